Context: an optimization exercise on an open-source flow, tuned for small area. The choices shown serve that exercise and are no tape-out recipe. The RTL was checked by simulation tests, not by an equivalence proof against the original design. Runs are listed by start time; runs that overlapped did not see each other's results, and the first one shown may already differ from the original design. Some runs may be left out. An edit can pass the tests and still lose a function that they never use.

### flow/run.sh
#!/bin/bash
# synth_recipe.tcl (not shown) runs the flow's synth.tcl, then flattens the netlist and writes it again
# the make line also repeats each setting of config.mk as NAME=value (left out here)
make -C /OpenROAD-flow-scripts/flow DESIGN_CONFIG=/design/flow/config.mk WORK_HOME=/design/flow/orfs CLKGATE_MAP_FILE= SYNTH_SCRIPT=/design/flow/synth_recipe.tcl finish
### flow/config.mk
export PLATFORM = sky130hd
export DESIGN_NAME = mtm_Alu
export DESIGN_NICKNAME = mtm_Alu
export VERILOG_FILES = /design/flow/design.v
export SDC_FILE = /design/flow/constraint.sdc
export NUM_CORES = 4
export LEC_CHECK = 0
export CAP_MARGIN = 20
export CORE_MARGIN = 2
export CORE_UTILIZATION = 40
export SLEW_MARGIN = 20
### flow/constraint.sdc
create_clock -name core_clock -period 10.0 [get_ports {clk}]
set_input_delay 2.0000 -clock core_clock [delete_from_list [all_inputs] [get_ports {clk}]]
set_output_delay 2.0000 -clock core_clock [all_outputs]
set_load 0.01 [all_outputs]
### flow/design.v
`timescale 1ns / 1ps
module mtm_Alu_deserializer (
    input wire clk,
    input wire rst,
    input wire serial_in,
    input wire ack_in,
    output reg [31:0] data_out_A,
    output reg [31:0] data_out_B,
    output reg ack,
    output reg frame_error,
    output reg crc_error, 
    output reg [2 :0] opcode
    );
  localparam 
       DES_IDLE               = 4'b0000,        
       START_BIT_SAMPLING     = 4'b0001,      
       PACKET_TYPE_SAMPLING   = 4'b0010,     
       DATA_BITS_SAMPLING     = 4'b0011,
       CMD_FIRST_BIT_SAMPLING = 4'b0100,
       CMD_OPCODE_SAMPLING    = 4'b0101,
       CMD_CRC_SAMPLING       = 4'b0110,
       STOP_BIT_SAMPLING      = 4'b0111,        
       LATCH_DATA             = 4'b1000, 
       FRAME_ERROR            = 4'b1001,
       CRC_CALC               = 4'b1010,
       CRC_ERROR              = 4'b1011,
       FRAME_SIZE = 7, 
       A_DATA_LAST = 4,
       B_DATA_LAST = 8,
       CMD_FRAME = 8,
       FRAME_NUMBER = 9,
       OVERSAMPLING_NUMBER = 15,
       DATA_OUT_SIZE = 31,  
       OPCODE_OUT_SIZE = 2,
       CRC_OUT_SIZE = 3;   
    reg[31:0] data_out_A_nxt;
    reg[31:0] data_out_B_nxt;
    reg ack_nxt;
    reg frame_error_nxt;    
    reg [2:0] opcode_nxt;
    reg crc_error_nxt;
    reg [DATA_OUT_SIZE:0] parallel_data_A;
    reg [DATA_OUT_SIZE:0] parallel_data_A_nxt; 
    reg [DATA_OUT_SIZE:0] parallel_data_B;
    reg [DATA_OUT_SIZE:0] parallel_data_B_nxt; 
    reg [CRC_OUT_SIZE:0] parallel_crc;
    reg [CRC_OUT_SIZE:0] parallel_crc_nxt;
    reg [OPCODE_OUT_SIZE:0] parallel_opcode; 
    reg [OPCODE_OUT_SIZE:0] parallel_opcode_nxt;
    reg [3:0] oversample_counter;  
    reg [3:0] oversample_counter_nxt;    
    reg [5:0] bit_counter; 
    reg [5:0] bit_counter_nxt;    
    reg [3:0] frame_counter;
    reg [3:0] frame_counter_nxt;
    reg [3:0]des_state;
    reg [3:0]des_state_nxt; 
    reg [3:0]crc_calc;
    reg [3:0]crc_calc_nxt; 
    always @( posedge clk)                                            
    begin 
        if(rst == 0)                                                                  
        begin
            data_out_A <= 32'b0;
            data_out_B <= 32'b0;
            ack <= 1'b0;       
            opcode <= 3'b0;
            frame_error <= 1'b0;  
            parallel_crc <= 4'b0;
            parallel_opcode <= 3'b0;
            oversample_counter <= 4'b0;           
            des_state <= DES_IDLE;            
            bit_counter <= 6'b0;
            parallel_data_A <= 32'b0;            
            parallel_data_B <= 32'b0;
            frame_counter <= 4'b0;          
            crc_calc <= 4'b0;
            crc_error <= 1'b0;
        end
        else                                                                                 
        begin 
            data_out_A <= data_out_A_nxt;
            data_out_B <= data_out_B_nxt;
            frame_error <=  frame_error_nxt;
            ack <= ack_nxt;
            opcode <= opcode_nxt;
            crc_error <= crc_error_nxt;
            parallel_data_A <= parallel_data_A_nxt;
            parallel_data_B <= parallel_data_B_nxt;
            parallel_crc <= parallel_crc_nxt;
            parallel_opcode <= parallel_opcode_nxt;
            oversample_counter <= oversample_counter_nxt; 
            frame_counter <= frame_counter_nxt;   
            bit_counter <= bit_counter_nxt; 
            crc_calc <= crc_calc_nxt;
            des_state <= des_state_nxt;
        end          
    end    
    always @*                                                                                 
    begin
    case( des_state )                                                                        
        DES_IDLE:                                                                            
        begin 
            data_out_A_nxt = data_out_A;
            data_out_B_nxt = data_out_B;                             
            opcode_nxt = opcode;
            ack_nxt = 1'b0; 
            frame_error_nxt = 1'b0;
            crc_error_nxt = 1'b0;
            parallel_data_A_nxt = parallel_data_A;
            parallel_data_B_nxt = parallel_data_B;
            parallel_crc_nxt = parallel_crc;
            parallel_opcode_nxt = parallel_opcode;
            frame_counter_nxt = frame_counter;
            oversample_counter_nxt = 4'b0;
            bit_counter_nxt = 6'b0; 
            crc_calc_nxt = crc_calc;
            if(( serial_in == 0 ) ) des_state_nxt = START_BIT_SAMPLING;
            else  des_state_nxt = DES_IDLE;
        end
        START_BIT_SAMPLING:                                                               
        begin 
            data_out_A_nxt = data_out_A;
            data_out_B_nxt = data_out_B;                             
            opcode_nxt = opcode;
            ack_nxt = 1'b0; 
            frame_error_nxt = 1'b0;
            crc_error_nxt = 1'b0; 
            parallel_crc_nxt = parallel_crc;
            parallel_opcode_nxt = parallel_opcode;
             crc_calc_nxt = crc_calc;
            if( oversample_counter == OVERSAMPLING_NUMBER/2 )
            begin                  
                if( frame_counter < A_DATA_LAST ) begin
                    parallel_data_A_nxt = parallel_data_A<<1;
                    parallel_data_B_nxt = parallel_data_B;
                end
                else if (frame_counter < B_DATA_LAST)
                begin
                    parallel_data_A_nxt = parallel_data_A;   
                    parallel_data_B_nxt = parallel_data_B<<1;
                end
                else 
                begin
                    parallel_data_A_nxt = parallel_data_A;   
                    parallel_data_B_nxt = parallel_data_B;
                end
                frame_counter_nxt       = frame_counter;
                oversample_counter_nxt  = 4'b0;
                bit_counter_nxt         = 6'b0; 
                des_state_nxt = PACKET_TYPE_SAMPLING;            
            end
            else 
            begin
                parallel_data_A_nxt = parallel_data_A;
                parallel_data_B_nxt = parallel_data_B;
                frame_counter_nxt       = frame_counter;
                oversample_counter_nxt  = oversample_counter+1'b1;
                bit_counter_nxt         = 6'b0; 
                 des_state_nxt = START_BIT_SAMPLING; 
            end       
        end
        PACKET_TYPE_SAMPLING:                                                         
        begin    
            data_out_A_nxt = data_out_A;
            data_out_B_nxt = data_out_B;                             
            opcode_nxt = opcode;
            ack_nxt = 1'b0; 
            frame_error_nxt = 1'b0;
            crc_error_nxt = 1'b0;
            parallel_data_A_nxt = parallel_data_A;
            parallel_data_B_nxt = parallel_data_B;
            parallel_crc_nxt = parallel_crc;
            parallel_opcode_nxt = parallel_opcode;
            crc_calc_nxt = crc_calc;
            if( oversample_counter == OVERSAMPLING_NUMBER )
            begin
                frame_counter_nxt       = frame_counter;
                oversample_counter_nxt  = 4'b0;
                bit_counter_nxt         = 6'b0; 
                if( ( serial_in == 1 ) && ( frame_counter == 8 ) ) 
                    des_state_nxt = CMD_FIRST_BIT_SAMPLING;
                else if( ( serial_in == 0 ) && ( frame_counter < 8 ) )
                    des_state_nxt = DATA_BITS_SAMPLING;     
                else 
                    des_state_nxt = FRAME_ERROR;            
            end
            else 
            begin       
                frame_counter_nxt       = frame_counter;
                oversample_counter_nxt  = oversample_counter+1'b1;
                bit_counter_nxt         = 6'b0; 
                des_state_nxt = PACKET_TYPE_SAMPLING;
            end            
        end
        DATA_BITS_SAMPLING:                                                                             
        begin       
            data_out_A_nxt = data_out_A;
            data_out_B_nxt = data_out_B;                            
            opcode_nxt = opcode;
            ack_nxt = 1'b0; 
            frame_error_nxt = 1'b0; 
            crc_error_nxt = 1'b0;
            parallel_crc_nxt = parallel_crc;
            parallel_opcode_nxt = parallel_opcode;  
             crc_calc_nxt = crc_calc;                                            
            if(( bit_counter == FRAME_SIZE ) && ( oversample_counter == OVERSAMPLING_NUMBER ))
            begin
                parallel_data_A_nxt = parallel_data_A;
                parallel_data_B_nxt = parallel_data_B;
                frame_counter_nxt       = frame_counter;
                oversample_counter_nxt  = 4'b0;
                bit_counter_nxt         = 6'b0; 
                des_state_nxt = STOP_BIT_SAMPLING;
            end            
            else if(oversample_counter == OVERSAMPLING_NUMBER)
            begin       
                if( frame_counter < A_DATA_LAST ) begin
                    parallel_data_A_nxt = parallel_data_A<<1;
                    parallel_data_B_nxt = parallel_data_B;
                end
                else 
                begin
                    parallel_data_A_nxt = parallel_data_A;   
                    parallel_data_B_nxt = parallel_data_B<<1;
                end
                frame_counter_nxt       = frame_counter;
                oversample_counter_nxt  = 4'b0;
                bit_counter_nxt         = bit_counter+1'b1;
                des_state_nxt = DATA_BITS_SAMPLING;              
            end
            else 
            begin  
                if( frame_counter < A_DATA_LAST )
                begin
                    parallel_data_A_nxt = { parallel_data_A[31:1] , serial_in };
                    parallel_data_B_nxt = parallel_data_B;
                end
                else 
                begin
                    parallel_data_A_nxt = parallel_data_A;  
                    parallel_data_B_nxt = { parallel_data_B[31:1] , serial_in };                                             
                end
                frame_counter_nxt       = frame_counter;
                oversample_counter_nxt  = oversample_counter+1'b1;
                bit_counter_nxt         = bit_counter;
                des_state_nxt = DATA_BITS_SAMPLING;                 
            end           
        end
        CMD_FIRST_BIT_SAMPLING:
        begin 
            data_out_A_nxt = data_out_A;
            data_out_B_nxt = data_out_B;                             
            opcode_nxt = opcode;
            ack_nxt = 1'b0; 
            frame_error_nxt = 1'b0;
            crc_error_nxt = 1'b0;
            parallel_data_A_nxt = parallel_data_A;
            parallel_data_B_nxt = parallel_data_B;
            parallel_crc_nxt = parallel_crc;
            parallel_opcode_nxt = parallel_opcode;
             crc_calc_nxt = crc_calc;
            if( oversample_counter == OVERSAMPLING_NUMBER )
            begin           
                frame_counter_nxt       = frame_counter;
                oversample_counter_nxt  = 4'b0;
                bit_counter_nxt         = 6'b0; 
                if( serial_in == 1 ) 
                    des_state_nxt = CMD_OPCODE_SAMPLING;
                else 
                    des_state_nxt = FRAME_ERROR;                
            end
            else 
            begin       
                frame_counter_nxt       = frame_counter;
                oversample_counter_nxt  = oversample_counter+1'b1;
                bit_counter_nxt         = 6'b0; 
                des_state_nxt = CMD_FIRST_BIT_SAMPLING;
            end            
        end
        CMD_OPCODE_SAMPLING:
        begin
            data_out_A_nxt = data_out_A;
            data_out_B_nxt = data_out_B;                             
            opcode_nxt = opcode;
            ack_nxt = 1'b0; 
            frame_error_nxt = 1'b0;
            crc_error_nxt = 1'b0;
            parallel_data_A_nxt = parallel_data_A;
            parallel_data_B_nxt = parallel_data_B;
            parallel_crc_nxt = parallel_crc;
             crc_calc_nxt = crc_calc;
            if(( bit_counter == OPCODE_OUT_SIZE ) && ( oversample_counter == OVERSAMPLING_NUMBER ))
            begin
                parallel_opcode_nxt = parallel_opcode;
                frame_counter_nxt       = frame_counter;
                oversample_counter_nxt  = 4'b0;
                bit_counter_nxt         = 6'b0; 
                des_state_nxt = CMD_CRC_SAMPLING;
            end            
            else if(oversample_counter == OVERSAMPLING_NUMBER)
            begin       
                parallel_opcode_nxt = parallel_opcode << 1;
                frame_counter_nxt       = frame_counter;
                oversample_counter_nxt  = 4'b0;
                bit_counter_nxt         = bit_counter+1'b1;
                des_state_nxt = CMD_OPCODE_SAMPLING;              
            end
            else 
            begin  
                parallel_opcode_nxt = {parallel_opcode[2:1], serial_in};
                frame_counter_nxt       = frame_counter;
                oversample_counter_nxt  = oversample_counter+1'b1;
                bit_counter_nxt         = bit_counter;
                des_state_nxt = CMD_OPCODE_SAMPLING;                 
            end           
        end
        CMD_CRC_SAMPLING:
        begin
            data_out_A_nxt = data_out_A;
            data_out_B_nxt = data_out_B;                             
            opcode_nxt = opcode;
            ack_nxt = 1'b0; 
            frame_error_nxt = 1'b0;
            crc_error_nxt = 1'b0;
            parallel_data_A_nxt = parallel_data_A;
            parallel_data_B_nxt = parallel_data_B;
            parallel_opcode_nxt = parallel_opcode;
             crc_calc_nxt = crc_calc;
            if(( bit_counter == CRC_OUT_SIZE ) && ( oversample_counter == OVERSAMPLING_NUMBER ))
            begin
                parallel_crc_nxt = parallel_crc;
                frame_counter_nxt       = frame_counter;
                oversample_counter_nxt  = 4'b0;
                bit_counter_nxt         = 6'b0; 
                des_state_nxt = STOP_BIT_SAMPLING;
            end            
            else if(oversample_counter == OVERSAMPLING_NUMBER)
            begin       
                parallel_crc_nxt = parallel_crc << 1;
                frame_counter_nxt       = frame_counter;
                oversample_counter_nxt  = 4'b0;
                bit_counter_nxt         = bit_counter+1'b1;
                des_state_nxt = CMD_CRC_SAMPLING;              
            end
            else 
            begin  
                parallel_crc_nxt = {parallel_crc[3:1], serial_in};
                frame_counter_nxt       = frame_counter;
                oversample_counter_nxt  = oversample_counter+1'b1;
                bit_counter_nxt         = bit_counter;
                des_state_nxt = CMD_CRC_SAMPLING;                 
            end           
        end
        STOP_BIT_SAMPLING:
        begin 
            data_out_A_nxt = data_out_A;
            data_out_B_nxt = data_out_B;                             
            opcode_nxt = opcode;
            ack_nxt = 1'b0; 
            frame_error_nxt = 1'b0;
            crc_error_nxt = 1'b0;
            parallel_data_A_nxt = parallel_data_A;
            parallel_data_B_nxt = parallel_data_B;
            parallel_crc_nxt = parallel_crc;
            parallel_opcode_nxt = parallel_opcode;
             crc_calc_nxt = crc_calc;
            if(oversample_counter == OVERSAMPLING_NUMBER)
            begin
                frame_counter_nxt       = frame_counter+1'b1;
                oversample_counter_nxt  = 4'b0;
                bit_counter_nxt         = 6'b0; 
                if( serial_in != 1 )
                    des_state_nxt = FRAME_ERROR;
                if(frame_counter == CMD_FRAME)
                    des_state_nxt = CRC_CALC;
                else
                    des_state_nxt = DES_IDLE;    
            end
            else 
            begin
                frame_counter_nxt       = frame_counter;
                oversample_counter_nxt  = oversample_counter+1'b1;
                bit_counter_nxt         = 6'b0; 
                des_state_nxt = STOP_BIT_SAMPLING;
            end                
        end
        CRC_CALC: 
        begin     
           data_out_A_nxt = data_out_A;
           data_out_B_nxt = data_out_B;                             
           opcode_nxt = opcode;
           ack_nxt = 1'b0; 
           frame_error_nxt = 1'b0;
           crc_error_nxt = 1'b0;
            parallel_data_A_nxt = parallel_data_A;
            parallel_data_B_nxt = parallel_data_B;
            parallel_crc_nxt = parallel_crc;
            parallel_opcode_nxt = parallel_opcode;
             crc_calc_nxt = nextCRC4_D68({parallel_data_A, parallel_data_B, 1'b1, parallel_opcode}, 4'b0000);
            frame_counter_nxt       = 4'b0;
            oversample_counter_nxt  = 4'b0;
            bit_counter_nxt         = 6'b0; 
            des_state_nxt = LATCH_DATA;
        end      
        LATCH_DATA: 
        begin     
            data_out_A_nxt = parallel_data_A;
            data_out_B_nxt = parallel_data_B;                             
            opcode_nxt = parallel_opcode;
            ack_nxt = 1'b1; 
            frame_error_nxt = 1'b0;
            crc_error_nxt = 1'b0;
            parallel_data_A_nxt = parallel_data_A;
            parallel_data_B_nxt = parallel_data_B;
            parallel_crc_nxt = parallel_crc;
            parallel_opcode_nxt = parallel_opcode;
             crc_calc_nxt = crc_calc;
            frame_counter_nxt       = 4'b0;
            oversample_counter_nxt  = 4'b0;
            bit_counter_nxt         = 6'b0; 
            if(crc_calc != parallel_crc) des_state_nxt =CRC_ERROR;
            else if( ack_in == 1'b1 )des_state_nxt = DES_IDLE;
            else des_state_nxt = LATCH_DATA;
        end        
        FRAME_ERROR: 
        begin     
            data_out_A_nxt = data_out_A;
            data_out_B_nxt = data_out_B;                            
            opcode_nxt = parallel_opcode;
            ack_nxt = 1'b0; 
            frame_error_nxt = 1'b1;
            crc_error_nxt = 1'b0;
            parallel_data_A_nxt = parallel_data_A;
            parallel_data_B_nxt = parallel_data_B;
            parallel_crc_nxt = parallel_crc;
            parallel_opcode_nxt = parallel_opcode;
            crc_calc_nxt = crc_calc;
            frame_counter_nxt       = 4'b0;
            oversample_counter_nxt  = 4'b0;
            bit_counter_nxt         = 6'b0; 
            des_state_nxt = FRAME_ERROR;
        end   
        CRC_ERROR: 
        begin     
            data_out_A_nxt = data_out_A;
            data_out_B_nxt = data_out_B;                            
            opcode_nxt = parallel_opcode;
            ack_nxt = 1'b0; 
            frame_error_nxt = 1'b0;
            crc_error_nxt = 1'b1;
            parallel_data_A_nxt = parallel_data_A;
            parallel_data_B_nxt = parallel_data_B;
            parallel_crc_nxt = parallel_crc;
            parallel_opcode_nxt = parallel_opcode;
            frame_counter_nxt       = 4'b0;
            oversample_counter_nxt  = 4'b0;
            bit_counter_nxt         = 6'b0; 
            des_state_nxt = CRC_ERROR;
            crc_calc_nxt = crc_calc;
        end   
        default: 
        begin     
            data_out_A_nxt = 0;
            data_out_B_nxt = 0;                            
            opcode_nxt = 3'b0;
            ack_nxt = 1'b0; 
            frame_error_nxt = 1'b0;
            crc_error_nxt = 1'b0;
            parallel_data_A_nxt = 0;
            parallel_data_B_nxt = 0;
            parallel_crc_nxt = 4'b0;
            parallel_opcode_nxt = 3'b0;
            frame_counter_nxt       = 4'b0;
            oversample_counter_nxt  = 4'b0;
            bit_counter_nxt         = 6'b0; 
            des_state_nxt = DES_IDLE;
            crc_calc_nxt = 4'b0;
        end   
    endcase
    end
    function [3:0] nextCRC4_D68;
      input [67:0] Data;
      input [3:0] crc;
      reg [67:0] d;
      reg [3:0] c;
      reg [3:0] newcrc;
    begin
      d = Data;
      c = crc;
      newcrc[0] = d[66] ^ d[64] ^ d[63] ^ d[60] ^ d[56] ^ d[55] ^ d[54] ^ d[53] ^ d[51] ^ d[49] ^ d[48] ^ d[45] ^ d[41] ^ d[40] ^ d[39] ^ d[38] ^ d[36] ^ d[34] ^ d[33] ^ d[30] ^ d[26] ^ d[25] ^ d[24] ^ d[23] ^ d[21] ^ d[19] ^ d[18] ^ d[15] ^ d[11] ^ d[10] ^ d[9] ^ d[8] ^ d[6] ^ d[4] ^ d[3] ^ d[0] ^ c[0] ^ c[2];
      newcrc[1] = d[67] ^ d[66] ^ d[65] ^ d[63] ^ d[61] ^ d[60] ^ d[57] ^ d[53] ^ d[52] ^ d[51] ^ d[50] ^ d[48] ^ d[46] ^ d[45] ^ d[42] ^ d[38] ^ d[37] ^ d[36] ^ d[35] ^ d[33] ^ d[31] ^ d[30] ^ d[27] ^ d[23] ^ d[22] ^ d[21] ^ d[20] ^ d[18] ^ d[16] ^ d[15] ^ d[12] ^ d[8] ^ d[7] ^ d[6] ^ d[5] ^ d[3] ^ d[1] ^ d[0] ^ c[1] ^ c[2] ^ c[3];
      newcrc[2] = d[67] ^ d[66] ^ d[64] ^ d[62] ^ d[61] ^ d[58] ^ d[54] ^ d[53] ^ d[52] ^ d[51] ^ d[49] ^ d[47] ^ d[46] ^ d[43] ^ d[39] ^ d[38] ^ d[37] ^ d[36] ^ d[34] ^ d[32] ^ d[31] ^ d[28] ^ d[24] ^ d[23] ^ d[22] ^ d[21] ^ d[19] ^ d[17] ^ d[16] ^ d[13] ^ d[9] ^ d[8] ^ d[7] ^ d[6] ^ d[4] ^ d[2] ^ d[1] ^ c[0] ^ c[2] ^ c[3];
      newcrc[3] = d[67] ^ d[65] ^ d[63] ^ d[62] ^ d[59] ^ d[55] ^ d[54] ^ d[53] ^ d[52] ^ d[50] ^ d[48] ^ d[47] ^ d[44] ^ d[40] ^ d[39] ^ d[38] ^ d[37] ^ d[35] ^ d[33] ^ d[32] ^ d[29] ^ d[25] ^ d[24] ^ d[23] ^ d[22] ^ d[20] ^ d[18] ^ d[17] ^ d[14] ^ d[10] ^ d[9] ^ d[8] ^ d[7] ^ d[5] ^ d[3] ^ d[2] ^ c[1] ^ c[3];
      nextCRC4_D68 = newcrc;
    end
    endfunction
endmodule
`timescale 1ns / 1ps
module  mtm_Alu_core(
        input wire clk,
        input wire rst,
        input wire req,
        input wire ack_in,
        output reg ack, 
        input  wire [31:0] a,
        input  wire [31:0] b,
        input  wire [2:0]  ALUControl,
        output reg  [31:0] Result,
        output reg         OP_Err,
        output reg [3:0]  ALUFlags,
        output reg [2:0]crc_out,
        output reg des_ack
        );
        localparam 
            IDLE = 3'b000,
            PROCESSING = 3'b001,
            CRC = 3'b010,
            FINISH = 3'b011,
            OP_ERR = 3'b101;
      reg [2:0]alu_state;
      reg [2:0]alu_state_nxt;
      reg  [31:0] Result_nxt;
      reg         OP_Err_nxt;
      reg [3:0]  ALUFlags_nxt;
      wire [32:0]   sum_nxt;
      reg [2:0]crc_out_nxt;
      reg ack_nxt;
       reg des_ack_nxt;
        wire  neg, zero, carry, overflow;
        wire [31:0] condinvb;
        wire [32:0]   sum;
        assign condinvb = ALUControl[0] ? ~b : b;
        assign sum      = {1'b0,a} + ({1'b0,condinvb} + {30'b0,ALUControl[0]});
        always @(posedge clk) begin
            if(rst==0) begin    
                alu_state <= IDLE;
                Result <= 0;
                ALUFlags <= 4'b0;
                OP_Err <= 1'b0;  
                ack <= 1'b0;           
                crc_out <= 3'b0;      
                des_ack <= 1'b0;
            end
            else begin
                alu_state <= alu_state_nxt;
                Result <= Result_nxt;
                ALUFlags <= ALUFlags_nxt;
                OP_Err <= OP_Err_nxt; 
                ack <= ack_nxt;    
                crc_out <= crc_out_nxt;    
                des_ack <= des_ack_nxt; 
            end
        end
        always @*
            case(alu_state) 
            IDLE:
            begin
                crc_out_nxt = crc_out; 
                Result_nxt = Result;
                OP_Err_nxt = OP_Err;
                ALUFlags_nxt = ALUFlags;
                des_ack_nxt <= 1'b0;
                ack_nxt = 1'b0;
                if(req == 1) alu_state_nxt = PROCESSING;               
                else alu_state_nxt = IDLE;
            end
            PROCESSING:
            begin
                des_ack_nxt <= 1'b1;
                ALUFlags_nxt ={neg, zero, carry, overflow};
                ack_nxt = 1'b0;    
                crc_out_nxt = crc_out; 
                casex (ALUControl[2:0])
                    3'b000: begin
                                Result_nxt = a & b;   
                                OP_Err_nxt = 1'b0;        
                                alu_state_nxt = CRC; 
                            end
                    3'b001: begin
                                Result_nxt = a | b;
                                OP_Err_nxt = 1'b0;
                                alu_state_nxt = CRC;
                            end
                    3'b10?: begin
                                Result_nxt = sum[31:0];
                                OP_Err_nxt = 1'b0;
                                alu_state_nxt = CRC;
                            end
                    default: begin 
                            Result_nxt = 0;
                            OP_Err_nxt = 1'b1;
                            alu_state_nxt = OP_ERR;
                        end
                endcase
              end
              CRC: 
              begin
                des_ack_nxt <= 1'b1;
                ALUFlags_nxt = ALUFlags;
                crc_out_nxt = nextCRC3_D37({Result, 1'b1, ALUFlags}, 3'b000); 
                Result_nxt = Result;
                OP_Err_nxt = OP_Err;
                ack_nxt = 1'b0;
                alu_state_nxt = FINISH;               
              end
              FINISH: 
              begin
                des_ack_nxt <= 1'b1;
                ALUFlags_nxt = ALUFlags;
                crc_out_nxt = crc_out; 
                Result_nxt = Result;
                OP_Err_nxt = OP_Err;
                ack_nxt = 1'b1;
                if(ack_in==1)alu_state_nxt = IDLE;   
                else alu_state_nxt = FINISH;             
              end
              OP_ERR: 
              begin
                des_ack_nxt <= 1'b0;
                ALUFlags_nxt = ALUFlags;
                crc_out_nxt = crc_out; 
                Result_nxt = Result;
                OP_Err_nxt = OP_Err;
                ack_nxt = 1'b0;
                alu_state_nxt = IDLE;              
              end
              default: 
              begin
               des_ack_nxt <= 1'b0;
                  crc_out_nxt = crc_out; 
                  Result_nxt = Result;
                  OP_Err_nxt = OP_Err;
                  ALUFlags_nxt = ALUFlags;
                  ack_nxt = 1'b0;
                  alu_state_nxt = IDLE;
              end
        endcase
    assign neg      = Result_nxt[31];
    assign zero     = (Result_nxt == {32{1'b0}});
    assign carry    = ( sum[32]&&((ALUControl == 3'b100))||(((ALUControl == 3'b101) && (b>a))) );
    assign overflow = sum[31]&&((ALUControl == 3'b100)&(!a[31]&!b[31]) )||!sum[31]&&(((ALUControl == 3'b101) & (a[31]&!b[31])));
      function [2:0] nextCRC3_D37;
        input [36:0] Data;
        input [2:0] crc;
        reg [36:0] d;
        reg [2:0] c;
        reg [2:0] newcrc;
      begin
        d = Data;
        c = crc;
        newcrc[0] = d[35] ^ d[32] ^ d[31] ^ d[30] ^ d[28] ^ d[25] ^ d[24] ^ d[23] ^ d[21] ^ d[18] ^ d[17] ^ d[16] ^ d[14] ^ d[11] ^ d[10] ^ d[9] ^ d[7] ^ d[4] ^ d[3] ^ d[2] ^ d[0] ^ c[1];
        newcrc[1] = d[36] ^ d[35] ^ d[33] ^ d[30] ^ d[29] ^ d[28] ^ d[26] ^ d[23] ^ d[22] ^ d[21] ^ d[19] ^ d[16] ^ d[15] ^ d[14] ^ d[12] ^ d[9] ^ d[8] ^ d[7] ^ d[5] ^ d[2] ^ d[1] ^ d[0] ^ c[1] ^ c[2];
        newcrc[2] = d[36] ^ d[34] ^ d[31] ^ d[30] ^ d[29] ^ d[27] ^ d[24] ^ d[23] ^ d[22] ^ d[20] ^ d[17] ^ d[16] ^ d[15] ^ d[13] ^ d[10] ^ d[9] ^ d[8] ^ d[6] ^ d[3] ^ d[2] ^ d[1] ^ c[0] ^ c[2];
        nextCRC3_D37 = newcrc;
      end
      endfunction
    endmodule
`timescale 1ns / 1ps
module mtm_Alu_serializer(
    input wire clk,
    input wire rst,
    input wire req,
    input wire [31:0]data_in,
    input wire [2:0]crc_in,
    input wire [3:0]alu_flags_in,
    input wire data_err_in,
    input wire crc_err_in,
    input wire op_err_in,
    output reg serial_out,
    output reg ack
    );
    reg serial_out_nxt;
    reg ack_nxt;
    reg [3:0] state;
    reg [3:0] state_nxt;
    reg [4:0] bit_counter;
    reg [4:0] bit_counter_nxt;
    reg [4:0] frame_counter;
    reg [4:0] frame_counter_nxt;
    reg [31:0]internal_data;
    reg [2:0]internal_crc;
    reg [3:0]internal_alu_flags;
    reg [31:0]internal_data_nxt;
    reg [2:0]internal_crc_nxt;
    reg [3:0]internal_alu_flags_nxt;
    reg [5:0] internal_errors;
    reg [5:0] internal_errors_nxt;
    reg [3:0] pclk_ctr;
    reg prst;
    localparam 
        IDLE = 4'b0000,
        LATCH_DATA = 4'b0001,
        START_SENDING = 4'b0010,
        CTL_BIT_SENDING = 4'b0011,
        DATA_BIT_SENDING = 4'b0100,
        DATA_BITS_SENDING = 4'b0101,
        CTL_FIRST_BIT_SENDING = 4'b0110,
        FLAGS_SENDING = 4'b0111,
        CRC_SENDING = 4'b1000,
        ERR_FLAGS_SENDING = 4'b1001,
        PARITY_SENDING = 4'b1010,
        STOP_SENDING = 4'b1011,
        ERROR_STOP = 4'b1100;   
always @(posedge clk ) begin
    if( rst == 0) begin 
        serial_out             <= 1'b1;
        ack                    <= 1'b1;
        state                  <= IDLE;
        bit_counter            <= 5'b0;
        frame_counter          <= 5'b0;
        internal_data          <= 32'b0;
        internal_crc           <= 3'b0;
        internal_alu_flags     <= 4'b0;
        internal_errors        <= 6'b0;
        pclk_ctr <= 4'b0;
    end 
    else begin
        serial_out             <= serial_out_nxt;
        ack                    <= ack_nxt;
        state                  <= state_nxt;
        bit_counter            <= bit_counter_nxt;
        frame_counter          <= frame_counter_nxt;
        internal_data          <= internal_data_nxt;
        internal_crc           <= internal_crc_nxt;
        internal_alu_flags     <= internal_alu_flags_nxt;
        internal_errors        <= internal_errors_nxt;
        pclk_ctr <= pclk_ctr +1'b1;
    end
end
always @* begin
if( pclk_ctr == 0 ) begin
    case( state ) 
        IDLE:  
        begin
            serial_out_nxt = 1'b1;
            ack_nxt = 1'b1;
            bit_counter_nxt = 5'b0;
            frame_counter_nxt = 5'b0;
            internal_data_nxt = internal_data;
            internal_crc_nxt = internal_crc;
            internal_alu_flags_nxt = internal_alu_flags;
            internal_errors_nxt = 6'b0;
            if((req == 1)||(crc_err_in|op_err_in|data_err_in)) state_nxt = LATCH_DATA;
            else state_nxt = IDLE;            
         end
         LATCH_DATA:
         begin
             serial_out_nxt = 1'b1;
             ack_nxt = 1'b1;
             bit_counter_nxt = 5'b0;
             frame_counter_nxt = 5'b0;
             internal_data_nxt = data_in;
             internal_crc_nxt = crc_in;
             internal_alu_flags_nxt = alu_flags_in;
             internal_errors_nxt = {crc_err_in,op_err_in,data_err_in, crc_err_in,op_err_in,data_err_in};
             state_nxt = START_SENDING;            
          end
          START_SENDING:
          begin
              serial_out_nxt = 1'b0;
              ack_nxt = 1'b0;
              bit_counter_nxt =   5'b0;
              frame_counter_nxt = frame_counter;
              internal_data_nxt = internal_data;
              internal_crc_nxt = internal_crc;
              internal_alu_flags_nxt = internal_alu_flags;
              internal_errors_nxt = internal_errors;
              if((frame_counter < 4 )&&(internal_errors == 0) )state_nxt = DATA_BIT_SENDING;
              else state_nxt = CTL_BIT_SENDING;
           end
           DATA_BIT_SENDING:
           begin
               serial_out_nxt = 1'b0;
               ack_nxt = 1'b0;
               bit_counter_nxt = 5'b0;
               frame_counter_nxt = frame_counter;
               internal_data_nxt = internal_data;
               internal_crc_nxt = internal_crc;
               internal_alu_flags_nxt = internal_alu_flags;
               internal_errors_nxt = internal_errors;
               state_nxt = DATA_BITS_SENDING;            
            end
           DATA_BITS_SENDING:
           begin
               serial_out_nxt = internal_data[31];
               ack_nxt = 1'b0;
               bit_counter_nxt = bit_counter + 1'b1;
               frame_counter_nxt = frame_counter;
               internal_data_nxt = internal_data<<1;
               internal_crc_nxt = internal_crc;
               internal_alu_flags_nxt = internal_alu_flags;
                internal_errors_nxt = internal_errors;
               if(bit_counter == 7) state_nxt = STOP_SENDING;
               else state_nxt = DATA_BITS_SENDING;            
            end
            STOP_SENDING:
            begin
                serial_out_nxt = 1'b1;
                ack_nxt = 1'b0;
                bit_counter_nxt = 5'b0;
                frame_counter_nxt = frame_counter+1'b1;
                internal_data_nxt = internal_data;
                internal_crc_nxt = internal_crc;
                internal_alu_flags_nxt = internal_alu_flags;
                 internal_errors_nxt = internal_errors;
                if(frame_counter < 4) state_nxt = START_SENDING;  
                else state_nxt = IDLE;
             end    
             CTL_BIT_SENDING:
             begin
                 serial_out_nxt = 1'b1;
                 ack_nxt = 1'b0;
                 bit_counter_nxt = 5'b0;
                 frame_counter_nxt = frame_counter;
                 internal_data_nxt = internal_data;
                 internal_crc_nxt = internal_crc;
                 internal_alu_flags_nxt = internal_alu_flags;
                 internal_errors_nxt = internal_errors;
                 state_nxt = CTL_FIRST_BIT_SENDING;            
              end 
              CTL_FIRST_BIT_SENDING:
              begin
                  serial_out_nxt = 1'b1;
                  ack_nxt = 1'b0;
                  bit_counter_nxt = 5'b0;
                  frame_counter_nxt = frame_counter;
                  internal_data_nxt = internal_data;
                  internal_crc_nxt = internal_crc;
                  internal_alu_flags_nxt = internal_alu_flags;
                  internal_errors_nxt = internal_errors;
                  if(internal_errors!=0) state_nxt = ERR_FLAGS_SENDING;
                  else state_nxt = FLAGS_SENDING;            
               end 
              FLAGS_SENDING:
              begin
                serial_out_nxt = internal_alu_flags[3];
                ack_nxt = 1'b0;
                bit_counter_nxt = bit_counter + 1'b1;
                frame_counter_nxt = frame_counter;
                internal_data_nxt = internal_data;
                internal_crc_nxt = internal_crc;
                internal_alu_flags_nxt = internal_alu_flags<<1;
                internal_errors_nxt = internal_errors;
                if(bit_counter == 3) state_nxt = CRC_SENDING;
                else state_nxt = FLAGS_SENDING;            
              end 
              CRC_SENDING:
              begin
                serial_out_nxt = internal_crc[2];
                ack_nxt = 1'b0;
                bit_counter_nxt = bit_counter + 1'b1;
                frame_counter_nxt = frame_counter;
                internal_data_nxt = internal_data;
                internal_crc_nxt = internal_crc<<1;
                internal_alu_flags_nxt = internal_alu_flags;
                internal_errors_nxt = internal_errors;
                if(bit_counter == 6) state_nxt = STOP_SENDING;
                else state_nxt = CRC_SENDING;            
              end 
              ERR_FLAGS_SENDING:
              begin
                serial_out_nxt = internal_errors[5];
                ack_nxt = 1'b0;
                bit_counter_nxt = bit_counter + 1'b1;
                frame_counter_nxt = frame_counter;
                internal_data_nxt = internal_data;
                internal_crc_nxt = internal_crc;
                internal_alu_flags_nxt = internal_alu_flags;
                internal_errors_nxt = internal_errors<<1;
                if(bit_counter == 5) state_nxt = PARITY_SENDING;
                else state_nxt = ERR_FLAGS_SENDING;            
              end 
              PARITY_SENDING:
              begin
                  serial_out_nxt = (^internal_errors)^1'b1;
                  ack_nxt = 1'b0;
                  bit_counter_nxt = 5'b0;
                  frame_counter_nxt = frame_counter;
                  internal_data_nxt = internal_data;
                  internal_crc_nxt = internal_crc;
                  internal_alu_flags_nxt = internal_alu_flags;
                  internal_errors_nxt = internal_errors;
               state_nxt = ERROR_STOP;            
               end
               ERROR_STOP:
               begin
                   serial_out_nxt = 1'b1;
                   ack_nxt = 1'b0;
                   bit_counter_nxt = 5'b0;
                   frame_counter_nxt = frame_counter;
                   internal_data_nxt = internal_data;
                   internal_crc_nxt = internal_crc;
                   internal_alu_flags_nxt = internal_alu_flags;
                   internal_errors_nxt = internal_errors;
                   state_nxt = ERROR_STOP;            
                end
                default:  
                begin
                    serial_out_nxt = 1'b1;
                    ack_nxt = 1'b1;
                    bit_counter_nxt = 5'b0;
                    frame_counter_nxt = 5'b0;
                    internal_data_nxt = internal_data;
                    internal_crc_nxt = internal_crc;
                    internal_alu_flags_nxt = internal_alu_flags;
                    internal_errors_nxt = 6'b0;
                    state_nxt = IDLE;            
                 end
    endcase
end    
 else begin
     serial_out_nxt = serial_out;
     ack_nxt = ack;
     bit_counter_nxt = bit_counter;
     frame_counter_nxt = frame_counter;
     internal_data_nxt = internal_data;
     internal_crc_nxt = internal_crc;
     internal_alu_flags_nxt = internal_alu_flags;
     internal_errors_nxt = internal_errors;
     state_nxt = state;            
 end 
end
endmodule
`timescale 1ns / 1ps
module mtm_Alu(
    input clk,
    input rst_n,
    input sin,
    output sout
    );
    wire [31:0]data_A;
    wire [31:0]data_B;
    wire [2:0]opcode;
    wire ack_des;
    wire ack_ser;
    wire data_error;
    wire crc_error;
    wire ack_alu;
    wire [31:0]result;
    wire op_err;
    wire [2:0]crc_out;
    wire [3:0]flags_out;
    wire des_ack;
    mtm_Alu_deserializer u_mtm_Alu_deserializer(
        .clk(clk),
        .rst(rst_n),
        .serial_in(sin),
        .data_out_A(data_A),
        .data_out_B(data_B),
        .ack(ack_des),
        .frame_error(data_error),
        .crc_error(crc_error), 
        .opcode(opcode),
        .ack_in(des_ack)
    );
    mtm_Alu_core u_mtm_Alu_core(
            .clk(clk),
            .rst(rst_n),
            .req(ack_des),
            .ack_in(!ack_ser),
            .ack(ack_alu), 
            .a(data_A),
            .b(data_B),
            .ALUControl(opcode),
            .Result(result),
            .OP_Err(op_err),
            .ALUFlags(flags_out),
            .crc_out(crc_out),
            .des_ack(des_ack)
            );
   mtm_Alu_serializer u_mtm_Alu_serializer(
        .clk(clk),
        .rst(rst_n),
        .req(ack_alu),
        .data_in(result),
        .crc_in(crc_out),
        .alu_flags_in(flags_out),
        .data_err_in(data_error),
        .crc_err_in(crc_error),
        .op_err_in(op_err),
        .serial_out(sout),
        .ack(ack_ser)
    );
endmodule
==> summary.txt, run 1 <==
Global routing
  – Initial antenna violation count: 0
  – First-pass GRT wire length: 69800 um
  – GRT Util Overall: 19.5%
  – Vias in the first global route: between 10k and 15k
  – GR Overflow Total: 0
  – Largest net degree at the start of global routing: 87

Die
  – Die Wd: 207 um
  – FP Rows: 74
  – Initial Util: 40.5%
  – I/O pins: 4
  – Die span in y: between 200 and 250 um
  – Die footprint: between 0.04 and 0.05 sq mm
  – Core area: 0.0407 sq mm

Detailed routing
  – Vias per inst: 5.45
  – Wirelength per Cell: 16.7 um
  – Initial DRC Count: 986
  – Post-route DRC: 0
  – Detailed Route WL: 42800 um
  – Routed Antenna Nets: 0
  – Via count: 14.0k
  – TritonRoute pass-1 iters: 5

STA
  – Minimum clock period: just under 5000 ps
  – Clk_skew: 12.8 ps
  – Period utilisation layout: 48.7%
  – Highest Clock Rate: about 0.2 GHz
  – Slew at the pin closest to its max-slew limit: 1020 ps
  – # setup viols final: 0
  – Slew Viols, Final: 0
  – Hold Vio Cnt, Final: 0
  – Setup TNS: 0 ps
  – Slew Limit Headroom: 32.2%
  – RSZ-0062 raised after global routing: no

Synth
  – Post-synth EDFFs: 0
  – Synth top cells by count: dfxtp_1, nor2_1, nand2_1, a21oi_1, ha_1
  – Post-synth top area share: between 30 and 40%
  – Synth warn: 3
  – Cell Area, Synth: 0.0165 sq mm
  – Net Count, Synth: 2224
  – Most common cell in the netlist: dfxtp_1
  – Average cell area after synthesis: 7.93 sq um
  – Synth area leader: dfxtp_1
  – Synth top area cells: dfxtp_1, ha_1, a21oi_1, xnor2_1, nor2_1
  – Register bit total from synthesis: about 270
  – Gate Count Post-Synth: 2078
  – Ys async rst share: 0%
  – Synth cell types: 84
  – Seq/Total Area, Yosys: 33.1%
  – Primary FF master, synth: dfxtp_1

Setup path
  – Startpoint types: flip-flop
  – Critical path class: flip-flop to flip-flop
  – Worst path max stage delay: 760 ps
  – Crit path DAT: 5330 ps
  – Critical-path cell list: buf_4 > mux2_4 > inv_1 > fa_1 > nor2b_1 > o2111ai_1 > a41oi_1 > a21oi_2 > o21ai_1 > a21boi_0 > xnor2_1 > a222oi_1 > nand4_1 > o31ai_1
  – Critical path peak fanout: 80
  – Slowest cell on the critical path: a41oi_1
  – Crit path required time: 10460 ps
  – Crit. End Element: flip-flop

Placement
  – GP Congestion: 0.887
  – Final HPWL from detailed placement: 31200 um
  – Number of buffers added on ports: 3

Clocking
  – Clock latency at the later pin of the worst-skew pair: 550 ps
  – CTS clk-pin slew, worst paths: 60 ps
  – Total CTS buffers: 30
  – CTS tree: yes
  – Hold_buf cts: 0
  – Post-CTS setup buffer count: 0
  – Max Buffers Root-to-Sink: 3
  – Clock root cell: clkbuf_16
  – CTS resizes: 0
  – Htree depth: 1
  – Clk sinks: 273

Layout
  – Layout cell share with drive strength beyond 1: 5.17%
  – Area growth, synth to finish: 8.82%
  – Final net count: around 2.2k
  – Antenna diodes: 0

Worst hold path
  – Min-Delay Path Class: flip-flop to flip-flop

Run
  – Max cap viols: 0

Status
  – Outcome: complete, no violations
## metrics by stage
step | util (%) | worst slack, ps | std cells | hold WS [ps] | cell area [sq um]
after floorplan | - | 5570 | 2078 | 418 | 16500
after global placement | 41.5 | 4640 | 2510 | 434 | 16900
after detailed placement | 41.5 | 4720 | 2510 | 443 | 16900
after CTS | 44.0 | 5140 | 2563 | 459 | 17900
after global routing | 44.0 | 4890 | 2563 | 488 | 17900
final | 44.0 | 5130 | 2563 | 451 | 17900
## worst max-delay path, delay by kind of cell (launching register included)
kind                     cells  cell delay (ps)
adder cells (fa/ha/maj)      1              410
XOR/XNOR                     1              150
AND/OR/NAND/NOR              2              380
AO/OA/AOI/OAI                7             2270
flip-flops                   1              380
buffers and inverters        2              810
multiplexers                 1              350
## cells by family after synthesis
group / after synthesis / share of synthesized area [%]
buffers and inverters: 238 / 5.55
DFF: 273 / 33.1
AOI/OAI and AO/OA: 502 / 19.7
and+or+nand+nor: 707 / 18.9
xor gates and xnor gates: 189 / 10.2
adders and majority gates: 143 / 10.9
muxes: 26 / 1.62
## final cells by class
class	count	area [sq um]
tap	532	666
sequential	273	5470
clock inverter	14	204
inverter	116	438
timing repair buffer	22	173
fill	4053	22800
multi-input combinational	1567	10200
clock buffer	39	836
## registers in the layout, indices dropped and copies added, names as in the netlist, 5 cells and up
signal                                  count
u_mtm_Alu_core.Result                      32
u_mtm_Alu_deserializer.data_out_A          32
u_mtm_Alu_deserializer.data_out_B          32
u_mtm_Alu_deserializer.parallel_data_A     32
u_mtm_Alu_deserializer.parallel_data_B     32
u_mtm_Alu_serializer.internal_data         32
u_mtm_Alu_deserializer.bit_counter          6
u_mtm_Alu_serializer.internal_errors        6
u_mtm_Alu_serializer.bit_counter            5
u_mtm_Alu_serializer.frame_counter          5
## cells in the final DEF (no fill, tap or decap), drive strengths merged, types with 25 or more instances in the layout
master	netlist	routed
a21oi	214	214
a22oi	58	58
dfxtp	273	273
nor3	25	25
nand2	233	233
inv	116	116
xnor2	114	114
xor2	74	74
o21ai	54	54
a211oi	50	50
nand3	57	57
ha	142	142
nand2b	25	25
clkbuf	104	39
nor2	265	265
## per-layer routing
layer  GRT usage [%]  vias up  share of wire [%]
met5               0        -                  0
met4            4.09        0                1.8
met3            1.83       51                3.8
met2            31.1      306                 45
met1            28.5     6565                 49
li1                -     7046                  -
## path summary, 6_finish.rpt
check	startpoint	endpoint	slack, ps	cells past startpoint
worst max-delay path	u_mtm_Alu_deserializer.opcode[0]$_SDFFE_PN0N_	u_mtm_Alu_core.ALUFlags[2]$_SDFFE_PN0N_	5130	14
worst min-delay path	u_mtm_Alu_deserializer.oversample_counter[0]$_SDFF_PN0_	u_mtm_Alu_deserializer.oversample_counter[0]$_SDFF_PN0_	450	1
worst max register to register	u_mtm_Alu_deserializer.opcode[0]$_SDFFE_PN0N_	u_mtm_Alu_core.ALUFlags[2]$_SDFFE_PN0N_	5130	14
worst min register to register	u_mtm_Alu_deserializer.oversample_counter[0]$_SDFF_PN0_	u_mtm_Alu_deserializer.oversample_counter[0]$_SDFF_PN0_	450	1
Power of run 1 is not shown: the default activity estimate is doubtful for this run.
==> run 2, diff against run 1 <==
==> flow/design.v (replaced) <==
module mtm_Alu (
    input  clk,
    input  rst_n,
    input  sin,
    output sout
);
  reg [5:0] ph;
  always @(posedge clk) ph <= ph + 6'd1;
  reg  [63:0] ring;
  reg         tx_act;
  reg  [2:0]  tfc;
  wire        txgo;
  reg       rx_act;    
  reg [3:0] os;        
  reg [3:0] bc;        
  reg [3:0] fc;        
  reg       cmd;       
  reg [3:0] c4;        
  reg [2:0] op;
  reg [2:0] err;       
  wire      dead = |err;
  wire smp  = rx_act & (os == 4'd7);
  wire pay  = ~bc[3];
  wire fb4  = c4[3] ^ sin;
  wire [3:0] c4n = {c4[2:0], 1'b0} ^ {2'b00, fb4, fb4};
  reg pend, run, cy;
  reg fN, fZ, fC, fV;
  reg resp;            
  wire a   = ring[15];
  wire b   = ring[47];
  wire i0  = (ph == 6'd48);
  wire i31 = (ph == 6'd15);
  wire cin = i0 ? op[0] : cy;
  wire bb  = b ^ op[0];
  wire s   = a ^ bb ^ cin;
  wire co  = (a & bb) | (a & cin) | (bb & cin);
  wire r   = op[2] ? s : (op[0] ? (a | b) : (a & b));
  wire [5:0]  u   = {fc[2:0], bc[2:0]} + ph + 6'd1;
  wire        dwr = rx_act & ~dead & ~cmd & pay & (u[3:0] == 4'd0);
  wire [3:0]  we;
  assign we[0] = dwr & (u[5:4] == 2'd0);
  assign we[1] = dwr & (u[5:4] == 2'd1);
  assign we[2] = dwr & (u[5:4] == 2'd2);
  assign we[3] = (dwr & (u[5:4] == 2'd3)) | run;
  wire din = run ? r : sin;
  genvar g;
  generate
    for (g = 0; g < 64; g = g + 1) begin : rg
      if (g % 16 == 0) begin : ins
        always @(posedge clk) ring[g] <= we[g / 16] ? din : ring[(g + 63) % 64];
      end else begin : sh
        always @(posedge clk) ring[g] <= ring[g - 1];
      end
    end
  endgenerate
  always @(posedge clk) begin
    if (!rst_n) begin
      rx_act <= 1'b0;
      fc     <= 4'd0;
      c4     <= 4'd0;
      err    <= 3'd0;
      pend   <= 1'b0;
      run    <= 1'b0;
      resp   <= 1'b0;
    end else begin
      if (!rx_act) begin
        if (!sin && !dead) begin
          rx_act <= 1'b1;
          os     <= 4'd1;
          bc     <= 4'd14;
        end
      end else begin
        os <= os + 4'd1;
        if (os == 4'd15) begin
          bc <= bc + 4'd1;
          if (bc == 4'd7) begin
            rx_act <= 1'b0;
            if (!cmd) fc <= fc + 4'd1;
          end
        end
      end
      if (smp && !dead) begin
        if (bc == 4'd15) begin
          cmd <= sin;
          if (sin ? (fc != 4'd8) : (fc == 4'd8)) err <= 3'b001;
        end
        if (pay) c4 <= c4n;
        if (cmd && bc == 4'd0 && !sin) err <= 3'b001;
        if (cmd && (bc == 4'd1 || bc == 4'd2 || bc == 4'd3)) op <= {op[1:0], sin};
        if (cmd && bc == 4'd3) pend <= 1'b1;
        if (cmd && bc == 4'd7) begin
          fc <= 4'd0;
          if (c4n != 4'd0) err <= {1'b1, op[1], 1'b0};
          else if (op[1]) err <= 3'b010;
          else resp <= 1'b1;
        end
      end
      if (pend && ph == 6'd47) begin
        pend <= 1'b0;
        run  <= 1'b1;
      end
      if (run && i31) run <= 1'b0;
      if (txgo && !dead) resp <= 1'b0;
    end
  end
  always @(posedge clk) begin
    if (run) begin
      cy <= co;
      fZ <= (i0 | fZ) & ~r;
      if (i31) begin
        fN <= r;
        fC <= op[2] & (co ^ op[0]);
        fV <= op[2] & ~b & (a ^ s) & ~(a ^ op[0]);
      end
    end
  end
  reg [3:0] tbc;       
  reg       so;
  reg       stg;       
  reg [2:0] c3;        
  wire bnd  = (ph[3:0] == 4'd15);
  assign txgo = bnd & ~tx_act & ((resp & ~pend & ~run) | (dead & (tfc != 3'd4)));
  wire [4:0] k    = {tfc[1:0], 3'b000} + {1'b0, tbc[3:0]} - 5'd1;
  wire [5:0] w    = {1'b0, k} + ph + 6'd1;
  wire       fwin = tx_act & ~tfc[2] & (tbc >= 4'd1) & (tbc <= 4'd8);
  wire       fet  = fwin & (w[3:0] == 4'd0);
  wire       tap  = (w[5:4] == 2'd0) ? ring[31] :
                    (w[5:4] == 2'd1) ? ring[47] :
                    (w[5:4] == 2'd2) ? ring[63] : ring[15];
  always @(posedge clk) if (fet) stg <= tap;
  wire [3:0] nb = tbc + 4'd1;
  wire [2:0] pp = nb[2:0] - 3'd2;      
  reg        pv;                       
  always @(*) begin
    if (!tfc[2]) pv = fet ? tap : stg;
    else if (dead)
      case (pp)
        3'd0, 3'd7: pv = 1'b1;
        3'd1, 3'd4: pv = err[2];
        3'd2, 3'd5: pv = err[1];
        default:    pv = err[0];
      endcase
    else
      case (pp)
        3'd0:    pv = 1'b1;
        3'd1:    pv = fN;
        3'd2:    pv = fZ;
        3'd3:    pv = fC;
        3'd4:    pv = fV;
        default: pv = c3[2];
      endcase
  end
  wire npay = (nb >= 4'd2) & (nb <= 4'd9);
  wire fb3  = c3[2] ^ pv;
  always @(posedge clk) begin
    if (!rst_n) begin
      tx_act <= 1'b0;
      tfc    <= 3'd0;
      so     <= 1'b1;
      c3     <= 3'd0;
    end else if (bnd) begin
      if (!tx_act) begin
        if (txgo) begin
          tx_act <= 1'b1;
          tbc    <= 4'd0;
          tfc    <= dead ? 3'd4 : 3'd0;
          so     <= 1'b0;
        end
      end else if (tbc == 4'd10) begin
        if (tfc == 3'd4) begin
          tx_act <= 1'b0;
          if (!dead) tfc <= 3'd0;
        end else begin
          tfc <= tfc + 3'd1;
          tbc <= 4'd0;
          so  <= 1'b0;
        end
      end else begin
        tbc <= nb;
        if (nb == 4'd1) so <= tfc[2];
        else if (nb == 4'd10) so <= 1'b1;
        else begin
          so <= pv;
          c3 <= {c3[1:0], 1'b0} ^ {1'b0, fb3, fb3};
        end
      end
    end
  end
  assign sout = so;
endmodule
==> run 2 against run 1 <==
  * Still clean on timing, DRC and antenna
  * Utilization increased by 3.3 points
  * Via count decreased by 79%
  * Hold slack got worse by 130 ps
  * Critical path type unchanged
  * Critical endpoint is now c3[1]$_SDFFE_PN0P_
  * Largest cell class is now sequential cells
==> summary.txt, run 2 <==
Detailed routing
  – Wirelength per Cell: 13.4 um (-20%)
  – TritonRoute pass-1 iters: 5 (unchanged)
  – Via count: 2910 (-79%)
  – Post-route DRC: 0 (unchanged)
  – Vias per inst: 4.92 (-9.8%)
  – Initial DRC Count: 164 (-83%)
  – Detailed Route WL: 7940 um (-81%)
  – Routed Antenna Nets: 0 (unchanged)

Die
  – FP Rows: 39 (-47%)
  – Core area: 0.0113 sq mm (-72%)
  – I/O pins: 4 (unchanged)
  – Initial Util: 40.6% (+0.12 points)
  – Die Wd: 111 um (-46%)
  – Die footprint: 0.0123 sq mm (-71%)
  – Die span in y: 111 um (-46%)

Layout
  – Design Area, Final: 0.00533 sq mm (-70%)
  – Commonest non-fill, non-tap cell in the layout: dfxtp_1
  – Area growth, synth to finish: 16.5%
  – Post-Layout Cell Count: 592 (-77%)
  – Final net count: 474 (-78%)
  – Most frequent cells in the layout: dfxtp_1, nor2_1, ha_1
  – Layout cell share with drive strength beyond 1: 9.80% (+4.6 points)
  – Biggest regs: ring x64, ph x6
  – Antenna diodes: 0 (unchanged)
  – Max reg flops: 64
  – Largest Register: ring
  – Fillers: 1024 (-75%)

Synth
  – Ys async rst share: 0% (unchanged)
  – Primary FF master, synth: dfxtp_1
  – Synth warn: 1 (-2)
  – Gate Count Post-Synth: 422 (-80%)
  – Cell Area, Synth: 0.00458 sq mm (-72%)
  – Net Count, Synth: 460 (-79%)
  – Synth top area cells: dfxtp_1, edfxtp_1, ha_1, nor2_1, xnor2_1
  – Register bit total from synthesis: 115 (-58%)
  – Post-synth top area share: 41.1% (+8.0 points)
  – Most common cell in the netlist: dfxtp_1
  – Post-synth EDFFs: 21 (+21)
  – Synth cell types: 52 (-38%)
  – Synth area leader: dfxtp_1
  – Average cell area after synthesis: 10.8 sq um (+37%)
  – Seq/Total Area, Yosys: 54.9% (+22 points)
  – Synth top cells by count: dfxtp_1, nor2_1, ha_1, nand2_1

Setup path
  – Critical path class: flip-flop to flip-flop
  – Slowest cell on the critical path: edfxtp_1
  – Crit path required time: 10340 ps (-120 ps)
  – Startpoint types: flip-flop
  – Critical-path cell list: inv_1 > ha_1 > inv_1 > fa_1 > xnor2_1 > ha_1 > or2_0 > a2111oi_0 > o21ai_0 > a31oi_1 > a32o_1 > mux2_4 > xnor3_1 > a21oi_1
  – Worst r2r src: tbc[1]$_SDFFCE_PP0P_
  – R2R Setup Slk: 6340 ps (+1210 ps)
  – Critical path peak fanout: 8 (-90%)
  – Crit. Startpoint: tbc[1]$_SDFFCE_PP0P_
  – Crit. End Element: flip-flop
  – Crit path DAT: 4000 ps (-1330 ps)
  – Worst path max stage delay: 510 ps (-250 ps)

STA
  – Hold Vio Cnt, Final: 0 (unchanged)
  – # setup viols final: 0 (unchanged)
  – Clk_skew: 7.60 ps (-5.16 ps)
  – Setup TNS: 0 ps (unchanged)
  – RSZ-0062 raised after global routing: no
  – Highest Clock Rate: 0.273 GHz (+33%)
  – Period utilisation layout: 36.6% (-12 points)
  – Slew Limit Headroom: 36.7% (+4.6 points)
  – Minimum clock period: 3660 ps (-1210 ps)
  – Slew Viols, Final: 0 (unchanged)
  – Slew at the pin closest to its max-slew limit: 940 ps (-77.5 ps)

Clocking
  – Clock latency at the later pin of the worst-skew pair: 410 ps (-140 ps)
  – Htree depth: 4 (+3)
  – Post-CTS setup buffer count: 0 (unchanged)
  – Total CTS buffers: 17 (-43%)
  – CTS tree: yes
  – CTS resizes: 0 (unchanged)
  – Clock root cell: clkbuf_16
  – Clk sinks: 115 (-58%)
  – Max Buffers Root-to-Sink: 2 (-1)
  – CTS clk-pin slew, worst paths: 50 ps (about the same)
  – Hold_buf cts: 0 (unchanged)

Global routing
  – GR Overflow Total: 0 (unchanged)
  – First-pass GRT wire length: 13900 um (-80%)
  – Initial antenna violation count: 0 (unchanged)
  – Vias in the first global route: 2848 (-78%)
  – Largest net degree at the start of global routing: 17 (-80%)
  – GRT Util Overall: 14.4% (-5.0 points)

Placement
  – GP Congestion: 0.823 (-7.3%)
  – Dpl cells: 560 (-78%)
  – Post-DP Area: 0.00475 sq mm (-72%)
  – Final HPWL from detailed placement: 5770 um (-81%)
  – Number of buffers added on ports: 3 (unchanged)

Worst hold path
  – Hold_sp: ring[35]$_DFF_P_
  – Min-Delay Path Class: flip-flop to flip-flop

Run
  – Max cap viols: 0 (unchanged)

Status
  – Outcome: complete, no violations
[run 2: cell types whose count changed after synthesis, moves of 21 or more]
cell,before,now
ha_1,142,33
o21ai_0,49,9
nand2_1,232,29
a21oi_1,213,24
dfxtp_1,273,94
xor2_1,73,12
a211oi_1,49,3
nor2_1,265,52
xnor2_1,114,14
nand3_1,57,7
edfxtp_1,0,21
a22oi_1,58,1
clkbuf_1,103,6
inv_1,115,24
[run 2: cell families (layout without fill, tap and decap cells)]
group	after synthesis	count (layout)	share of synthesized area (%)
AND/OR/NAND/NOR	137	137	14.3
adder cells (fa/ha/maj)	35	35	9.90
AO/OA/AOI/OAI	58	58	8.15
flip-flops	115	115	54.9
multiplexers	17	17	4.07
buffers and inverters	32	59	2.68
XOR/XNOR	28	28	5.99
[run 2: worst paths after layout]
check        cells past startpoint                 end
max                             14  c3[1]$_SDFFE_PN0P_
min                              0    ring[36]$_DFF_P_
max reg2reg                     14  c3[1]$_SDFFE_PN0P_
min reg2reg                      0    ring[36]$_DFF_P_
[run 2: layout make-up]
| type | count | area, sq um | area share (%) |
|---|---|---|---|
| well taps | 143 | 179 | 3.36 |
| clock buffers | 18 | 429 | 8.05 |
| inverters | 24 | 90.1 | 1.69 |
| clock inverters | 14 | 151 | 2.84 |
| multi-input cells | 275 | 1940 | 36.4 |
| repair buffers | 3 | 30.0 | 0.563 |
| flip-flops and latches | 115 | 2510 | 47.1 |
[run 2: worst max-delay path: cells and delay by family (launching register included)]
family	cells	cell delay, ps
flops	1	510
fa+ha+maj	3	980
mux	1	170
simple gates	1	220
buf+inv	2	310
compound gates	5	1020
xor+xnor	2	380
[run 2: stage by stage]
stage                     utilization [%]  worst slack [ps]  hold WS [ps]
after detailed placement             42.2              6310           312
after floorplan                         -              6630           310
after global routing                 47.3              6020           322
after global placement               42.2              6390           310
after CTS                            47.3              6320           322
final                                47.3              6340           322
[run 2: metal layers]
| metal | vias to the layer above | global-route usage, % | wire length (um) |
|---|---|---|---|
| met2 | 35 | 21.8 | 3630 |
| li1 | 1489 | - | - |
| met5 | - | 0 | 0 |
| met1 | 1373 | 19.1 | 3950 |
| met4 | 0 | 6.75 | 139 |
| met3 | 13 | 4.26 | 218 |
Power of run 2 is not shown: the default activity estimate is doubtful for this run.
==> run 3, diff against run 2 <==
--- a/flow/config.mk
+++ b/flow/config.mk
@@ -9,3 +9,6 @@
 export CORE_MARGIN = 2
 export CORE_UTILIZATION = 40
+export CTS_BUF_LIST = sky130_fd_sc_hd__clkbuf_4
+export CTS_CLUSTER_DIAMETER = 200
+export CTS_CLUSTER_SIZE = 60
 export SLEW_MARGIN = 20
==> run 3 against run 2 <==
  * Still clean
  * Sequential share of layout area up 2.7 points
  * Cell count stayed put
  * Synthesized area unchanged
  * Synthesized cell count did not move
  * Via count down 0.10%
  * Design area down 5.5%
  * Non-clock buffer count unchanged
  * Register-to-register slack about the same
  * First-iteration DRC count is 5.5% lower
  * Critical path type unchanged
==> summary.txt, run 3 <==
Layout
  – Most frequent cells in the layout: dfxtp_1, nor2_1, ha_1
  – Commonest non-fill, non-tap cell in the layout: dfxtp_1
  – Layout cell share with drive strength beyond 1: 10.0% (+0.22 points)
  – Largest Register: ring
  – Max reg flops: 64 (unchanged)
  – Final net count: 474 (unchanged)
  – Area growth, synth to finish: 10.1%
  – Biggest regs: ring x64, ph x6
  – Antenna diodes: 0 (unchanged)
  – Post-Layout Cell Count: 592 (unchanged)

STA
  – Minimum clock period: 3660 ps (-3.29 ps)
  – Slew Viols, Final: 0 (unchanged)
  – Setup TNS: 0 ps (unchanged)
  – Clk_skew: 21.5 ps (+13.9 ps)
  – Hold Vio Cnt, Final: 0 (unchanged)
  – Highest Clock Rate: 0.273 GHz (about the same)
  – Slew Limit Headroom: 37.2% (+0.43 points)
  – RSZ-0062 raised after global routing: no
  – Slew at the pin closest to its max-slew limit: 934 ps (-6.38 ps)
  – WHS: 320 ps (-1.35 ps)
  – # setup viols final: 0 (unchanged)
  – Period utilisation layout: 36.6% (about the same)

Synth
  – Seq/Total Area, Yosys: 54.9% (unchanged)
  – Post-synth top area share: 41.1% (unchanged)
  – Register bit total from synthesis: 115 (unchanged)
  – Most common cell in the netlist: dfxtp_1
  – Average cell area after synthesis: 10.8 sq um (unchanged)
  – Synth warn: 1 (unchanged)
  – Post-synth EDFFs: 21 (unchanged)
  – Synth cell types: 52 (unchanged)
  – Net Count, Synth: 460 (unchanged)
  – Synth top cells by count: dfxtp_1, nor2_1, ha_1, nand2_1
  – Primary FF master, synth: dfxtp_1
  – Synth top area cells: dfxtp_1, edfxtp_1, ha_1, nor2_1, xnor2_1
  – Gate Count Post-Synth: 422 (unchanged)
  – Synth area leader: dfxtp_1
  – Ys async rst share: 0% (unchanged)
  – Cell Area, Synth: 0.00458 sq mm (unchanged)

Global routing
  – GRT Util Overall: 14.3% (-0.13 points)
  – First-pass GRT wire length: 13800 um (-0.60%)
  – Vias in the first global route: 2822 (-0.91%)
  – Grt met3 use: 4.92% (+0.66 points)
  – Largest net degree at the start of global routing: 17 (unchanged)
  – Initial antenna violation count: 0 (unchanged)
  – Grt peak-use layer: met2
  – Global Route met1 Usage: 19.1% (-0.063 points)
  – Met2 Use GR: 21.5% (-0.25 points)
  – GR Overflow Total: 0 (unchanged)

Clocking
  – Clock root cell: clkbuf_4
  – CTS resizes: 0 (unchanged)
  – Hold_buf cts: 0 (unchanged)
  – Post-CTS setup buffer count: 0 (unchanged)
  – CTS clk-pin slew, worst paths: 110 ps (+60 ps)
  – CTS tree: yes
  – Total CTS buffers: 17 (unchanged)
  – Max Buffers Root-to-Sink: 2 (unchanged)
  – Htree depth: 4 (unchanged)
  – Clock latency at the later pin of the worst-skew pair: 520 ps (+110 ps)
  – Clk sinks: 115 (unchanged)

Placement
  – GP Congestion: 0.823 (unchanged)
  – Number of buffers added on ports: 3 (unchanged)
  – Final HPWL from detailed placement: 5770 um (unchanged)
  – Dpl cells: 560 (unchanged)

Run
  – Max cap viols: 0 (unchanged)

Detailed routing
  – Vias per inst: 4.91 (-0.10%)
  – Detailed Route WL: 7830 um (-1.4%)
  – Routed Antenna Nets: 0 (unchanged)
  – Post-route DRC: 0 (unchanged)
  – TritonRoute pass-1 iters: 4 (-1)
  – Initial DRC Count: 155 (-5.5%)
  – Via count: 2907 (-0.10%)
  – Wirelength per Cell: 13.2 um (-1.4%)

Setup path
  – Critical path peak fanout: 8 (unchanged)
  – Crit path required time: 10450 ps (+110 ps)
  – Crit. End Element: flip-flop
  – Critical path class: flip-flop to flip-flop
  – Crit path DAT: 4100 ps (+100 ps)
  – Startpoint types: flip-flop

Die
  – Initial Util: 40.6% (unchanged)
  – Die footprint: 0.0123 sq mm (unchanged)
  – Die span in y: 111 um (unchanged)
  – Core area: 0.0113 sq mm (unchanged)
  – Die Wd: 111 um (unchanged)
  – I/O pins: 4 (unchanged)
  – FP Rows: 39 (unchanged)

Worst hold path
  – Min-Delay Path Class: flip-flop to flip-flop

Status
  – Outcome: complete, no violations
[run 3: cell counts after synthesis]
Identical to the previous run, type by type.
[run 3: kinds of logic (layout without fill, tap and decap cells)]
group           Yosys count  in the layout  synth area share, %
simple gates            137            137                 14.3
flops                   115            115                 54.9
compound gates           58             58                 8.15
fa+ha+maj                35             35                 9.90
buf+inv                  32             59                 2.68
xor+xnor                 28             28                 5.99
mux                      17             17                 4.07
[run 3: final timing paths]
| kind | endpoint | startpoint | cells past startpoint | slack, ps |
|---|---|---|---|---|
| setup / recovery | c3[1]$_SDFFE_PN0P_ | tbc[1]$_SDFFCE_PP0P_ | 14 | 6340 |
| hold / removal | ring[30]$_DFF_P_ | ring[29]$_DFF_P_ | 0 | 320 |
| hold reg to reg | ring[30]$_DFF_P_ | ring[29]$_DFF_P_ | 0 | 320 |
| setup reg to reg | c3[1]$_SDFFE_PN0P_ | tbc[1]$_SDFFCE_PP0P_ | 14 | 6340 |
[run 3: final cells by class]
class                           count  area (sq um)
Fill cell                        1056          6230
Sequential cell                   115          2510
Multi-Input combinational cell    275          1940
Tap cell                          143           179
Clock inverter                     14           151
Clock buffer                       18           135
Inverter                           24          90.1
Timing Repair Buffer                3          30.0
[run 3: layer usage]
metal  share of wire (%)  wire (um)
met2                  46       3600
met3                 3.7        288
met1                  49       3830
met5                   0          0
met4                 1.5        116
[run 3: metrics by stage]
| stage | util (%) | instance area (sq um) | worst slack (ps) |
|---|---|---|---|
| global route | 44.7 | 5040 | 6000 |
| floorplan | - | 4580 | 6630 |
| CTS | 44.7 | 5040 | 6310 |
| detailed placement | 42.2 | 4750 | 6310 |
| finish | 44.7 | 5040 | 6340 |
| global placement | 42.2 | 4750 | 6390 |
[run 3: critical path: stages (launching register included)]
cell	delay (ps)
edfxtp_1	520
inv_1	190
ha_1	300
inv_1	120
fa_1	380
xnor2_1	180
ha_1	280
or2_0	220
a2111oi_0	330
o21ai_0	180
a31oi_1	170
a32o_1	200
mux2_4	170
xnor3_1	200
a21oi_1	140
Power of run 3 is not shown: the default activity estimate is doubtful for this run.
==> run 4, diff against run 3 <==
==> flow/design.v (replaced) <==
module mtm_Alu (
    input  clk,
    input  rst_n,
    input  sin,
    output sout
);
  reg [5:0] ph;
  always @(posedge clk) ph <= ph + 6'd1;
  wire tick = (ph[3:0] == 4'd15);
  reg  [63:0] ring;
  reg [3:0] bc;        
  reg [3:0] fc;        
  reg       cmd;       
  reg       h, hv;     
  reg [3:0] c4;        
  reg [2:0] op;
  reg [1:0] e;         
  wire      dead = |e;
  wire s_type = tick & (bc == 4'd14);
  wire s_pay  = tick & ((bc == 4'd15) | (bc <= 4'd6));    
  wire s_stop = tick & (bc == 4'd7);
  wire fb4    = c4[3] ^ sin;
  wire [3:0] c4n = {c4[2:0], 1'b0} ^ {2'b00, fb4, fb4};
  reg pend, run, resp, cy;
  reg fN, fZ, fC, fV;
  wire a   = ring[15];
  wire b   = ring[47];
  wire i0  = (ph == 6'd48);
  wire i31 = (ph == 6'd15);
  wire cin = i0 ? op[0] : cy;
  wire bb  = b ^ op[0];
  wire s   = a ^ bb ^ cin;
  wire co  = (a & bb) | (a & cin) | (bb & cin);
  wire r   = op[2] ? s : (op[0] ? (a | b) : (a & b));
  wire       dwr = hv & (ph[3:0] == ~{fc[0], bc[2:0]});
  wire [1:0] dsel = fc[2:1] + ph[5:4] + 2'd1;
  wire [3:0] we;
  assign we[0] = dwr & (dsel == 2'd0);
  assign we[1] = dwr & (dsel == 2'd1);
  assign we[2] = dwr & (dsel == 2'd2);
  assign we[3] = (dwr & (dsel == 2'd3)) | run;
  wire din = run ? r : h;
  genvar g;
  generate
    for (g = 0; g < 64; g = g + 1) begin : rg
      if (g % 16 == 0) begin : ins
        always @(posedge clk) ring[g] <= we[g / 16] ? din : ring[(g + 63) % 64];
      end else begin : sh
        always @(posedge clk) ring[g] <= ring[g - 1];
      end
    end
  endgenerate
  reg [3:0] tbc;       
  reg [2:0] tfc;       
  reg       so;
  reg       stg;       
  reg [2:0] c3;        
  wire txgo = (tbc == 4'd14) & ((resp & ~pend & ~run) | dead);
  wire       fet  = ~tfc[2] & ~tbc[3] & (ph[3:0] == ~{tfc[0], tbc[2:0]});
  wire [1:0] tsel = ph[5:4] + {1'b0, tfc[1]} + 2'd2;
  wire       tap  = (tsel == 2'd0) ? ring[15] :
                    (tsel == 2'd1) ? ring[31] :
                    (tsel == 2'd2) ? ring[47] : ring[63];
  always @(posedge clk) if (fet) stg <= tap;
  reg pv;              
  always @(*) begin
    if (!tfc[2]) pv = fet ? tap : stg;
    else if (dead)
      case (tbc[2:0])
        3'd0, 3'd7: pv = 1'b1;
        3'd1, 3'd4: pv = e[1] & e[0];
        3'd2, 3'd5: pv = e[1] & op[1];
        default:    pv = ~e[1];
      endcase
    else
      case (tbc[2:0])
        3'd0:    pv = 1'b1;
        3'd1:    pv = fN;
        3'd2:    pv = fZ;
        3'd3:    pv = fC;
        3'd4:    pv = fV;
        default: pv = c3[2];
      endcase
  end
  wire fb3 = c3[2] ^ pv;
  always @(posedge clk) begin
    if (!rst_n) begin
      bc   <= 4'd8;
      fc   <= 4'd0;
      c4   <= 4'd0;
      e    <= 2'd0;
      pend <= 1'b0;
      run  <= 1'b0;
      resp <= 1'b0;
    end else begin
      if (bc == 4'd8) begin
        if (!sin && !dead) bc <= tick ? 4'd14 : 4'd13;
      end else if (tick) bc <= bc + 4'd1;
      if (!dead) begin
        if (s_type) begin
          cmd <= sin;
          if (sin ^ fc[3]) e <= 2'b01;
        end
        if (s_stop && !cmd) fc <= fc + 4'd1;
        if (s_pay) begin
          c4 <= c4n;
          if (cmd) begin
            if (bc == 4'd15 && !sin) e <= 2'b01;
            if (bc <= 4'd2) op <= {op[1:0], sin};
            if (bc == 4'd2) pend <= 1'b1;
            if (bc == 4'd6) begin
              fc <= 4'd0;
              if (c4n != 4'd0) e <= 2'b11;
              else if (op[1]) e <= 2'b10;
              else resp <= 1'b1;
            end
          end
        end
      end
      if (pend && ph == 6'd47) begin
        pend <= 1'b0;
        run  <= 1'b1;
      end
      if (run && i31) run <= 1'b0;
      if (tick && txgo) resp <= 1'b0;
    end
  end
  always @(posedge clk) begin
    if (dwr) hv <= 1'b0;
    if (s_pay && !cmd) begin
      h  <= sin;
      hv <= 1'b1;
    end
  end
  always @(posedge clk) begin
    if (run) begin
      cy <= co;
      fZ <= (i0 | fZ) & ~r;
      if (i31) begin
        fN <= r;
        fC <= op[2] & (co ^ op[0]);
        fV <= op[2] & ~b & (a ^ s) & ~(a ^ op[0]);
      end
    end
  end
  always @(posedge clk) begin
    if (!rst_n) begin
      tbc <= 4'd14;
      so  <= 1'b1;
      c3  <= 3'd0;
    end else if (tick) begin
      case (tbc)
        4'd14: if (txgo) begin
          tbc <= 4'd15;
          tfc <= dead ? 3'd4 : 3'd0;
          so  <= 1'b0;
        end
        4'd13: ;
        4'd15: begin
          tbc <= 4'd0;
          so  <= tfc[2];
        end
        4'd8: begin
          tbc <= 4'd9;
          so  <= 1'b1;
        end
        4'd9: begin
          if (tfc[2]) tbc <= dead ? 4'd13 : 4'd14;
          else begin
            tbc <= 4'd15;
            tfc <= tfc + 3'd1;
            so  <= 1'b0;
          end
        end
        default: begin
          tbc <= tbc + 4'd1;
          so  <= pv;
          c3  <= {c3[1:0], 1'b0} ^ {1'b0, fb3, fb3};
        end
      endcase
    end
  end
  assign sout = so;
endmodule
--- a/flow/config.mk
+++ b/flow/config.mk
@@ -9,6 +9,4 @@
 export CORE_MARGIN = 2
 export CORE_UTILIZATION = 40
-export CTS_BUF_LIST = sky130_fd_sc_hd__clkbuf_4
-export CTS_CLUSTER_DIAMETER = 200
-export CTS_CLUSTER_SIZE = 60
+export CTS_BUF_LIST = sky130_fd_sc_hd__clkbuf_4 sky130_fd_sc_hd__clkbuf_8
 export SLEW_MARGIN = 20
==> run 4 against run 3 <==
  * Clock skew is 15 ps lower
  * Synthesized cell count fell by 11%
  * Count of clock-buffer cells in the layout fell by 9
  * Via count is 12% lower
  * Routed wire length shrank 9.2%
  * Sequential share of layout area increased by 2.6 points
  * Hold slack gained 12 ps
  * Global-route usage shrank 0.47 points
  * Critical endpoint is now tfc[1]$_SDFFCE_PN0P_
==> summary.txt, run 4 <==
Status
  – Outcome: complete, no violations

Die
  – FP Rows: 37 (-5.1%)
  – Core area: 0.0102 sq mm (-9.2%)
  – Die span in y: 106 um (-4.3%)
  – I/O pins: 4 (unchanged)
  – Die footprint: 0.0113 sq mm (-8.3%)
  – Initial Util: 40.9% (+0.27 points)
  – Die Wd: 106 um (-4.3%)

Setup path
  – Crit path DAT: 3870 ps (-230 ps)
  – Crit. Startpoint: rst_n
  – Startpoint types: primary input
  – Reg2Reg Depth: 9 (-5)
  – Critical path peak fanout: 15 (+7)
  – Crit. End Element: flip-flop
  – Critical path class: primary input to flip-flop
  – FF-to-FF End: ring[16]$_DFF_P_
  – Worst r2r src: ph[0]$_DFF_P_
  – R2R Setup Slk: 7430 ps (+1090 ps)
  – Crit path required time: 10040 ps (-410 ps)

Worst hold path
  – Hold_sp: ring[54]$_DFF_P_
  – Worst hold stages: 0 (unchanged)
  – Min-Delay Path Class: flip-flop to flip-flop
  – Worst hold endpoint: ring[55]$_DFF_P_

Layout
  – Commonest non-fill, non-tap cell in the layout: dfxtp_1
  – Antenna diodes: 0 (unchanged)
  – Fillers: 953 (-9.8%)
  – Area growth, synth to finish: 6.41%
  – Most frequent cells in the layout: dfxtp_1, nor2_1, nand2_1
  – Biggest regs: ring x64, ph x6
  – Area of the multi-input gates: 0.00166 sq mm (-14%)
  – Layout cell share with drive strength beyond 1: 8.14% (-1.9 points)
  – Util after Layout: 43.5% (-1.2 points)
  – Max reg flops: 64 (unchanged)
  – Sequential Area: 0.00233 sq mm (-7.2%)
  – Final net count: 399 (-16%)
  – Post-Layout Cell Count: 517 (-13%)
  – Largest Register: ring

Clocking
  – Post-CTS setup buffer count: 0 (unchanged)
  – Clk sinks: 110 (-4.3%)
  – Htree depth: 3 (-1)
  – CTS tree: yes
  – Max Buffers Root-to-Sink: 2 (unchanged)
  – Hold_buf cts: 0 (unchanged)
  – Clock latency at the later pin of the worst-skew pair: 360 ps (-160 ps)
  – CTS resizes: 0 (unchanged)
  – Clock root cell: clkbuf_8
  – CTS clk-pin slew, worst paths: 100 ps (about the same)
  – Total CTS buffers: 9 (-8)

Global routing
  – Initial antenna violation count: 0 (unchanged)
  – GRT Util Overall: 13.8% (-0.47 points)
  – Global Route met1 Usage: 19.0% (-0.078 points)
  – Vias in the first global route: 2449 (-13%)
  – Grt met3 use: 3.43% (-1.5 points)
  – Met2 Use GR: 21.1% (-0.45 points)
  – Largest net degree at the start of global routing: 20 (+3)
  – First-pass GRT wire length: 12200 um (-12%)
  – GR Overflow Total: 0 (unchanged)
  – Grt peak-use layer: met2

Synth
  – Synth top area cells: dfxtp_1, edfxtp_1, ha_1, nor2_1, xor2_1
  – Synth area leader: dfxtp_1
  – Synth warn: 1 (unchanged)
  – Primary FF master, synth: dfxtp_1
  – Net Count, Synth: 399 (-13%)
  – Synth cell types: 59 (+13%)
  – Seq/Total Area, Yosys: 55.8% (+0.88 points)
  – Gate Count Post-Synth: 377 (-11%)
  – Ys async rst share: 0% (unchanged)
  – Most common cell in the netlist: dfxtp_1
  – Synth top cells by count: dfxtp_1, nor2_1, nand2_1, inv_1, ha_1
  – Cell Area, Synth: 0.00418 sq mm (-8.6%)
  – Average cell area after synthesis: 11.1 sq um (+2.3%)
  – Register bit total from synthesis: 110 (-4.3%)
  – Post-synth top area share: 46.5% (+5.3 points)
  – Post-synth EDFFs: 13 (-38%)

Detailed routing
  – Wirelength per Cell: 13.8 um (+4.0%)
  – Vias per inst: 4.97 (+1.2%)
  – Via count: 2569 (-12%)
  – Routed Antenna Nets: 0 (unchanged)
  – TritonRoute pass-1 iters: 5 (+1)
  – Initial DRC Count: 128 (-17%)
  – Post-route DRC: 0 (unchanged)
  – Detailed Route WL: 7110 um (-9.2%)

STA
  – Slew Viols, Final: 0 (unchanged)
  – Minimum clock period: 3830 ps (+174 ps)
  – RSZ-0062 raised after global routing: no
  – Highest Clock Rate: 0.261 GHz (-4.6%)
  – Clk_skew: 6.91 ps (-14.6 ps)
  – Slew at the pin closest to its max-slew limit: 715 ps (-219 ps)
  – Setup TNS: 0 ps (unchanged)
  – Period utilisation layout: 38.3% (+1.7 points)
  – # setup viols final: 0 (unchanged)
  – Slew Limit Headroom: 52.3% (+15 points)
  – Hold Vio Cnt, Final: 0 (unchanged)

Placement
  – Number of buffers added on ports: 3 (unchanged)
  – GP Congestion: 0.846 (+2.8%)
  – Final HPWL from detailed placement: 5080 um (-12%)
  – Dpl cells: 502 (-10%)

Run
  – Max cap viols: 0 (unchanged)
==> run 4: cell count changes after synthesis, moves of 4 or more <==
cell,before,now
xnor2_1,14,10
clkbuf_8,0,4
inv_1,24,20
a21oi_1,24,12
ha_1,33,18
buf_2,1,5
nand3_1,7,11
nor2_1,52,37
edfxtp_1,21,13
==> run 4: logic make-up (layout without fill, tap and decap cells) <==
| group | after synthesis | after routing | synth area share (%) |
|---|---|---|---|
| and+or+nand+nor | 116 | 116 | 14.0 |
| adders and majority gates | 20 | 20 | 6.11 |
| DFF | 110 | 110 | 55.8 |
| AOI/OAI and AO/OA | 57 | 57 | 10.3 |
| muxes | 16 | 16 | 4.40 |
| xor gates and xnor gates | 24 | 24 | 5.03 |
| buffers and inverters | 34 | 38 | 4.43 |
==> run 4: layout make-up <==
class | count | area share, %
clock inverters | 6 | 1.21
clock buffers | 9 | 2.78
well taps | 136 | 3.83
flip-flops and latches | 110 | 52.4
inverters | 20 | 1.69
repair buffers | 3 | 0.675
multi-input cells | 233 | 37.4
==> run 4: routing by layer <==
metal,part of all wire [%],routed length [um]
met2,45,3180
met4,1.3,91
met1,50,3530
met5,0,0
met3,4.2,302
==> run 4: how the worst max path moves through the flow <==
stage	end	slack, ps	cells past startpoint
global placement	tfc[0]$_SDFFCE_PN0P_	5920	4
global route	tfc[0]$_SDFFCE_PN0P_	6030	4
floorplan	e[0]$_SDFFE_PN0N_	6940	8
detailed placement	tfc[1]$_SDFFCE_PN0P_	5750	4
CTS	tfc[0]$_SDFFCE_PN0P_	6160	4
finish	tfc[1]$_SDFFCE_PN0P_	6170	4
==> run 4: worst max-delay path, stage by stage <==
cell	delay, ps
clkdlybuf4s50_1	780
inv_1	380
a211oi_1	360
a21boi_0	350
==> run 4: stage by stage <==
step	setup slack, ps	cell area (sq um)	hold slack (ps)
after global placement	5920	4270	310
final	6170	4450	332
after detailed placement	5750	4270	312
after CTS	6160	4450	334
after global routing	6030	4450	331
after floorplan	6940	4180	310
Power of run 4 is not shown: the default activity estimate is doubtful for this run.
==> run 5, diff against run 4 <==
--- a/flow/config.mk
+++ b/flow/config.mk
@@ -9,4 +9,4 @@
 export CORE_MARGIN = 2
 export CORE_UTILIZATION = 40
-export CTS_BUF_LIST = sky130_fd_sc_hd__clkbuf_4 sky130_fd_sc_hd__clkbuf_8
+export CTS_BUF_LIST = sky130_fd_sc_hd__clkbuf_8
 export SLEW_MARGIN = 20
==> run 5 against run 4 <==
  * Design area did not move
  * Clock skew did not move
  * Setup slack did not move
  * Global-route usage did not move
  * Register-to-register slack barely moved
  * Synthesized area did not move
  * Maximum frequency did not move
  * Critical endpoint unchanged
==> summary.txt, run 5 <==
Clocking
  – Hold_buf cts: 0 (unchanged)
  – Htree depth: 3 (unchanged)
  – CTS clk-pin slew, worst paths: 100 ps (about the same)
  – CTS resizes: 0 (unchanged)
  – Post-CTS setup buffer count: 0 (unchanged)
  – Clock latency at the later pin of the worst-skew pair: 360 ps (about the same)
  – Clock root cell: clkbuf_8
  – Clk sinks: 110 (unchanged)
  – Max Buffers Root-to-Sink: 2 (unchanged)
  – CTS tree: yes
  – Total CTS buffers: 9 (unchanged)

Layout
  – Max reg flops: 64 (unchanged)
  – Final net count: 399 (unchanged)
  – Area growth, synth to finish: 6.41% (unchanged)
  – Design Area, Final: 0.00445 sq mm (unchanged)
  – Antenna diodes: 0 (unchanged)
  – Layout cell share with drive strength beyond 1: 8.14% (unchanged)
  – Largest Register: ring
  – Commonest non-fill, non-tap cell in the layout: dfxtp_1
  – Most frequent cells in the layout: dfxtp_1, nor2_1, nand2_1
  – Biggest regs: ring x64, ph x6

Setup path
  – Critical-path cell list: clkdlybuf4s50_1 > inv_1 > a211oi_1 > a21boi_0
  – Crit. End Element: flip-flop
  – Worst path bufs/invs: 2 (unchanged)
  – Slowest cell on the critical path: clkdlybuf4s50_1
  – Crit path DAT: 3870 ps (about the same)
  – Critical path peak fanout: 15 (unchanged)
  – Critical path class: primary input to flip-flop
  – Worst path max stage delay: 780 ps (about the same)
  – Startpoint types: primary input
  – Crit path required time: 10040 ps (about the same)
  – Top delay family on crit path: buffers and inverters

STA
  – Setup TNS: 0 ps (unchanged)
  – WHS: 332 ps (unchanged)
  – Final worst slack: 6170 ps (unchanged)
  – Period utilisation layout: 38.3% (unchanged)
  – RSZ-0062 raised after global routing: no
  – # setup viols final: 0 (unchanged)
  – Minimum clock period: 3830 ps (unchanged)
  – Slew at the pin closest to its max-slew limit: 715 ps (unchanged)
  – Slew Limit Headroom: 52.3% (unchanged)
  – Slew Viols, Final: 0 (unchanged)
  – Clk_skew: 6.91 ps (unchanged)
  – Highest Clock Rate: 0.261 GHz (unchanged)
  – Hold Vio Cnt, Final: 0 (unchanged)

Detailed routing
  – Routed Antenna Nets: 0 (unchanged)
  – Post-route DRC: 0 (unchanged)
  – Via count: 2569 (unchanged)
  – Wirelength per Cell: 13.8 um (unchanged)
  – Detailed Route WL: 7110 um (unchanged)
  – Initial DRC Count: 128 (unchanged)
  – Vias per inst: 4.97 (unchanged)
  – TritonRoute pass-1 iters: 5 (unchanged)

Synth
  – Gate Count Post-Synth: 377 (unchanged)
  – Synth area leader: dfxtp_1
  – Synth top area cells: dfxtp_1, edfxtp_1, ha_1, nor2_1, xor2_1
  – Synth top cells by count: dfxtp_1, nor2_1, nand2_1, inv_1, ha_1
  – Cell Area, Synth: 0.00418 sq mm (unchanged)
  – Register bit total from synthesis: 110 (unchanged)
  – Most common cell in the netlist: dfxtp_1
  – Post-synth top area share: 46.5% (unchanged)
  – Ys async rst share: 0% (unchanged)
  – Average cell area after synthesis: 11.1 sq um (unchanged)
  – Seq/Total Area, Yosys: 55.8% (unchanged)
  – Synth cell types: 59 (unchanged)
  – Net Count, Synth: 399 (unchanged)
  – Synth warn: 1 (unchanged)
  – Primary FF master, synth: dfxtp_1
  – Post-synth EDFFs: 13 (unchanged)

Die
  – I/O pins: 4 (unchanged)
  – Die Wd: 106 um (unchanged)
  – Initial Util: 40.9% (unchanged)
  – Die footprint: 0.0113 sq mm (unchanged)
  – Core area: 0.0102 sq mm (unchanged)
  – FP Rows: 37 (unchanged)
  – Die span in y: 106 um (unchanged)

Placement
  – Post-DP Area: 0.00427 sq mm (unchanged)
  – GP Congestion: 0.846 (unchanged)
  – Dpl ws: 5750 ps (unchanged)
  – Final HPWL from detailed placement: 5080 um (unchanged)
  – Number of buffers added on ports: 3 (unchanged)

Global routing
  – GRT Util Overall: 13.8% (unchanged)
  – Largest net degree at the start of global routing: 20 (unchanged)
  – Initial antenna violation count: 0 (unchanged)
  – First-pass GRT wire length: 12200 um (unchanged)
  – Vias in the first global route: 2449 (unchanged)
  – GR Overflow Total: 0 (unchanged)

Worst hold path
  – Min-Delay Path Class: flip-flop to flip-flop

Status
  – Outcome: complete, no violations

Run
  – Max cap viols: 0 (unchanged)
run 5: cell counts in the layout (fill, tap and decap cells not counted):
No cell type changed its count.
run 5: cell type report:
class                   count  area (sq um)
inverters                  20          75.1
repair buffers              3          30.0
clock buffers               9           124
multi-input cells         233          1660
flip-flops and latches    110          2330
fillers                   953          5780
well taps                 136           170
clock inverters             6          53.8
run 5: final timing paths:
check,cells after the start,from,slack [ps],endpoint
max,4,rst_n,6170,tfc[1]$_SDFFCE_PN0P_
min,0,ring[54]$_DFF_P_,330,ring[55]$_DFF_P_
max reg2reg,9,ph[0]$_DFF_P_,7430,ring[16]$_DFF_P_
min reg2reg,0,ring[54]$_DFF_P_,330,ring[55]$_DFF_P_
run 5: layer usage:
metal  track usage (%)  vias to the layer above  share of wire [%]
li1                  -                     1307                  -
met1              19.0                     1211                 50
met2              21.1                       44                 45
met3              3.43                        7                4.2
met4              5.26                        0                1.3
met5                 0                        -                  0
run 5: cell families (layout without fill, tap and decap cells):
group                    after synthesis  count (layout)  synth area share, %
flip-flops                           110             110                 55.8
multiplexers                          16              16                 4.40
buffers and inverters                 34              38                 4.43
AO/OA/AOI/OAI                         57              57                 10.3
AND/OR/NAND/NOR                      116             116                 14.0
adder cells (fa/ha/maj)               20              20                 6.11
XOR/XNOR                              24              24                 5.03
run 5: per-stage QoR:
step / cells / utilization [%]
after global placement: 502 / 41.7
final: 517 / 43.5
after floorplan: 377 / -
after global routing: 517 / 43.5
after CTS: 517 / 43.5
after detailed placement: 502 / 41.7
Power of run 5 is not shown: the default activity estimate is doubtful for this run.
==> run 6, diff against run 5 <==
--- a/flow/config.mk
+++ b/flow/config.mk
@@ -6,4 +6,5 @@
 export NUM_CORES = 4
 export LEC_CHECK = 0
+export ABC_AREA = 1
 export CAP_MARGIN = 20
 export CORE_MARGIN = 2
==> run 6 against run 5 <==
  * Register-to-register slack better by 40 ps
  * Cell count up 17%
  * Flip-flop and latch count unchanged
  * Synthesized cell count up 20%
  * Utilization up 1.3 points
  * Hold slack worse by 5.5 ps
  * Via count up 12%
  * Clock skew up 1.7 ps
  * Highest routed layer unchanged
==> summary.txt, run 6 <==
Status
  – Outcome: complete, no violations

Layout
  – Commonest non-fill, non-tap cell in the layout: dfxtp_1
  – Final net count: 484 (+21%)
  – Most frequent cells in the layout: dfxtp_1, inv_1, nand2_1
  – Antenna diodes: 0 (unchanged)
  – Max reg flops: 64 (unchanged)
  – Largest Register: ring
  – Biggest regs: ring x64, ph x6
  – Fillers: 975 (+2.3%)
  – Area growth, synth to finish: 8.77%
  – Layout cell share with drive strength beyond 1: 12.4% (+4.3 points)
  – Util after Layout: 44.8% (+1.3 points)
  – Post-Layout Cell Count: 603 (+17%)

Global routing
  – Largest net degree at the start of global routing: 22 (+10%)
  – First-pass GRT wire length: 13300 um (+8.7%)
  – GRT Util Overall: 15.1% (+1.3 points)
  – Initial antenna violation count: 0 (unchanged)
  – GR Overflow Total: 0 (unchanged)
  – Vias in the first global route: 2732 (+12%)

Detailed routing
  – Met3 Wirelength: 423 um (+40%)
  – Initial DRC Count: 189 (+48%)
  – Detailed Route WL: 7690 um (+8.2%)
  – Routed Antenna Nets: 0 (unchanged)
  – Via count: 2883 (+12%)
  – Top layer in use: met4
  – DR WL met2: 3450 um (+8.2%)
  – Wirelength per Cell: 12.8 um (-7.2%)
  – DRT met1 WL: 3670 um (+4.0%)
  – TritonRoute pass-1 iters: 5 (unchanged)
  – Vias per inst: 4.78 (-3.8%)
  – Post-route DRC: 0 (unchanged)

Die
  – Die span in y: 107 um (+0.81%)
  – Core area: 0.0103 sq mm (+0.91%)
  – Initial Util: 41.2% (+0.32 points)
  – Die Wd: 107 um (+0.81%)
  – Die footprint: 0.0115 sq mm (+1.6%)
  – I/O pins: 4 (unchanged)
  – FP Rows: 37 (unchanged)

STA
  – # setup viols final: 0 (unchanged)
  – Slew Limit Headroom: 58.5% (+6.3 points)
  – Hold Vio Cnt, Final: 0 (unchanged)
  – Clk_skew: 8.60 ps (+1.69 ps)
  – RSZ-0062 raised after global routing: no
  – Period utilisation layout: 37.1% (-1.2 points)
  – Slew Viols, Final: 0 (unchanged)
  – Setup TNS: 0 ps (unchanged)
  – Minimum clock period: 3710 ps (-118 ps)
  – Slew at the pin closest to its max-slew limit: 620 ps (-94.8 ps)
  – Highest Clock Rate: 0.269 GHz (+3.2%)
  – Final worst slack: 6290 ps (+118 ps)

Clocking
  – Clock latency at the later pin of the worst-skew pair: 380 ps (+20 ps)
  – Hold_buf cts: 0 (unchanged)
  – Total CTS buffers: 9 (unchanged)
  – Clk sinks: 110 (unchanged)
  – Htree depth: 3 (unchanged)
  – CTS clk-pin slew, worst paths: 110 ps (about the same)
  – CTS tree: yes
  – CTS resizes: 0 (unchanged)
  – Clock root cell: clkbuf_8
  – Max Buffers Root-to-Sink: 2 (unchanged)
  – Post-CTS setup buffer count: 0 (unchanged)

Synth
  – Post-synth top area share: 45.7% (-0.78 points)
  – Cell Area, Synth: 0.00425 sq mm (+1.7%)
  – Synth top area cells: dfxtp_1, edfxtp_1, inv_1, ha_1, nand2_1
  – Post-synth EDFFs: 13 (unchanged)
  – Synth cell types: 42 (-29%)
  – Synth top cells by count: dfxtp_1, inv_1, nand2_1, nor2_1, nand3_1
  – Ys async rst share: 0% (unchanged)
  – Seq/Total Area, Yosys: 54.9% (-0.94 points)
  – Primary FF master, synth: dfxtp_1
  – Average cell area after synthesis: 9.39 sq um (-15%)
  – Register bit total from synthesis: 110 (unchanged)
  – Synth warn: 1 (unchanged)
  – Most common cell in the netlist: dfxtp_1
  – Net Count, Synth: 475 (+19%)
  – Gate Count Post-Synth: 453 (+20%)
  – Synth area leader: dfxtp_1

Setup path
  – Critical path peak fanout: 18 (+3)
  – Crit path required time: 10060 ps (+20 ps)
  – Critical path class: primary input to flip-flop
  – Crit. End Element: flip-flop
  – Crit. Startpoint: rst_n
  – Worst setup path endpoint: tfc[0]$_SDFFCE_PN0P_
  – Worst r2r src: ph[0]$_DFF_P_
  – FF-to-FF End: ring[16]$_DFF_P_
  – R2R Setup Slk: 7470 ps (+40 ps)
  – Crit path DAT: 3780 ps (-90 ps)
  – Startpoint types: primary input
  – Reg2Reg Depth: 9 (unchanged)

Placement
  – Final HPWL from detailed placement: 5820 um (+14%)
  – Dpl ws: 5860 ps (+107 ps)
  – Number of buffers added on ports: 3 (unchanged)
  – Dpl cells: 587 (+17%)
  – GP Congestion: 0.929 (+9.9%)

Run
  – Max cap viols: 0 (unchanged)

Worst hold path
  – Min-Delay Path Class: flip-flop to flip-flop
-- run 6: kinds of logic (layout without fill, tap and decap cells) --
logic type	count (synthesis)	after routing	share of synthesized area, %
buf+inv	73	87	6.68
flops	110	110	54.9
fa+ha+maj	19	19	5.77
mux	2	2	0.471
compound gates	69	69	9.30
simple gates	168	168	20.5
xor+xnor	12	12	2.47
-- run 6: final cells by class --
| class | count | area (sq um) | area share, % |
|---|---|---|---|
| multi-input cells | 270 | 1640 | 35.4 |
| flip-flops and latches | 110 | 2330 | 50.4 |
| clock buffers | 9 | 124 | 2.68 |
| repair buffers | 3 | 30.0 | 0.649 |
| inverters | 68 | 255 | 5.52 |
| well taps | 136 | 170 | 3.68 |
| clock inverters | 7 | 77.6 | 1.68 |
-- run 6: worst min-delay path by stage --
stage	to	startpoint	cells after the start	slack (ps)
2_1_floorplan	ring[10]$_DFF_P_	ring[9]$_DFF_P_	0	310
3_3_place_gp	ring[23]$_DFF_P_	ring[22]$_DFF_P_	0	310
3_5_place_dp	ring[23]$_DFF_P_	ring[22]$_DFF_P_	0	310
4_1_cts	ring[26]$_DFF_P_	ring[25]$_DFF_P_	0	330
5_1_grt	ring[6]$_DFF_P_	ring[5]$_DFF_P_	0	340
6_report	ring[26]$_DFF_P_	ring[25]$_DFF_P_	0	330
-- run 6: per-stage QoR --
step	hold slack, ps	cell area (sq um)
floorplan	310	4250
global placement	310	4420
detailed placement	312	4420
CTS	329	4620
global route	335	4620
finish	326	4620
-- run 6: worst max-delay path, cell delays in order --
cell and delay (ps):
clkdlybuf4s50_1 870, inv_1 290, nor2_1 230, nand2_1 90, nor3_1 300
-- run 6: per-layer routing --
metal	track usage, %	vias up
li1	-	1493
met2	22.1	62
met4	6.12	0
met3	5.47	15
met5	0	-
met1	20.2	1313
Power of run 6 is not shown: the default activity estimate is doubtful for this run.
==> run 7, diff against run 6 <==
--- a/flow/design.v
+++ b/flow/design.v
@@ -11,10 +11,10 @@
   reg [3:0] bc;        
   reg [3:0] fc;        
-  reg       cmd;       
-  reg       h, hv;     
+  reg       h;         
   reg [3:0] c4;        
   reg [2:0] op;
   reg [1:0] e;         
   wire      dead = |e;
+  wire      cmd  = fc[3];
   wire s_type = tick & (bc == 4'd14);
   wire s_pay  = tick & ((bc == 4'd15) | (bc <= 4'd6));    
@@ -22,6 +22,8 @@
   wire fb4    = c4[3] ^ sin;
   wire [3:0] c4n = {c4[2:0], 1'b0} ^ {2'b00, fb4, fb4};
-  reg pend, run, resp, cy;
+  reg cy;
   reg fN, fZ, fC, fV;
+  wire run = cmd & (ph[5:4] == 2'd3 ? (bc >= 4'd3 && bc <= 4'd6) :
+                    ph[5:4] == 2'd0 ? (bc >= 4'd4 && bc <= 4'd7) : 1'b0);
   wire a   = ring[15];
   wire b   = ring[47];
@@ -33,5 +35,5 @@
   wire co  = (a & bb) | (a & cin) | (bb & cin);
   wire r   = op[2] ? s : (op[0] ? (a | b) : (a & b));
-  wire       dwr = hv & (ph[3:0] == ~{fc[0], bc[2:0]});
+  wire       dwr = ~cmd & ~bc[3] & (ph[3:0] == ~{fc[0], bc[2:0]});
   wire [1:0] dsel = fc[2:1] + ph[5:4] + 2'd1;
   wire [3:0] we;
@@ -56,5 +58,5 @@
   reg       stg;       
   reg [2:0] c3;        
-  wire txgo = (tbc == 4'd14) & ((resp & ~pend & ~run) | dead);
+  wire txgo = ((tbc == 4'd12) & ~run) | ((tbc == 4'd14) & dead);
   wire       fet  = ~tfc[2] & ~tbc[3] & (ph[3:0] == ~{tfc[0], tbc[2:0]});
   wire [1:0] tsel = ph[5:4] + {1'b0, tfc[1]} + 2'd2;
@@ -90,7 +92,4 @@
       c4   <= 4'd0;
       e    <= 2'd0;
-      pend <= 1'b0;
-      run  <= 1'b0;
-      resp <= 1'b0;
     end else begin
       if (bc == 4'd8) begin
@@ -98,9 +97,6 @@
       end else if (tick) bc <= bc + 4'd1;
       if (!dead) begin
-        if (s_type) begin
-          cmd <= sin;
-          if (sin ^ fc[3]) e <= 2'b01;
-        end
-        if (s_stop && !cmd) fc <= fc + 4'd1;
+        if (s_type && (sin ^ cmd)) e <= 2'b01;
+        if (s_stop) fc <= cmd ? 4'd0 : fc + 4'd1;
         if (s_pay) begin
           c4 <= c4n;
@@ -108,32 +104,17 @@
             if (bc == 4'd15 && !sin) e <= 2'b01;
             if (bc <= 4'd2) op <= {op[1:0], sin};
-            if (bc == 4'd2) pend <= 1'b1;
             if (bc == 4'd6) begin
-              fc <= 4'd0;
               if (c4n != 4'd0) e <= 2'b11;
               else if (op[1]) e <= 2'b10;
-              else resp <= 1'b1;
             end
           end
         end
       end
-      if (pend && ph == 6'd47) begin
-        pend <= 1'b0;
-        run  <= 1'b1;
-      end
-      if (run && i31) run <= 1'b0;
-      if (tick && txgo) resp <= 1'b0;
     end
   end
+  always @(posedge clk) if (s_pay && !cmd) h <= sin;
   always @(posedge clk) begin
-    if (dwr) hv <= 1'b0;
-    if (s_pay && !cmd) begin
-      h  <= sin;
-      hv <= 1'b1;
-    end
-  end
-  always @(posedge clk) begin
+    cy <= co;
     if (run) begin
-      cy <= co;
       fZ <= (i0 | fZ) & ~r;
       if (i31) begin
@@ -149,7 +130,9 @@
       so  <= 1'b1;
       c3  <= 3'd0;
+    end else if (!dead && s_pay && cmd && bc == 4'd6 && c4n == 4'd0 && !op[1]) begin
+      tbc <= 4'd12;
     end else if (tick) begin
       case (tbc)
-        4'd14: if (txgo) begin
+        4'd12, 4'd14: if (txgo) begin
           tbc <= 4'd15;
           tfc <= dead ? 3'd4 : 3'd0;
--- a/flow/config.mk
+++ b/flow/config.mk
@@ -6,5 +6,4 @@
 export NUM_CORES = 4
 export LEC_CHECK = 0
-export ABC_AREA = 1
 export CAP_MARGIN = 20
 export CORE_MARGIN = 2
==> run 7 against run 6 <==
  * Design area down 6.1%
  * First-iteration DRC count down 46%
  * Critical endpoint is now c3[0]$_SDFFE_PN0P_
  * Hold slack better by 9.4 ps
  * Clock skew down 0.88 ps
  * Non-clock buffer count unchanged
  * Still clean
  * Critical path depth up 4
  * Utilization down 0.36 points
  * Cell count down 15%
  * Register-to-register slack worse by 410 ps
==> summary.txt, run 7 <==
STA
  – WHS: 336 ps (+9.41 ps)
  – Period utilisation layout: 42.5% (+5.3 points)
  – RSZ-0062 raised after global routing: no
  – Setup TNS: 0 ps (unchanged)
  – Slew at the pin closest to its max-slew limit: 819 ps (+199 ps)
  – Highest Clock Rate: 0.236 GHz (-13%)
  – # setup viols final: 0 (unchanged)
  – Clk_skew: 7.72 ps (-0.884 ps)
  – Final worst slack: 5750 ps (-532 ps)
  – Slew Viols, Final: 0 (unchanged)
  – Minimum clock period: 4250 ps (+532 ps)
  – Hold Vio Cnt, Final: 0 (unchanged)
  – Slew Limit Headroom: 44.9% (-14 points)

Detailed routing
  – Wirelength per Cell: 14.1 um (+11%)
  – TritonRoute pass-1 iters: 4 (-1)
  – Routed Antenna Nets: 0 (unchanged)
  – Detailed Route WL: 7210 um (-6.3%)
  – Initial DRC Count: 103 (-46%)
  – Post-route DRC: 0 (unchanged)
  – Vias per inst: 5.07 (+6.0%)
  – Via count: 2585 (-10%)

Setup path
  – Critical-path cell list: clkdlybuf4s50_1 > xnor2_1 > ha_1 > nor4b_1 > nand4_1 > nor4_2 > nor3_1 > o21ai_0 > a31oi_1
  – Reg2Reg Depth: 8 (-1)
  – Critical path depth: 9 (+4)
  – Startpoint types: primary input
  – Slowest cell on the critical path: clkdlybuf4s50_1
  – Worst path max stage delay: 600 ps (-270 ps)
  – Critical path class: primary input to flip-flop
  – Crit. End Element: flip-flop
  – Crit path DAT: 4470 ps (+690 ps)
  – Worst path bufs/invs: 1 (-1)
  – Top delay family on crit path: simple AND/OR/NAND/NOR gates
  – Critical path peak fanout: 7 (-11)
  – Crit path required time: 10230 ps (+170 ps)

Layout
  – Util after Layout: 44.4% (-0.36 points)
  – Commonest non-fill, non-tap cell in the layout: dfxtp_1
  – Largest Register: ring
  – Final net count: 392 (-19%)
  – Antenna diodes: 0 (unchanged)
  – Area growth, synth to finish: 7.49%
  – Most frequent cells in the layout: dfxtp_1, nor2_1, a21oi_1, ha_1
  – Biggest regs: ring x64, ph x6
  – Max reg flops: 64 (unchanged)
  – Layout cell share with drive strength beyond 1: 9.02% (-3.4 points)

Status
  – Outcome: complete, no violations

Placement
  – Number of buffers added on ports: 3 (unchanged)
  – Final HPWL from detailed placement: 4970 um (-15%)
  – GP Congestion: 0.852 (-8.4%)
  – Dpl ws: 5420 ps (-437 ps)

Clocking
  – Clock latency at the later pin of the worst-skew pair: 370 ps (about the same)
  – Clk sinks: 105 (-4.5%)
  – CTS clk-pin slew, worst paths: 110 ps (about the same)
  – Max Buffers Root-to-Sink: 2 (unchanged)
  – Htree depth: 3 (unchanged)
  – CTS tree: yes
  – CTS resizes: 0 (unchanged)
  – Total CTS buffers: 9 (unchanged)
  – Post-CTS setup buffer count: 0 (unchanged)
  – Clock root cell: clkbuf_8
  – Hold_buf cts: 0 (unchanged)

Worst hold path
  – Worst hold stages: 0 (unchanged)
  – Min-Delay Path Class: flip-flop to flip-flop

Synth
  – Net Count, Synth: 395 (-17%)
  – XOR/XNOR Fraction of Synth Area: 4.74% (+2.3 points)
  – Synth area leader: dfxtp_1
  – Synth warn: 1 (unchanged)
  – Main combinational cell family by area after synthesis: simple AND/OR/NAND/NOR gates
  – Post-synth top area share: 46.6% (+0.90 points)
  – Most common cell in the netlist: dfxtp_1
  – Primary FF master, synth: dfxtp_1
  – Simple-gate share of the synthesized area: 16.8% (-3.7 points)
  – Seq/Total Area, Yosys: 54.8% (-0.10 points)
  – Register bit total from synthesis: 105 (-4.5%)
  – Synth cell types: 53 (+26%)
  – Synth top area cells: dfxtp_1, edfxtp_1, ha_1, xor2_1, mux2_2
  – Synth top cells by count: dfxtp_1, nor2_1, a21oi_1, ha_1
  – Gate Count Post-Synth: 375 (-17%)
  – Post-Synth Adder-Cell Area: 5.45% (-0.32 points)
  – Cell Area, Synth: 0.00404 sq mm (-5.0%)
  – Ys async rst share: 0% (unchanged)
  – Average cell area after synthesis: 10.8 sq um (+15%)
  – Post-synth EDFFs: 11 (-2)
  – Compound-gate portion of the synthesized area: 9.45% (+0.15 points)
  – Mux contribution to synthesized area: 5.05% (+4.6 points)

Die
  – FP Rows: 36 (-2.7%)
  – Die span in y: 105 um (-2.4%)
  – Die footprint: 0.0109 sq mm (-4.8%)
  – Die Wd: 105 um (-2.4%)
  – I/O pins: 4 (unchanged)
  – Initial Util: 41.3% (+0.15 points)
  – Core area: 0.00977 sq mm (-5.3%)

Global routing
  – Largest net degree at the start of global routing: 27 (+23%)
  – GRT Util Overall: 14.1% (-0.97 points)
  – Initial antenna violation count: 0 (unchanged)
  – First-pass GRT wire length: 12200 um (-8.2%)
  – GR Overflow Total: 0 (unchanged)
  – Vias in the first global route: 2485 (-9.0%)

Run
  – Max cap viols: 0 (unchanged)
==> run 7: cell types whose count changed in the layout (fill, tap and decap cells not counted), sizes merged, moves of 7 or more <==
cell,change
a21oi,-7
inv,-52
mux2,+9
nand2,-50
nand3,-26
nand4,+7
nor2,-24
nor2b,+14
o21ai,-17
==> run 7: worst paths after layout <==
check                         from                  to  slack (ps)
setup reg to reg     ph[5]$_DFF_P_    ring[16]$_DFF_P_        7060
setup / recovery               sin  c3[0]$_SDFFE_PN0P_        5750
hold / removal    ring[40]$_DFF_P_    ring[41]$_DFF_P_         340
hold reg to reg   ring[40]$_DFF_P_    ring[41]$_DFF_P_         340
==> run 7: cell type report <==
class,instances,area (sq um)
fillers,955,5430
multi-input cells,238,1670
inverters,15,56.3
flip-flops and latches,105,2210
clock inverters,7,80.1
well taps,133,166
repair buffers,3,30.0
clock buffers,9,124
==> run 7: kinds of logic (layout without fill, tap and decap cells) <==
logic type,after synthesis,after routing
AOI/OAI and AO/OA,60,60
xor gates and xnor gates,21,21
adders and majority gates,17,17
buffers and inverters,32,34
DFF,105,105
muxes,18,18
and+or+nand+nor,122,122
==> run 7: per-layer routing <==
metal,vias up,wire [um],global-route usage [%]
met5,-,0,0
li1,1309,-,-
met2,30,3230,21.0
met4,0,103,5.50
met3,9,226,3.26
met1,1237,3640,19.9
==> run 7: per-stage QoR <==
stage               std cells  cell area [sq um]
floorplan                 375               4040
global placement          494               4140
detailed placement        494               4140
CTS                       510               4340
global route              510               4340
finish                    510               4340
Power of run 7 is not shown: the default activity estimate is doubtful for this run.
==> run 8, diff against run 7 <==
==> flow/flow/run.sh (new file) <==
#!/bin/bash
# Standard layout, with clock tree synthesis told not to add dummy loads.
set -euo pipefail
export CTS_ARGS="-sink_clustering_enable -repair_clock_nets -buf_list sky130_fd_sc_hd__clkbuf_8 -dont_use_dummy_load"
bash standard.sh > standard.log 2>&1
==> flow/standard.sh (new file) <==
#!/bin/bash
# synth_recipe.tcl (not shown) runs the flow's synth.tcl, then flattens the netlist and writes it again
# the make line also repeats each setting of config.mk as NAME=value (left out here)
make -C /OpenROAD-flow-scripts/flow DESIGN_CONFIG=/design/flow/config.mk WORK_HOME=/design/flow/orfs CLKGATE_MAP_FILE= SYNTH_SCRIPT=/design/flow/synth_recipe.tcl "${@:-finish}"
removed: flow/run.sh
==> run 8 against run 7 <==
  * Clock skew grew 24 ps
  * Cell count is 1.4% lower
  * Design area is 1.8% lower
  * Setup slack worse by 36 ps
  * Die area did not move
  * Flip-flop and latch count unchanged
  * Routed wire length decreased by 0.68%
  * First-iteration DRC count increased by 18%
  * Utilization decreased by 0.82 points
  * Global-route usage is 0.080 points lower
  * Via count fell by 1.2%
  * Critical endpoint unchanged
  * Highest routed layer unchanged
==> summary.txt, run 8 <==
Layout
  – Most frequent cells in the layout: dfxtp_1, nor2_1, a21oi_1, ha_1
  – Max reg flops: 64 (unchanged)
  – Final net count: 392 (unchanged)
  – Commonest non-fill, non-tap cell in the layout: dfxtp_1
  – Biggest regs: ring x64, ph x6
  – Antenna diodes: 0 (unchanged)
  – Util after Layout: 43.6% (-0.82 points)
  – Largest Register: ring
  – Area growth, synth to finish: 5.51%
  – Layout cell share with drive strength beyond 1: 7.30% (-1.7 points)

Synth
  – Most common cell in the netlist: dfxtp_1
  – Average cell area after synthesis: 10.8 sq um (unchanged)
  – Register bit total from synthesis: 105 (unchanged)
  – Net Count, Synth: 395 (unchanged)
  – Gate Count Post-Synth: 375 (unchanged)
  – Synth area leader: dfxtp_1
  – Post-synth top area share: 46.6% (unchanged)
  – Primary FF master, synth: dfxtp_1
  – Synth cell types: 53 (unchanged)
  – Ys async rst share: 0% (unchanged)
  – Synth warn: 1 (unchanged)
  – Post-synth EDFFs: 11 (unchanged)
  – Synth top cells by count: dfxtp_1, nor2_1, a21oi_1, ha_1
  – Cell Area, Synth: 0.00404 sq mm (unchanged)
  – Synth top area cells: dfxtp_1, edfxtp_1, ha_1, xor2_1, mux2_2
  – Seq/Total Area, Yosys: 54.8% (unchanged)

STA
  – Period utilisation layout: 42.8% (+0.36 points)
  – Clk_skew: 32.2 ps (+24.5 ps)
  – Minimum clock period: 4280 ps (+36.5 ps)
  – # setup viols final: 0 (unchanged)
  – Setup TNS: 0 ps (unchanged)
  – Highest Clock Rate: 0.234 GHz (-0.85%)
  – Slew Limit Headroom: 45.0% (+0.14 points)
  – Hold Vio Cnt, Final: 0 (unchanged)
  – Slew Viols, Final: 0 (unchanged)
  – Slew at the pin closest to its max-slew limit: 817 ps (-2.03 ps)
  – RSZ-0062 raised after global routing: no

Setup path
  – Critical path peak fanout: 7 (unchanged)
  – FF-to-FF End: ring[16]$_DFF_P_
  – Slowest cell on the critical path: clkdlybuf4s50_1
  – Crit path DAT: 4490 ps (+20 ps)
  – Startpoint types: primary input
  – Critical path class: primary input to flip-flop
  – Worst path max stage delay: 600 ps (about the same)
  – Crit path required time: 10200 ps (-30 ps)
  – Crit. End Element: flip-flop
  – R2R Setup Slk: 7060 ps (about the same)
  – Critical-path cell list: clkdlybuf4s50_1 > xnor2_1 > ha_1 > nor4b_1 > nand4_1 > nor4_2 > nor3_1 > o21ai_0 > a31oi_1
  – Reg2Reg Depth: 8 (unchanged)
  – Worst r2r src: ph[5]$_DFF_P_

Worst hold path
  – Min-Delay Path Class: flip-flop to flip-flop
  – Hold_sp: ring[0]$_DFF_P_
  – Worst hold stages: 0 (unchanged)
  – Worst hold endpoint: ring[1]$_DFF_P_

Clocking
  – Total CTS buffers: 9 (unchanged)
  – CTS tree: yes
  – CTS resizes: 0 (unchanged)
  – CTS clk-pin slew, worst paths: 110 ps (about the same)
  – Clk sinks: 105 (unchanged)
  – Post-CTS setup buffer count: 0 (unchanged)
  – Htree depth: 3 (unchanged)
  – Max Buffers Root-to-Sink: 2 (unchanged)
  – Hold_buf cts: 0 (unchanged)
  – Clock latency at the later pin of the worst-skew pair: 360 ps (about the same)
  – Clock root cell: clkbuf_8

Detailed routing
  – Via count: 2555 (-1.2%)
  – Routed Antenna Nets: 0 (unchanged)
  – Post-route DRC: 0 (unchanged)
  – Vias per inst: 5.08 (+0.21%)
  – Initial DRC Count: 122 (+18%)
  – TritonRoute pass-1 iters: 4 (unchanged)
  – Detailed Route WL: 7160 um (-0.68%)
  – Wirelength per Cell: 14.2 um (+0.70%)

Die
  – Initial Util: 41.3% (unchanged)
  – Die Wd: 105 um (unchanged)
  – FP Rows: 36 (unchanged)
  – I/O pins: 4 (unchanged)
  – Die span in y: 105 um (unchanged)
  – Core area: 0.00977 sq mm (unchanged)
  – Die footprint: 0.0109 sq mm (unchanged)

Placement
  – Number of buffers added on ports: 3 (unchanged)
  – Final HPWL from detailed placement: 4970 um (unchanged)
  – GP Congestion: 0.852 (unchanged)

Global routing
  – Largest net degree at the start of global routing: 27 (unchanged)
  – GRT Util Overall: 14.1% (-0.080 points)
  – Initial antenna violation count: 0 (unchanged)
  – Vias in the first global route: 2484 (-0.040%)
  – First-pass GRT wire length: 12200 um (-0.29%)
  – GR Overflow Total: 0 (unchanged)

Run
  – Max cap viols: 0 (unchanged)

Status
  – Outcome: complete, no violations
run 8: layout make-up:
class                      instances  area, sq um
timing repair buffer               3         30.0
tap                              133          166
multi-input combinational        238         1670
inverter                          15         56.3
clock buffer                       9          124
fill                             956         5510
sequential                       105         2210
run 8: cells by family after synthesis:
logic type,after synthesis,share of synthesized area (%)
flops,105,54.8
xor+xnor,21,4.74
buf+inv,32,3.81
fa+ha+maj,17,5.45
mux,18,5.05
compound gates,60,9.45
simple gates,122,16.8
run 8: worst max-delay path, delay by kind of cell:
kind | cells | cell delay, ps
simple gates | 4 | 1230
buf+inv | 1 | 600
xor+xnor | 1 | 170
fa+ha+maj | 1 | 200
compound gates | 2 | 290
run 8: through the flow:
step,instance area [sq um],hold WS [ps],cells,worst slack (ps)
6_report,4260,312,503,5720
5_1_grt,4260,322,503,5500
4_1_cts,4260,314,503,5770
3_5_place_dp,4140,312,494,5420
3_3_place_gp,4140,311,494,5530
2_1_floorplan,4040,310,375,6380
run 8: worst max path at each step:
stage | slack (ps) | end | depth (start not counted) | from
global route | 5500 | c3[0]$_SDFFE_PN0P_ | 9 | sin
finish | 5720 | c3[0]$_SDFFE_PN0P_ | 9 | sin
global placement | 5530 | c3[0]$_SDFFE_PN0P_ | 9 | sin
CTS | 5770 | c3[0]$_SDFFE_PN0P_ | 9 | sin
detailed placement | 5420 | c3[0]$_SDFFE_PN0P_ | 9 | sin
floorplan | 6380 | c3[0]$_SDFFE_PN0P_ | 8 | sin
run 8: per-layer routing:
layer	routed length (um)	global-route usage, %	part of all wire [%]
met4	113	6.27	1.6
met2	3210	21.0	45
met1	3680	19.8	51
met5	0	0	0
met3	148	2.51	2.1
Power of run 8 is not shown: the default activity estimate is doubtful for this run.
==> run 9, diff against run 8 <==
==> flow/flow/run.sh (replaced) <==
#!/bin/bash
# Standard layout, with a flatter clock tree: large clusters, no dummy loads.
set -euo pipefail
export CTS_ARGS="-sink_clustering_enable -repair_clock_nets -buf_list sky130_fd_sc_hd__clkbuf_16 -root_buf sky130_fd_sc_hd__clkbuf_16 -sink_clustering_size 100 -sink_clustering_max_diameter 500 -dont_use_dummy_load"
bash standard.sh > standard.log 2>&1
==> run 9 against run 8 <==
  * Via count rose by 0.12%
  * Maximum frequency fell by 0.60%
  * Synthesized area did not move
  * Synthesized cell count did not move
  * Largest cell class unchanged
==> summary.txt, run 9 <==
Setup path
  – Startpoint types: primary input
  – FF-to-FF End: ring[48]$_DFF_P_
  – Top delay family on crit path: simple AND/OR/NAND/NOR gates
  – Crit. End Element: flip-flop
  – Critical-path cell list: clkdlybuf4s50_1 > xnor2_1 > ha_1 > nor4b_1 > nand4_1 > nor4_2 > nor3_1 > o21ai_0 > a31oi_1
  – Critical path peak fanout: 7 (unchanged)
  – Worst r2r src: ph[5]$_DFF_P_
  – R2R Setup Slk: 7030 ps (-30 ps)
  – Crit path required time: 10180 ps (-20 ps)
  – Worst path bufs/invs: 1 (unchanged)
  – Critical path class: primary input to flip-flop
  – Worst path max stage delay: 600 ps (about the same)
  – Reg2Reg Depth: 8 (unchanged)
  – Slowest cell on the critical path: clkdlybuf4s50_1
  – Crit path DAT: 4490 ps (about the same)

Synth
  – Most common cell in the netlist: dfxtp_1
  – Cell Area, Synth: 0.00404 sq mm (unchanged)
  – Synth top cells by count: dfxtp_1, nor2_1, a21oi_1, ha_1
  – Gate Count Post-Synth: 375 (unchanged)
  – Seq/Total Area, Yosys: 54.8% (unchanged)
  – Net Count, Synth: 395 (unchanged)
  – Synth warn: 1 (unchanged)
  – Ys async rst share: 0% (unchanged)
  – Synth top area cells: dfxtp_1, edfxtp_1, ha_1, xor2_1, mux2_2
  – Register bit total from synthesis: 105 (unchanged)
  – Synth area leader: dfxtp_1
  – Primary FF master, synth: dfxtp_1
  – Post-synth EDFFs: 11 (unchanged)
  – Synth cell types: 53 (unchanged)
  – Average cell area after synthesis: 10.8 sq um (unchanged)
  – Post-synth top area share: 46.6% (unchanged)

Die
  – Die footprint: 0.0109 sq mm (unchanged)
  – Initial Util: 41.3% (unchanged)
  – I/O pins: 4 (unchanged)
  – Die Wd: 105 um (unchanged)
  – FP Rows: 36 (unchanged)
  – Die span in y: 105 um (unchanged)
  – Core area: 0.00977 sq mm (unchanged)

Clocking
  – CTS tree: yes
  – Hold_buf cts: 0 (unchanged)
  – Clock root cell: clkbuf_16
  – Clk sinks: 105 (unchanged)
  – Htree depth: 3 (unchanged)
  – CTS resizes: 0 (unchanged)
  – Max Buffers Root-to-Sink: 2 (unchanged)
  – Post-CTS setup buffer count: 0 (unchanged)
  – CTS clk-pin slew, worst paths: 70 ps (-40 ps)
  – Total CTS buffers: 9 (unchanged)
  – Clock latency at the later pin of the worst-skew pair: 340 ps (-20 ps)

Layout
  – Area growth, synth to finish: 8.02%
  – Max reg flops: 64 (unchanged)
  – Antenna diodes: 0 (unchanged)
  – Layout cell share with drive strength beyond 1: 7.30% (unchanged)
  – Fillers: 942 (-1.5%)
  – Most frequent cells in the layout: dfxtp_1, nor2_1, a21oi_1, ha_1
  – Post-Layout Cell Count: 503 (unchanged)
  – Commonest non-fill, non-tap cell in the layout: dfxtp_1
  – Largest Register: ring
  – Design Area, Final: 0.00436 sq mm (+2.4%)
  – Final net count: 392 (unchanged)
  – Biggest regs: ring x64, ph x6

Placement
  – GP Congestion: 0.852 (unchanged)
  – Final HPWL from detailed placement: 4970 um (unchanged)
  – Dpl cells: 494 (unchanged)
  – Number of buffers added on ports: 3 (unchanged)
  – Post-DP Area: 0.00414 sq mm (unchanged)

STA
  – Minimum clock period: 4310 ps (+25.7 ps)
  – Period utilisation layout: 43.1% (+0.26 points)
  – Hold Vio Cnt, Final: 0 (unchanged)
  – RSZ-0062 raised after global routing: no
  – Setup TNS: 0 ps (unchanged)
  – Slew Limit Headroom: 42.8% (-2.2 points)
  – # setup viols final: 0 (unchanged)
  – Highest Clock Rate: 0.232 GHz (-0.60%)
  – Clk_skew: 20.1 ps (-12.0 ps)
  – Slew at the pin closest to its max-slew limit: 850 ps (+32.5 ps)
  – Slew Viols, Final: 0 (unchanged)

Detailed routing
  – Post-route DRC: 0 (unchanged)
  – Via count: 2558 (+0.12%)
  – Wirelength per Cell: 14.4 um (+1.2%)
  – Vias per inst: 5.09 (+0.12%)
  – Initial DRC Count: 111 (-9.0%)
  – Detailed Route WL: 7240 um (+1.2%)
  – TritonRoute pass-1 iters: 4 (unchanged)
  – Routed Antenna Nets: 0 (unchanged)

Global routing
  – GR Overflow Total: 0 (unchanged)
  – Largest net degree at the start of global routing: 27 (unchanged)
  – First-pass GRT wire length: 12200 um (+0.74%)
  – Vias in the first global route: 2486 (+0.081%)
  – GRT Util Overall: 14.2% (+0.11 points)
  – Initial antenna violation count: 0 (unchanged)

Worst hold path
  – Hold_sp: ring[0]$_DFF_P_
  – Worst hold stages: 0 (unchanged)
  – Min-Delay Path Class: flip-flop to flip-flop
  – Worst hold endpoint: ring[1]$_DFF_P_

Run
  – Max cap viols: 0 (unchanged)

Status
  – Outcome: complete, no violations
-- run 9: cell types whose count changed in the layout (fill, tap and decap cells not counted) --
cell,delta
clkbuf_8,-9
clkbuf_16,+9
-- run 9: cell families (layout without fill, tap and decap cells) --
family | after synthesis | in the layout | synth area share, %
compound gates | 60 | 60 | 9.45
xor+xnor | 21 | 21 | 4.74
fa+ha+maj | 17 | 17 | 5.45
buf+inv | 32 | 27 | 3.81
flops | 105 | 105 | 54.8
mux | 18 | 18 | 5.05
simple gates | 122 | 122 | 16.8
-- run 9: per-layer routing --
layer / global-route usage [%] / vias to the layer above / wire [um] / share of wire [%]
li1: - / 1304 / - / -
met1: 19.9 / 1228 / 3700 / 51
met2: 21.2 / 20 / 3260 / 45
met3: 3.45 / 6 / 179 / 2.5
met4: 4.92 / 0 / 103 / 1.4
met5: 0 / - / 0 / 0
-- run 9: area by class of cell --
cell class | instances | area [sq um] | share of cell area (%)
flip-flops and latches | 105 | 2210 | 50.7
inverters | 15 | 56.3 | 1.29
repair buffers | 3 | 30.0 | 0.688
well taps | 133 | 166 | 3.81
clock buffers | 9 | 225 | 5.16
multi-input cells | 238 | 1670 | 38.4
-- run 9: worst max-delay path by stage --
stage	depth (start not counted)	startpoint	slack (ps)	to
final	9	sin	5690	c3[0]$_SDFFE_PN0P_
after floorplan	8	sin	6380	c3[0]$_SDFFE_PN0P_
after global placement	9	sin	5530	c3[0]$_SDFFE_PN0P_
after CTS	9	sin	5730	c3[0]$_SDFFE_PN0P_
after detailed placement	9	sin	5420	c3[0]$_SDFFE_PN0P_
after global routing	9	sin	5470	c3[0]$_SDFFE_PN0P_
-- run 9: per-stage QoR --
stage	util, %	hold slack [ps]	worst slack [ps]
finish	44.6	315	5690
global route	44.6	332	5470
CTS	44.6	319	5730
detailed placement	42.3	312	5420
global placement	42.3	311	5530
floorplan	-	310	6380
Power of run 9 is not shown: the default activity estimate is doubtful for this run.
==> run 10, diff against run 9 <==
==> flow/flow/run.sh (replaced) <==
#!/bin/bash
# The standard layout (standard.sh), with three changes:
#  - synthesis maps logic with an area-oriented ABC script (ORFS's ABC_AREA
#    path, its script replaced by two rounds of "strash; dch; map -a"),
#  - no adder extraction (ADDER_MAP_FILE empty), so counters are left to ABC,
#  - clock tree synthesis adds no dummy loads.
# Registers come out of synthesis exactly as in the standard flow: ABC and the
# adder step only touch combinational logic.
set -euo pipefail
here=$PWD
rm -rf "$here/scripts_area"
cp -r "$FLOW_HOME/scripts" "$here/scripts_area"
printf 'strash\ndch\nmap -a\nstrash\ndch\nmap -a\n' > "$here/scripts_area/abc_area.script"
export SCRIPTS_DIR="$here/scripts_area"
export ADDER_MAP_FILE=
export ABC_AREA=1
export CTS_ARGS="-sink_clustering_enable -repair_clock_nets -buf_list sky130_fd_sc_hd__clkbuf_8 -dont_use_dummy_load"
bash standard.sh > standard.log 2>&1
==> run 10 against run 9 <==
  * Still clean
  * Design area fell by 12%
  * Sequential share of layout area up 7.0 points
  * First-iteration DRC count is 2.7% higher
  * Clock skew is 15 ps higher
  * Synthesized area down 12%
  * Critical path type unchanged
  * Highest routed layer unchanged
==> summary.txt, run 10 <==
Status
  – Outcome: complete, no violations

STA
  – # setup viols final: 0 (unchanged)
  – Slew Limit Headroom: 60.1% (+17 points)
  – Minimum clock period: 3910 ps (-394 ps)
  – Slew at the pin closest to its max-slew limit: 593 ps (-256 ps)
  – Period utilisation layout: 39.1% (-3.9 points)
  – Setup TNS: 0 ps (unchanged)
  – WHS: 315 ps (+0.452 ps)
  – Clk_skew: 35.5 ps (+15.4 ps)
  – RSZ-0062 raised after global routing: no
  – Slew Viols, Final: 0 (unchanged)
  – Highest Clock Rate: 0.255 GHz (+10%)
  – Hold Vio Cnt, Final: 0 (unchanged)

Worst hold path
  – Worst hold stages: 0 (unchanged)
  – Min-Delay Path Class: flip-flop to flip-flop

Layout
  – Largest Register: ring
  – Util after Layout: 44.2% (-0.46 points)
  – Commonest non-fill, non-tap cell in the layout: dfxtp_1
  – Area growth, synth to finish: 8.15%
  – Antenna diodes: 0 (unchanged)
  – Most frequent cells in the layout: dfxtp_1, nor2_1, clkinv_1
  – Final net count: 400 (+2.0%)
  – Fillers: 831 (-12%)
  – Max reg flops: 64 (unchanged)
  – Biggest regs: ring x64, ph x6
  – Layout cell share with drive strength beyond 1: 2.53% (-4.8 points)

Run
  – Max cap viols: 0 (unchanged)

Setup path
  – Crit path DAT: 4160 ps (-330 ps)
  – Crit. End Element: flip-flop
  – Reg2Reg Depth: 12 (+4)
  – Crit path required time: 10240 ps (+60 ps)
  – Slowest cell on the critical path: clkdlybuf4s50_1
  – Critical-path cell list: clkdlybuf4s50_1 > xnor2_1 > clkinv_1 > nor2_1 > clkinv_1 > nor3_1 > clkinv_1 > nor2_1 > nand3_1 > clkinv_1 > nor3_1 > clkinv_1 > nand2_1 > nand2_1 > nor2_1 > a211oi_1
  – Critical path class: primary input to flip-flop
  – Cell mode on critical path: clkinv_1
  – Critical path peak fanout: 5 (-2)
  – Startpoint types: primary input
  – Worst path max stage delay: 590 ps (about the same)

Synth
  – Mux contribution to synthesized area: 0% (-5.0 points)
  – Cell Area, Synth: 0.00355 sq mm (-12%)
  – Synth area leader: dfxtp_1
  – Post-synth EDFFs: 11 (unchanged)
  – Ys async rst share: 0% (unchanged)
  – Synth warn: 1 (unchanged)
  – Compound-gate portion of the synthesized area: 14.9% (+5.5 points)
  – Net Count, Synth: 386 (-2.3%)
  – Synth cell types: 30 (-43%)
  – Most common cell in the netlist: dfxtp_1
  – Gate Count Post-Synth: 383 (+2.1%)
  – Primary FF master, synth: dfxtp_1
  – Main combinational cell family by area after synthesis: compound AO/OA/AOI/OAI gates
  – Post-synth top area share: 53.1% (+6.5 points)
  – Synth top area cells: dfxtp_1, edfxtp_1, nor2_1, clkinv_1, a21oi_1
  – Average cell area after synthesis: 9.26 sq um (-14%)
  – Simple-gate share of the synthesized area: 14.4% (-2.3 points)
  – Post-Synth Adder-Cell Area: 0% (-5.5 points)
  – Synth top cells by count: dfxtp_1, nor2_1, clkinv_1, a21oi_1, o21ai_0
  – XOR/XNOR Fraction of Synth Area: 2.22% (-2.5 points)
  – Seq/Total Area, Yosys: 62.4% (+7.6 points)
  – Register bit total from synthesis: 105 (unchanged)

Detailed routing
  – TritonRoute pass-1 iters: 4 (unchanged)
  – Routed Antenna Nets: 0 (unchanged)
  – Wirelength per Cell: 13.1 um (-9.1%)
  – Detailed Route WL: 6580 um (-9.1%)
  – Via count: 2540 (-0.70%)
  – Post-route DRC: 0 (unchanged)
  – Vias per inst: 5.05 (-0.70%)
  – Initial DRC Count: 114 (+2.7%)

Die
  – FP Rows: 34 (-5.6%)
  – Core area: 0.00868 sq mm (-11%)
  – I/O pins: 4 (unchanged)
  – Die Wd: 98.2 um (-6.1%)
  – Initial Util: 40.9% (-0.47 points)
  – Die span in y: 98.2 um (-6.1%)
  – Die footprint: 0.00963 sq mm (-12%)

Clocking
  – Clock root cell: clkbuf_8
  – Total CTS buffers: 9 (unchanged)
  – Max Buffers Root-to-Sink: 2 (unchanged)
  – Clock latency at the later pin of the worst-skew pair: 370 ps (+30 ps)
  – Clk sinks: 105 (unchanged)
  – Post-CTS setup buffer count: 0 (unchanged)
  – CTS tree: yes
  – Htree depth: 3 (unchanged)
  – Hold_buf cts: 0 (unchanged)
  – CTS resizes: 0 (unchanged)
  – CTS clk-pin slew, worst paths: 100 ps (+30 ps)

Placement
  – Final HPWL from detailed placement: 4720 um (-4.9%)
  – Number of buffers added on ports: 3 (unchanged)
  – GP Congestion: 0.852 (about the same)

Global routing
  – GRT Util Overall: 14.5% (+0.33 points)
  – Vias in the first global route: 2345 (-5.7%)
  – Initial antenna violation count: 0 (unchanged)
  – GR Overflow Total: 0 (unchanged)
  – Largest net degree at the start of global routing: 22 (-19%)
  – First-pass GRT wire length: 11100 um (-9.0%)
-- run 10: cell count changes after synthesis, moves of 8 or more --
cell	change
xor2_1	-9
o21ai_0	+15
inv_1	-15
clkinv_1	+57
a21oi_1	+13
mux2i_1	-8
mux2_2	-9
nor2_1	+52
ha_1	-16
nand4_1	-8
nor2b_1	-13
-- run 10: per-layer routing --
layer / GRT usage, % / share of wire, % / vias up
met4: 4.95 / 1.5 / 0
met1: 20.5 / 51 / 1168
met2: 20.8 / 43 / 50
met5: 0 / 0 / -
li1: - / - / 1313
met3: 4.94 / 4.3 / 9
-- run 10: path summary, 6_finish.rpt --
path | start | end | slack [ps]
max | sin | c3[1]$_SDFFE_PN0P_ | 6090
min | ring[5]$_DFF_P_ | ring[6]$_DFF_P_ | 320
max reg2reg | bc[0]$_SDFFE_PN0P_ | op[2]$_DFFE_PP_ | 6990
min reg2reg | ring[5]$_DFF_P_ | ring[6]$_DFF_P_ | 320
-- run 10: critical path: cells and delay by family --
kind	cells	cell delay [ps]
compound gates	1	170
buf+inv	6	1100
xor+xnor	1	180
simple gates	8	720
-- run 10: final cells by class --
type | count | area [sq um] | share of cell area, %
Tap cell | 108 | 135 | 3.52
Inverter | 57 | 214 | 5.58
Timing Repair Buffer | 3 | 30.0 | 0.783
Clock buffer | 9 | 124 | 3.23
Sequential cell | 105 | 2210 | 57.7
Multi-Input combinational cell | 221 | 1120 | 29.2
-- run 10: cells by family (layout without fill, tap and decap cells) --
family                    after synthesis  count (layout)
xor gates and xnor gates                9               9
AOI/OAI and AO/OA                      88              88
and+or+nand+nor                       124             124
DFF                                   105             105
buffers and inverters                  57              69
-- run 10: per-stage QoR --
step	instance area (sq um)	setup WS (ps)	cells
3_3_place_gp	3710	5850	494
3_5_place_dp	3710	5690	494
4_1_cts	3830	6080	503
5_1_grt	3830	5800	503
6_report	3830	6090	503
2_1_floorplan	3550	6540	383
Power of run 10 is not shown: the default activity estimate is doubtful for this run.
==> run 11, diff against run 10 <==
--- a/flow/flow/run.sh
+++ b/flow/flow/run.sh
@@ -15,4 +15,4 @@
 export ADDER_MAP_FILE=
 export ABC_AREA=1
-export CTS_ARGS="-sink_clustering_enable -repair_clock_nets -buf_list sky130_fd_sc_hd__clkbuf_8 -dont_use_dummy_load"
+export CTS_ARGS="-repair_clock_nets -buf_list sky130_fd_sc_hd__clkbuf_8 -dont_use_dummy_load"
 bash standard.sh > standard.log 2>&1
==> run 11 against run 10 <==
  * Register-to-register slack is essentially flat
  * Non-clock buffer count stayed put
  * First-iteration DRC count did not move
  * Routed wire length is the same
  * Via count is the same
  * Critical endpoint unchanged
  * Die area unchanged
  * Global-route usage did not move
  * Clock skew is the same
  * Still clean
  * Maximum frequency stayed put
  * Synthesized area stayed put
==> summary.txt, run 11 <==
Setup path
  – Crit path required time: 10240 ps (about the same)
  – Startpoint types: primary input
  – Reg2Reg Depth: 12 (unchanged)
  – Cell mode on critical path: clkinv_1
  – Crit. End Element: flip-flop
  – Critical-path cell list: clkdlybuf4s50_1 > xnor2_1 > clkinv_1 > nor2_1 > clkinv_1 > nor3_1 > clkinv_1 > nor2_1 > nand3_1 > clkinv_1 > nor3_1 > clkinv_1 > nand2_1 > nand2_1 > nor2_1 > a211oi_1
  – Critical path peak fanout: 5 (unchanged)
  – Crit path DAT: 4160 ps (about the same)
  – Worst path max stage delay: 590 ps (about the same)
  – Slowest cell on the critical path: clkdlybuf4s50_1
  – Critical path class: primary input to flip-flop

Die
  – Die Wd: 98.2 um (unchanged)
  – Core area: 0.00868 sq mm (unchanged)
  – I/O pins: 4 (unchanged)
  – Die span in y: 98.2 um (unchanged)
  – Initial Util: 40.9% (unchanged)
  – FP Rows: 34 (unchanged)
  – Die footprint: 0.00963 sq mm (unchanged)

Clocking
  – Clock latency at the later pin of the worst-skew pair: 370 ps (about the same)
  – CTS resizes: 0 (unchanged)
  – Total CTS buffers: 9 (unchanged)
  – Max Buffers Root-to-Sink: 2 (unchanged)
  – CTS clk-pin slew, worst paths: 100 ps (about the same)
  – CTS tree: yes
  – Clock root cell: clkbuf_8
  – Hold_buf cts: 0 (unchanged)
  – Post-CTS setup buffer count: 0 (unchanged)
  – Htree depth: 3 (unchanged)
  – Clk sinks: 105 (unchanged)

Detailed routing
  – Vias per inst: 5.05 (unchanged)
  – Detailed Route WL: 6580 um (unchanged)
  – Via count: 2540 (unchanged)
  – Post-route DRC: 0 (unchanged)
  – Initial DRC Count: 114 (unchanged)
  – Wirelength per Cell: 13.1 um (unchanged)
  – Routed Antenna Nets: 0 (unchanged)
  – TritonRoute pass-1 iters: 4 (unchanged)

Synth
  – Synth area leader: dfxtp_1
  – Most common cell in the netlist: dfxtp_1
  – Register bit total from synthesis: 105 (unchanged)
  – Synth warn: 1 (unchanged)
  – Seq/Total Area, Yosys: 62.4% (unchanged)
  – Gate Count Post-Synth: 383 (unchanged)
  – Net Count, Synth: 386 (unchanged)
  – Synth top cells by count: dfxtp_1, nor2_1, clkinv_1, a21oi_1, o21ai_0
  – Cell Area, Synth: 0.00355 sq mm (unchanged)
  – Post-synth top area share: 53.1% (unchanged)
  – Primary FF master, synth: dfxtp_1
  – Average cell area after synthesis: 9.26 sq um (unchanged)
  – Post-synth EDFFs: 11 (unchanged)
  – Ys async rst share: 0% (unchanged)
  – Synth cell types: 30 (unchanged)
  – Synth top area cells: dfxtp_1, edfxtp_1, nor2_1, clkinv_1, a21oi_1

STA
  – Hold Vio Cnt, Final: 0 (unchanged)
  – Slew at the pin closest to its max-slew limit: 593 ps (unchanged)
  – Highest Clock Rate: 0.255 GHz (unchanged)
  – # setup viols final: 0 (unchanged)
  – Minimum clock period: 3910 ps (unchanged)
  – Period utilisation layout: 39.1% (unchanged)
  – Slew Limit Headroom: 60.1% (unchanged)
  – RSZ-0062 raised after global routing: no
  – Slew Viols, Final: 0 (unchanged)
  – Clk_skew: 35.5 ps (unchanged)
  – Setup TNS: 0 ps (unchanged)

Global routing
  – Largest net degree at the start of global routing: 22 (unchanged)
  – GRT Util Overall: 14.5% (unchanged)
  – GR Overflow Total: 0 (unchanged)
  – Initial antenna violation count: 0 (unchanged)
  – First-pass GRT wire length: 11100 um (unchanged)
  – Vias in the first global route: 2345 (unchanged)

Layout
  – Max reg flops: 64 (unchanged)
  – Layout cell share with drive strength beyond 1: 2.53% (unchanged)
  – Largest Register: ring
  – Final net count: 400 (unchanged)
  – Antenna diodes: 0 (unchanged)
  – Area growth, synth to finish: 8.15% (unchanged)
  – Commonest non-fill, non-tap cell in the layout: dfxtp_1
  – Biggest regs: ring x64, ph x6
  – Most frequent cells in the layout: dfxtp_1, nor2_1, clkinv_1
  – Fillers: 831 (unchanged)

Placement
  – Final HPWL from detailed placement: 4720 um (unchanged)
  – Number of buffers added on ports: 3 (unchanged)
  – GP Congestion: 0.852 (unchanged)

Run
  – Max cap viols: 0 (unchanged)

Status
  – Outcome: complete, no violations

Worst hold path
  – Worst hold stages: 0 (unchanged)
  – Min-Delay Path Class: flip-flop to flip-flop
## run 11: cell counts after synthesis
Identical to the previous run, type by type.
## run 11: per-stage QoR
stage                     setup WS (ps)  std cells  util (%)  hold slack [ps]  cell area (sq um)
after global routing               5800        503      44.2              320               3830
final                              6090        503      44.2              315               3830
after floorplan                    6540        383         -              310               3550
after global placement             5850        494      42.8              311               3710
after detailed placement           5690        494      42.8              312               3710
after CTS                          6080        503      44.2              323               3830
## run 11: area by class of cell
type / instances / area [sq um] / share of cell area, %
sequential: 105 / 2210 / 57.7
inverter: 57 / 214 / 5.58
timing repair buffer: 3 / 30.0 / 0.783
clock buffer: 9 / 124 / 3.23
multi-input combinational: 221 / 1120 / 29.2
tap: 108 / 135 / 3.52
## run 11: final timing paths
path | start | slack [ps] | endpoint
setup / recovery | sin | 6090 | c3[1]$_SDFFE_PN0P_
hold / removal | ring[5]$_DFF_P_ | 320 | ring[6]$_DFF_P_
setup reg to reg | bc[0]$_SDFFE_PN0P_ | 6990 | op[2]$_DFFE_PP_
hold reg to reg | ring[5]$_DFF_P_ | 320 | ring[6]$_DFF_P_
## run 11: logic make-up (layout without fill, tap and decap cells)
logic type                after synthesis  in the layout  share of synthesized area [%]
DFF                                   105            105                           62.4
AOI/OAI and AO/OA                      88             88                           14.9
xor gates and xnor gates                9              9                           2.22
buffers and inverters                  57             69                           6.03
and+or+nand+nor                       124            124                           14.4
## run 11: routing by layer
metal / vias up / wire length (um) / track usage (%)
li1: 1313 / - / -
met1: 1168 / 3380 / 20.5
met2: 50 / 2810 / 20.8
met3: 9 / 283 / 4.94
met4: 0 / 101 / 4.95
met5: - / 0 / 0
## run 11: worst max-delay path: cells and delay by family
kind	cells	cell delay, ps
compound gates	1	170
xor+xnor	1	180
buf+inv	6	1100
simple gates	8	720
Power of run 11 is not shown: the default activity estimate is doubtful for this run.
==> run 12, diff against run 11 <==
--- a/flow/flow/run.sh
+++ b/flow/flow/run.sh
@@ -15,4 +15,4 @@
 export ADDER_MAP_FILE=
 export ABC_AREA=1
-export CTS_ARGS="-repair_clock_nets -buf_list sky130_fd_sc_hd__clkbuf_8 -dont_use_dummy_load"
+export CTS_ARGS="-sink_clustering_enable -repair_clock_nets -buf_list sky130_fd_sc_hd__clkbuf_8 -dont_use_dummy_load -sink_clustering_size 50 -sink_clustering_max_diameter 300"
 bash standard.sh > standard.log 2>&1
==> run 12 against run 11 <==
  * Still clean
  * Sequential share of layout area did not move
  * Maximum frequency did not move
  * Flip-flop and latch count did not move
  * Setup slack did not move
  * Synthesized area did not move
  * Count of clock-buffer cells in the layout did not move
  * Global-route usage did not move
==> summary.txt, run 12 <==
Status
  – Outcome: complete, no violations

Synth
  – Synth area leader: dfxtp_1
  – Primary FF master, synth: dfxtp_1
  – Gate Count Post-Synth: 383 (unchanged)
  – Synth top cells by count: dfxtp_1, nor2_1, clkinv_1, a21oi_1, o21ai_0
  – Synth cell types: 30 (unchanged)
  – Most common cell in the netlist: dfxtp_1
  – Register bit total from synthesis: 105 (unchanged)
  – Synth top area cells: dfxtp_1, edfxtp_1, nor2_1, clkinv_1, a21oi_1
  – Seq/Total Area, Yosys: 62.4% (unchanged)
  – Net Count, Synth: 386 (unchanged)
  – Post-synth top area share: 53.1% (unchanged)
  – Average cell area after synthesis: 9.26 sq um (unchanged)
  – Cell Area, Synth: 0.00355 sq mm (unchanged)
  – Synth warn: 1 (unchanged)
  – Post-synth EDFFs: 11 (unchanged)
  – Ys async rst share: 0% (unchanged)

Die
  – Die footprint: 0.00963 sq mm (unchanged)
  – Initial Util: 40.9% (unchanged)
  – FP Rows: 34 (unchanged)
  – Die span in y: 98.2 um (unchanged)
  – Core area: 0.00868 sq mm (unchanged)
  – Die Wd: 98.2 um (unchanged)
  – I/O pins: 4 (unchanged)

Setup path
  – Critical path peak fanout: 5 (unchanged)
  – Worst path max stage delay: 590 ps (about the same)
  – Crit path required time: 10240 ps (about the same)
  – Startpoint types: primary input
  – Critical-path cell list: clkdlybuf4s50_1 > xnor2_1 > clkinv_1 > nor2_1 > clkinv_1 > nor3_1 > clkinv_1 > nor2_1 > nand3_1 > clkinv_1 > nor3_1 > clkinv_1 > nand2_1 > nand2_1 > nor2_1 > a211oi_1
  – Worst path bufs/invs: 6 (unchanged)
  – Crit. Startpoint: sin
  – Crit. End Element: flip-flop
  – Critical path class: primary input to flip-flop
  – Slowest cell on the critical path: clkdlybuf4s50_1
  – Cell mode on critical path: clkinv_1
  – R2R Setup Slk: 6990 ps (about the same)
  – Worst r2r src: bc[0]$_SDFFE_PN0P_
  – Worst setup path endpoint: c3[1]$_SDFFE_PN0P_
  – Crit path DAT: 4160 ps (about the same)
  – FF-to-FF End: op[2]$_DFFE_PP_
  – Critical path depth: 16 (unchanged)
  – Reg2Reg Depth: 12 (unchanged)
  – Top delay family on crit path: buffers and inverters

Detailed routing
  – Vias per inst: 5.05 (unchanged)
  – Initial DRC Count: 114 (unchanged)
  – Wirelength per Cell: 13.1 um (unchanged)
  – Routed Antenna Nets: 0 (unchanged)
  – Post-route DRC: 0 (unchanged)
  – Detailed Route WL: 6580 um (unchanged)
  – Via count: 2540 (unchanged)
  – TritonRoute pass-1 iters: 4 (unchanged)

Clocking
  – CTS resizes: 0 (unchanged)
  – Htree depth: 3 (unchanged)
  – Total CTS buffers: 9 (unchanged)
  – CTS tree: yes
  – Hold_buf cts: 0 (unchanged)
  – Clock latency at the later pin of the worst-skew pair: 370 ps (about the same)
  – Post-CTS setup buffer count: 0 (unchanged)
  – Clock root cell: clkbuf_8
  – Clk sinks: 105 (unchanged)
  – Max Buffers Root-to-Sink: 2 (unchanged)
  – CTS clk-pin slew, worst paths: 100 ps (about the same)

Layout
  – Largest Register: ring
  – Most frequent cells in the layout: dfxtp_1, nor2_1, clkinv_1
  – Post-Layout Cell Count: 503 (unchanged)
  – Antenna diodes: 0 (unchanged)
  – Max reg flops: 64 (unchanged)
  – Design Area, Final: 0.00383 sq mm (unchanged)
  – Layout cell share with drive strength beyond 1: 2.53% (unchanged)
  – Final net count: 400 (unchanged)
  – Biggest regs: ring x64, ph x6
  – Area growth, synth to finish: 8.15% (unchanged)
  – Commonest non-fill, non-tap cell in the layout: dfxtp_1

Placement
  – Dpl cells: 494 (unchanged)
  – GP Congestion: 0.852 (unchanged)
  – Post-DP Area: 0.00371 sq mm (unchanged)
  – Number of buffers added on ports: 3 (unchanged)
  – Final HPWL from detailed placement: 4720 um (unchanged)

STA
  – Setup TNS: 0 ps (unchanged)
  – Minimum clock period: 3910 ps (unchanged)
  – # setup viols final: 0 (unchanged)
  – Slew Viols, Final: 0 (unchanged)
  – Clk_skew: 35.5 ps (unchanged)
  – RSZ-0062 raised after global routing: no
  – Hold Vio Cnt, Final: 0 (unchanged)
  – Slew Limit Headroom: 60.1% (unchanged)
  – Slew at the pin closest to its max-slew limit: 593 ps (unchanged)
  – Period utilisation layout: 39.1% (unchanged)
  – Highest Clock Rate: 0.255 GHz (unchanged)

Global routing
  – GRT Util Overall: 14.5% (unchanged)
  – GR Overflow Total: 0 (unchanged)
  – Global Route met1 Usage: 20.5% (unchanged)
  – Largest net degree at the start of global routing: 22 (unchanged)
  – First-pass GRT wire length: 11100 um (unchanged)
  – Vias in the first global route: 2345 (unchanged)
  – Grt met3 use: 4.94% (unchanged)
  – Met2 Use GR: 20.8% (unchanged)
  – Initial antenna violation count: 0 (unchanged)
  – Grt peak-use layer: met2

Worst hold path
  – Min-Delay Path Class: flip-flop to flip-flop

Run
  – Max cap viols: 0 (unchanged)
[run 12: cell counts after synthesis]
No cell type changed its count.
[run 12: metal layers]
layer  vias to the layer above  wire (um)
met3                         9        283
li1                       1313          -
met5                         -          0
met1                      1168       3380
met2                        50       2810
met4                         0        101
[run 12: how the worst min path moves through the flow]
stage	cells after the start	from	slack, ps	to
global placement	0	ring[2]$_DFF_P_	310	ring[3]$_DFF_P_
CTS	0	ring[5]$_DFF_P_	320	ring[6]$_DFF_P_
floorplan	0	ring[9]$_DFF_P_	310	ring[10]$_DFF_P_
global route	0	ring[5]$_DFF_P_	320	ring[6]$_DFF_P_
finish	0	ring[5]$_DFF_P_	320	ring[6]$_DFF_P_
detailed placement	0	ring[23]$_DFF_P_	310	ring[24]$_DFF_P_
[run 12: final cells by class]
class	instances	area [sq um]
inverter	57	214
clock buffer	9	124
multi-input combinational	221	1120
sequential	105	2210
timing repair buffer	3	30.0
tap	108	135
fill	831	4840
[run 12: through the flow]
step | utilization (%) | hold slack [ps] | setup WS [ps]
5_1_grt | 44.2 | 320 | 5800
3_3_place_gp | 42.8 | 311 | 5850
4_1_cts | 44.2 | 323 | 6080
2_1_floorplan | - | 310 | 6540
6_report | 44.2 | 315 | 6090
3_5_place_dp | 42.8 | 312 | 5690
[run 12: cell families after synthesis]
logic type             after synthesis  share of synthesized area (%)
XOR/XNOR                             9                           2.22
AO/OA/AOI/OAI                       88                           14.9
buffers and inverters               57                           6.03
flip-flops                         105                           62.4
AND/OR/NAND/NOR                    124                           14.4
Power of run 12 is not shown: the default activity estimate is doubtful for this run.
==> run 13, diff against run 12 <==
--- a/flow/flow/run.sh
+++ b/flow/flow/run.sh
@@ -15,4 +15,4 @@
 export ADDER_MAP_FILE=
 export ABC_AREA=1
-export CTS_ARGS="-sink_clustering_enable -repair_clock_nets -buf_list sky130_fd_sc_hd__clkbuf_8 -dont_use_dummy_load -sink_clustering_size 50 -sink_clustering_max_diameter 300"
+export CTS_ARGS="-sink_clustering_enable -repair_clock_nets -buf_list sky130_fd_sc_hd__clkbuf_8 -dont_use_dummy_load"
 bash standard.sh > standard.log 2>&1
--- a/flow/config.mk
+++ b/flow/config.mk
@@ -8,5 +8,6 @@
 export CAP_MARGIN = 20
 export CORE_MARGIN = 2
-export CORE_UTILIZATION = 40
+export CORE_UTILIZATION = 80
 export CTS_BUF_LIST = sky130_fd_sc_hd__clkbuf_8
+export PLACE_DENSITY = 0.9
 export SLEW_MARGIN = 20
==> run 13 against run 12 <==
  * Utilization increased by 43 points
  * First-iteration DRC count increased to 4.0 times the previous value
  * Clock skew shrank 22 ps
  * Sequential share of layout area grew 1.1 points
  * Hold slack got worse by 0.65 ps
  * Via count grew 17%
  * Maximum frequency decreased by 6.8%
  * Critical path type unchanged
  * Largest cell class unchanged
==> summary.txt, run 13 <==
Setup path
  – Worst setup path endpoint: c3[1]$_SDFFE_PN0P_
  – Startpoint types: primary input
  – Crit path DAT: 4470 ps (+310 ps)
  – Top delay family on crit path: buffers and inverters
  – Worst path max stage delay: 550 ps (-40 ps)
  – Slowest cell on the critical path: clkdlybuf4s50_1
  – FF-to-FF End: op[0]$_DFFE_PP_
  – Crit. End Element: flip-flop
  – Reg2Reg Depth: 8 (-4)
  – Critical path depth: 16 (unchanged)
  – Worst path bufs/invs: 6 (unchanged)
  – R2R Setup Slk: 6630 ps (-360 ps)
  – Cell mode on critical path: clkinv_1
  – Crit path required time: 10270 ps (+30 ps)
  – Critical path peak fanout: 5 (unchanged)
  – Crit. Startpoint: sin
  – Worst r2r src: ph[2]$_DFF_P_
  – Critical path class: primary input to flip-flop
  – Critical-path cell list: clkdlybuf4s50_1 > xnor2_1 > clkinv_1 > nor2_1 > clkinv_1 > nor3_1 > clkinv_1 > nor2_1 > nand3_1 > clkinv_1 > nor3_1 > clkinv_1 > nand2_1 > nand2_1 > nor2_1 > a211oi_1

STA
  – Slew Viols, Final: 0 (unchanged)
  – Setup TNS: 0 ps (unchanged)
  – Final worst slack: 5800 ps (-285 ps)
  – Minimum clock period: 4200 ps (+285 ps)
  – # setup viols final: 0 (unchanged)
  – Clk_skew: 13.3 ps (-22.2 ps)
  – Period utilisation layout: 42.0% (+2.8 points)
  – Slew Limit Headroom: 46.3% (-14 points)
  – Highest Clock Rate: 0.238 GHz (-6.8%)
  – Slew at the pin closest to its max-slew limit: 798 ps (+204 ps)
  – Hold Vio Cnt, Final: 0 (unchanged)
  – RSZ-0062 raised after global routing: no

Synth
  – Average cell area after synthesis: 9.26 sq um (unchanged)
  – Synth top area cells: dfxtp_1, edfxtp_1, nor2_1, clkinv_1, a21oi_1
  – Cell Area, Synth: 0.00355 sq mm (unchanged)
  – Seq/Total Area, Yosys: 62.4% (unchanged)
  – Post-synth EDFFs: 11 (unchanged)
  – Gate Count Post-Synth: 383 (unchanged)
  – Ys async rst share: 0% (unchanged)
  – Synth area leader: dfxtp_1
  – Register bit total from synthesis: 105 (unchanged)
  – Synth cell types: 30 (unchanged)
  – Net Count, Synth: 386 (unchanged)
  – Synth top cells by count: dfxtp_1, nor2_1, clkinv_1, a21oi_1, o21ai_0
  – Synth warn: 1 (unchanged)
  – Primary FF master, synth: dfxtp_1
  – Most common cell in the netlist: dfxtp_1
  – Post-synth top area share: 53.1% (unchanged)

Detailed routing
  – Initial DRC Count: 453 (+300%)
  – Via count: 2979 (+17%)
  – Routed Antenna Nets: 0 (unchanged)
  – Detailed Route WL: 8860 um (+35%)
  – Vias per inst: 6.66 (+32%)
  – Post-route DRC: 0 (unchanged)
  – Wirelength per Cell: 19.8 um (+51%)
  – TritonRoute pass-1 iters: 5 (+1)

Placement
  – GP Congestion: 0.931 (+9.2%)
  – Dpl cells: 438 (-11%)
  – Dpl ws: 5590 ps (-101 ps)
  – Final HPWL from detailed placement: 6220 um (+32%)
  – Number of buffers added on ports: 3 (unchanged)

Layout
  – Post-Layout Cell Count: 447 (-11%)
  – Commonest non-fill, non-tap cell in the layout: dfxtp_1
  – Most frequent cells in the layout: dfxtp_1, nor2_1, clkinv_1
  – Area growth, synth to finish: 6.17%
  – Antenna diodes: 0 (unchanged)
  – Largest Register: ring
  – Layout cell share with drive strength beyond 1: 2.53% (unchanged)
  – Fillers: 206 (-75%)
  – Max reg flops: 64 (unchanged)
  – Biggest regs: ring x64, ph x6
  – Final net count: 400 (unchanged)

Clocking
  – Post-CTS setup buffer count: 0 (unchanged)
  – Total CTS buffers: 9 (unchanged)
  – Htree depth: 3 (unchanged)
  – Max Buffers Root-to-Sink: 2 (unchanged)
  – Hold_buf cts: 0 (unchanged)
  – Clock root cell: clkbuf_8
  – CTS tree: yes
  – Clk sinks: 105 (unchanged)
  – CTS resizes: 0 (unchanged)
  – CTS clk-pin slew, worst paths: 90 ps (about the same)
  – Clock latency at the later pin of the worst-skew pair: 360 ps (about the same)

Global routing
  – Initial antenna violation count: 0 (unchanged)
  – Largest net degree at the start of global routing: 17 (-23%)
  – First-pass GRT wire length: 13800 um (+24%)
  – GR Overflow Total: 0 (unchanged)
  – Vias in the first global route: 2924 (+25%)
  – GRT Util Overall: 37.1% (+23 points)

Run
  – Max cap viols: 0 (unchanged)

Status
  – Outcome: complete, no violations

Die
  – Die footprint: 0.00498 sq mm (-48%)
  – FP Rows: 24 (-29%)
  – Die Wd: 70.6 um (-28%)
  – Core area: 0.00432 sq mm (-50%)
  – I/O pins: 4 (unchanged)
  – Die span in y: 70.6 um (-28%)
  – Initial Util: 82.0% (+41 points)

Worst hold path
  – Hold_sp: ring[7]$_DFF_P_
  – Min-Delay Path Class: flip-flop to flip-flop
## run 13: logic make-up (layout without fill, tap and decap cells)
kind of cell           count (synthesis)  in the layout  synth area share [%]
buffers and inverters                 57             69                  6.03
flip-flops                           105            105                  62.4
AND/OR/NAND/NOR                      124            124                  14.4
XOR/XNOR                               9              9                  2.22
AO/OA/AOI/OAI                         88             88                  14.9
## run 13: layout make-up
| class | count | area, sq um | area share (%) |
|---|---|---|---|
| flip-flops and latches | 105 | 2210 | 58.8 |
| multi-input cells | 221 | 1120 | 29.7 |
| well taps | 52 | 65.1 | 1.73 |
| repair buffers | 3 | 30.0 | 0.798 |
| inverters | 57 | 214 | 5.68 |
| clock buffers | 9 | 124 | 3.29 |
## run 13: how the worst min path moves through the flow
stage               depth (start not counted)               end  slack [ps]
floorplan                                   0  ring[10]$_DFF_P_         310
global placement                            0   ring[1]$_DFF_P_         310
detailed placement                          0  ring[53]$_DFF_P_         310
CTS                                         0   ring[8]$_DFF_P_         320
global route                                0   ring[8]$_DFF_P_         330
finish                                      0   ring[8]$_DFF_P_         310
## run 13: routing by layer
layer / routed length (um) / vias to the layer above / track usage, %
li1: - / 1308 / -
met1: 3170 / 1382 / 41.1
met2: 4380 / 220 / 63.8
met3: 836 / 69 / 11.4
met4: 474 / 0 / 20.5
met5: 0 / - / 0
## run 13: metrics by stage
step / util (%) / instance area, sq um / hold WS, ps
after global placement: 84.2 / 3640 / 310
after CTS: 87.1 / 3760 / 318
after global routing: 87.1 / 3760 / 331
final: 87.1 / 3760 / 315
after detailed placement: 84.2 / 3640 / 312
after floorplan: - / 3550 / 310
## run 13: worst register-to-register path, cell delays in order, from the launching register on
cell	delay, ps
dfxtp_1	450
clkinv_1	150
nor3_1	450
nand2_1	410
nor2_1	300
clkinv_1	150
nor2_1	370
clkinv_1	250
nor3_1	470
Power of run 13 is not shown: the default activity estimate is doubtful for this run.
==> run 14, diff against run 13 <==
--- a/flow/config.mk
+++ b/flow/config.mk
@@ -8,6 +8,5 @@
 export CAP_MARGIN = 20
 export CORE_MARGIN = 2
-export CORE_UTILIZATION = 80
+export CORE_UTILIZATION = 65
 export CTS_BUF_LIST = sky130_fd_sc_hd__clkbuf_8
-export PLACE_DENSITY = 0.9
 export SLEW_MARGIN = 20
==> run 14 against run 13 <==
  * Setup slack improved by 200 ps
  * Design area grew 0.60%
  * Synthesized cell count unchanged
  * Synthesized area is the same
  * Critical path depth fell by 3
  * Cell count grew 4.0%
  * Via count is 13% lower
  * Non-clock buffer count unchanged
  * Routed wire length decreased by 21%
  * Critical path type unchanged
==> summary.txt, run 14 <==
Global routing
  – Initial antenna violation count: 0 (unchanged)
  – First-pass GRT wire length: 11800 um (-15%)
  – GR Overflow Total: 0 (unchanged)
  – Largest net degree at the start of global routing: 19 (+2)
  – GRT Util Overall: 25.7% (-11 points)
  – Vias in the first global route: 2468 (-16%)

Layout
  – Area growth, synth to finish: 6.81%
  – Util after Layout: 73.2% (-14 points)
  – Fillers: 358 (+74%)
  – Final net count: 400 (unchanged)
  – Most frequent cells in the layout: dfxtp_1, nor2_1, clkinv_1
  – Layout cell share with drive strength beyond 1: 2.53% (unchanged)
  – Largest Register: ring
  – Biggest regs: ring x64, ph x6
  – Antenna diodes: 0 (unchanged)
  – Max reg flops: 64 (unchanged)
  – Commonest non-fill, non-tap cell in the layout: dfxtp_1

Clocking
  – Hold_buf cts: 0 (unchanged)
  – Post-CTS setup buffer count: 0 (unchanged)
  – Clock latency at the later pin of the worst-skew pair: 360 ps (about the same)
  – CTS resizes: 0 (unchanged)
  – Htree depth: 3 (unchanged)
  – CTS tree: yes
  – Total CTS buffers: 9 (unchanged)
  – Clk sinks: 105 (unchanged)
  – Clock root cell: clkbuf_8
  – Max Buffers Root-to-Sink: 2 (unchanged)
  – CTS clk-pin slew, worst paths: 90 ps (about the same)

Detailed routing
  – Post-route DRC: 0 (unchanged)
  – Initial DRC Count: 226 (-50%)
  – Detailed Route WL: 7020 um (-21%)
  – Vias per inst: 5.60 (-16%)
  – TritonRoute pass-1 iters: 4 (-1)
  – Wirelength per Cell: 15.1 um (-24%)
  – Routed Antenna Nets: 0 (unchanged)
  – Via count: 2605 (-13%)

STA
  – RSZ-0062 raised after global routing: no
  – Highest Clock Rate: 0.250 GHz (+5.0%)
  – # setup viols final: 0 (unchanged)
  – Minimum clock period: 4000 ps (-199 ps)
  – Clk_skew: 24.8 ps (+11.5 ps)
  – Period utilisation layout: 40.0% (-2.0 points)
  – Slew Limit Headroom: 55.3% (+9.0 points)
  – Slew at the pin closest to its max-slew limit: 664 ps (-134 ps)
  – Slew Viols, Final: 0 (unchanged)
  – Hold Vio Cnt, Final: 0 (unchanged)
  – Setup TNS: 0 ps (unchanged)

Setup path
  – Critical-path cell list: clkdlybuf4s50_1 > xnor2_1 > clkinv_1 > nor2_1 > clkinv_1 > nor3_1 > clkinv_1 > nor2_1 > nand3_1 > clkinv_1 > nor2_1 > clkinv_1 > nor4_1
  – Crit path DAT: 3970 ps (-500 ps)
  – Cell mode on critical path: clkinv_1
  – Crit. End Element: flip-flop
  – Critical path class: primary input to flip-flop
  – Slowest cell on the critical path: clkdlybuf4s50_1
  – Crit path required time: 9970 ps (-300 ps)
  – Critical path peak fanout: 5 (unchanged)
  – Worst path max stage delay: 610 ps (+60 ps)
  – Startpoint types: primary input

Synth
  – Primary FF master, synth: dfxtp_1
  – Synth area leader: dfxtp_1
  – Cell Area, Synth: 0.00355 sq mm (unchanged)
  – Synth warn: 1 (unchanged)
  – Ys async rst share: 0% (unchanged)
  – Post-synth top area share: 53.1% (unchanged)
  – Synth top area cells: dfxtp_1, edfxtp_1, nor2_1, clkinv_1, a21oi_1
  – Seq/Total Area, Yosys: 62.4% (unchanged)
  – Gate Count Post-Synth: 383 (unchanged)
  – Most common cell in the netlist: dfxtp_1
  – Synth cell types: 30 (unchanged)
  – Net Count, Synth: 386 (unchanged)
  – Post-synth EDFFs: 11 (unchanged)
  – Register bit total from synthesis: 105 (unchanged)
  – Average cell area after synthesis: 9.26 sq um (unchanged)
  – Synth top cells by count: dfxtp_1, nor2_1, clkinv_1, a21oi_1, o21ai_0

Worst hold path
  – Min-Delay Path Class: flip-flop to flip-flop

Run
  – Max cap viols: 0 (unchanged)

Die
  – Die span in y: 77.9 um (+10%)
  – FP Rows: 26 (+8.3%)
  – Die footprint: 0.00606 sq mm (+22%)
  – Initial Util: 68.6% (-13 points)
  – Core area: 0.00517 sq mm (+20%)
  – I/O pins: 4 (unchanged)
  – Die Wd: 77.9 um (+10%)

Placement
  – Final HPWL from detailed placement: 4990 um (-20%)
  – Number of buffers added on ports: 3 (unchanged)
  – GP Congestion: 0.894 (-4.0%)

Status
  – Outcome: complete, no violations
run 14: cell counts in the layout (fill, tap and decap cells not counted):
No cell type changed its count.
run 14: worst max-delay path: cells and delay by family:
kind / cells / cell delay (ps)
buffers and inverters: 6 / 1040
AND/OR/NAND/NOR: 6 / 810
XOR/XNOR: 1 / 120
run 14: area by class of cell:
type	instances	area, sq um	area share (%)
Multi-Input combinational cell	221	1120	29.6
Sequential cell	105	2210	58.4
Timing Repair Buffer	3	30.0	0.793
Tap cell	70	87.6	2.31
Inverter	57	214	5.65
Clock buffer	9	124	3.27
run 14: cells by family after synthesis:
logic type,after synthesis,share of synthesized area (%)
AND/OR/NAND/NOR,124,14.4
flip-flops,105,62.4
AO/OA/AOI/OAI,88,14.9
buffers and inverters,57,6.03
XOR/XNOR,9,2.22
run 14: path summary, 6_finish.rpt:
| check | from | endpoint | slack, ps | cells after the start |
|---|---|---|---|---|
| max | sin | tfc[0]$_SDFFCE_PN0P_ | 6000 | 13 |
| min | ring[9]$_DFF_P_ | ring[10]$_DFF_P_ | 310 | 0 |
| min reg2reg | ring[9]$_DFF_P_ | ring[10]$_DFF_P_ | 310 | 0 |
| max reg2reg | bc[1]$_SDFFE_PN0P_ | tfc[0]$_SDFFCE_PN0P_ | 7030 | 16 |
run 14: stage by stage:
stage	hold WS (ps)	worst slack (ps)	area [sq um]	cells
2_1_floorplan	310	6540	3550	383
3_3_place_gp	310	5840	3660	456
4_1_cts	315	6070	3790	465
3_5_place_dp	312	5720	3660	456
6_report	307	6000	3790	465
5_1_grt	320	5690	3790	465
run 14: routing by layer:
| metal | vias up | share of wire [%] | track usage, % |
|---|---|---|---|
| li1 | 1313 | - | - |
| met3 | 8 | 6.2 | 8.26 |
| met2 | 75 | 47 | 40.8 |
| met1 | 1209 | 45 | 33.7 |
| met5 | - | 0 | 0 |
| met4 | 0 | 1.1 | 7.86 |
Power of run 14 is not shown: the default activity estimate is doubtful for this run.
==> run 15, diff against run 14 <==
==> flow/flow/run.sh (replaced) <==
#!/bin/bash
# The standard layout (standard.sh), with these changes:
#  - synthesis maps logic with an area-oriented ABC script (ORFS's ABC_AREA
#    path, with its script replaced by the one below),
#  - no adder extraction (ADDER_MAP_FILE empty), so counters are left to ABC,
#  - the port buffers are the smallest buffer, sky130_fd_sc_hd__buf_1,
#  - clock tree synthesis adds no dummy loads.
# Registers come out of synthesis exactly as in the standard flow: ABC and the
# adder step only touch combinational logic.
set -euo pipefail
here=$PWD
rm -rf "$here/scripts_area"
cp -r "$FLOW_HOME/scripts" "$here/scripts_area"
printf 'strash\ndch\nmap -a\nstrash\n&get -n\n&dch\n&nf -a -R 100\n&put\n' > "$here/scripts_area/abc_area.script"
export SCRIPTS_DIR="$here/scripts_area"
export ADDER_MAP_FILE=
export ABC_AREA=1
export BUFFER_PORTS_ARGS="-buffer_cell sky130_fd_sc_hd__buf_1"
export CTS_ARGS="-sink_clustering_enable -repair_clock_nets -buf_list sky130_fd_sc_hd__clkbuf_8 -dont_use_dummy_load"
bash standard.sh > standard.log 2>&1
--- a/flow/config.mk
+++ b/flow/config.mk
@@ -8,5 +8,5 @@
 export CAP_MARGIN = 20
 export CORE_MARGIN = 2
-export CORE_UTILIZATION = 65
+export CORE_UTILIZATION = 40
 export CTS_BUF_LIST = sky130_fd_sc_hd__clkbuf_8
 export SLEW_MARGIN = 20
==> run 15 against run 14 <==
  * Still clean
  * Cell count shrank 3.9%
  * Register-to-register slack gained 140 ps
  * Count of clock-buffer cells in the layout unchanged
  * Maximum frequency rose by 8.9%
  * Critical path depth decreased by 5
  * Hold slack better by 0.93 ps
  * Via count down 9.0%
  * Design area grew 0.63%
  * Non-clock buffer count rose by 1
  * Setup slack better by 330 ps
  * First-iteration DRC count shrank 45%
==> summary.txt, run 15 <==
Layout
  – Antenna diodes: 0 (unchanged)
  – Final net count: 344 (-14%)
  – Biggest regs: ring x64, ph x6
  – Commonest non-fill, non-tap cell in the layout: dfxtp_1
  – Max reg flops: 64 (unchanged)
  – Fillers: 823 (+130%)
  – Layout cell share with drive strength beyond 1: 3.24% (+0.71 points)
  – Area growth, synth to finish: 7.86%
  – Largest Register: ring
  – Most frequent cells in the layout: dfxtp_1, nor2_1, nand2_1

Setup path
  – Worst r2r src: tbc[1]$_SDFFE_PN1P_
  – Crit path DAT: 3920 ps (-50 ps)
  – Critical path peak fanout: 6 (+1)
  – Crit path required time: 10250 ps (+280 ps)
  – Critical path class: primary input to flip-flop
  – Crit. End Element: flip-flop
  – Crit. Startpoint: sin
  – Startpoint types: primary input

STA
  – # setup viols final: 0 (unchanged)
  – Clk_skew: 26.0 ps (+1.18 ps)
  – Slew Limit Headroom: 38.0% (-17 points)
  – Highest Clock Rate: 0.272 GHz (+8.9%)
  – Hold Vio Cnt, Final: 0 (unchanged)
  – Slew at the pin closest to its max-slew limit: 906 ps (+242 ps)
  – Slew Viols, Final: 0 (unchanged)
  – Period utilisation layout: 36.7% (-3.3 points)
  – Setup TNS: 0 ps (unchanged)
  – RSZ-0062 raised after global routing: no
  – Minimum clock period: 3670 ps (-326 ps)

Synth
  – Post-synth EDFFs: 11 (unchanged)
  – Seq/Total Area, Yosys: 62.6% (+0.22 points)
  – Gate Count Post-Synth: 326 (-15%)
  – Primary FF master, synth: dfxtp_1
  – Ys async rst share: 0% (unchanged)
  – Synth cell types: 48 (+60%)
  – Net Count, Synth: 329 (-15%)
  – Synth warn: 1 (unchanged)
  – Synth top area cells: dfxtp_1, edfxtp_1, nor2_1, nand2_1, xor2_1
  – Synth area leader: dfxtp_1
  – Average cell area after synthesis: 10.8 sq um (+17%)
  – Synth top cells by count: dfxtp_1, nor2_1, nand2_1, a21oi_1, o21ai_0
  – Cell Area, Synth: 0.00353 sq mm (-0.35%)
  – Most common cell in the netlist: dfxtp_1
  – Register bit total from synthesis: 105 (unchanged)
  – Post-synth top area share: 53.3% (+0.19 points)

Clocking
  – Max Buffers Root-to-Sink: 2 (unchanged)
  – Post-CTS setup buffer count: 0 (unchanged)
  – Total CTS buffers: 9 (unchanged)
  – Clock latency at the later pin of the worst-skew pair: 360 ps (about the same)
  – CTS clk-pin slew, worst paths: 100 ps (about the same)
  – CTS resizes: 0 (unchanged)
  – CTS tree: yes
  – Clock root cell: clkbuf_8
  – Hold_buf cts: 0 (unchanged)
  – Htree depth: 3 (unchanged)
  – Clk sinks: 105 (unchanged)

Detailed routing
  – Vias per inst: 5.30 (-5.3%)
  – Wirelength per Cell: 13.7 um (-9.4%)
  – Post-route DRC: 0 (unchanged)
  – Initial DRC Count: 125 (-45%)
  – Via count: 2371 (-9.0%)
  – Detailed Route WL: 6110 um (-13%)
  – Routed Antenna Nets: 0 (unchanged)
  – TritonRoute pass-1 iters: 4 (unchanged)

Global routing
  – First-pass GRT wire length: 10400 um (-12%)
  – Met2 Use GR: 20.7% (-20 points)
  – Grt peak-use layer: met2
  – Initial antenna violation count: 0 (unchanged)
  – Largest net degree at the start of global routing: 22 (+3)
  – GRT Util Overall: 13.6% (-12 points)
  – Vias in the first global route: 2187 (-11%)
  – GR Overflow Total: 0 (unchanged)
  – Global Route met1 Usage: 18.1% (-16 points)
  – Grt met3 use: 3.29% (-5.0 points)

Placement
  – Number of buffers added on ports: 3 (unchanged)
  – GP Congestion: 0.835 (-6.5%)
  – Final HPWL from detailed placement: 4170 um (-16%)

Die
  – Die span in y: 98.0 um (+26%)
  – I/O pins: 4 (unchanged)
  – Core area: 0.00864 sq mm (+67%)
  – FP Rows: 34 (+31%)
  – Die footprint: 0.00960 sq mm (+58%)
  – Initial Util: 40.9% (-28 points)
  – Die Wd: 98.0 um (+26%)

Status
  – Outcome: complete, no violations

Worst hold path
  – Min-Delay Path Class: flip-flop to flip-flop
  – Hold_sp: ring[29]$_DFF_P_

Run
  – Max cap viols: 0 (unchanged)
==> run 15: cell types whose count changed after synthesis, sizes merged, moves of 6 or more <==
cell | previous run | this run
xor2 | 4 | 11
nor3 | 15 | 2
o21ai | 27 | 16
a211oi | 9 | 2
clkinv | 57 | 7
a21oi | 29 | 18
mux2 | 0 | 6
nand2 | 20 | 29
nor2 | 75 | 39
==> run 15: final cells by class <==
class	instances	area (sq um)	area share, %
clock buffers	9	124	3.25
inverters	7	26.3	0.689
multi-input cells	214	1290	34.0
flip-flops and latches	105	2210	58.0
well taps	108	135	3.55
repair buffers	4	18.8	0.492
==> run 15: path summary, 6_finish.rpt <==
kind | slack [ps] | to | cells after the start
worst max-delay path | 6330 | c3[1]$_SDFFE_PN0P_ | 8
worst min-delay path | 310 | ring[30]$_DFF_P_ | 0
worst max register to register | 7170 | c3[1]$_SDFFE_PN0P_ | 8
worst min register to register | 310 | ring[30]$_DFF_P_ | 0
==> run 15: critical path: stages <==
cell and delay, ps:
buf_1 230, xor2_1 160, or4_1 450, nor2_1 140
nand3_1 170, nand3_1 220, mux2_1 340, o211a_1 200
==> run 15: cell families after synthesis <==
group	synth area share (%)
compound gates	14.0
buf+inv	0.744
mux	2.83
flops	62.6
simple gates	14.8
fa+ha+maj	0.283
xor+xnor	4.71
==> run 15: routing by layer <==
metal | share of wire (%) | vias to the layer above | wire [um]
li1 | - | 1190 | -
met1 | 50 | 1129 | 3060
met2 | 44 | 44 | 2700
met3 | 3.8 | 8 | 232
met4 | 1.9 | 0 | 119
met5 | 0 | - | 0
==> run 15: metrics by stage <==
stage | util, % | hold slack [ps] | worst slack [ps] | instance area [sq um] | cells
after detailed placement | 42.7 | 312 | 5970 | 3690 | 438
after CTS | 44.1 | 306 | 6350 | 3810 | 447
after global routing | 44.1 | 303 | 6180 | 3810 | 447
after floorplan | - | 310 | 6380 | 3530 | 326
final | 44.1 | 308 | 6330 | 3810 | 447
after global placement | 42.7 | 310 | 6020 | 3690 | 438
Power of run 15 is not shown: the default activity estimate is doubtful for this run.
==> run 16, diff against run 15 <==
--- a/flow/flow/run.sh
+++ b/flow/flow/run.sh
@@ -17,4 +17,4 @@
 export ABC_AREA=1
 export BUFFER_PORTS_ARGS="-buffer_cell sky130_fd_sc_hd__buf_1"
-export CTS_ARGS="-sink_clustering_enable -repair_clock_nets -buf_list sky130_fd_sc_hd__clkbuf_8 -dont_use_dummy_load"
+export CTS_ARGS="-sink_clustering_enable -repair_clock_nets -buf_list sky130_fd_sc_hd__clkbuf_4 -root_buf sky130_fd_sc_hd__clkbuf_8 -dont_use_dummy_load"
 bash standard.sh > standard.log 2>&1
==> run 16 against run 15 <==
  * Global-route usage did not move
  * Via count did not move
  * Highest routed layer unchanged
  * Still clean on timing, DRC and antenna
  * Synthesized area did not move
  * Cell count did not move
  * Flip-flop and latch count did not move
  * Sequential share of layout area did not move
==> summary.txt, run 16 <==
Synth
  – Synth cell types: 48 (unchanged)
  – Register bit total from synthesis: 105 (unchanged)
  – Synth warn: 1 (unchanged)
  – Seq/Total Area, Yosys: 62.6% (unchanged)
  – Primary FF master, synth: dfxtp_1
  – Net Count, Synth: 329 (unchanged)
  – Gate Count Post-Synth: 326 (unchanged)
  – Ys async rst share: 0% (unchanged)
  – Most common cell in the netlist: dfxtp_1
  – Synth top cells by count: dfxtp_1, nor2_1, nand2_1, a21oi_1, o21ai_0
  – Post-synth EDFFs: 11 (unchanged)
  – Synth area leader: dfxtp_1
  – Synth top area cells: dfxtp_1, edfxtp_1, nor2_1, nand2_1, xor2_1
  – Average cell area after synthesis: 10.8 sq um (unchanged)
  – Cell Area, Synth: 0.00353 sq mm (unchanged)
  – Post-synth top area share: 53.3% (unchanged)

Die
  – Die span in y: 98.0 um (unchanged)
  – Die footprint: 0.00960 sq mm (unchanged)
  – FP Rows: 34 (unchanged)
  – Die Wd: 98.0 um (unchanged)
  – I/O pins: 4 (unchanged)
  – Core area: 0.00864 sq mm (unchanged)
  – Initial Util: 40.9% (unchanged)

Placement
  – GP Congestion: 0.835 (unchanged)
  – Number of buffers added on ports: 3 (unchanged)
  – Final HPWL from detailed placement: 4170 um (unchanged)

Clocking
  – CTS resizes: 0 (unchanged)
  – Clock latency at the later pin of the worst-skew pair: 360 ps (about the same)
  – Clk sinks: 105 (unchanged)
  – Hold_buf cts: 0 (unchanged)
  – Total CTS buffers: 9 (unchanged)
  – CTS clk-pin slew, worst paths: 100 ps (about the same)
  – CTS tree: yes
  – Clock root cell: clkbuf_8
  – Htree depth: 3 (unchanged)
  – Max Buffers Root-to-Sink: 2 (unchanged)
  – Post-CTS setup buffer count: 0 (unchanged)

Setup path
  – Slowest cell on the critical path: or4_1
  – Crit path required time: 10250 ps (about the same)
  – Cell mode on critical path: nand3_1
  – Worst path bufs/invs: 1 (unchanged)
  – Critical path class: primary input to flip-flop
  – Startpoint types: primary input
  – Crit path DAT: 3920 ps (about the same)
  – Worst path max stage delay: 450 ps (about the same)
  – Top delay family on crit path: simple AND/OR/NAND/NOR gates
  – Crit. End Element: flip-flop
  – Critical-path cell list: buf_1 > xor2_1 > or4_1 > nor2_1 > nand3_1 > nand3_1 > mux2_1 > o211a_1
  – Critical path peak fanout: 6 (unchanged)

STA
  – Period utilisation layout: 36.7% (unchanged)
  – Hold Vio Cnt, Final: 0 (unchanged)
  – Minimum clock period: 3670 ps (unchanged)
  – Slew Viols, Final: 0 (unchanged)
  – RSZ-0062 raised after global routing: no
  – Highest Clock Rate: 0.272 GHz (unchanged)
  – Slew at the pin closest to its max-slew limit: 906 ps (unchanged)
  – # setup viols final: 0 (unchanged)
  – Slew Limit Headroom: 38.0% (unchanged)
  – Clk_skew: 26.0 ps (unchanged)
  – Setup TNS: 0 ps (unchanged)

Detailed routing
  – TritonRoute pass-1 iters: 4 (unchanged)
  – Vias per inst: 5.30 (unchanged)
  – DR WL met2: 2700 um (unchanged)
  – DRT met1 WL: 3060 um (unchanged)
  – Initial DRC Count: 125 (unchanged)
  – Routed Antenna Nets: 0 (unchanged)
  – Detailed Route WL: 6110 um (unchanged)
  – Wirelength per Cell: 13.7 um (unchanged)
  – Via count: 2371 (unchanged)
  – Met3 Wirelength: 232 um (unchanged)
  – Top layer in use: met4
  – Post-route DRC: 0 (unchanged)

Layout
  – Fillers: 823 (unchanged)
  – Antenna diodes: 0 (unchanged)
  – Commonest non-fill, non-tap cell in the layout: dfxtp_1
  – Most frequent cells in the layout: dfxtp_1, nor2_1, nand2_1
  – Area growth, synth to finish: 7.86% (unchanged)
  – Util after Layout: 44.1% (unchanged)
  – Final net count: 344 (unchanged)
  – Max reg flops: 64 (unchanged)
  – Largest Register: ring
  – Layout cell share with drive strength beyond 1: 3.24% (unchanged)
  – Biggest regs: ring x64, ph x6

Global routing
  – GRT Util Overall: 13.6% (unchanged)
  – Largest net degree at the start of global routing: 22 (unchanged)
  – GR Overflow Total: 0 (unchanged)
  – Vias in the first global route: 2187 (unchanged)
  – First-pass GRT wire length: 10400 um (unchanged)
  – Initial antenna violation count: 0 (unchanged)

Run
  – Max cap viols: 0 (unchanged)

Worst hold path
  – Min-Delay Path Class: flip-flop to flip-flop

Status
  – Outcome: complete, no violations
## run 16: cell counts in the layout (fill, tap and decap cells not counted)
No cell type changed its count.
## run 16: final cells by class
class / instances / area [sq um] / share of cell area [%]
clock buffers: 9 / 124 / 3.25
flip-flops and latches: 105 / 2210 / 58.0
well taps: 108 / 135 / 3.55
multi-input cells: 214 / 1290 / 34.0
inverters: 7 / 26.3 / 0.689
repair buffers: 4 / 18.8 / 0.492
## run 16: cells by family after synthesis
group,synth area share [%]
compound gates,14.0
xor+xnor,4.71
fa+ha+maj,0.283
buf+inv,0.744
flops,62.6
mux,2.83
simple gates,14.8
## run 16: worst reg2reg max path, cell delays in order, from the launching register on
cell       delay [ps]
dfxtp_1           690
nor2b_1           200
nand2_1           130
nor2_1            120
a2111oi_0         680
nand3_1           300
a211oi_1          420
nand2_1           100
o211a_1           110
## run 16: metal layers
layer  vias to the layer above  track usage (%)
li1                       1190                -
met1                      1129             18.1
met2                        44             20.7
met3                         8             3.29
met4                         0             7.05
met5                         -                0
## run 16: final timing paths
kind / startpoint / endpoint / slack, ps / cells after the start
setup / recovery: sin / c3[1]$_SDFFE_PN0P_ / 6330 / 8
hold / removal: ring[29]$_DFF_P_ / ring[30]$_DFF_P_ / 310 / 0
setup reg to reg: tbc[1]$_SDFFE_PN1P_ / c3[1]$_SDFFE_PN0P_ / 7170 / 8
hold reg to reg: ring[29]$_DFF_P_ / ring[30]$_DFF_P_ / 310 / 0
## run 16: metrics by stage
| stage | worst slack [ps] | hold slack [ps] | area (sq um) | cells |
|---|---|---|---|---|
| floorplan | 6380 | 310 | 3530 | 326 |
| finish | 6330 | 308 | 3810 | 447 |
| detailed placement | 5970 | 312 | 3690 | 438 |
| CTS | 6350 | 306 | 3810 | 447 |
| global placement | 6020 | 310 | 3690 | 438 |
| global route | 6180 | 303 | 3810 | 447 |
Power of run 16 is not shown: the default activity estimate is doubtful for this run.
==> run 17, diff against run 16 <==
--- a/flow/design.v
+++ b/flow/design.v
@@ -14,6 +14,6 @@
   reg [3:0] c4;        
   reg [2:0] op;
-  reg [1:0] e;         
-  wire      dead = |e;
+  reg  [2:0] tfc;      
+  wire      dead = tfc[2] & (tfc[1] | tfc[0]);
   wire      cmd  = fc[3];
   wire s_type = tick & (bc == 4'd14);
@@ -54,5 +54,4 @@
   endgenerate
   reg [3:0] tbc;       
-  reg [2:0] tfc;       
   reg       so;
   reg       stg;       
@@ -71,7 +70,7 @@
       case (tbc[2:0])
         3'd0, 3'd7: pv = 1'b1;
-        3'd1, 3'd4: pv = e[1] & e[0];
-        3'd2, 3'd5: pv = e[1] & op[1];
-        default:    pv = ~e[1];
+        3'd1, 3'd4: pv = tfc[1] & tfc[0];
+        3'd2, 3'd5: pv = tfc[1] & op[1];
+        default:    pv = ~tfc[1];
       endcase
     else
@@ -91,21 +90,15 @@
       fc   <= 4'd0;
       c4   <= 4'd0;
-      e    <= 2'd0;
     end else begin
-      if (bc == 4'd8) begin
-        if (!sin && !dead) bc <= tick ? 4'd14 : 4'd13;
-      end else if (tick) bc <= bc + 4'd1;
+      if (tick) begin
+        if (bc != 4'd8) bc <= bc + 4'd1;
+        else if (!sin && !dead) bc <= 4'd14;
+      end
       if (!dead) begin
-        if (s_type && (sin ^ cmd)) e <= 2'b01;
         if (s_stop) fc <= cmd ? 4'd0 : fc + 4'd1;
         if (s_pay) begin
           c4 <= c4n;
           if (cmd) begin
-            if (bc == 4'd15 && !sin) e <= 2'b01;
             if (bc <= 4'd2) op <= {op[1:0], sin};
-            if (bc == 4'd6) begin
-              if (c4n != 4'd0) e <= 2'b11;
-              else if (op[1]) e <= 2'b10;
-            end
           end
         end
@@ -125,16 +118,23 @@
     end
   end
+  wire e_frm = ~dead & ((s_type & (sin ^ cmd)) | (s_pay & cmd & (bc == 4'd15) & ~sin));
+  wire c0    = ~dead & s_pay & cmd & (bc == 4'd6);
   always @(posedge clk) begin
     if (!rst_n) begin
       tbc <= 4'd14;
+      tfc <= 3'd0;
       so  <= 1'b1;
       c3  <= 3'd0;
-    end else if (!dead && s_pay && cmd && bc == 4'd6 && c4n == 4'd0 && !op[1]) begin
-      tbc <= 4'd12;
+    end else if (e_frm) begin
+      tfc <= 3'd5;
+    end else if (c0) begin
+      if (c4n != 4'd0) tfc <= 3'd7;
+      else if (op[1]) tfc <= 3'd6;
+      else tbc <= 4'd12;
     end else if (tick) begin
       case (tbc)
         4'd12, 4'd14: if (txgo) begin
           tbc <= 4'd15;
-          tfc <= dead ? 3'd4 : 3'd0;
+          if (!dead) tfc <= 3'd0;
           so  <= 1'b0;
         end
--- a/flow/flow/run.sh
+++ b/flow/flow/run.sh
@@ -17,4 +17,4 @@
 export ABC_AREA=1
 export BUFFER_PORTS_ARGS="-buffer_cell sky130_fd_sc_hd__buf_1"
-export CTS_ARGS="-sink_clustering_enable -repair_clock_nets -buf_list sky130_fd_sc_hd__clkbuf_4 -root_buf sky130_fd_sc_hd__clkbuf_8 -dont_use_dummy_load"
+export CTS_ARGS="-sink_clustering_enable -repair_clock_nets -buf_list sky130_fd_sc_hd__clkbuf_8 -dont_use_dummy_load"
 bash standard.sh > standard.log 2>&1
==> run 17 against run 16 <==
  * Highest routed layer unchanged
  * Sequential share of layout area down 1.1 points
  * Via count increased by 1.3%
  * Cell count rose by 0.22%
  * Setup slack better by 21 ps
  * Routed wire length grew 3.5%
  * Critical path depth rose by 1
  * Clock skew grew 13 ps
  * Critical path type unchanged
==> summary.txt, run 17 <==
Worst hold path
  – Worst hold endpoint: ring[33]$_DFF_P_
  – Min-Delay Path Class: flip-flop to flip-flop
  – Worst hold stages: 0 (unchanged)
  – Hold_sp: ring[32]$_DFF_P_

Synth
  – Average cell area after synthesis: 10.7 sq um (-1.6%)
  – Register bit total from synthesis: 103 (-1.9%)
  – Synth top area cells: dfxtp_1, edfxtp_1, o21ai_0, a21oi_1, nor2_1
  – Net Count, Synth: 329 (unchanged)
  – Primary FF master, synth: dfxtp_1
  – Cell Area, Synth: 0.00348 sq mm (-1.6%)
  – Gate Count Post-Synth: 326 (unchanged)
  – Seq/Total Area, Yosys: 61.6% (-1.0 points)
  – Synth top cells by count: dfxtp_1, nor2_1, nand2_1, o21ai_0, a21oi_1
  – Synth area leader: dfxtp_1
  – Post-synth EDFFs: 8 (-3)
  – Post-synth top area share: 54.7% (+1.4 points)
  – Most common cell in the netlist: dfxtp_1
  – Synth warn: 1 (unchanged)
  – Ys async rst share: 0% (unchanged)
  – Synth cell types: 45 (-6.3%)

STA
  – Setup TNS: 0 ps (unchanged)
  – Slew Viols, Final: 0 (unchanged)
  – Hold Vio Cnt, Final: 0 (unchanged)
  – Minimum clock period: 3650 ps (-21.3 ps)
  – RSZ-0062 raised after global routing: no
  – Period utilisation layout: 36.5% (-0.21 points)
  – Final worst slack: 6350 ps (+21.3 ps)
  – Slew Limit Headroom: 43.3% (+5.3 points)
  – # setup viols final: 0 (unchanged)
  – Slew at the pin closest to its max-slew limit: 843 ps (-63.3 ps)
  – Clk_skew: 38.9 ps (+12.9 ps)
  – Highest Clock Rate: 0.274 GHz (+0.58%)
  – WHS: 308 ps (+0.155 ps)

Detailed routing
  – Vias per inst: 5.36 (+1.1%)
  – Via count: 2403 (+1.3%)
  – Post-route DRC: 0 (unchanged)
  – Initial DRC Count: 122 (-2.4%)
  – Routed Antenna Nets: 0 (unchanged)
  – Wirelength per Cell: 14.1 um (+3.3%)
  – Detailed Route WL: 6330 um (+3.5%)
  – TritonRoute pass-1 iters: 6 (+2)

Global routing
  – Vias in the first global route: 2199 (+0.55%)
  – Initial antenna violation count: 0 (unchanged)
  – GR Overflow Total: 0 (unchanged)
  – GRT Util Overall: 14.1% (+0.44 points)
  – Largest net degree at the start of global routing: 24 (+9.1%)
  – First-pass GRT wire length: 10800 um (+4.1%)

Setup path
  – FF-to-FF End: tfc[1]$_SDFFE_PP0P_
  – Startpoint types: primary input
  – Critical path class: primary input to flip-flop
  – Worst r2r src: ph[2]$_DFF_P_
  – Crit. End Element: flip-flop
  – R2R Setup Slk: 6850 ps (-320 ps)
  – Critical path peak fanout: 6 (unchanged)
  – Reg2Reg Depth: 10 (+2)
  – Crit path required time: 10260 ps (about the same)
  – Crit path DAT: 3910 ps (about the same)

Layout
  – Max reg flops: 64 (unchanged)
  – Biggest regs: ring x64, ph x6
  – Largest Register: ring
  – Antenna diodes: 0 (unchanged)
  – Final net count: 345 (+0.29%)
  – Layout cell share with drive strength beyond 1: 3.53% (+0.28 points)
  – Most frequent cells in the layout: dfxtp_1, nor2_1, nand2_1
  – Area growth, synth to finish: 8.20%
  – Commonest non-fill, non-tap cell in the layout: dfxtp_1

Placement
  – Dpl ws: 6020 ps (+57.7 ps)
  – GP Congestion: 0.853 (+2.1%)
  – Final HPWL from detailed placement: 4270 um (+2.4%)
  – Number of buffers added on ports: 3 (unchanged)

Clocking
  – Post-CTS setup buffer count: 0 (unchanged)
  – Clock root cell: clkbuf_8
  – Htree depth: 3 (unchanged)
  – CTS resizes: 0 (unchanged)
  – Clock latency at the later pin of the worst-skew pair: 370 ps (about the same)
  – Total CTS buffers: 9 (unchanged)
  – CTS clk-pin slew, worst paths: 120 ps (+20 ps)
  – Max Buffers Root-to-Sink: 2 (unchanged)
  – Clk sinks: 103 (-1.9%)
  – Hold_buf cts: 0 (unchanged)
  – CTS tree: yes

Die
  – Die footprint: 0.00945 sq mm (-1.5%)
  – Die span in y: 97.2 um (-0.77%)
  – Core area: 0.00859 sq mm (-0.49%)
  – I/O pins: 4 (unchanged)
  – Die Wd: 97.2 um (-0.77%)
  – FP Rows: 34 (unchanged)
  – Initial Util: 40.5% (-0.45 points)

Run
  – Max cap viols: 0 (unchanged)

Status
  – Outcome: complete, no violations
run 17: cell types whose count changed in the layout (fill, tap and decap cells not counted), moves of 4 or more:
| cell | change |
|---|---|
| nor2_1 | -12 |
| a31oi_1 | -4 |
| a21oi_1 | +4 |
| clkinv_1 | +4 |
| o21ai_0 | +9 |
| nor3_1 | +6 |
| nor2b_1 | -5 |
run 17: kinds of logic after synthesis:
logic type | synth area share, %
AO/OA/AOI/OAI | 14.4
XOR/XNOR | 4.28
adder cells (fa/ha/maj) | 0.288
buffers and inverters | 1.19
flip-flops | 61.6
multiplexers | 3.78
AND/OR/NAND/NOR | 14.5
run 17: how the worst max path moves through the flow:
| stage | start | end | slack (ps) | depth (start not counted) |
|---|---|---|---|---|
| 3_3_place_gp | sin | tfc[1]$_SDFFE_PP0P_ | 6100 | 9 |
| 3_5_place_dp | sin | tfc[1]$_SDFFE_PP0P_ | 6020 | 9 |
| 4_1_cts | sin | tfc[1]$_SDFFE_PP0P_ | 6380 | 9 |
| 2_1_floorplan | sin | tbc[1]$_SDFFE_PN1P_ | 6230 | 6 |
| 5_1_grt | sin | tfc[0]$_SDFFE_PN0P_ | 6250 | 7 |
| 6_report | sin | tfc[1]$_SDFFE_PP0P_ | 6350 | 9 |
run 17: layout make-up:
type	instances	area (sq um)
well taps	108	135
clock buffers	9	124
fillers	844	4830
inverters	11	41.3
flip-flops and latches	103	2140
repair buffers	5	26.3
multi-input cells	212	1290
run 17: critical path, cell delays in order:
cell and delay, ps:
buf_1 220, xor2_1 160, or4_1 430, or3_1 400, and4_1 230, o21a_1 150
o21ai_0 110, o22ai_1 100, nor3_1 120
run 17: per-layer routing:
| layer | track usage [%] | vias to the layer above | routed length (um) |
|---|---|---|---|
| li1 | - | 1210 | - |
| met1 | 20.2 | 1125 | 3230 |
| met2 | 20.2 | 61 | 2680 |
| met3 | 4.46 | 7 | 344 |
| met4 | 4.81 | 0 | 70 |
| met5 | 0 | - | 0 |
run 17: per-stage QoR:
stage	instance area (sq um)	utilization (%)	cells
2_1_floorplan	3480	-	326
3_3_place_gp	3640	42.3	439
3_5_place_dp	3640	42.3	439
4_1_cts	3760	43.8	448
5_1_grt	3760	43.8	448
6_report	3760	43.8	448
Power of run 17 is not shown: the default activity estimate is doubtful for this run.
==> run 18, diff against run 17 <==
--- a/flow/design.v
+++ b/flow/design.v
@@ -55,16 +55,23 @@
   reg [3:0] tbc;       
   reg       so;
-  reg       stg;       
   reg [2:0] c3;        
-  wire txgo = ((tbc == 4'd12) & ~run) | ((tbc == 4'd14) & dead);
-  wire       fet  = ~tfc[2] & ~tbc[3] & (ph[3:0] == ~{tfc[0], tbc[2:0]});
-  wire [1:0] tsel = ph[5:4] + {1'b0, tfc[1]} + 2'd2;
-  wire       tap  = (tsel == 2'd0) ? ring[15] :
-                    (tsel == 2'd1) ? ring[31] :
-                    (tsel == 2'd2) ? ring[47] : ring[63];
-  always @(posedge clk) if (fet) stg <= tap;
+  wire ttick = (ph[2:0] == 3'd7) & (ph[3] ^ tfc[0]);
+  wire txgo  = ((tbc == 4'd12) & ((tfc != 3'd0) | (ph[5:4] == 2'd0))) |
+               ((tbc == 4'd14) & dead);
+  reg tap;
+  always @(*)
+    case (tbc[2:0])
+      3'd0: tap = ring[15];
+      3'd1: tap = ring[32];
+      3'd2: tap = ring[49];
+      3'd3: tap = ring[2];
+      3'd4: tap = ring[19];
+      3'd5: tap = ring[36];
+      3'd6: tap = ring[53];
+      default: tap = ring[6];
+    endcase
   reg pv;              
   always @(*) begin
-    if (!tfc[2]) pv = fet ? tap : stg;
+    if (!tfc[2]) pv = tap;
     else if (dead)
       case (tbc[2:0])
@@ -131,10 +138,12 @@
       if (c4n != 4'd0) tfc <= 3'd7;
       else if (op[1]) tfc <= 3'd6;
-      else tbc <= 4'd12;
-    end else if (tick) begin
+      else begin
+        tbc <= 4'd12;
+        tfc <= 3'd0;
+      end
+    end else if (ttick) begin
       case (tbc)
         4'd12, 4'd14: if (txgo) begin
           tbc <= 4'd15;
-          if (!dead) tfc <= 3'd0;
           so  <= 1'b0;
         end
@@ -151,7 +160,6 @@
           if (tfc[2]) tbc <= dead ? 4'd13 : 4'd14;
           else begin
-            tbc <= 4'd15;
+            tbc <= 4'd12;
             tfc <= tfc + 3'd1;
-            so  <= 1'b0;
           end
         end
==> run 18 against run 17 <==
  * Maximum frequency grew 3.9%
  * Utilization rose by 0.88 points
  * First-iteration DRC count is 19% lower
  * Setup slack better by 140 ps
  * Clock skew decreased by 12 ps
==> summary.txt, run 18 <==
Status
  – Outcome: complete, no violations

Synth
  – Synth top area cells: dfxtp_1, edfxtp_1, nand2_1, nor2_1, a21oi_1
  – Average cell area after synthesis: 10.5 sq um (-1.7%)
  – Primary FF master, synth: dfxtp_1
  – Net Count, Synth: 327 (-0.61%)
  – Seq/Total Area, Yosys: 62.5% (+0.89 points)
  – Synth top cells by count: dfxtp_1, nand2_1, nor2_1, a21oi_1, o21ai_0
  – Register bit total from synthesis: 102 (-0.97%)
  – Main combinational cell family by area after synthesis: simple AND/OR/NAND/NOR gates
  – Post-Synth Adder-Cell Area: 0.295% (+0.0069 points)
  – Most common cell in the netlist: dfxtp_1
  – Post-synth EDFFs: 8 (unchanged)
  – Synth cell types: 38 (-16%)
  – Ys async rst share: 0% (unchanged)
  – Post-synth top area share: 55.4% (+0.72 points)
  – Simple-gate share of the synthesized area: 15.1% (+0.57 points)
  – Compound-gate portion of the synthesized area: 14.4% (about the same)
  – Mux contribution to synthesized area: 2.65% (-1.1 points)
  – XOR/XNOR Fraction of Synth Area: 4.13% (-0.16 points)
  – Cell Area, Synth: 0.00340 sq mm (-2.3%)
  – Synth warn: 1 (unchanged)
  – Gate Count Post-Synth: 324 (-0.61%)
  – Synth area leader: dfxtp_1

Setup path
  – FF-to-FF End: tbc[0]$_SDFFE_PN0P_
  – Startpoint types: primary input
  – Critical path class: primary input to flip-flop
  – Crit path DAT: 3750 ps (-160 ps)
  – Critical path peak fanout: 6 (unchanged)
  – Worst path max stage delay: 450 ps (+20 ps)
  – Cell mode on critical path: a21oi_1
  – Critical-path cell list: buf_1 > xor2_1 > or4_1 > o21ai_0 > nand2_1 > a21oi_1 > nand3_1 > a21oi_1 > o211ai_1
  – Reg2Reg Depth: 10 (unchanged)
  – Worst r2r src: tfc[0]$_SDFFE_PN0P_
  – R2R Setup Slk: 7150 ps (+300 ps)
  – Crit path required time: 10230 ps (-30 ps)
  – Crit. End Element: flip-flop
  – Worst path bufs/invs: 1 (unchanged)
  – Slowest cell on the critical path: or4_1
  – Top delay family on crit path: simple AND/OR/NAND/NOR gates

Global routing
  – Largest net degree at the start of global routing: 25 (+4.2%)
  – Initial antenna violation count: 0 (unchanged)
  – GR Overflow Total: 0 (unchanged)
  – Vias in the first global route: 2092 (-4.9%)
  – First-pass GRT wire length: 10100 um (-6.3%)
  – GRT Util Overall: 14.5% (+0.39 points)

Layout
  – Final net count: 342 (-0.87%)
  – Layout cell share with drive strength beyond 1: 2.97% (-0.56 points)
  – Most frequent cells in the layout: dfxtp_1, nand2_1, nor2_1
  – Commonest non-fill, non-tap cell in the layout: dfxtp_1
  – Biggest regs: ring x64, ph x6
  – Largest Register: ring
  – Max reg flops: 64 (unchanged)
  – Design Area, Final: 0.00367 sq mm (-2.5%)
  – Area growth, synth to finish: 8.07%
  – Antenna diodes: 0 (unchanged)

Worst hold path
  – Worst hold stages: 0 (unchanged)
  – Min-Delay Path Class: flip-flop to flip-flop
  – Hold_sp: ring[50]$_DFF_P_
  – Worst hold endpoint: ring[51]$_DFF_P_

Die
  – Die footprint: 0.00924 sq mm (-2.2%)
  – Die span in y: 96.1 um (-1.1%)
  – Initial Util: 41.3% (+0.86 points)
  – I/O pins: 4 (unchanged)
  – FP Rows: 33 (-2.9%)
  – Core area: 0.00822 sq mm (-4.4%)
  – Die Wd: 96.1 um (-1.1%)

STA
  – Slew Limit Headroom: 56.2% (+13 points)
  – RSZ-0062 raised after global routing: no
  – Clk_skew: 26.8 ps (-12.1 ps)
  – Minimum clock period: 3510 ps (-138 ps)
  – Slew at the pin closest to its max-slew limit: 648 ps (-194 ps)
  – WHS: 311 ps (+3.39 ps)
  – Setup TNS: 0 ps (unchanged)
  – Highest Clock Rate: 0.285 GHz (+3.9%)
  – Slew Viols, Final: 0 (unchanged)
  – # setup viols final: 0 (unchanged)
  – Hold Vio Cnt, Final: 0 (unchanged)
  – Period utilisation layout: 35.1% (-1.4 points)

Clocking
  – Clk sinks: 102 (-0.97%)
  – CTS resizes: 0 (unchanged)
  – Clock latency at the later pin of the worst-skew pair: 360 ps (about the same)
  – Max Buffers Root-to-Sink: 2 (unchanged)
  – Post-CTS setup buffer count: 0 (unchanged)
  – Total CTS buffers: 9 (unchanged)
  – Clock root cell: clkbuf_8
  – Hold_buf cts: 0 (unchanged)
  – CTS tree: yes
  – Htree depth: 3 (unchanged)
  – CTS clk-pin slew, worst paths: 100 ps (-20 ps)

Detailed routing
  – Post-route DRC: 0 (unchanged)
  – TritonRoute pass-1 iters: 4 (-2)
  – Initial DRC Count: 99 (-19%)
  – Detailed Route WL: 5860 um (-7.3%)
  – Wirelength per Cell: 13.3 um (-6.0%)
  – Via count: 2312 (-3.8%)
  – Routed Antenna Nets: 0 (unchanged)
  – Vias per inst: 5.23 (-2.5%)

Placement
  – Final HPWL from detailed placement: 4140 um (-3.0%)
  – Post-DP Area: 0.00355 sq mm (-2.5%)
  – Number of buffers added on ports: 3 (unchanged)
  – GP Congestion: 0.806 (-5.5%)

Run
  – Max cap viols: 0 (unchanged)
[run 18: cell types whose count changed after synthesis, moves of 4 or more]
cell     previous run  this run
nand2_1            26        34
nor2b_1             0         8
o21ai_0            25        20
o31ai_1             1         5
nor2_1             27        34
[run 18: cell families (layout without fill, tap and decap cells)]
logic type / count (synthesis) / count (layout)
simple gates: 111 / 111
flops: 102 / 102
compound gates: 77 / 77
xor+xnor: 16 / 16
buf+inv: 9 / 22
mux: 8 / 8
fa+ha+maj: 1 / 1
[run 18: cell type report]
class,count,area [sq um]
fill,792,4550
inverter,9,33.8
clock buffer,9,124
sequential,102,2120
timing repair buffer,4,18.8
multi-input combinational,213,1240
tap,105,131
[run 18: per-stage QoR]
stage               worst slack, ps  instances  util, %
global placement               6230        433     43.2
CTS                            6520        442     44.7
floorplan                      6540        324        -
detailed placement             6130        433     43.2
finish                         6490        442     44.7
global route                   6200        442     44.7
[run 18: routing by layer]
metal	routed length (um)	GRT usage, %	vias to the layer above
met4	64	5.00	0
met2	2540	21.8	60
met1	2890	19.2	1064
met5	0	0	-
li1	-	-	1180
met3	376	5.17	8
[run 18: worst max-delay path by stage]
stage,from,end,slack (ps),cells after the start
6_report,sin,tbc[3]$_SDFFE_PN1P_,6490,9
2_1_floorplan,sin,tbc[3]$_SDFFE_PN1P_,6540,8
4_1_cts,sin,tbc[3]$_SDFFE_PN1P_,6520,9
3_5_place_dp,sin,tbc[3]$_SDFFE_PN1P_,6130,9
5_1_grt,sin,tbc[3]$_SDFFE_PN1P_,6200,9
3_3_place_gp,sin,tbc[3]$_SDFFE_PN1P_,6230,9
Power of run 18 is not shown: the default activity estimate is doubtful for this run.
==> run 19, diff against run 18 <==
--- a/flow/design.v
+++ b/flow/design.v
@@ -22,6 +22,6 @@
   wire fb4    = c4[3] ^ sin;
   wire [3:0] c4n = {c4[2:0], 1'b0} ^ {2'b00, fb4, fb4};
-  reg cy;
-  reg fN, fZ, fC, fV;
+  reg cy;              
+  reg fZ;
   wire run = cmd & (ph[5:4] == 2'd3 ? (bc >= 4'd3 && bc <= 4'd6) :
                     ph[5:4] == 2'd0 ? (bc >= 4'd4 && bc <= 4'd7) : 1'b0);
@@ -84,12 +84,12 @@
       case (tbc[2:0])
         3'd0:    pv = 1'b1;
-        3'd1:    pv = fN;
+        3'd1:    pv = op[2];
         3'd2:    pv = fZ;
-        3'd3:    pv = fC;
-        3'd4:    pv = fV;
-        default: pv = c3[2];
+        3'd3:    pv = op[0];
+        3'd4:    pv = cy;
+        default: pv = c3[1];
       endcase
   end
-  wire fb3 = c3[2] ^ pv;
+  wire fb3 = c3[2] ^ so;
   always @(posedge clk) begin
     if (!rst_n) begin
@@ -106,7 +106,4 @@
         if (s_pay) begin
           c4 <= c4n;
-          if (cmd) begin
-            if (bc <= 4'd2) op <= {op[1:0], sin};
-          end
         end
       end
@@ -115,12 +112,12 @@
   always @(posedge clk) if (s_pay && !cmd) h <= sin;
   always @(posedge clk) begin
-    cy <= co;
+    if (s_pay && cmd && bc <= 4'd2) op <= {op[1:0], sin};
     if (run) begin
       fZ <= (i0 | fZ) & ~r;
       if (i31) begin
-        fN <= r;
-        fC <= op[2] & (co ^ op[0]);
-        fV <= op[2] & ~b & (a ^ s) & ~(a ^ op[0]);
-      end
+        op[2] <= r;
+        op[0] <= op[2] & (co ^ op[0]);
+        cy    <= op[2] & ~b & (a ^ s) & ~(a ^ op[0]);
+      end else cy <= co;
     end
   end
@@ -132,5 +129,4 @@
       tfc <= 3'd0;
       so  <= 1'b1;
-      c3  <= 3'd0;
     end else if (e_frm) begin
       tfc <= 3'd5;
@@ -167,9 +163,12 @@
           tbc <= tbc + 4'd1;
           so  <= pv;
-          c3  <= {c3[1:0], 1'b0} ^ {1'b0, fb3, fb3};
         end
       endcase
     end
   end
+  always @(posedge clk) begin
+    if (!rst_n) c3 <= 3'd0;
+    else if (ttick && tbc >= 4'd1 && tbc <= 4'd8) c3 <= {c3[1], c3[0] ^ fb3, fb3};
+  end
   assign sout = so;
 endmodule
==> run 19 against run 18 <==
  * Synthesized area shrank 1.1%
  * Flip-flop and latch count shrank 3
  * First-iteration DRC count shrank 26%
  * Design area shrank 1.3%
  * Sequential share of layout area shrank 2.0 points
  * Largest cell class unchanged
  * Die area shrank 1.1%
  * Cell count grew 2.0%
==> summary.txt, run 19 <==
Status
  – Outcome: complete, no violations

STA
  – Clk_skew: 31.7 ps (+4.91 ps)
  – # setup viols final: 0 (unchanged)
  – Setup TNS: 0 ps (unchanged)
  – Slew Viols, Final: 0 (unchanged)
  – Hold Vio Cnt, Final: 0 (unchanged)
  – RSZ-0062 raised after global routing: no
  – Highest Clock Rate: 0.274 GHz (-3.7%)
  – Final worst slack: 6350 ps (-135 ps)
  – Period utilisation layout: 36.5% (+1.3 points)
  – Minimum clock period: 3650 ps (+135 ps)
  – Slew Limit Headroom: 46.4% (-9.8 points)
  – Slew at the pin closest to its max-slew limit: 798 ps (+150 ps)

Layout
  – Layout cell share with drive strength beyond 1: 2.60% (-0.37 points)
  – Most frequent cells in the layout: dfxtp_1, nor2_1, o21ai_0
  – Final net count: 351 (+2.6%)
  – Largest Register: ring
  – Antenna diodes: 0 (unchanged)
  – Biggest regs: ring x64, ph x6
  – Util after Layout: 44.3% (-0.34 points)
  – Area growth, synth to finish: 7.94%
  – Commonest non-fill, non-tap cell in the layout: dfxtp_1
  – Max reg flops: 64 (unchanged)

Synth
  – Seq/Total Area, Yosys: 60.2% (-2.3 points)
  – Cell Area, Synth: 0.00336 sq mm (-1.1%)
  – Primary FF master, synth: dfxtp_1
  – Gate Count Post-Synth: 334 (+3.1%)
  – XOR/XNOR Fraction of Synth Area: 4.70% (+0.57 points)
  – Simple-gate share of the synthesized area: 15.2% (+0.10 points)
  – Post-synth EDFFs: 4 (-4)
  – Compound-gate portion of the synthesized area: 15.0% (+0.65 points)
  – Synth cell types: 40 (+5.3%)
  – Most common cell in the netlist: dfxtp_1
  – Synth warn: 1 (unchanged)
  – Average cell area after synthesis: 10.1 sq um (-4.1%)
  – Post-Synth Adder-Cell Area: 0.596% (+0.30 points)
  – Synth area leader: dfxtp_1
  – Synth top cells by count: dfxtp_1, nor2_1, o21ai_0, a21oi_1, nand2_1
  – Synth top area cells: dfxtp_1, nor2_1, o21ai_0, a21oi_1, edfxtp_1
  – Main combinational cell family by area after synthesis: simple AND/OR/NAND/NOR gates
  – Mux contribution to synthesized area: 3.50% (+0.85 points)
  – Register bit total from synthesis: 99 (-2.9%)
  – Net Count, Synth: 337 (+3.1%)
  – Post-synth top area share: 56.7% (+1.2 points)
  – Ys async rst share: 0% (unchanged)

Die
  – Core area: 0.00818 sq mm (-0.50%)
  – Die span in y: 95.6 um (-0.55%)
  – Initial Util: 41.1% (-0.27 points)
  – Die footprint: 0.00914 sq mm (-1.1%)
  – I/O pins: 4 (unchanged)
  – FP Rows: 33 (unchanged)
  – Die Wd: 95.6 um (-0.55%)

Detailed routing
  – Wirelength per Cell: 13.4 um (+0.73%)
  – Detailed Route WL: 6030 um (+2.8%)
  – Routed Antenna Nets: 0 (unchanged)
  – Vias per inst: 5.15 (-1.6%)
  – Initial DRC Count: 73 (-26%)
  – TritonRoute pass-1 iters: 4 (unchanged)
  – Via count: 2322 (+0.43%)
  – Post-route DRC: 0 (unchanged)

Global routing
  – GR Overflow Total: 0 (unchanged)
  – Largest net degree at the start of global routing: 21 (-16%)
  – GRT Util Overall: 14.7% (+0.26 points)
  – First-pass GRT wire length: 10400 um (+2.9%)
  – Initial antenna violation count: 0 (unchanged)
  – Vias in the first global route: 2151 (+2.8%)

Clocking
  – CTS resizes: 0 (unchanged)
  – Total CTS buffers: 9 (unchanged)
  – Clock root cell: clkbuf_8
  – Clk sinks: 99 (-2.9%)
  – CTS tree: yes
  – Max Buffers Root-to-Sink: 2 (unchanged)
  – CTS clk-pin slew, worst paths: 90 ps (about the same)
  – Htree depth: 3 (unchanged)
  – Post-CTS setup buffer count: 0 (unchanged)
  – Hold_buf cts: 0 (unchanged)
  – Clock latency at the later pin of the worst-skew pair: 360 ps (about the same)

Setup path
  – Startpoint types: primary input
  – Critical path class: primary input to flip-flop
  – Crit. End Element: flip-flop
  – Worst path max stage delay: 310 ps (-140 ps)
  – Crit path required time: 10230 ps (about the same)
  – Crit path DAT: 3880 ps (+130 ps)
  – Slowest cell on the critical path: or3_1
  – Critical-path cell list: buf_1 > xor2_1 > nor4_1 > nor2_1 > a21oi_1 > o211ai_1 > nor2_1 > xor2_1 > or3_1
  – Critical path peak fanout: 8 (+2)

Run
  – Max cap viols: 0 (unchanged)

Placement
  – Final HPWL from detailed placement: 4170 um (+0.69%)
  – Number of buffers added on ports: 3 (unchanged)
  – Dpl ws: 6050 ps (-79.8 ps)
  – GP Congestion: 0.938 (+16%)

Worst hold path
  – Min-Delay Path Class: flip-flop to flip-flop
[run 19: changes by cell type after synthesis, moves of 5 or more]
cell / delta
mux2i_1: +5
nand2_1: -9
o21ai_0: +11
nor2_1: +8
nor2b_1: -6
a21oi_1: +5
[run 19: through the flow]
| stage | instances | hold slack (ps) | cell area (sq um) |
|---|---|---|---|
| after global routing | 451 | 313 | 3620 |
| final | 451 | 310 | 3620 |
| after floorplan | 334 | 310 | 3360 |
| after CTS | 451 | 312 | 3620 |
| after detailed placement | 442 | 312 | 3500 |
| after global placement | 442 | 310 | 3500 |
[run 19: path summary, 6_finish.rpt]
| path | startpoint | to | slack (ps) | cells past startpoint |
|---|---|---|---|---|
| worst max-delay path | sin | tbc[2]$_SDFFE_PN1P_ | 6350 | 9 |
| worst min-delay path | ring[28]$_DFF_P_ | ring[29]$_DFF_P_ | 310 | 0 |
| worst max register to register | ph[0]$_DFF_P_ | tbc[2]$_SDFFE_PN1P_ | 6670 | 9 |
| worst min register to register | ring[28]$_DFF_P_ | ring[29]$_DFF_P_ | 310 | 0 |
[run 19: cells by family after synthesis]
group / after synthesis
flip-flops: 99
XOR/XNOR: 18
adder cells (fa/ha/maj): 2
multiplexers: 11
AND/OR/NAND/NOR: 111
AO/OA/AOI/OAI: 86
buffers and inverters: 7
[run 19: layer usage]
layer,wire [um],GRT usage [%]
met1,3130,19.9
met2,2590,22.1
met3,225,4.43
met4,78,5.71
met5,0,0
[run 19: critical path, delay by kind of cell]
| family | cells | cell delay (ps) |
|---|---|---|
| buffers and inverters | 1 | 270 |
| AO/OA/AOI/OAI | 2 | 540 |
| AND/OR/NAND/NOR | 4 | 840 |
| XOR/XNOR | 2 | 240 |
[run 19: layout make-up]
| cell class | count | area, sq um |
|---|---|---|
| fillers | 773 | 4550 |
| clock buffers | 9 | 124 |
| multi-input cells | 228 | 1310 |
| inverters | 7 | 26.3 |
| well taps | 105 | 131 |
| repair buffers | 3 | 11.3 |
| flip-flops and latches | 99 | 2020 |
Power of run 19 is not shown: the default activity estimate is doubtful for this run.
==> run 20, diff against run 19 <==
--- a/flow/flow/run.sh
+++ b/flow/flow/run.sh
@@ -2,5 +2,6 @@
 # The standard layout (standard.sh), with these changes:
 #  - synthesis maps logic with an area-oriented ABC script (ORFS's ABC_AREA
-#    path, with its script replaced by the one below),
+#    path, with its script replaced by the one below: 20 s of &deepsyn on
+#    the AIG, then area mapping),
 #  - no adder extraction (ADDER_MAP_FILE empty), so counters are left to ABC,
 #  - the port buffers are the smallest buffer, sky130_fd_sc_hd__buf_1,
@@ -12,5 +13,5 @@
 rm -rf "$here/scripts_area"
 cp -r "$FLOW_HOME/scripts" "$here/scripts_area"
-printf 'strash\ndch\nmap -a\nstrash\n&get -n\n&dch\n&nf -a -R 100\n&put\n' > "$here/scripts_area/abc_area.script"
+printf 'strash\n&get -n\n&deepsyn -T 20\n&put\ndch\nmap -a\nstrash\n&get -n\n&dch\n&nf -a -R 100\n&put\n' > "$here/scripts_area/abc_area.script"
 export SCRIPTS_DIR="$here/scripts_area"
 export ADDER_MAP_FILE=
==> run 20 against run 19 <==
  * Maximum frequency up 12%
  * Still clean
  * Register-to-register slack better by 600 ps
  * Count of clock-buffer cells in the layout unchanged
  * Non-clock buffer count unchanged
  * Utilization up 0.55 points
  * Design area down 4.3%
  * Clock skew down 2.4 ps
==> summary.txt, run 20 <==
STA
  – # setup viols final: 0 (unchanged)
  – Hold Vio Cnt, Final: 0 (unchanged)
  – Period utilisation layout: 32.6% (-3.9 points)
  – Slew at the pin closest to its max-slew limit: 628 ps (-170 ps)
  – Slew Viols, Final: 0 (unchanged)
  – Slew Limit Headroom: 57.7% (+11 points)
  – Setup TNS: 0 ps (unchanged)
  – Clk_skew: 29.3 ps (-2.44 ps)
  – Highest Clock Rate: 0.307 GHz (+12%)
  – Minimum clock period: 3260 ps (-394 ps)
  – RSZ-0062 raised after global routing: no

Clocking
  – Total CTS buffers: 9 (unchanged)
  – Clk sinks: 99 (unchanged)
  – CTS resizes: 0 (unchanged)
  – Max Buffers Root-to-Sink: 2 (unchanged)
  – CTS tree: yes
  – Clock root cell: clkbuf_8
  – Post-CTS setup buffer count: 0 (unchanged)
  – Htree depth: 3 (unchanged)
  – CTS clk-pin slew, worst paths: 100 ps (about the same)
  – Clock latency at the later pin of the worst-skew pair: 360 ps (about the same)
  – Hold_buf cts: 0 (unchanged)

Global routing
  – First-pass GRT wire length: 9390 um (-9.7%)
  – Largest net degree at the start of global routing: 20 (-4.8%)
  – GR Overflow Total: 0 (unchanged)
  – GRT Util Overall: 13.7% (-1.0 points)
  – Initial antenna violation count: 0 (unchanged)
  – Vias in the first global route: 2041 (-5.1%)

Synth
  – Primary FF master, synth: dfxtp_1
  – Post-synth top area share: 59.4% (+2.7 points)
  – Register bit total from synthesis: 99 (unchanged)
  – Most common cell in the netlist: dfxtp_1
  – Synth warn: 1 (unchanged)
  – Post-synth EDFFs: 4 (unchanged)
  – Simple-gate share of the synthesized area: 16.4% (+1.2 points)
  – Ys async rst share: 0% (unchanged)
  – Synth cell types: 35 (-13%)
  – Gate Count Post-Synth: 310 (-7.2%)
  – Synth area leader: dfxtp_1
  – Compound-gate portion of the synthesized area: 12.5% (-2.5 points)
  – Post-Synth Adder-Cell Area: 0% (-0.60 points)
  – Main combinational cell family by area after synthesis: simple AND/OR/NAND/NOR gates
  – Synth top cells by count: dfxtp_1, nand2_1, nor2_1, a21oi_1, nor3_1
  – Cell Area, Synth: 0.00320 sq mm (-4.5%)
  – Mux contribution to synthesized area: 2.69% (-0.81 points)
  – Average cell area after synthesis: 10.3 sq um (+2.8%)
  – XOR/XNOR Fraction of Synth Area: 4.65% (-0.050 points)
  – Seq/Total Area, Yosys: 63.1% (+2.9 points)
  – Synth top area cells: dfxtp_1, nand2_1, nor2_1, edfxtp_1, a21oi_1
  – Net Count, Synth: 313 (-7.1%)

Die
  – Die footprint: 0.00874 sq mm (-4.4%)
  – Die span in y: 93.5 um (-2.2%)
  – Die Wd: 93.5 um (-2.2%)
  – FP Rows: 32 (-3.0%)
  – I/O pins: 4 (unchanged)
  – Initial Util: 41.5% (+0.40 points)
  – Core area: 0.00773 sq mm (-5.5%)

Setup path
  – Top delay family on crit path: simple AND/OR/NAND/NOR gates
  – Startpoint types: primary input
  – Crit. End Element: flip-flop
  – Worst path max stage delay: 340 ps (+30 ps)
  – Slowest cell on the critical path: buf_1
  – Critical path peak fanout: 11 (+3)
  – Crit path DAT: 3490 ps (-390 ps)
  – Cell mode on critical path: nor2_1
  – Critical path depth: 6 (-3)
  – Reg2Reg Depth: 12 (+3)
  – Crit path required time: 10230 ps (about the same)
  – Critical path class: primary input to flip-flop
  – Worst path bufs/invs: 2 (+1)
  – Critical-path cell list: buf_1 > clkinv_1 > or2_0 > nor2_1 > nor2_1 > a22o_1

Layout
  – Final net count: 327 (-6.8%)
  – Commonest non-fill, non-tap cell in the layout: dfxtp_1
  – Max reg flops: 64 (unchanged)
  – Fillers: 738 (-4.5%)
  – Largest Register: ring
  – Biggest regs: ring x64, ph x6
  – Sequential Area: 0.00202 sq mm (unchanged)
  – Area growth, synth to finish: 8.20%
  – Antenna diodes: 0 (unchanged)
  – Area of the multi-input gates: 0.00116 sq mm (-11%)
  – Most frequent cells in the layout: dfxtp_1, nand2_1, nor2_1
  – Layout cell share with drive strength beyond 1: 2.80% (+0.19 points)

Worst hold path
  – Worst hold stages: 0 (unchanged)
  – Min-Delay Path Class: flip-flop to flip-flop

Run
  – Max cap viols: 0 (unchanged)

Placement
  – Final HPWL from detailed placement: 3860 um (-7.5%)
  – GP Congestion: 0.835 (-11%)
  – Number of buffers added on ports: 3 (unchanged)

Detailed routing
  – Via count: 2146 (-7.6%)
  – Routed Antenna Nets: 0 (unchanged)
  – Detailed Route WL: 5400 um (-10%)
  – Post-route DRC: 0 (unchanged)
  – TritonRoute pass-1 iters: 4 (unchanged)
  – Vias per inst: 5.06 (-1.7%)
  – Initial DRC Count: 114 (+56%)
  – Wirelength per Cell: 12.7 um (-4.8%)

Status
  – Outcome: complete, no violations
[run 20: changes by cell type in the layout (fill, tap and decap cells not counted), sizes merged, moves of 3 or more]
cell,change
nor2,-8
nor3,+7
nand2,+13
a22o,+5
nand3,-6
a21oi,-3
o21ai,-19
or3,-5
[run 20: per-layer routing]
layer  wire length [um]  vias to the layer above  global-route usage, %
li1                   -                     1117                      -
met1               2800                      989                   18.1
met2               2350                       34                   21.3
met3                181                        6                   4.83
met4                 57                        0                   3.68
met5                  0                        -                      0
[run 20: cell families (layout without fill, tap and decap cells)]
family / after synthesis / count (layout)
flip-flops: 99 / 99
XOR/XNOR: 17 / 17
AO/OA/AOI/OAI: 64 / 64
multiplexers: 8 / 8
buffers and inverters: 6 / 18
AND/OR/NAND/NOR: 116 / 116
[run 20: path summary, 6_finish.rpt]
kind                          from             endpoint  slack (ps)
hold reg to reg   ring[37]$_DFF_P_     ring[38]$_DFF_P_         300
hold / removal    ring[37]$_DFF_P_     ring[38]$_DFF_P_         300
setup / recovery             rst_n   c4[1]$_SDFFE_PN0N_        6740
setup reg to reg     ph[0]$_DFF_P_  tbc[0]$_SDFFE_PN0P_        7270
[run 20: final cells by class]
cell class | instances | share of cell area, %
inverter | 6 | 0.650
clock buffer | 9 | 3.57
multi-input combinational | 205 | 33.5
tap | 102 | 3.68
timing repair buffer | 3 | 0.325
sequential | 99 | 58.3
[run 20: worst reg2reg max path, cell delays in order, from the launching register on]
cell       delay, ps
dfxtp_1          480
and3_1           330
and2_0           350
nand2_1          180
nor2_1           170
o2111ai_1        160
and2_0           230
nand2_1          110
nor2_1            80
a21oi_1          210
nand2_1          100
o21bai_1         140
a21oi_1           50
[run 20: through the flow]
step | instance area [sq um] | instances | setup WS, ps | hold slack (ps) | util (%)
floorplan | 3200 | 310 | 6890 | 310 | -
global placement | 3340 | 415 | 6470 | 310 | 43.3
detailed placement | 3340 | 415 | 6420 | 312 | 43.3
CTS | 3470 | 424 | 6780 | 308 | 44.9
global route | 3470 | 424 | 6560 | 305 | 44.9
finish | 3470 | 424 | 6740 | 303 | 44.9
Power of run 20 is not shown: the default activity estimate is doubtful for this run.
==> run 21, diff against run 20 <==
--- a/flow/flow/run.sh
+++ b/flow/flow/run.sh
@@ -18,4 +18,4 @@
 export ABC_AREA=1
 export BUFFER_PORTS_ARGS="-buffer_cell sky130_fd_sc_hd__buf_1"
-export CTS_ARGS="-sink_clustering_enable -repair_clock_nets -buf_list sky130_fd_sc_hd__clkbuf_8 -dont_use_dummy_load"
+export CTS_ARGS="-sink_clustering_enable -repair_clock_nets -buf_list sky130_fd_sc_hd__clkbuf_4 -root_buf sky130_fd_sc_hd__clkbuf_8 -sink_clustering_size 10 -sink_clustering_max_diameter 40 -dont_use_dummy_load"
 bash standard.sh > standard.log 2>&1
==> run 21 against run 20 <==
  * Maximum frequency is the same
  * Routed wire length is the same
  * Count of clock-buffer cells in the layout did not move
  * Register-to-register slack hardly changed
  * Synthesized area is the same
  * First-iteration DRC count stayed put
  * Utilization did not move
  * Cell count unchanged
  * Global-route usage is the same
==> summary.txt, run 21 <==
STA
  – Slew Limit Headroom: 57.7% (unchanged)
  – RSZ-0062 raised after global routing: no
  – # setup viols final: 0 (unchanged)
  – Period utilisation layout: 32.6% (unchanged)
  – Slew at the pin closest to its max-slew limit: 628 ps (unchanged)
  – Slew Viols, Final: 0 (unchanged)
  – Minimum clock period: 3260 ps (unchanged)
  – Final worst slack: 6740 ps (unchanged)
  – WHS: 303 ps (unchanged)
  – Highest Clock Rate: 0.307 GHz (unchanged)
  – Hold Vio Cnt, Final: 0 (unchanged)
  – Setup TNS: 0 ps (unchanged)
  – Clk_skew: 29.3 ps (unchanged)

Placement
  – Post-DP Area: 0.00334 sq mm (unchanged)
  – GP Congestion: 0.835 (unchanged)
  – Dpl ws: 6420 ps (unchanged)
  – Number of buffers added on ports: 3 (unchanged)
  – Final HPWL from detailed placement: 3860 um (unchanged)

Setup path
  – Worst path max stage delay: 340 ps (about the same)
  – Crit path DAT: 3490 ps (about the same)
  – Worst path bufs/invs: 2 (unchanged)
  – Startpoint types: primary input
  – Crit path required time: 10230 ps (about the same)
  – Slowest cell on the critical path: buf_1
  – Cell mode on critical path: nor2_1
  – Critical-path cell list: buf_1 > clkinv_1 > or2_0 > nor2_1 > nor2_1 > a22o_1
  – Crit. End Element: flip-flop
  – Critical path peak fanout: 11 (unchanged)
  – Top delay family on crit path: simple AND/OR/NAND/NOR gates
  – Critical path class: primary input to flip-flop

Detailed routing
  – Via count: 2146 (unchanged)
  – Wirelength per Cell: 12.7 um (unchanged)
  – Initial DRC Count: 114 (unchanged)
  – TritonRoute pass-1 iters: 4 (unchanged)
  – Routed Antenna Nets: 0 (unchanged)
  – Detailed Route WL: 5400 um (unchanged)
  – Vias per inst: 5.06 (unchanged)
  – Post-route DRC: 0 (unchanged)

Synth
  – Net Count, Synth: 313 (unchanged)
  – Primary FF master, synth: dfxtp_1
  – Register bit total from synthesis: 99 (unchanged)
  – Synth warn: 1 (unchanged)
  – Most common cell in the netlist: dfxtp_1
  – Average cell area after synthesis: 10.3 sq um (unchanged)
  – Post-synth top area share: 59.4% (unchanged)
  – Cell Area, Synth: 0.00320 sq mm (unchanged)
  – Synth top area cells: dfxtp_1, nand2_1, nor2_1, edfxtp_1, a21oi_1
  – Synth area leader: dfxtp_1
  – Ys async rst share: 0% (unchanged)
  – Post-synth EDFFs: 4 (unchanged)
  – Gate Count Post-Synth: 310 (unchanged)
  – Synth top cells by count: dfxtp_1, nand2_1, nor2_1, a21oi_1, nor3_1
  – Seq/Total Area, Yosys: 63.1% (unchanged)
  – Synth cell types: 35 (unchanged)

Die
  – Die span in y: 93.5 um (unchanged)
  – Initial Util: 41.5% (unchanged)
  – FP Rows: 32 (unchanged)
  – Core area: 0.00773 sq mm (unchanged)
  – I/O pins: 4 (unchanged)
  – Die Wd: 93.5 um (unchanged)
  – Die footprint: 0.00874 sq mm (unchanged)

Layout
  – Layout cell share with drive strength beyond 1: 2.80% (unchanged)
  – Antenna diodes: 0 (unchanged)
  – Final net count: 327 (unchanged)
  – Biggest regs: ring x64, ph x6
  – Largest Register: ring
  – Max reg flops: 64 (unchanged)
  – Design Area, Final: 0.00347 sq mm (unchanged)
  – Area growth, synth to finish: 8.20% (unchanged)
  – Most frequent cells in the layout: dfxtp_1, nand2_1, nor2_1
  – Commonest non-fill, non-tap cell in the layout: dfxtp_1

Global routing
  – First-pass GRT wire length: 9390 um (unchanged)
  – Largest net degree at the start of global routing: 20 (unchanged)
  – Vias in the first global route: 2041 (unchanged)
  – GR Overflow Total: 0 (unchanged)
  – GRT Util Overall: 13.7% (unchanged)
  – Initial antenna violation count: 0 (unchanged)

Status
  – Outcome: complete, no violations

Clocking
  – Post-CTS setup buffer count: 0 (unchanged)
  – Max Buffers Root-to-Sink: 2 (unchanged)
  – Clk sinks: 99 (unchanged)
  – Clock latency at the later pin of the worst-skew pair: 360 ps (about the same)
  – CTS clk-pin slew, worst paths: 100 ps (about the same)
  – CTS tree: yes
  – Clock root cell: clkbuf_8
  – Hold_buf cts: 0 (unchanged)
  – Htree depth: 3 (unchanged)
  – Total CTS buffers: 9 (unchanged)
  – CTS resizes: 0 (unchanged)

Run
  – Max cap viols: 0 (unchanged)

Worst hold path
  – Min-Delay Path Class: flip-flop to flip-flop
run 21: cell counts after synthesis:
Identical to the previous run, type by type.
run 21: final timing paths:
kind	slack, ps	to	from	cells past startpoint
min	300	ring[38]$_DFF_P_	ring[37]$_DFF_P_	0
max reg2reg	7270	tbc[0]$_SDFFE_PN0P_	ph[0]$_DFF_P_	12
min reg2reg	300	ring[38]$_DFF_P_	ring[37]$_DFF_P_	0
max	6740	c4[1]$_SDFFE_PN0N_	rst_n	6
run 21: stage by stage:
step	utilization [%]	instances
global route	44.9	424
CTS	44.9	424
global placement	43.3	415
detailed placement	43.3	415
finish	44.9	424
floorplan	-	310
run 21: metal layers:
metal,up-vias,GRT usage [%],share of wire (%),wire (um)
met5,-,0,0,0
met2,34,21.3,44,2350
met1,989,18.1,52,2800
met3,6,4.83,3.4,181
met4,0,3.68,1.1,57
li1,1117,-,-,-
run 21: kinds of logic after synthesis:
family	synth area share [%]
and+or+nand+nor	16.4
muxes	2.69
DFF	63.1
buffers and inverters	0.703
xor gates and xnor gates	4.65
AOI/OAI and AO/OA	12.5
run 21: layout make-up:
class	instances	area, sq um
Multi-Input combinational cell	205	1160
Timing Repair Buffer	3	11.3
Tap cell	102	128
Sequential cell	99	2020
Inverter	6	22.5
Clock buffer	9	124
Fill cell	738	4260
Power of run 21 is not shown: the default activity estimate is doubtful for this run.
==> run 22, diff against run 21 <==
--- a/flow/flow/run.sh
+++ b/flow/flow/run.sh
@@ -18,4 +18,4 @@
 export ABC_AREA=1
 export BUFFER_PORTS_ARGS="-buffer_cell sky130_fd_sc_hd__buf_1"
-export CTS_ARGS="-sink_clustering_enable -repair_clock_nets -buf_list sky130_fd_sc_hd__clkbuf_4 -root_buf sky130_fd_sc_hd__clkbuf_8 -sink_clustering_size 10 -sink_clustering_max_diameter 40 -dont_use_dummy_load"
+export CTS_ARGS="-sink_clustering_enable -repair_clock_nets -buf_list sky130_fd_sc_hd__clkbuf_2 -root_buf sky130_fd_sc_hd__clkbuf_8 -sink_clustering_size 8 -sink_clustering_max_diameter 30 -dont_use_dummy_load"
 bash standard.sh > standard.log 2>&1
==> run 22 against run 21 <==
  * Still clean
  * Design area did not move
  * Global-route usage did not move
  * Maximum frequency did not move
  * First-iteration DRC count did not move
  * Largest cell class unchanged
==> summary.txt, run 22 <==
Status
  – Outcome: complete, no violations

Synth
  – Net Count, Synth: 313 (unchanged)
  – Primary FF master, synth: dfxtp_1
  – Post-synth top area share: 59.4% (unchanged)
  – Gate Count Post-Synth: 310 (unchanged)
  – Post-synth EDFFs: 4 (unchanged)
  – Synth area leader: dfxtp_1
  – Synth top area cells: dfxtp_1, nand2_1, nor2_1, edfxtp_1, a21oi_1
  – Register bit total from synthesis: 99 (unchanged)
  – Most common cell in the netlist: dfxtp_1
  – Synth cell types: 35 (unchanged)
  – Synth top cells by count: dfxtp_1, nand2_1, nor2_1, a21oi_1, nor3_1
  – Ys async rst share: 0% (unchanged)
  – Seq/Total Area, Yosys: 63.1% (unchanged)
  – Synth warn: 1 (unchanged)
  – Average cell area after synthesis: 10.3 sq um (unchanged)
  – Cell Area, Synth: 0.00320 sq mm (unchanged)

Die
  – Die Wd: 93.5 um (unchanged)
  – Core area: 0.00773 sq mm (unchanged)
  – Die span in y: 93.5 um (unchanged)
  – FP Rows: 32 (unchanged)
  – I/O pins: 4 (unchanged)
  – Die footprint: 0.00874 sq mm (unchanged)
  – Initial Util: 41.5% (unchanged)

Setup path
  – Critical path class: primary input to flip-flop
  – Startpoint types: primary input
  – Cell mode on critical path: nor2_1
  – Crit path required time: 10230 ps (about the same)
  – Critical path peak fanout: 11 (unchanged)
  – Worst r2r src: ph[0]$_DFF_P_
  – Crit. Startpoint: rst_n
  – Slowest cell on the critical path: buf_1
  – Crit. End Element: flip-flop
  – Critical-path cell list: buf_1 > clkinv_1 > or2_0 > nor2_1 > nor2_1 > a22o_1
  – Crit path DAT: 3490 ps (about the same)
  – Worst path max stage delay: 340 ps (about the same)

Global routing
  – Largest net degree at the start of global routing: 20 (unchanged)
  – GR Overflow Total: 0 (unchanged)
  – First-pass GRT wire length: 9390 um (unchanged)
  – Vias in the first global route: 2041 (unchanged)
  – Initial antenna violation count: 0 (unchanged)
  – GRT Util Overall: 13.7% (unchanged)

Layout
  – Commonest non-fill, non-tap cell in the layout: dfxtp_1
  – Util after Layout: 44.9% (unchanged)
  – Layout cell share with drive strength beyond 1: 2.80% (unchanged)
  – Design Area, Final: 0.00347 sq mm (unchanged)
  – Most frequent cells in the layout: dfxtp_1, nand2_1, nor2_1
  – Area growth, synth to finish: 8.20% (unchanged)
  – Antenna diodes: 0 (unchanged)
  – Biggest regs: ring x64, ph x6
  – Fillers: 738 (unchanged)
  – Largest Register: ring
  – Final net count: 327 (unchanged)
  – Max reg flops: 64 (unchanged)

Clocking
  – Total CTS buffers: 9 (unchanged)
  – Post-CTS setup buffer count: 0 (unchanged)
  – Clk sinks: 99 (unchanged)
  – CTS clk-pin slew, worst paths: 100 ps (about the same)
  – Htree depth: 3 (unchanged)
  – Clock root cell: clkbuf_8
  – Hold_buf cts: 0 (unchanged)
  – Clock latency at the later pin of the worst-skew pair: 360 ps (about the same)
  – Max Buffers Root-to-Sink: 2 (unchanged)
  – CTS resizes: 0 (unchanged)
  – CTS tree: yes

Detailed routing
  – TritonRoute pass-1 iters: 4 (unchanged)
  – Wirelength per Cell: 12.7 um (unchanged)
  – Initial DRC Count: 114 (unchanged)
  – Post-route DRC: 0 (unchanged)
  – Detailed Route WL: 5400 um (unchanged)
  – Via count: 2146 (unchanged)
  – Vias per inst: 5.06 (unchanged)
  – Routed Antenna Nets: 0 (unchanged)

STA
  – Clk_skew: 29.3 ps (unchanged)
  – Setup TNS: 0 ps (unchanged)
  – Hold Vio Cnt, Final: 0 (unchanged)
  – # setup viols final: 0 (unchanged)
  – Slew Viols, Final: 0 (unchanged)
  – Period utilisation layout: 32.6% (unchanged)
  – Slew at the pin closest to its max-slew limit: 628 ps (unchanged)
  – Minimum clock period: 3260 ps (unchanged)
  – RSZ-0062 raised after global routing: no
  – Highest Clock Rate: 0.307 GHz (unchanged)
  – Slew Limit Headroom: 57.7% (unchanged)

Worst hold path
  – Min-Delay Path Class: flip-flop to flip-flop
  – Hold_sp: ring[37]$_DFF_P_

Placement
  – Final HPWL from detailed placement: 3860 um (unchanged)
  – Post-DP Area: 0.00334 sq mm (unchanged)
  – GP Congestion: 0.835 (unchanged)
  – Number of buffers added on ports: 3 (unchanged)

Run
  – Max cap viols: 0 (unchanged)
-- run 22: worst max-delay path: cells and delay by family --
kind / cells / cell delay, ps
compound gates: 1 / 240
buf+inv: 2 / 570
simple gates: 3 / 660
-- run 22: layer usage --
| layer | up-vias | wire (um) | global-route usage, % |
|---|---|---|---|
| li1 | 1117 | - | - |
| met1 | 989 | 2800 | 18.1 |
| met2 | 34 | 2350 | 21.3 |
| met3 | 6 | 181 | 4.83 |
| met4 | 0 | 57 | 3.68 |
| met5 | - | 0 | 0 |
-- run 22: layout make-up --
cell class / count / area (sq um) / share of cell area (%)
multi-input combinational: 205 / 1160 / 33.5
sequential: 99 / 2020 / 58.3
tap: 102 / 128 / 3.68
clock buffer: 9 / 124 / 3.57
timing repair buffer: 3 / 11.3 / 0.325
inverter: 6 / 22.5 / 0.650
-- run 22: cells by family after synthesis --
family / share of synthesized area [%]
mux: 2.69
compound gates: 12.5
buf+inv: 0.703
xor+xnor: 4.65
flops: 63.1
simple gates: 16.4
-- run 22: through the flow --
| step | setup slack (ps) | hold WS (ps) | instances |
|---|---|---|---|
| floorplan | 6890 | 310 | 310 |
| finish | 6740 | 303 | 424 |
| global route | 6560 | 305 | 424 |
| global placement | 6470 | 310 | 415 |
| CTS | 6780 | 308 | 424 |
| detailed placement | 6420 | 312 | 415 |
-- run 22: worst paths after layout --
path         depth (start not counted)                   to  slack, ps
max                                  6   c4[1]$_SDFFE_PN0N_       6740
min reg2reg                          0     ring[38]$_DFF_P_        300
max reg2reg                         12  tbc[0]$_SDFFE_PN0P_       7270
min                                  0     ring[38]$_DFF_P_        300
Power of run 22 is not shown: the default activity estimate is doubtful for this run.
==> run 23, diff against run 22 <==
--- a/flow/design.v
+++ b/flow/design.v
@@ -23,5 +23,4 @@
   wire [3:0] c4n = {c4[2:0], 1'b0} ^ {2'b00, fb4, fb4};
   reg cy;              
-  reg fZ;
   wire run = cmd & (ph[5:4] == 2'd3 ? (bc >= 4'd3 && bc <= 4'd6) :
                     ph[5:4] == 2'd0 ? (bc >= 4'd4 && bc <= 4'd7) : 1'b0);
@@ -85,5 +84,5 @@
         3'd0:    pv = 1'b1;
         3'd1:    pv = op[2];
-        3'd2:    pv = fZ;
+        3'd2:    pv = op[1];
         3'd3:    pv = op[0];
         3'd4:    pv = cy;
@@ -94,10 +93,10 @@
   always @(posedge clk) begin
     if (!rst_n) begin
-      bc   <= 4'd8;
+      bc[3:2] <= 2'b10;
       fc   <= 4'd0;
       c4   <= 4'd0;
     end else begin
       if (tick) begin
-        if (bc != 4'd8) bc <= bc + 4'd1;
+        if (!(bc[3] & ~bc[2])) bc <= bc + 4'd1;
         else if (!sin && !dead) bc <= 4'd14;
       end
@@ -113,6 +112,7 @@
   always @(posedge clk) begin
     if (s_pay && cmd && bc <= 4'd2) op <= {op[1:0], sin};
+    if (ttick && !tfc[2] && !tbc[3])
+      op[1] <= ~tap & (op[1] | (tfc[1:0] == 2'd0 && tbc[2:0] == 3'd0));
     if (run) begin
-      fZ <= (i0 | fZ) & ~r;
       if (i31) begin
         op[2] <= r;
@@ -127,5 +127,5 @@
     if (!rst_n) begin
       tbc <= 4'd14;
-      tfc <= 3'd0;
+      tfc[2] <= 1'b0;      
       so  <= 1'b1;
     end else if (e_frm) begin
--- a/flow/flow/run.sh
+++ b/flow/flow/run.sh
@@ -18,4 +18,4 @@
 export ABC_AREA=1
 export BUFFER_PORTS_ARGS="-buffer_cell sky130_fd_sc_hd__buf_1"
-export CTS_ARGS="-sink_clustering_enable -repair_clock_nets -buf_list sky130_fd_sc_hd__clkbuf_2 -root_buf sky130_fd_sc_hd__clkbuf_8 -sink_clustering_size 8 -sink_clustering_max_diameter 30 -dont_use_dummy_load"
+export CTS_ARGS="-sink_clustering_enable -repair_clock_nets -buf_list sky130_fd_sc_hd__clkbuf_8 -dont_use_dummy_load"
 bash standard.sh > standard.log 2>&1
==> run 23 against run 22 <==
  * Cell count is 1.7% higher
  * Register-to-register slack better by 170 ps
  * Count of clock-buffer cells in the layout stayed put
  * Synthesized cell count is 2.3% higher
  * Non-clock buffer count stayed put
  * Synthesized area is 1.6% higher
  * Die area is 1.5% higher
  * Routed wire length is 11% higher
  * Flip-flop and latch count is 1 lower
  * Hold slack better by 1.1 ps
  * Utilization is 0.18 points higher
  * Via count is 2.9% higher
  * Critical path type unchanged
  * Largest cell class unchanged
  * Highest routed layer unchanged
==> summary.txt, run 23 <==
Layout
  – Fillers: 739 (+0.14%)
  – Post-Layout Cell Count: 431 (+1.7%)
  – Most frequent cells in the layout: dfxtp_1, nor2_1, nand2_1
  – Antenna diodes: 0 (unchanged)
  – Commonest non-fill, non-tap cell in the layout: dfxtp_1
  – Final net count: 334 (+2.1%)
  – Max reg flops: 64 (unchanged)
  – Layout cell share with drive strength beyond 1: 2.74% (-0.059 points)
  – Area growth, synth to finish: 8.07%
  – Biggest regs: ring x64, ph x6
  – Largest Register: ring

STA
  – Period utilisation layout: 34.1% (+1.5 points)
  – Clk_skew: 26.3 ps (-2.99 ps)
  – Slew Viols, Final: 0 (unchanged)
  – Setup TNS: 0 ps (unchanged)
  – Slew Limit Headroom: 62.4% (+4.7 points)
  – Slew at the pin closest to its max-slew limit: 564 ps (-64.1 ps)
  – Minimum clock period: 3410 ps (+154 ps)
  – # setup viols final: 0 (unchanged)
  – Highest Clock Rate: 0.293 GHz (-4.5%)
  – Hold Vio Cnt, Final: 0 (unchanged)
  – RSZ-0062 raised after global routing: no

Clocking
  – Clock root cell: clkbuf_8
  – CTS tree: yes
  – Post-CTS setup buffer count: 0 (unchanged)
  – Clock latency at the later pin of the worst-skew pair: 360 ps (about the same)
  – Clk sinks: 98 (-1.0%)
  – Total CTS buffers: 9 (unchanged)
  – CTS clk-pin slew, worst paths: 100 ps (about the same)
  – CTS resizes: 0 (unchanged)
  – Hold_buf cts: 0 (unchanged)
  – Max Buffers Root-to-Sink: 2 (unchanged)
  – Htree depth: 3 (unchanged)

Global routing
  – Grt peak-use layer: met2
  – Vias in the first global route: 2041 (unchanged)
  – Initial antenna violation count: 0 (unchanged)
  – GR Overflow Total: 0 (unchanged)
  – First-pass GRT wire length: 10100 um (+7.1%)
  – Global Route met1 Usage: 20.9% (+2.8 points)
  – Largest net degree at the start of global routing: 19 (-5.0%)
  – GRT Util Overall: 15.2% (+1.5 points)
  – Grt met3 use: 6.58% (+1.7 points)
  – Met2 Use GR: 21.1% (-0.15 points)

Setup path
  – Crit. End Element: flip-flop
  – Critical path peak fanout: 12 (+1)
  – Top delay family on crit path: simple AND/OR/NAND/NOR gates
  – Startpoint types: primary input
  – Critical-path cell list: buf_1 > clkinv_1 > or2_0 > nor3_1 > nor2_1 > a32o_1
  – Worst r2r src: ph[0]$_DFF_P_
  – Worst path bufs/invs: 2 (unchanged)
  – Reg2Reg Depth: 8 (-4)
  – Critical path class: primary input to flip-flop
  – Critical path depth: 6 (unchanged)
  – R2R Setup Slk: 7440 ps (+170 ps)
  – Crit path required time: 10250 ps (+20 ps)
  – Worst setup path endpoint: c4[1]$_SDFFE_PN0N_
  – Crit path DAT: 3660 ps (+170 ps)
  – Crit. Startpoint: rst_n
  – Slowest cell on the critical path: nor3_1
  – Worst path max stage delay: 390 ps (+50 ps)
  – FF-to-FF End: c4[1]$_SDFFE_PN0N_

Detailed routing
  – Vias per inst: 5.13 (+1.3%)
  – Post-route DRC: 0 (unchanged)
  – Detailed Route WL: 6000 um (+11%)
  – Via count: 2209 (+2.9%)
  – Initial DRC Count: 107 (-6.1%)
  – TritonRoute pass-1 iters: 4 (unchanged)
  – Routed Antenna Nets: 0 (unchanged)
  – Wirelength per Cell: 13.9 um (+9.4%)

Synth
  – Synth top cells by count: dfxtp_1, nor2_1, nand2_1, o21ai_0
  – Net Count, Synth: 320 (+2.2%)
  – Post-synth EDFFs: 7 (+3)
  – Post-synth top area share: 56.0% (-3.4 points)
  – Ys async rst share: 0% (unchanged)
  – Cell Area, Synth: 0.00325 sq mm (+1.6%)
  – Most common cell in the netlist: dfxtp_1
  – Synth area leader: dfxtp_1
  – Synth cell types: 36 (+2.9%)
  – Synth warn: 1 (unchanged)
  – Synth top area cells: dfxtp_1, edfxtp_1, nor2_1, o21ai_0, nand2_1
  – Seq/Total Area, Yosys: 62.4% (-0.66 points)
  – Gate Count Post-Synth: 317 (+2.3%)
  – Primary FF master, synth: dfxtp_1
  – Average cell area after synthesis: 10.3 sq um (-0.68%)
  – Register bit total from synthesis: 98 (-1.0%)

Die
  – Die footprint: 0.00887 sq mm (+1.5%)
  – Die Wd: 94.2 um (+0.74%)
  – FP Rows: 32 (unchanged)
  – Initial Util: 41.7% (+0.22 points)
  – I/O pins: 4 (unchanged)
  – Die span in y: 94.2 um (+0.74%)
  – Core area: 0.00781 sq mm (+1.0%)

Worst hold path
  – Worst hold stages: 0 (unchanged)
  – Min-Delay Path Class: flip-flop to flip-flop
  – Hold_sp: ring[41]$_DFF_P_

Placement
  – Number of buffers added on ports: 3 (unchanged)
  – Final HPWL from detailed placement: 4200 um (+9.0%)
  – GP Congestion: 0.886 (+6.2%)
  – Dpl cells: 422 (+1.7%)

Status
  – Outcome: complete, no violations

Run
  – Max cap viols: 0 (unchanged)
-- run 23: cell types whose count changed after synthesis, sizes merged, moves of 3 or more --
cell and change:
nand2b +5, or2 +3, nor2b +3, o21a +3
a211oi -3, clkinv +3, edfxtp +3, a31oi -5
nor3 -6, nand2 -7, dfxtp -4, o21ai +12
a21oi -5, nand3 +10
-- run 23: through the flow --
step                      util, %  hold slack [ps]  cell area [sq um]  setup slack (ps)
final                        45.0              304               3520              6590
after detailed placement     43.5              312               3390              6210
after CTS                    45.0              310               3520              6590
after global routing         45.0              300               3520              6400
after global placement       43.5              311               3390              6260
after floorplan                 -              310               3250              6900
-- run 23: worst min path at each step --
stage	end	slack (ps)
after global placement	ring[14]$_DFF_P_	310
after detailed placement	ring[9]$_DFF_P_	310
after CTS	ring[24]$_DFF_P_	310
final	ring[42]$_DFF_P_	300
after global routing	ring[24]$_DFF_P_	300
after floorplan	ring[10]$_DFF_P_	310
-- run 23: layout make-up --
class,instances,area [sq um],area share [%]
Tap cell,102,128,3.63
Timing Repair Buffer,3,11.3,0.320
Sequential cell,98,2030,57.8
Multi-Input combinational cell,210,1190,33.8
Clock buffer,9,124,3.52
Inverter,9,33.8,0.961
-- run 23: cells by family (layout without fill, tap and decap cells) --
| family | after synthesis | count (layout) | synth area share [%] |
|---|---|---|---|
| AND/OR/NAND/NOR | 122 | 122 | 17.8 |
| flip-flops | 98 | 98 | 62.4 |
| AO/OA/AOI/OAI | 67 | 67 | 12.6 |
| XOR/XNOR | 14 | 14 | 3.77 |
| buffers and inverters | 9 | 21 | 1.04 |
| multiplexers | 7 | 7 | 2.35 |
-- run 23: metal layers --
layer | part of all wire, % | vias to the layer above
li1 | - | 1131
met1 | 50 | 1015
met2 | 42 | 54
met3 | 6.9 | 9
met5 | 0 | -
met4 | 1.6 | 0
-- run 23: worst reg2reg max path, stage by stage (launching register included) --
cell and delay, ps:
dfxtp_1 440, and3_1 280, nand2_1 210, or2_0 370, xnor2_1 180, or2_0 220, nor3_1 390, nor2_1 150
a32o_1 230
Power of run 23 is not shown: the default activity estimate is doubtful for this run.

==> re-timing with driven ports <==
The results above use ideal ports. As a check the final layouts listed here were re-extracted and re-timed, cells and wires unchanged.
Step 1: set_driving_cell puts a clkbuf_16 on clk and a buf_2 on each other input, an assumption about the parent block.
Step 2 times the ports against the registers' clock, not the clock port: input delays grow and output delays shrink by t, the midpoint of the rising clock arrivals with the driver on.
Three values: ideal ports, drivers, drivers and shift; two values: the first two.
run	t, ns	setup slack, ns	clock arrival spread, ns	pins driven straight from the clock port
run 1	0.595	5.130 / 5.130 / 4.750	0.013 / 0.013	1
run 2	0.440	6.339 / 6.339 / 6.331	0.007 / 0.008	1
run 3	0.534	6.343 / 6.343 / 6.336	0.024 / 0.024	1
run 4	0.386	6.168 / 6.164 / 5.778	0.008 / 0.008	1
run 5	0.386	6.168 / 6.164 / 5.778	0.008 / 0.008	1
run 6	0.411	6.286 / 6.296 / 5.885	0.009 / 0.010	1
run 7	0.393	5.754 / 5.762 / 5.369	0.009 / 0.009	1
run 8	0.377	5.717 / 5.725 / 5.348	0.036 / 0.036	1
run 9	0.367	5.692 / 5.708 / 5.341	0.023 / 0.023	1
run 10	0.383	6.086 / 6.094 / 5.711	0.036 / 0.036	1
run 11	0.383	6.086 / 6.094 / 5.711	0.036 / 0.036	1
run 12	0.383	6.086 / 6.094 / 5.711	0.036 / 0.036	1
run 13	0.379	5.802 / 5.799 / 5.420	0.013 / 0.014	1
run 14	0.373	6.000 / 6.003 / 5.630	0.025 / 0.025	1
run 15	0.381	6.326 / 6.336 / 5.955	0.027 / 0.026	1
run 16	0.381	6.326 / 6.336 / 5.955	0.027 / 0.026	1
run 17	0.378	6.348 / 6.352 / 5.975	0.045 / 0.045	1
run 18	0.381	6.485 / 6.494 / 6.114	0.027 / 0.027	1
run 19	0.377	6.351 / 6.362 / 5.985	0.032 / 0.033	1
run 20	0.372	6.745 / 6.751 / 6.379	0.030 / 0.030	1
run 21	0.372	6.745 / 6.751 / 6.379	0.030 / 0.030	1
run 22	0.372	6.745 / 6.751 / 6.379	0.030 / 0.030	1
run 23	0.380	6.591 / 6.600 / 6.220	0.027 / 0.028	1
After both steps every run listed still meets setup and hold. For run 6, which loses most, drivers alone change the setup slack by +0.010 ns; drivers and shift together by -0.401 ns.
